What follows belongs to an exercise in optimizing a design on an open flow for small area, a short achievable clock period and few clock cycles per item; a production flow would make more cautious choices. The RTL was checked by simulation tests, not by an equivalence proof against the original design. The runs stand in the order in which they began. Some may have run side by side, so a run need not build on the results above it, and the first need not be the original design. The series may have gaps, and a smaller design here may also do less where the tests do not look.

[flow/run.sh]
#!/bin/bash
# synth_recipe.tcl (not shown) runs the flow's synth.tcl, then flattens the netlist and writes it again
# the make line also repeats each setting of config.mk as NAME=value (left out here)
make -C /OpenROAD-flow-scripts/flow DESIGN_CONFIG=/design/flow/config.mk WORK_HOME=/design/flow/orfs CLKGATE_MAP_FILE= SYNTH_SCRIPT=/design/flow/synth_recipe.tcl finish
[flow/config.mk]
export PLATFORM = sky130hd
export DESIGN_NAME = Cfu
export DESIGN_NICKNAME = Cfu
export VERILOG_FILES = /design/flow/design.v
export SDC_FILE = /design/flow/constraint.sdc
export NUM_CORES = 4
export LEC_CHECK = 0
export CAP_MARGIN = 20
export CORE_MARGIN = 2
export CORE_UTILIZATION = 40
export SLEW_MARGIN = 20
[flow/constraint.sdc]
create_clock -name core_clock -period 20.0 [get_ports {clk}]
set_input_delay 4.0000 -clock core_clock [delete_from_list [all_inputs] [get_ports {clk}]]
set_output_delay 4.0000 -clock core_clock [all_outputs]
set_load 0.01 [all_outputs]
[flow/design.v]
module Cfu (
    input               cmd_valid,
    output              cmd_ready,
    input      [9:0]    cmd_payload_function_id,
    input      [31:0]   cmd_payload_inputs_0,
    input      [31:0]   cmd_payload_inputs_1,
    output reg          rsp_valid,
    input               rsp_ready,
    output reg [31:0]   rsp_payload_outputs_0,
    input               reset,
    input               clk
);
    reg signed [31:0] InputOffset, FilterOffset;
    reg signed [31:0] accumulator;  
    reg signed [31:0] acc0, acc1, acc2, acc3;
    reg [31:0] global_input;
    wire [31:0] simd_input = (cmd_payload_function_id[9:3] == 7'd0) ? cmd_payload_inputs_0 : global_input;
    wire [31:0] simd_filter = (cmd_payload_function_id[9:3] == 7'd0) ? cmd_payload_inputs_1 : cmd_payload_inputs_0;
    wire signed [31:0] prod_0, prod_1, prod_2, prod_3;
    assign prod_0 = ($signed(simd_input[7 : 0]) + InputOffset) * ($signed(simd_filter[7 : 0]) + FilterOffset);
    assign prod_1 = ($signed(simd_input[15: 8]) + InputOffset) * ($signed(simd_filter[15: 8]) + FilterOffset);
    assign prod_2 = ($signed(simd_input[23:16]) + InputOffset) * ($signed(simd_filter[23:16]) + FilterOffset);
    assign prod_3 = ($signed(simd_input[31:24]) + InputOffset) * ($signed(simd_filter[31:24]) + FilterOffset);
    wire signed [31:0] sum_prods;
    assign sum_prods = prod_0 + prod_1 + prod_2 + prod_3;
    assign cmd_ready = ~rsp_valid;
    always @(posedge clk) begin
        if (reset) begin
            rsp_payload_outputs_0 <= 32'b0;
            rsp_valid <= 1'b0;
            InputOffset <= 32'd0;
            FilterOffset <= 32'd0;
            accumulator <= 32'd0;
            acc0 <= 32'd0;
            acc1 <= 32'd0;
            acc2 <= 32'd0;
            acc3 <= 32'd0;
            global_input <= 32'd0;
        end else if (rsp_valid) begin
            if (rsp_ready) rsp_valid <= 1'b0;
        end else if (cmd_valid) begin
            rsp_valid <= 1'b1;
            case (cmd_payload_function_id[9:3])
                7'd0: begin
                    accumulator <= accumulator + sum_prods;
                    rsp_payload_outputs_0 <= accumulator;
                end
                7'd1: begin
                    accumulator <= 32'd0;
                    rsp_payload_outputs_0 <= 32'd0;
                end
                7'd2: begin
                    InputOffset <= $signed(cmd_payload_inputs_0);
                    rsp_payload_outputs_0 <= $signed(cmd_payload_inputs_0);
                end
                7'd3: begin
                    FilterOffset <= $signed(cmd_payload_inputs_0);
                    rsp_payload_outputs_0 <= $signed(cmd_payload_inputs_0);
                end
                7'd4: begin
                    rsp_payload_outputs_0 <= accumulator;
                end
                7'd5: begin
                    global_input <= cmd_payload_inputs_0;
                end
                7'd6: begin
                    acc0 <= acc0 + sum_prods;
                end
                7'd7: begin
                    acc1 <= acc1 + sum_prods;
                end
                7'd8: begin
                    acc2 <= acc2 + sum_prods;
                end
                7'd9: begin
                    acc3 <= acc3 + sum_prods;
                end
                7'd10: begin
                    acc0 <= 32'd0;
                    acc1 <= 32'd0;
                    acc2 <= 32'd0;
                    acc3 <= 32'd0;
                end
                7'd11: rsp_payload_outputs_0 <= acc0;
                7'd12: rsp_payload_outputs_0 <= acc1;
                7'd13: rsp_payload_outputs_0 <= acc2;
                7'd14: rsp_payload_outputs_0 <= acc3;
                default: rsp_payload_outputs_0 <= 32'b0;
            endcase
        end
    end
endmodule
==> metrics.csv, run 1 <==
stage,metric,value,unit
global_route,overflow,0,
synthesis,syn_area,95400,sq um
synthesis,syn_area_per_cell,8.479,sq um
min_path,min_from,global_input[10],
placement,place.gp.congestion,1.051,
placement,port_buffers,108,
die,die_h,492.4,um
synthesis,synthDistinctLibCells,97,
synthesis,synth_xor_area_frac,0.06488,
min_path,hold_depth,2,
critical_path,reg2reg_to,acc3[31],
critical_path,crit_path_top_delay_cell,clkdlybuf4s50_1,
timing,worst_pin_slew,1.188,ns
placement,dp_hpwl,341.2,mm
finish,nets,14590,
die,row_count,179,
finish,fin_area,106200,sq um
timing,rsz0062_at_grt,false,
critical_path,r2r_start,FilterOffset[1],
timing,maxSlewViolCount,0,
clocking,clk_latency,0.56,ns
timing,clock_skew,0.02379,ns
critical_path,slowest_delay,0.74,ns
synthesis,synthFlopType,dfxtp_1,
clocking,post_cts.repair.setup_buffers,0,
global_route,track_usage,0.3258,
finish,utilization,0.4467,
drt,dr.pass1.iters,9,
synthesis,synth_fp_nets,14120,
min_path,hp-class,flip-flop to flip-flop,
synthesis,synth-seq-area-share,0.06065,
run,cap_violations,0,
critical_path,worstSetupEndpointType,flip-flop,
clocking,h-tree-depth,2,
timing,max_freq,51.42,MHz
drt,num_vias,82150,
placement,placed_area,104900,sq um
die,dieWidth,492.4,um
global_route,grt_pass1_vias,84060,
critical_path,crit_type,input port to flip-flop,
clocking,cts-root-buf,clkbuf_16,
clocking,cts_buffer_depth,3,
finish,drive_above_1_share,0.08351,
global_route,grt_max_degree,122,
synthesis,synth_mux_area_frac,0.008774,
die,die_area,242400,sq um
critical_path,crit_fanout,18,
synthesis,synthAdderAreaFrac,0.5087,
drt,avgRoutedWirePerCell,26.59,um
die,core,237600,sq um
synthesis,yosys.area_share.simple,0.1559,
synthesis,ys_ff_latch,289,
outcome,outcome,finished clean,
global_route,grt_pass1_wl,573.0,mm
finish,area_growth,11.27,%
synthesis,synth_edf_count,0,
timing,hold_viol_final,0,
critical_path,r2r_setup_slack,4.43,ns
critical_path,worstRegToRegCells,48,
finish,fillCellCount,23570,
clocking,ctsHoldBuffers,0,
synthesis,yosys.area.top_type,fa_1,
critical_path,cp_common_cell,fa_1,
timing,setup_viol,0,
clocking,cts_tree,done,
timing,finalCritPeriodShare,0.9724,
drt,ant_nets,0,
critical_path,arrival,19.84,ns
finish,mostFrequentLayoutCell,inv_1,
critical_path,crit_required,20.39,ns
synthesis,synth_top_family_by_area,adder cells,
synthesis,synth-async-reset-ratio,0,
drt,drt_iter0_drc,7997,
finish,layout_common_cells,"2258 x inv_1, 1808 x fa_1, 1506 x nand2_1",
synthesis,synth_top_cell_area_share,0.3796,
critical_path,start_kind,input port,
timing,tns,0,ns
die,initial_utilization,0.4015,
timing,min_period,19.45,ns
clocking,path_clk_slew,0.06,ns
timing,max_slew_margin,0.2022,
placement,pre_cts_ws,0.1163,ns
drt,viasPerCell,5.503,
drt,wl,396.9,mm
clocking,cts_buffers,35,
min_path,min_to,global_input[10],
clocking,cts_sinks,289,
synthesis,yosysWarnings,1,
die,num_io_pins,112,
timing,setup_ws,0.5524,ns
synthesis,synth_compound_area_frac,0.09655,
synthesis,synth_area_leaders,"fa_1 38%, ha_1 13%, inv_1 8.9%",
drt,drc,0,
global_route,grt_antenna_before_repair,20,
synthesis,synthesis.instances,11250,
worst max path at each step:
stage	to	cells past startpoint	slack, ns	startpoint
after floorplan	acc0[31]	51	1.68	cmd_payload_function_id[4]
after global placement	acc3[31]	58	0.29	cmd_payload_function_id[5]
after detailed placement	accumulator[31]	55	0.12	cmd_payload_function_id[5]
after CTS	acc3[31]	58	0.66	cmd_payload_function_id[5]
after global routing	acc1[31]	60	0.05	cmd_payload_function_id[5]
final	acc3[31]	55	0.55	cmd_payload_function_id[5]
per-stage QoR:
step / std cells / hold WS (ns)
floorplan: 11250 / 0.4329
global placement: 14850 / 0.4406
detailed placement: 14850 / 0.4447
CTS: 14910 / 0.4549
global route: 14920 / 0.4748
finish: 14930 / 0.4536
critical path: cells and delay by family:
kind / cells / cell delay, ns
buffers and inverters: 8 / 1.96
multiplexers: 1 / 0.40
AO/OA/AOI/OAI: 13 / 2.76
AND/OR/NAND/NOR: 4 / 0.51
XOR/XNOR: 17 / 4.32
adder cells (fa/ha/maj): 12 / 5.87
sequential cells by signal, indices dropped and copies added (netlist names), 32 cells and up:
| name | cells |
|---|---|
| FilterOffset | 32 |
| acc0 | 32 |
| accumulator | 32 |
| acc3 | 32 |
| acc2 | 32 |
| rsp_payload_outputs_0 | 32 |
| acc1 | 32 |
| global_input | 32 |
| InputOffset | 32 |
cells by family (layout without fill, tap and decap cells):
logic type	count (synthesis)	in the layout
DFF	289	289
other	0	14
adders and majority gates	2793	2793
xor gates and xnor gates	641	641
AOI/OAI and AO/OA	1396	1396
and+or+nand+nor	3401	3401
buffers and inverters	2656	3152
muxes	75	75
per-layer routing:
layer / vias to the layer above / GRT usage / wire length [um] / part of all wire
met5: - / 0 / 57 / 0.00014
met4: 8 / 0.1985 / 29790 / 0.075
met3: 780 / 0.06576 / 37140 / 0.094
met2: 3928 / 0.4972 / 171800 / 0.43
met1: 41570 / 0.4255 / 158200 / 0.40
li1: 35860 / - / - / -
cell type report:
type,instances,area (sq um),share of cell area
Clock inverter,12,137.6,0.001297
Clock buffer,51,1069,0.01007
Antenna cell,14,35.03,0.0003300
Tap cell,3167,3963,0.03733
Timing Repair Buffer,829,6624,0.06240
Sequential cell,289,5787,0.05451
Inverter,2260,8483,0.07992
Multi-Input combinational cell,8306,80050,0.7541
cell usage after synthesis (19+ instances only):
library cell	instances
inv_1	2258
fa_1	1809
nand2_1	1507
nor2_1	1002
ha_1	984
a21oi_1	458
xnor2_1	425
clkbuf_1	392
and2_1	337
dfxtp_1	289
o21ai_0	206
xor2_1	175
a21o_1	113
nor3_1	102
a22oi_1	101
nor2b_1	92
nand2b_1	91
nand3_1	75
a222oi_1	64
mux2_2	64
a31oi_1	60
o21a_1	56
a211oi_1	45
a21boi_0	43
or3_1	41
or2_2	38
xnor3_1	32
and3_1	31
o21bai_1	31
nand4_1	25
o211ai_1	24
o31a_1	20
o31ai_1	19
repair_timing:
action                                  CTS  global route
endpoints found under the setup margin    0             4
resized for setup                         0             2
hold endpoints to repair                  0             0
Testbench counts, summed over its fixed seeds: cycles 25,482, items 12,741.
Power of run 1 is not shown: the default activity estimate is doubtful for this run.
==> run 2, diff against run 1 <==
==> flow/design.v (replaced) <==
module Cfu (
    input               cmd_valid,
    output              cmd_ready,
    input      [9:0]    cmd_payload_function_id,
    input      [31:0]   cmd_payload_inputs_0,
    input      [31:0]   cmd_payload_inputs_1,
    output              rsp_valid,
    input               rsp_ready,
    output     [31:0]   rsp_payload_outputs_0,
    input               reset,
    input               clk
);
    reg [31:0] InputOffset, FilterOffset, accumulator;
    reg [31:0] acc0, acc1, acc2, acc3, global_input;
    reg [31:0] kprod;    
    reg [31:0] cg;       
    reg [31:0] hold;     
    reg        pend;     
    reg        f0ph;     
    reg  [2:0] kstep;    
    reg        cgpend;   
    wire [31:0] in0 = cmd_payload_inputs_0;
    wire [31:0] in1 = cmd_payload_inputs_1;
    wire [6:0]  f   = cmd_payload_function_id[9:3];
    wire is0   = (f == 7'd0);
    wire is1   = (f == 7'd1);
    wire is2   = (f == 7'd2);
    wire is3   = (f == 7'd3);
    wire is4   = (f == 7'd4);
    wire is5   = (f == 7'd5);
    wire isMac = (f == 7'd6) | (f == 7'd7) | (f == 7'd8) | (f == 7'd9);
    wire is10  = (f == 7'd10);
    wire isRd  = (f == 7'd11) | (f == 7'd12) | (f == 7'd13) | (f == 7'd14);
    wire kbusy  = (kstep != 3'd0);
    wire dpbusy = kbusy | cgpend;
    wire usesDp = is0 | is5 | isMac;
    wire stall  = (usesDp & dpbusy) | (is0 & ~f0ph);
    assign cmd_ready = ~pend & ~stall;
    wire   accept    = cmd_valid & cmd_ready;
    assign rsp_valid = pend | accept;
    wire f0a = cmd_valid & ~pend & is0 & ~f0ph & ~dpbusy;
    wire f0b = accept & is0;
    reg [31:0] accsel_r;
    always @(*) begin
        case (f[1:0])
            2'd3: accsel_r = acc0;    
            2'd0: accsel_r = acc1;    
            2'd1: accsel_r = acc2;    
            default: accsel_r = acc3;  
        endcase
    end
    reg [31:0] rsp;
    always @(*) begin
        if (pend)                 rsp = hold;
        else if (is0)             rsp = f0ph ? hold : accumulator;
        else if (is2 | is3)       rsp = in0;
        else if (is4)             rsp = accumulator;
        else if (isRd)            rsp = accsel_r;
        else                      rsp = 32'd0;
    end
    assign rsp_payload_outputs_0 = rsp;
    wire mK   = kbusy;
    wire mCg  = ~kbusy & cgpend;
    wire mF0a = ~dpbusy & f0a;
    wire mF0b = ~dpbusy & f0b;
    wire mF5  = ~dpbusy & accept & is5;
    wire mMac = ~dpbusy & accept & isMac;
    wire [31:0] io4 = {InputOffset[29:0], 2'b00};
    reg  [7:0]  kbyte;
    always @(*) begin
        case (kstep)
            3'd1: kbyte = InputOffset[31:24];
            3'd2: kbyte = InputOffset[23:16];
            3'd3: kbyte = InputOffset[15:8];
            default: kbyte = InputOffset[7:0];
        endcase
    end
    wire [31:0] V = mCg ? global_input : (mF0b ? in1 : in0);
    wire [31:0] U = mMac ? global_input : (mF0a ? in1 : 32'd0);
    wire [31:0] X = (mMac | mF0b) ? InputOffset : FilterOffset;
    wire [31:0] C = mMac ? cg : ((mCg | mF0a | mF5) ? {kprod[29:0], 2'b00} : 32'd0);
    reg [31:0] accsel_m;
    always @(*) begin
        case (f[1:0])
            2'd2: accsel_m = acc0;    
            2'd3: accsel_m = acc1;    
            2'd0: accsel_m = acc2;    
            default: accsel_m = acc3;  
        endcase
    end
    wire [31:0] M = mK ? ((kstep == 3'd1) ? 32'd0 : {kprod[23:0], 8'd0}) :
                    (mF0a | mF0b) ? accumulator :
                    mMac ? accsel_m : 32'd0;
    wire signed [9:0] sv = $signed(V[7:0]) + $signed(V[15:8]) + $signed(V[23:16]) + $signed(V[31:24]);
    wire signed [9:0] S  = mK ? $signed({2'b00, kbyte}) : sv;
    wire signed [15:0] p0 = $signed(U[7:0])   * $signed(V[7:0]);
    wire signed [15:0] p1 = $signed(U[15:8])  * $signed(V[15:8]);
    wire signed [15:0] p2 = $signed(U[23:16]) * $signed(V[23:16]);
    wire signed [15:0] p3 = $signed(U[31:24]) * $signed(V[31:24]);
    wire [31:0] xs = X * {{22{S[9]}}, S};
    wire [31:0] R  = M + C + xs + {{16{p0[15]}}, p0} + {{16{p1[15]}}, p1}
                           + {{16{p2[15]}}, p2} + {{16{p3[15]}}, p3};
    always @(posedge clk) begin
        hold <= rsp;
        if (reset) begin
            InputOffset <= 32'd0;
            FilterOffset <= 32'd0;
            accumulator <= 32'd0;
            acc0 <= 32'd0; acc1 <= 32'd0; acc2 <= 32'd0; acc3 <= 32'd0;
            global_input <= 32'd0;
            kprod <= 32'd0;
            cg <= 32'd0;
            pend <= 1'b0;
            f0ph <= 1'b0;
            kstep <= 3'd0;
            cgpend <= 1'b0;
        end else begin
            pend <= pend ? ~rsp_ready : (accept & ~rsp_ready);
            if (mF0a) f0ph <= 1'b1;
            else if (f0b) f0ph <= 1'b0;
            if (accept & is2) InputOffset <= in0;
            if (accept & is3) FilterOffset <= in0;
            if (accept & (is2 | is3)) begin
                kstep <= 3'd1;
                cgpend <= 1'b1;
            end else if (kbusy) begin
                kstep <= (kstep == 3'd4) ? 3'd0 : kstep + 3'd1;
            end else if (mCg) begin
                cgpend <= 1'b0;
            end
            if (mK) kprod <= R;
            if (mCg | mF5) cg <= R;
            if (accept & is5) global_input <= in0;
            if (mF0a | mF0b) accumulator <= R;
            else if (accept & is1) accumulator <= 32'd0;
            if (accept & is10) begin
                acc0 <= 32'd0; acc1 <= 32'd0; acc2 <= 32'd0; acc3 <= 32'd0;
            end else if (mMac) begin
                case (f[1:0])
                    2'd2: acc0 <= R;
                    2'd3: acc1 <= R;
                    2'd0: acc2 <= R;
                    default: acc3 <= R;
                endcase
            end
        end
    end
endmodule
==> run 2 against run 1 <==
Against the previous run:
- sequential share of layout area up 11 points
- synthesized cell count down 59%
- non-clock buffer count down 636
- via count down 61%
- worst setup slack better by 1.5 ns
- wire length down 68%
==> metrics.csv, run 2 <==
stage,metric,value,unit
die,core,96990,sq um
critical_path,reg2reg_to,accumulator[22],
synthesis,synth-seq-area-share,0.1817,
critical_path,worstRegToRegCells,49,
drt,ant_nets,0,
drt,dr.pass1.iters,5,
finish,mostFrequentLayoutCell,nand2_1,
global_route,track_usage,0.2543,
drt,viasPerCell,5.367,
critical_path,cp-startpoint,cmd_payload_function_id[6],
min_path,hold_depth,2,
critical_path,arrival,18.53,ns
clocking,cts-resized-gates,0,
synthesis,yosys.area.top_type,fa_1,
placement,port_buffers,108,
synthesis,syn_area_per_cell,8.606,sq um
min_path,min_from,FilterOffset[27],
timing,clock_skew,0.04824,ns
die,row_count,114,
synthesis,yosys-top-cells-count,"812 x nand2_1, 758 x inv_1, 600 x fa_1",
clocking,cts-root-buf,clkbuf_16,
global_route,grt_max_degree,89,
critical_path,cp_top_family,adder cells,
placement,dp_hpwl,98.22,mm
timing,worst_pin_slew,1.194,ns
finish,n_antenna_cell,0,
timing,min_period,17.99,ns
critical_path,crit_required,20.54,ns
critical_path,path_buf_inv,10,
timing,tns,0,ns
timing,maxSlewViolCount,0,
die,die_h,317.1,um
die,num_io_pins,112,
clocking,clk_latency,0.64,ns
clocking,path_clk_slew,0.06,ns
placement,pre_cts_ws,1.545,ns
placement,place.gp.congestion,0.9040,
finish,area_growth,10.55,%
synthesis,synth_edf_count,0,
synthesis,synthesis.instances,4557,
finish,fillCellCount,9539,
timing,setup_ws,2.015,ns
min_path,min_to,FilterOffset[27],
global_route,grt_pass1_vias,32310,
clocking,cts_sinks,356,
synthesis,synthDistinctLibCells,78,
drt,drt_iter0_drc,2538,
finish,nets,5462,
drt,avgRoutedWirePerCell,21.32,um
drt,drc,0,
critical_path,r2r_setup_slack,5.26,ns
synthesis,synth_area_leaders,"fa_1 31%, dfxtp_1 18%, nand2_1 7.8%",
synthesis,synth.most_common_cell,nand2_1,
min_path,hp-class,flip-flop to flip-flop,
clocking,ctsHoldBuffers,0,
run,cap_violations,0,
timing,rsz0062_at_grt,false,
critical_path,slowest_delay,0.77,ns
synthesis,syn_area,39220,sq um
finish,drive_above_1_share,0.07208,
clocking,cts_buffers,44,
drt,wl,125.7,mm
synthesis,synth-async-reset-ratio,0,
drt,num_vias,31650,
die,initial_utilization,0.4043,
timing,finalCritPeriodShare,0.8993,
synthesis,synthFlopType,dfxtp_1,
synthesis,yosysWarnings,1,
finish,layout_common_cells,"810 x nand2_1, 758 x inv_1, 600 x fa_1",
critical_path,crit_fanout,14,
critical_path,crit_type,input port to flip-flop,
clocking,cts_tree,done,
timing,setup_viol,0,
synthesis,synth_fp_nets,5433,
timing,hold_viol_final,0,
die,die_area,100600,sq um
clocking,h-tree-depth,2,
synthesis,synth_top_cell_area_share,0.3063,
critical_path,cp_common_cell,fa_1,
timing,max_freq,55.60,MHz
outcome,outcome,finished clean,
global_route,grt_antenna_before_repair,5,
global_route,overflow,0,
die,dieWidth,317.1,um
critical_path,r2r_start,kstep[1],
critical_path,worstSetupEndpointType,flip-flop,
timing,max_slew_margin,0.2015,
global_route,grt_pass1_wl,194.1,mm
critical_path,start_kind,input port,
critical_path,crit_path_top_delay_cell,xnor2_1,
clocking,post_cts.repair.setup_buffers,0,
clocking,cts_buffer_depth,3,
synthesis,ys_ff_latch,356,
## run 2: cell types whose count changed after synthesis, sizes merged, moves of 141 or more
cell	change
fa	-1209
nand2	-695
xor2	-156
xnor2	-329
inv	-1500
clkbuf	-212
ha	-786
o21ai	-141
nor2	-615
and2	-305
## run 2: per-layer routing
layer  global-route usage  wire length [um]  vias up
li1                     -                 -    14450
met3              0.05113             10480      229
met4              0.08717              4549        6
met5                    0                47        -
met1               0.3369             52480    15800
met2               0.4152             58150     1159
## run 2: cell type report
type,count,area [sq um],share of cell area
well taps,1276,1597,0.03682
clock buffers,63,1314,0.03030
inverters,759,2849,0.06571
flip-flops and latches,356,7127,0.1644
multi-input cells,3232,28560,0.6587
clock inverters,17,182.7,0.004213
repair buffers,193,1728,0.03985
## run 2: worst max path at each step
stage	endpoint	slack [ns]	cells after the start
floorplan	acc2[24]	3.66	52
global placement	accumulator[22]	1.58	49
detailed placement	accumulator[29]	1.55	50
CTS	accumulator[22]	2.13	49
global route	acc2[22]	1.26	49
finish	accumulator[22]	2.01	49
## run 2: logic make-up after synthesis
group	Yosys count	synth area share
AO/OA/AOI/OAI	739	0.1159
XOR/XNOR	122	0.02890
adder cells (fa/ha/maj)	798	0.3694
buffers and inverters	969	0.09319
flip-flops	356	0.1817
multiplexers	144	0.05816
AND/OR/NAND/NOR	1429	0.1526
## run 2: stage by stage
stage | utilization | instance area [sq um] | cells | hold WS (ns)
after CTS | 0.4470 | 43360 | 5896 | 0.4554
after detailed placement | 0.4316 | 41860 | 5816 | 0.4469
final | 0.4470 | 43360 | 5896 | 0.4507
after global placement | 0.4316 | 41860 | 5816 | 0.4391
after floorplan | - | 39220 | 4557 | 0.4316
after global routing | 0.4470 | 43360 | 5896 | 0.4665
## run 2: tightest hold or removal path: stages (launching register included)
cell and delay, ns:
dfxtp_1 0.30, nand2_1 0.05, a21oi_1 0.05
Testbench counts for the RTL of run 2, summed over its fixed seeds: cycles 13,054, items 12,741.
Power of run 2 is not shown: the default activity estimate is doubtful for this run.
==> run 3, diff against run 2 <==
==> flow/design.v (replaced) <==
module Cfu (
    input               cmd_valid,
    output              cmd_ready,
    input      [9:0]    cmd_payload_function_id,
    input      [31:0]   cmd_payload_inputs_0,
    input      [31:0]   cmd_payload_inputs_1,
    output              rsp_valid,
    input               rsp_ready,
    output     [31:0]   rsp_payload_outputs_0,
    input               reset,
    input               clk
);
    reg [31:0] InputOffset, FilterOffset, accumulator;
    reg [31:0] acc0, acc1, acc2, acc3, global_input;
    reg [31:0] kprod;    
    reg [31:0] cg;       
    reg [31:0] hold;     
    reg [31:0] opa;      
    reg        pend;     
    reg        f0ph;     
    reg  [2:0] kstep;    
    reg        op_mac, op_cg, op_p2;
    wire       op_p1 = f0ph;    
    reg  [1:0] op_k;
    wire [31:0] in0 = cmd_payload_inputs_0;
    wire [31:0] in1 = cmd_payload_inputs_1;
    wire [6:0]  f   = cmd_payload_function_id[9:3];
    wire is0   = (f == 7'd0);
    wire is1   = (f == 7'd1);
    wire is2   = (f == 7'd2);
    wire is3   = (f == 7'd3);
    wire is4   = (f == 7'd4);
    wire is5   = (f == 7'd5);
    wire isMac = (f == 7'd6) | (f == 7'd7) | (f == 7'd8) | (f == 7'd9);
    wire is10  = (f == 7'd10);
    wire isRd  = (f == 7'd11) | (f == 7'd12) | (f == 7'd13) | (f == 7'd14);
    wire [1:0] kmac = f[1:0] - 2'd2;
    wire [1:0] krd  = f[1:0] - 2'd3;
    wire kbusy = (kstep != 3'd0);
    wire stall = (is0 & ~f0ph)
               | ((is0 | is5 | isMac) & kbusy)
               | (is4 & op_p2)
               | (isRd & op_mac & (op_k == krd));
    assign cmd_ready = ~pend & ~stall;
    wire   accept    = cmd_valid & cmd_ready;
    assign rsp_valid = pend | accept;
    reg [31:0] accsel_r;
    always @(*) begin
        case (krd)
            2'd0: accsel_r = acc0;
            2'd1: accsel_r = acc1;
            2'd2: accsel_r = acc2;
            default: accsel_r = acc3;
        endcase
    end
    reg [31:0] rsp;
    always @(*) begin
        if (pend)                 rsp = hold;
        else if (is0)             rsp = f0ph ? accumulator : in1;
        else if (is2 | is3)       rsp = in0;
        else if (is4)             rsp = accumulator;
        else if (isRd)            rsp = accsel_r;
        else                      rsp = 32'd0;
    end
    assign rsp_payload_outputs_0 = rsp;
    reg  [7:0]  kbyte;
    always @(*) begin
        case (kstep)
            3'd1: kbyte = InputOffset[31:24];
            3'd2: kbyte = InputOffset[23:16];
            3'd3: kbyte = InputOffset[15:8];
            default: kbyte = InputOffset[7:0];
        endcase
    end
    reg [31:0] accsel_m;
    always @(*) begin
        case (op_k)
            2'd0: accsel_m = acc0;
            2'd1: accsel_m = acc1;
            2'd2: accsel_m = acc2;
            default: accsel_m = acc3;
        endcase
    end
    wire [31:0] V = op_p1 ? hold : (op_cg ? global_input : opa);
    wire [31:0] U = op_mac ? global_input : (op_p1 ? opa : 32'd0);
    wire [31:0] X = (op_mac | op_p1) ? InputOffset : FilterOffset;
    wire [31:0] C = op_mac ? cg : ((op_p1 | op_cg) ? {kprod[29:0], 2'b00} : 32'd0);
    wire [31:0] M = kbusy ? ((kstep == 3'd1) ? 32'd0 : {kprod[23:0], 8'd0}) :
                    (op_p1 | op_p2) ? accumulator :
                    op_mac ? accsel_m : 32'd0;
    wire [31:0] R;
    cfu_dp dp (.U(U), .V(V), .X(X), .M(M), .C(C), .kmode(kbusy), .kbyte(kbyte), .R(R));
    always @(posedge clk) begin
        hold <= rsp;
        opa <= in0;
        if (reset) begin
            InputOffset <= 32'd0;
            FilterOffset <= 32'd0;
            accumulator <= 32'd0;
            acc0 <= 32'd0; acc1 <= 32'd0; acc2 <= 32'd0; acc3 <= 32'd0;
            global_input <= 32'd0;
            kprod <= 32'd0;
            cg <= 32'd0;
            pend <= 1'b0;
            f0ph <= 1'b0;
            kstep <= 3'd0;
            op_mac <= 1'b0; op_cg <= 1'b0; op_p2 <= 1'b0;
            op_k <= 2'd0;
        end else begin
            pend <= pend ? ~rsp_ready : (accept & ~rsp_ready);
            f0ph <= cmd_valid & ~pend & is0 & ~f0ph & ~kbusy;
            op_p2  <= accept & is0;
            op_mac <= accept & isMac;
            op_k   <= kmac;
            op_cg  <= (accept & is5) | ((kstep == 3'd4) & ~(accept & (is2 | is3)));
            if (accept & is2) InputOffset <= in0;
            if (accept & is3) FilterOffset <= in0;
            if (accept & (is2 | is3)) kstep <= 3'd1;
            else if (kbusy) kstep <= (kstep == 3'd4) ? 3'd0 : kstep + 3'd1;
            if (kbusy) kprod <= R;
            if (op_cg) cg <= R;
            if (accept & is5) global_input <= in0;
            if (accept & is1) accumulator <= 32'd0;
            else if (op_p1 | op_p2) accumulator <= R;
            if (accept & is10) begin
                acc0 <= 32'd0; acc1 <= 32'd0; acc2 <= 32'd0; acc3 <= 32'd0;
            end else if (op_mac) begin
                case (op_k)
                    2'd0: acc0 <= R;
                    2'd1: acc1 <= R;
                    2'd2: acc2 <= R;
                    default: acc3 <= R;
                endcase
            end
        end
    end
endmodule
module cfu_dp (
    input  [31:0] U, V, X, M, C,
    input         kmode,
    input  [7:0]  kbyte,
    output [31:0] R
);
    wire n1 = ~V[7];
    wire n2 = ~V[15];
    wire n3 = ~V[23];
    wire n4 = ~V[31];
    wire s5 = V[0] ^ V[16] ^ V[24];
    wire c6 = (V[0] & V[16]) | (V[0] & V[24]) | (V[16] & V[24]);
    wire s7 = V[17] ^ V[1] ^ V[25];
    wire c8 = (V[17] & V[1]) | (V[17] & V[25]) | (V[1] & V[25]);
    wire s9 = V[9] ^ c6;
    wire c10 = V[9] & c6;
    wire s11 = V[10] ^ V[18] ^ V[26];
    wire c12 = (V[10] & V[18]) | (V[10] & V[26]) | (V[18] & V[26]);
    wire s13 = V[2] ^ c8 ^ s11;
    wire c14 = (V[2] & c8) | (V[2] & s11) | (c8 & s11);
    wire s15 = V[11] ^ V[19] ^ V[27];
    wire c16 = (V[11] & V[19]) | (V[11] & V[27]) | (V[19] & V[27]);
    wire s17 = V[3] ^ c12 ^ s15;
    wire c18 = (V[3] & c12) | (V[3] & s15) | (c12 & s15);
    wire s19 = V[12] ^ V[20] ^ V[28];
    wire c20 = (V[12] & V[20]) | (V[12] & V[28]) | (V[20] & V[28]);
    wire s21 = V[4] ^ c16 ^ s19;
    wire c22 = (V[4] & c16) | (V[4] & s19) | (c16 & s19);
    wire s23 = V[13] ^ V[21] ^ V[29];
    wire c24 = (V[13] & V[21]) | (V[13] & V[29]) | (V[21] & V[29]);
    wire s25 = V[5] ^ c20 ^ s23;
    wire c26 = (V[5] & c20) | (V[5] & s23) | (c20 & s23);
    wire s27 = V[14] ^ V[22] ^ V[30];
    wire c28 = (V[14] & V[22]) | (V[14] & V[30]) | (V[22] & V[30]);
    wire s29 = V[6] ^ c24 ^ s27;
    wire c30 = (V[6] & c24) | (V[6] & s27) | (c24 & s27);
    wire s31 = n1 ^ n2 ^ n3;
    wire c32 = (n1 & n2) | (n1 & n3) | (n2 & n3);
    wire s33 = n4 ^ c28 ^ s31;
    wire c34 = (n4 & c28) | (n4 & s31) | (c28 & s31);
    wire [9:0] sva = {1'b1, c32, c30, c26, c22, c18, c14, c10, s7, V[8]};
    wire [9:0] svb = {1'b0, c34, s33, s29, s25, s21, s17, s13, s9, s5};
    wire [9:0] sv = sva + svb;
    wire [9:0] S = kmode ? {2'b00, kbyte} : sv;
    wire bo35 = S[0] ^ 1'b0;
    wire bt36 = (S[1] & ~S[0] & ~1'b0) | (~S[1] & S[0] & 1'b0);
    wire bp37 = (bo35 & X[0]) ^ S[1];
    wire bp38 = ((bo35 & X[1]) | (bt36 & X[0])) ^ S[1];
    wire bp39 = ((bo35 & X[2]) | (bt36 & X[1])) ^ S[1];
    wire bp40 = ((bo35 & X[3]) | (bt36 & X[2])) ^ S[1];
    wire bp41 = ((bo35 & X[4]) | (bt36 & X[3])) ^ S[1];
    wire bp42 = ((bo35 & X[5]) | (bt36 & X[4])) ^ S[1];
    wire bp43 = ((bo35 & X[6]) | (bt36 & X[5])) ^ S[1];
    wire bp44 = ((bo35 & X[7]) | (bt36 & X[6])) ^ S[1];
    wire bp45 = ((bo35 & X[8]) | (bt36 & X[7])) ^ S[1];
    wire bp46 = ((bo35 & X[9]) | (bt36 & X[8])) ^ S[1];
    wire bp47 = ((bo35 & X[10]) | (bt36 & X[9])) ^ S[1];
    wire bp48 = ((bo35 & X[11]) | (bt36 & X[10])) ^ S[1];
    wire bp49 = ((bo35 & X[12]) | (bt36 & X[11])) ^ S[1];
    wire bp50 = ((bo35 & X[13]) | (bt36 & X[12])) ^ S[1];
    wire bp51 = ((bo35 & X[14]) | (bt36 & X[13])) ^ S[1];
    wire bp52 = ((bo35 & X[15]) | (bt36 & X[14])) ^ S[1];
    wire bp53 = ((bo35 & X[16]) | (bt36 & X[15])) ^ S[1];
    wire bp54 = ((bo35 & X[17]) | (bt36 & X[16])) ^ S[1];
    wire bp55 = ((bo35 & X[18]) | (bt36 & X[17])) ^ S[1];
    wire bp56 = ((bo35 & X[19]) | (bt36 & X[18])) ^ S[1];
    wire bp57 = ((bo35 & X[20]) | (bt36 & X[19])) ^ S[1];
    wire bp58 = ((bo35 & X[21]) | (bt36 & X[20])) ^ S[1];
    wire bp59 = ((bo35 & X[22]) | (bt36 & X[21])) ^ S[1];
    wire bp60 = ((bo35 & X[23]) | (bt36 & X[22])) ^ S[1];
    wire bp61 = ((bo35 & X[24]) | (bt36 & X[23])) ^ S[1];
    wire bp62 = ((bo35 & X[25]) | (bt36 & X[24])) ^ S[1];
    wire bp63 = ((bo35 & X[26]) | (bt36 & X[25])) ^ S[1];
    wire bp64 = ((bo35 & X[27]) | (bt36 & X[26])) ^ S[1];
    wire bp65 = ((bo35 & X[28]) | (bt36 & X[27])) ^ S[1];
    wire bp66 = ((bo35 & X[29]) | (bt36 & X[28])) ^ S[1];
    wire bp67 = ((bo35 & X[30]) | (bt36 & X[29])) ^ S[1];
    wire bp68 = ((bo35 & X[31]) | (bt36 & X[30])) ^ S[1];
    wire bo69 = S[2] ^ S[1];
    wire bt70 = (S[3] & ~S[2] & ~S[1]) | (~S[3] & S[2] & S[1]);
    wire bp71 = (bo69 & X[0]) ^ S[3];
    wire bp72 = ((bo69 & X[1]) | (bt70 & X[0])) ^ S[3];
    wire bp73 = ((bo69 & X[2]) | (bt70 & X[1])) ^ S[3];
    wire bp74 = ((bo69 & X[3]) | (bt70 & X[2])) ^ S[3];
    wire bp75 = ((bo69 & X[4]) | (bt70 & X[3])) ^ S[3];
    wire bp76 = ((bo69 & X[5]) | (bt70 & X[4])) ^ S[3];
    wire bp77 = ((bo69 & X[6]) | (bt70 & X[5])) ^ S[3];
    wire bp78 = ((bo69 & X[7]) | (bt70 & X[6])) ^ S[3];
    wire bp79 = ((bo69 & X[8]) | (bt70 & X[7])) ^ S[3];
    wire bp80 = ((bo69 & X[9]) | (bt70 & X[8])) ^ S[3];
    wire bp81 = ((bo69 & X[10]) | (bt70 & X[9])) ^ S[3];
    wire bp82 = ((bo69 & X[11]) | (bt70 & X[10])) ^ S[3];
    wire bp83 = ((bo69 & X[12]) | (bt70 & X[11])) ^ S[3];
    wire bp84 = ((bo69 & X[13]) | (bt70 & X[12])) ^ S[3];
    wire bp85 = ((bo69 & X[14]) | (bt70 & X[13])) ^ S[3];
    wire bp86 = ((bo69 & X[15]) | (bt70 & X[14])) ^ S[3];
    wire bp87 = ((bo69 & X[16]) | (bt70 & X[15])) ^ S[3];
    wire bp88 = ((bo69 & X[17]) | (bt70 & X[16])) ^ S[3];
    wire bp89 = ((bo69 & X[18]) | (bt70 & X[17])) ^ S[3];
    wire bp90 = ((bo69 & X[19]) | (bt70 & X[18])) ^ S[3];
    wire bp91 = ((bo69 & X[20]) | (bt70 & X[19])) ^ S[3];
    wire bp92 = ((bo69 & X[21]) | (bt70 & X[20])) ^ S[3];
    wire bp93 = ((bo69 & X[22]) | (bt70 & X[21])) ^ S[3];
    wire bp94 = ((bo69 & X[23]) | (bt70 & X[22])) ^ S[3];
    wire bp95 = ((bo69 & X[24]) | (bt70 & X[23])) ^ S[3];
    wire bp96 = ((bo69 & X[25]) | (bt70 & X[24])) ^ S[3];
    wire bp97 = ((bo69 & X[26]) | (bt70 & X[25])) ^ S[3];
    wire bp98 = ((bo69 & X[27]) | (bt70 & X[26])) ^ S[3];
    wire bp99 = ((bo69 & X[28]) | (bt70 & X[27])) ^ S[3];
    wire bp100 = ((bo69 & X[29]) | (bt70 & X[28])) ^ S[3];
    wire bo101 = S[4] ^ S[3];
    wire bt102 = (S[5] & ~S[4] & ~S[3]) | (~S[5] & S[4] & S[3]);
    wire bp103 = (bo101 & X[0]) ^ S[5];
    wire bp104 = ((bo101 & X[1]) | (bt102 & X[0])) ^ S[5];
    wire bp105 = ((bo101 & X[2]) | (bt102 & X[1])) ^ S[5];
    wire bp106 = ((bo101 & X[3]) | (bt102 & X[2])) ^ S[5];
    wire bp107 = ((bo101 & X[4]) | (bt102 & X[3])) ^ S[5];
    wire bp108 = ((bo101 & X[5]) | (bt102 & X[4])) ^ S[5];
    wire bp109 = ((bo101 & X[6]) | (bt102 & X[5])) ^ S[5];
    wire bp110 = ((bo101 & X[7]) | (bt102 & X[6])) ^ S[5];
    wire bp111 = ((bo101 & X[8]) | (bt102 & X[7])) ^ S[5];
    wire bp112 = ((bo101 & X[9]) | (bt102 & X[8])) ^ S[5];
    wire bp113 = ((bo101 & X[10]) | (bt102 & X[9])) ^ S[5];
    wire bp114 = ((bo101 & X[11]) | (bt102 & X[10])) ^ S[5];
    wire bp115 = ((bo101 & X[12]) | (bt102 & X[11])) ^ S[5];
    wire bp116 = ((bo101 & X[13]) | (bt102 & X[12])) ^ S[5];
    wire bp117 = ((bo101 & X[14]) | (bt102 & X[13])) ^ S[5];
    wire bp118 = ((bo101 & X[15]) | (bt102 & X[14])) ^ S[5];
    wire bp119 = ((bo101 & X[16]) | (bt102 & X[15])) ^ S[5];
    wire bp120 = ((bo101 & X[17]) | (bt102 & X[16])) ^ S[5];
    wire bp121 = ((bo101 & X[18]) | (bt102 & X[17])) ^ S[5];
    wire bp122 = ((bo101 & X[19]) | (bt102 & X[18])) ^ S[5];
    wire bp123 = ((bo101 & X[20]) | (bt102 & X[19])) ^ S[5];
    wire bp124 = ((bo101 & X[21]) | (bt102 & X[20])) ^ S[5];
    wire bp125 = ((bo101 & X[22]) | (bt102 & X[21])) ^ S[5];
    wire bp126 = ((bo101 & X[23]) | (bt102 & X[22])) ^ S[5];
    wire bp127 = ((bo101 & X[24]) | (bt102 & X[23])) ^ S[5];
    wire bp128 = ((bo101 & X[25]) | (bt102 & X[24])) ^ S[5];
    wire bp129 = ((bo101 & X[26]) | (bt102 & X[25])) ^ S[5];
    wire bp130 = ((bo101 & X[27]) | (bt102 & X[26])) ^ S[5];
    wire bo131 = S[6] ^ S[5];
    wire bt132 = (S[7] & ~S[6] & ~S[5]) | (~S[7] & S[6] & S[5]);
    wire bp133 = (bo131 & X[0]) ^ S[7];
    wire bp134 = ((bo131 & X[1]) | (bt132 & X[0])) ^ S[7];
    wire bp135 = ((bo131 & X[2]) | (bt132 & X[1])) ^ S[7];
    wire bp136 = ((bo131 & X[3]) | (bt132 & X[2])) ^ S[7];
    wire bp137 = ((bo131 & X[4]) | (bt132 & X[3])) ^ S[7];
    wire bp138 = ((bo131 & X[5]) | (bt132 & X[4])) ^ S[7];
    wire bp139 = ((bo131 & X[6]) | (bt132 & X[5])) ^ S[7];
    wire bp140 = ((bo131 & X[7]) | (bt132 & X[6])) ^ S[7];
    wire bp141 = ((bo131 & X[8]) | (bt132 & X[7])) ^ S[7];
    wire bp142 = ((bo131 & X[9]) | (bt132 & X[8])) ^ S[7];
    wire bp143 = ((bo131 & X[10]) | (bt132 & X[9])) ^ S[7];
    wire bp144 = ((bo131 & X[11]) | (bt132 & X[10])) ^ S[7];
    wire bp145 = ((bo131 & X[12]) | (bt132 & X[11])) ^ S[7];
    wire bp146 = ((bo131 & X[13]) | (bt132 & X[12])) ^ S[7];
    wire bp147 = ((bo131 & X[14]) | (bt132 & X[13])) ^ S[7];
    wire bp148 = ((bo131 & X[15]) | (bt132 & X[14])) ^ S[7];
    wire bp149 = ((bo131 & X[16]) | (bt132 & X[15])) ^ S[7];
    wire bp150 = ((bo131 & X[17]) | (bt132 & X[16])) ^ S[7];
    wire bp151 = ((bo131 & X[18]) | (bt132 & X[17])) ^ S[7];
    wire bp152 = ((bo131 & X[19]) | (bt132 & X[18])) ^ S[7];
    wire bp153 = ((bo131 & X[20]) | (bt132 & X[19])) ^ S[7];
    wire bp154 = ((bo131 & X[21]) | (bt132 & X[20])) ^ S[7];
    wire bp155 = ((bo131 & X[22]) | (bt132 & X[21])) ^ S[7];
    wire bp156 = ((bo131 & X[23]) | (bt132 & X[22])) ^ S[7];
    wire bp157 = ((bo131 & X[24]) | (bt132 & X[23])) ^ S[7];
    wire bp158 = ((bo131 & X[25]) | (bt132 & X[24])) ^ S[7];
    wire bo159 = S[8] ^ S[7];
    wire bt160 = (S[9] & ~S[8] & ~S[7]) | (~S[9] & S[8] & S[7]);
    wire bp161 = (bo159 & X[0]) ^ S[9];
    wire bp162 = ((bo159 & X[1]) | (bt160 & X[0])) ^ S[9];
    wire bp163 = ((bo159 & X[2]) | (bt160 & X[1])) ^ S[9];
    wire bp164 = ((bo159 & X[3]) | (bt160 & X[2])) ^ S[9];
    wire bp165 = ((bo159 & X[4]) | (bt160 & X[3])) ^ S[9];
    wire bp166 = ((bo159 & X[5]) | (bt160 & X[4])) ^ S[9];
    wire bp167 = ((bo159 & X[6]) | (bt160 & X[5])) ^ S[9];
    wire bp168 = ((bo159 & X[7]) | (bt160 & X[6])) ^ S[9];
    wire bp169 = ((bo159 & X[8]) | (bt160 & X[7])) ^ S[9];
    wire bp170 = ((bo159 & X[9]) | (bt160 & X[8])) ^ S[9];
    wire bp171 = ((bo159 & X[10]) | (bt160 & X[9])) ^ S[9];
    wire bp172 = ((bo159 & X[11]) | (bt160 & X[10])) ^ S[9];
    wire bp173 = ((bo159 & X[12]) | (bt160 & X[11])) ^ S[9];
    wire bp174 = ((bo159 & X[13]) | (bt160 & X[12])) ^ S[9];
    wire bp175 = ((bo159 & X[14]) | (bt160 & X[13])) ^ S[9];
    wire bp176 = ((bo159 & X[15]) | (bt160 & X[14])) ^ S[9];
    wire bp177 = ((bo159 & X[16]) | (bt160 & X[15])) ^ S[9];
    wire bp178 = ((bo159 & X[17]) | (bt160 & X[16])) ^ S[9];
    wire bp179 = ((bo159 & X[18]) | (bt160 & X[17])) ^ S[9];
    wire bp180 = ((bo159 & X[19]) | (bt160 & X[18])) ^ S[9];
    wire bp181 = ((bo159 & X[20]) | (bt160 & X[19])) ^ S[9];
    wire bp182 = ((bo159 & X[21]) | (bt160 & X[20])) ^ S[9];
    wire bp183 = ((bo159 & X[22]) | (bt160 & X[21])) ^ S[9];
    wire bp184 = ((bo159 & X[23]) | (bt160 & X[22])) ^ S[9];
    wire pp185 = U[0] & V[0];
    wire pp186 = U[0] & V[1];
    wire pp187 = U[0] & V[2];
    wire pp188 = U[0] & V[3];
    wire pp189 = U[0] & V[4];
    wire pp190 = U[0] & V[5];
    wire pp191 = U[0] & V[6];
    wire pn192 = ~(U[0] & V[7]);
    wire pp193 = U[1] & V[0];
    wire pp194 = U[1] & V[1];
    wire pp195 = U[1] & V[2];
    wire pp196 = U[1] & V[3];
    wire pp197 = U[1] & V[4];
    wire pp198 = U[1] & V[5];
    wire pp199 = U[1] & V[6];
    wire pn200 = ~(U[1] & V[7]);
    wire pp201 = U[2] & V[0];
    wire pp202 = U[2] & V[1];
    wire pp203 = U[2] & V[2];
    wire pp204 = U[2] & V[3];
    wire pp205 = U[2] & V[4];
    wire pp206 = U[2] & V[5];
    wire pp207 = U[2] & V[6];
    wire pn208 = ~(U[2] & V[7]);
    wire pp209 = U[3] & V[0];
    wire pp210 = U[3] & V[1];
    wire pp211 = U[3] & V[2];
    wire pp212 = U[3] & V[3];
    wire pp213 = U[3] & V[4];
    wire pp214 = U[3] & V[5];
    wire pp215 = U[3] & V[6];
    wire pn216 = ~(U[3] & V[7]);
    wire pp217 = U[4] & V[0];
    wire pp218 = U[4] & V[1];
    wire pp219 = U[4] & V[2];
    wire pp220 = U[4] & V[3];
    wire pp221 = U[4] & V[4];
    wire pp222 = U[4] & V[5];
    wire pp223 = U[4] & V[6];
    wire pn224 = ~(U[4] & V[7]);
    wire pp225 = U[5] & V[0];
    wire pp226 = U[5] & V[1];
    wire pp227 = U[5] & V[2];
    wire pp228 = U[5] & V[3];
    wire pp229 = U[5] & V[4];
    wire pp230 = U[5] & V[5];
    wire pp231 = U[5] & V[6];
    wire pn232 = ~(U[5] & V[7]);
    wire pp233 = U[6] & V[0];
    wire pp234 = U[6] & V[1];
    wire pp235 = U[6] & V[2];
    wire pp236 = U[6] & V[3];
    wire pp237 = U[6] & V[4];
    wire pp238 = U[6] & V[5];
    wire pp239 = U[6] & V[6];
    wire pn240 = ~(U[6] & V[7]);
    wire pn241 = ~(U[7] & V[0]);
    wire pn242 = ~(U[7] & V[1]);
    wire pn243 = ~(U[7] & V[2]);
    wire pn244 = ~(U[7] & V[3]);
    wire pn245 = ~(U[7] & V[4]);
    wire pn246 = ~(U[7] & V[5]);
    wire pn247 = ~(U[7] & V[6]);
    wire pp248 = U[7] & V[7];
    wire pp249 = U[8] & V[8];
    wire pp250 = U[8] & V[9];
    wire pp251 = U[8] & V[10];
    wire pp252 = U[8] & V[11];
    wire pp253 = U[8] & V[12];
    wire pp254 = U[8] & V[13];
    wire pp255 = U[8] & V[14];
    wire pn256 = ~(U[8] & V[15]);
    wire pp257 = U[9] & V[8];
    wire pp258 = U[9] & V[9];
    wire pp259 = U[9] & V[10];
    wire pp260 = U[9] & V[11];
    wire pp261 = U[9] & V[12];
    wire pp262 = U[9] & V[13];
    wire pp263 = U[9] & V[14];
    wire pn264 = ~(U[9] & V[15]);
    wire pp265 = U[10] & V[8];
    wire pp266 = U[10] & V[9];
    wire pp267 = U[10] & V[10];
    wire pp268 = U[10] & V[11];
    wire pp269 = U[10] & V[12];
    wire pp270 = U[10] & V[13];
    wire pp271 = U[10] & V[14];
    wire pn272 = ~(U[10] & V[15]);
    wire pp273 = U[11] & V[8];
    wire pp274 = U[11] & V[9];
    wire pp275 = U[11] & V[10];
    wire pp276 = U[11] & V[11];
    wire pp277 = U[11] & V[12];
    wire pp278 = U[11] & V[13];
    wire pp279 = U[11] & V[14];
    wire pn280 = ~(U[11] & V[15]);
    wire pp281 = U[12] & V[8];
    wire pp282 = U[12] & V[9];
    wire pp283 = U[12] & V[10];
    wire pp284 = U[12] & V[11];
    wire pp285 = U[12] & V[12];
    wire pp286 = U[12] & V[13];
    wire pp287 = U[12] & V[14];
    wire pn288 = ~(U[12] & V[15]);
    wire pp289 = U[13] & V[8];
    wire pp290 = U[13] & V[9];
    wire pp291 = U[13] & V[10];
    wire pp292 = U[13] & V[11];
    wire pp293 = U[13] & V[12];
    wire pp294 = U[13] & V[13];
    wire pp295 = U[13] & V[14];
    wire pn296 = ~(U[13] & V[15]);
    wire pp297 = U[14] & V[8];
    wire pp298 = U[14] & V[9];
    wire pp299 = U[14] & V[10];
    wire pp300 = U[14] & V[11];
    wire pp301 = U[14] & V[12];
    wire pp302 = U[14] & V[13];
    wire pp303 = U[14] & V[14];
    wire pn304 = ~(U[14] & V[15]);
    wire pn305 = ~(U[15] & V[8]);
    wire pn306 = ~(U[15] & V[9]);
    wire pn307 = ~(U[15] & V[10]);
    wire pn308 = ~(U[15] & V[11]);
    wire pn309 = ~(U[15] & V[12]);
    wire pn310 = ~(U[15] & V[13]);
    wire pn311 = ~(U[15] & V[14]);
    wire pp312 = U[15] & V[15];
    wire pp313 = U[16] & V[16];
    wire pp314 = U[16] & V[17];
    wire pp315 = U[16] & V[18];
    wire pp316 = U[16] & V[19];
    wire pp317 = U[16] & V[20];
    wire pp318 = U[16] & V[21];
    wire pp319 = U[16] & V[22];
    wire pn320 = ~(U[16] & V[23]);
    wire pp321 = U[17] & V[16];
    wire pp322 = U[17] & V[17];
    wire pp323 = U[17] & V[18];
    wire pp324 = U[17] & V[19];
    wire pp325 = U[17] & V[20];
    wire pp326 = U[17] & V[21];
    wire pp327 = U[17] & V[22];
    wire pn328 = ~(U[17] & V[23]);
    wire pp329 = U[18] & V[16];
    wire pp330 = U[18] & V[17];
    wire pp331 = U[18] & V[18];
    wire pp332 = U[18] & V[19];
    wire pp333 = U[18] & V[20];
    wire pp334 = U[18] & V[21];
    wire pp335 = U[18] & V[22];
    wire pn336 = ~(U[18] & V[23]);
    wire pp337 = U[19] & V[16];
    wire pp338 = U[19] & V[17];
    wire pp339 = U[19] & V[18];
    wire pp340 = U[19] & V[19];
    wire pp341 = U[19] & V[20];
    wire pp342 = U[19] & V[21];
    wire pp343 = U[19] & V[22];
    wire pn344 = ~(U[19] & V[23]);
    wire pp345 = U[20] & V[16];
    wire pp346 = U[20] & V[17];
    wire pp347 = U[20] & V[18];
    wire pp348 = U[20] & V[19];
    wire pp349 = U[20] & V[20];
    wire pp350 = U[20] & V[21];
    wire pp351 = U[20] & V[22];
    wire pn352 = ~(U[20] & V[23]);
    wire pp353 = U[21] & V[16];
    wire pp354 = U[21] & V[17];
    wire pp355 = U[21] & V[18];
    wire pp356 = U[21] & V[19];
    wire pp357 = U[21] & V[20];
    wire pp358 = U[21] & V[21];
    wire pp359 = U[21] & V[22];
    wire pn360 = ~(U[21] & V[23]);
    wire pp361 = U[22] & V[16];
    wire pp362 = U[22] & V[17];
    wire pp363 = U[22] & V[18];
    wire pp364 = U[22] & V[19];
    wire pp365 = U[22] & V[20];
    wire pp366 = U[22] & V[21];
    wire pp367 = U[22] & V[22];
    wire pn368 = ~(U[22] & V[23]);
    wire pn369 = ~(U[23] & V[16]);
    wire pn370 = ~(U[23] & V[17]);
    wire pn371 = ~(U[23] & V[18]);
    wire pn372 = ~(U[23] & V[19]);
    wire pn373 = ~(U[23] & V[20]);
    wire pn374 = ~(U[23] & V[21]);
    wire pn375 = ~(U[23] & V[22]);
    wire pp376 = U[23] & V[23];
    wire pp377 = U[24] & V[24];
    wire pp378 = U[24] & V[25];
    wire pp379 = U[24] & V[26];
    wire pp380 = U[24] & V[27];
    wire pp381 = U[24] & V[28];
    wire pp382 = U[24] & V[29];
    wire pp383 = U[24] & V[30];
    wire pn384 = ~(U[24] & V[31]);
    wire pp385 = U[25] & V[24];
    wire pp386 = U[25] & V[25];
    wire pp387 = U[25] & V[26];
    wire pp388 = U[25] & V[27];
    wire pp389 = U[25] & V[28];
    wire pp390 = U[25] & V[29];
    wire pp391 = U[25] & V[30];
    wire pn392 = ~(U[25] & V[31]);
    wire pp393 = U[26] & V[24];
    wire pp394 = U[26] & V[25];
    wire pp395 = U[26] & V[26];
    wire pp396 = U[26] & V[27];
    wire pp397 = U[26] & V[28];
    wire pp398 = U[26] & V[29];
    wire pp399 = U[26] & V[30];
    wire pn400 = ~(U[26] & V[31]);
    wire pp401 = U[27] & V[24];
    wire pp402 = U[27] & V[25];
    wire pp403 = U[27] & V[26];
    wire pp404 = U[27] & V[27];
    wire pp405 = U[27] & V[28];
    wire pp406 = U[27] & V[29];
    wire pp407 = U[27] & V[30];
    wire pn408 = ~(U[27] & V[31]);
    wire pp409 = U[28] & V[24];
    wire pp410 = U[28] & V[25];
    wire pp411 = U[28] & V[26];
    wire pp412 = U[28] & V[27];
    wire pp413 = U[28] & V[28];
    wire pp414 = U[28] & V[29];
    wire pp415 = U[28] & V[30];
    wire pn416 = ~(U[28] & V[31]);
    wire pp417 = U[29] & V[24];
    wire pp418 = U[29] & V[25];
    wire pp419 = U[29] & V[26];
    wire pp420 = U[29] & V[27];
    wire pp421 = U[29] & V[28];
    wire pp422 = U[29] & V[29];
    wire pp423 = U[29] & V[30];
    wire pn424 = ~(U[29] & V[31]);
    wire pp425 = U[30] & V[24];
    wire pp426 = U[30] & V[25];
    wire pp427 = U[30] & V[26];
    wire pp428 = U[30] & V[27];
    wire pp429 = U[30] & V[28];
    wire pp430 = U[30] & V[29];
    wire pp431 = U[30] & V[30];
    wire pn432 = ~(U[30] & V[31]);
    wire pn433 = ~(U[31] & V[24]);
    wire pn434 = ~(U[31] & V[25]);
    wire pn435 = ~(U[31] & V[26]);
    wire pn436 = ~(U[31] & V[27]);
    wire pn437 = ~(U[31] & V[28]);
    wire pn438 = ~(U[31] & V[29]);
    wire pn439 = ~(U[31] & V[30]);
    wire pp440 = U[31] & V[31];
    wire s441 = C[0] ^ M[0] ^ pp185;
    wire c442 = (C[0] & M[0]) | (C[0] & pp185) | (M[0] & pp185);
    wire s443 = pp249 ^ pp313 ^ pp377;
    wire c444 = (pp249 & pp313) | (pp249 & pp377) | (pp313 & pp377);
    wire s445 = s441 ^ s443 ^ S[1];
    wire c446 = (s441 & s443) | (s441 & S[1]) | (s443 & S[1]);
    wire s447 = C[1] ^ M[1] ^ pp186;
    wire c448 = (C[1] & M[1]) | (C[1] & pp186) | (M[1] & pp186);
    wire s449 = pp193 ^ pp250 ^ pp257;
    wire c450 = (pp193 & pp250) | (pp193 & pp257) | (pp250 & pp257);
    wire s451 = pp314 ^ pp321 ^ pp378;
    wire c452 = (pp314 & pp321) | (pp314 & pp378) | (pp321 & pp378);
    wire s453 = pp385 ^ c442 ^ c444;
    wire c454 = (pp385 & c442) | (pp385 & c444) | (c442 & c444);
    wire s455 = s447 ^ s449 ^ s451;
    wire c456 = (s447 & s449) | (s447 & s451) | (s449 & s451);
    wire s457 = s453 ^ s455 ^ c446;
    wire c458 = (s453 & s455) | (s453 & c446) | (s455 & c446);
    wire s459 = C[2] ^ M[2] ^ pp187;
    wire c460 = (C[2] & M[2]) | (C[2] & pp187) | (M[2] & pp187);
    wire s461 = pp194 ^ pp201 ^ pp251;
    wire c462 = (pp194 & pp201) | (pp194 & pp251) | (pp201 & pp251);
    wire s463 = pp258 ^ pp265 ^ pp315;
    wire c464 = (pp258 & pp265) | (pp258 & pp315) | (pp265 & pp315);
    wire s465 = pp322 ^ pp329 ^ pp379;
    wire c466 = (pp322 & pp329) | (pp322 & pp379) | (pp329 & pp379);
    wire s467 = pp386 ^ pp393 ^ c448;
    wire c468 = (pp386 & pp393) | (pp386 & c448) | (pp393 & c448);
    wire s469 = c450 ^ c452 ^ s459;
    wire c470 = (c450 & c452) | (c450 & s459) | (c452 & s459);
    wire s471 = s461 ^ s463 ^ s465;
    wire c472 = (s461 & s463) | (s461 & s465) | (s463 & s465);
    wire s473 = c454 ^ c456 ^ s467;
    wire c474 = (c454 & c456) | (c454 & s467) | (c456 & s467);
    wire s475 = s469 ^ s471 ^ s473;
    wire c476 = (s469 & s471) | (s469 & s473) | (s471 & s473);
    wire s477 = s475 ^ S[3] ^ bp39;
    wire c478 = (s475 & S[3]) | (s475 & bp39) | (S[3] & bp39);
    wire s479 = bp71 ^ c458;
    wire c480 = bp71 & c458;
    wire s481 = C[3] ^ M[3] ^ pp188;
    wire c482 = (C[3] & M[3]) | (C[3] & pp188) | (M[3] & pp188);
    wire s483 = pp195 ^ pp202 ^ pp209;
    wire c484 = (pp195 & pp202) | (pp195 & pp209) | (pp202 & pp209);
    wire s485 = pp252 ^ pp259 ^ pp266;
    wire c486 = (pp252 & pp259) | (pp252 & pp266) | (pp259 & pp266);
    wire s487 = pp273 ^ pp316 ^ pp323;
    wire c488 = (pp273 & pp316) | (pp273 & pp323) | (pp316 & pp323);
    wire s489 = pp330 ^ pp337 ^ pp380;
    wire c490 = (pp330 & pp337) | (pp330 & pp380) | (pp337 & pp380);
    wire s491 = pp387 ^ pp394 ^ pp401;
    wire c492 = (pp387 & pp394) | (pp387 & pp401) | (pp394 & pp401);
    wire s493 = c460 ^ c462 ^ c464;
    wire c494 = (c460 & c462) | (c460 & c464) | (c462 & c464);
    wire s495 = c466 ^ s481 ^ s483;
    wire c496 = (c466 & s481) | (c466 & s483) | (s481 & s483);
    wire s497 = s485 ^ s487 ^ s489;
    wire c498 = (s485 & s487) | (s485 & s489) | (s487 & s489);
    wire s499 = s491 ^ c468 ^ c470;
    wire c500 = (s491 & c468) | (s491 & c470) | (c468 & c470);
    wire s501 = c472 ^ s493 ^ s495;
    wire c502 = (c472 & s493) | (c472 & s495) | (s493 & s495);
    wire s503 = s497 ^ c474 ^ s499;
    wire c504 = (s497 & c474) | (s497 & s499) | (c474 & s499);
    wire s505 = s501 ^ c476 ^ s503;
    wire c506 = (s501 & c476) | (s501 & s503) | (c476 & s503);
    wire s507 = s505 ^ bp40 ^ bp72;
    wire c508 = (s505 & bp40) | (s505 & bp72) | (bp40 & bp72);
    wire s509 = c480 ^ c478;
    wire c510 = c480 & c478;
    wire s511 = C[4] ^ M[4] ^ pp189;
    wire c512 = (C[4] & M[4]) | (C[4] & pp189) | (M[4] & pp189);
    wire s513 = pp196 ^ pp203 ^ pp210;
    wire c514 = (pp196 & pp203) | (pp196 & pp210) | (pp203 & pp210);
    wire s515 = pp217 ^ pp253 ^ pp260;
    wire c516 = (pp217 & pp253) | (pp217 & pp260) | (pp253 & pp260);
    wire s517 = pp267 ^ pp274 ^ pp281;
    wire c518 = (pp267 & pp274) | (pp267 & pp281) | (pp274 & pp281);
    wire s519 = pp317 ^ pp324 ^ pp331;
    wire c520 = (pp317 & pp324) | (pp317 & pp331) | (pp324 & pp331);
    wire s521 = pp338 ^ pp345 ^ pp381;
    wire c522 = (pp338 & pp345) | (pp338 & pp381) | (pp345 & pp381);
    wire s523 = pp388 ^ pp395 ^ pp402;
    wire c524 = (pp388 & pp395) | (pp388 & pp402) | (pp395 & pp402);
    wire s525 = pp409 ^ c482 ^ c484;
    wire c526 = (pp409 & c482) | (pp409 & c484) | (c482 & c484);
    wire s527 = c486 ^ c488 ^ c490;
    wire c528 = (c486 & c488) | (c486 & c490) | (c488 & c490);
    wire s529 = c492 ^ s511 ^ s513;
    wire c530 = (c492 & s511) | (c492 & s513) | (s511 & s513);
    wire s531 = s515 ^ s517 ^ s519;
    wire c532 = (s515 & s517) | (s515 & s519) | (s517 & s519);
    wire s533 = s521 ^ s523 ^ c494;
    wire c534 = (s521 & s523) | (s521 & c494) | (s523 & c494);
    wire s535 = c496 ^ c498 ^ s525;
    wire c536 = (c496 & c498) | (c496 & s525) | (c498 & s525);
    wire s537 = s527 ^ s529 ^ s531;
    wire c538 = (s527 & s529) | (s527 & s531) | (s529 & s531);
    wire s539 = c500 ^ c502 ^ s533;
    wire c540 = (c500 & c502) | (c500 & s533) | (c502 & s533);
    wire s541 = s535 ^ s537 ^ c504;
    wire c542 = (s535 & s537) | (s535 & c504) | (s537 & c504);
    wire s543 = s539 ^ c506 ^ s541;
    wire c544 = (s539 & c506) | (s539 & s541) | (c506 & s541);
    wire s545 = s543 ^ S[5] ^ bp103;
    wire c546 = (s543 & S[5]) | (s543 & bp103) | (S[5] & bp103);
    wire s547 = bp41 ^ bp73 ^ c508;
    wire c548 = (bp41 & bp73) | (bp41 & c508) | (bp73 & c508);
    wire s549 = s545 ^ c510;
    wire c550 = s545 & c510;
    wire s551 = C[5] ^ M[5] ^ pp190;
    wire c552 = (C[5] & M[5]) | (C[5] & pp190) | (M[5] & pp190);
    wire s553 = pp197 ^ pp204 ^ pp211;
    wire c554 = (pp197 & pp204) | (pp197 & pp211) | (pp204 & pp211);
    wire s555 = pp218 ^ pp225 ^ pp254;
    wire c556 = (pp218 & pp225) | (pp218 & pp254) | (pp225 & pp254);
    wire s557 = pp261 ^ pp268 ^ pp275;
    wire c558 = (pp261 & pp268) | (pp261 & pp275) | (pp268 & pp275);
    wire s559 = pp282 ^ pp289 ^ pp318;
    wire c560 = (pp282 & pp289) | (pp282 & pp318) | (pp289 & pp318);
    wire s561 = pp325 ^ pp332 ^ pp339;
    wire c562 = (pp325 & pp332) | (pp325 & pp339) | (pp332 & pp339);
    wire s563 = pp346 ^ pp353 ^ pp382;
    wire c564 = (pp346 & pp353) | (pp346 & pp382) | (pp353 & pp382);
    wire s565 = pp389 ^ pp396 ^ pp403;
    wire c566 = (pp389 & pp396) | (pp389 & pp403) | (pp396 & pp403);
    wire s567 = pp410 ^ pp417 ^ c512;
    wire c568 = (pp410 & pp417) | (pp410 & c512) | (pp417 & c512);
    wire s569 = c514 ^ c516 ^ c518;
    wire c570 = (c514 & c516) | (c514 & c518) | (c516 & c518);
    wire s571 = c520 ^ c522 ^ c524;
    wire c572 = (c520 & c522) | (c520 & c524) | (c522 & c524);
    wire s573 = s551 ^ s553 ^ s555;
    wire c574 = (s551 & s553) | (s551 & s555) | (s553 & s555);
    wire s575 = s557 ^ s559 ^ s561;
    wire c576 = (s557 & s559) | (s557 & s561) | (s559 & s561);
    wire s577 = s563 ^ s565 ^ c526;
    wire c578 = (s563 & s565) | (s563 & c526) | (s565 & c526);
    wire s579 = c528 ^ c530 ^ c532;
    wire c580 = (c528 & c530) | (c528 & c532) | (c530 & c532);
    wire s581 = s567 ^ s569 ^ s571;
    wire c582 = (s567 & s569) | (s567 & s571) | (s569 & s571);
    wire s583 = s573 ^ s575 ^ c534;
    wire c584 = (s573 & s575) | (s573 & c534) | (s575 & c534);
    wire s585 = c536 ^ c538 ^ s577;
    wire c586 = (c536 & c538) | (c536 & s577) | (c538 & s577);
    wire s587 = s579 ^ s581 ^ c540;
    wire c588 = (s579 & s581) | (s579 & c540) | (s581 & c540);
    wire s589 = s583 ^ s585 ^ c542;
    wire c590 = (s583 & s585) | (s583 & c542) | (s585 & c542);
    wire s591 = s587 ^ c544 ^ s589;
    wire c592 = (s587 & c544) | (s587 & s589) | (c544 & s589);
    wire s593 = s591 ^ bp104 ^ bp42;
    wire c594 = (s591 & bp104) | (s591 & bp42) | (bp104 & bp42);
    wire s595 = bp74 ^ c546 ^ s593;
    wire c596 = (bp74 & c546) | (bp74 & s593) | (c546 & s593);
    wire s597 = c548 ^ s595;
    wire c598 = c548 & s595;
    wire s599 = C[6] ^ M[6] ^ pp191;
    wire c600 = (C[6] & M[6]) | (C[6] & pp191) | (M[6] & pp191);
    wire s601 = pp198 ^ pp205 ^ pp212;
    wire c602 = (pp198 & pp205) | (pp198 & pp212) | (pp205 & pp212);
    wire s603 = pp219 ^ pp226 ^ pp233;
    wire c604 = (pp219 & pp226) | (pp219 & pp233) | (pp226 & pp233);
    wire s605 = pp255 ^ pp262 ^ pp269;
    wire c606 = (pp255 & pp262) | (pp255 & pp269) | (pp262 & pp269);
    wire s607 = pp276 ^ pp283 ^ pp290;
    wire c608 = (pp276 & pp283) | (pp276 & pp290) | (pp283 & pp290);
    wire s609 = pp297 ^ pp319 ^ pp326;
    wire c610 = (pp297 & pp319) | (pp297 & pp326) | (pp319 & pp326);
    wire s611 = pp333 ^ pp340 ^ pp347;
    wire c612 = (pp333 & pp340) | (pp333 & pp347) | (pp340 & pp347);
    wire s613 = pp354 ^ pp361 ^ pp383;
    wire c614 = (pp354 & pp361) | (pp354 & pp383) | (pp361 & pp383);
    wire s615 = pp390 ^ pp397 ^ pp404;
    wire c616 = (pp390 & pp397) | (pp390 & pp404) | (pp397 & pp404);
    wire s617 = pp411 ^ pp418 ^ pp425;
    wire c618 = (pp411 & pp418) | (pp411 & pp425) | (pp418 & pp425);
    wire s619 = c552 ^ c554 ^ c556;
    wire c620 = (c552 & c554) | (c552 & c556) | (c554 & c556);
    wire s621 = c558 ^ c560 ^ c562;
    wire c622 = (c558 & c560) | (c558 & c562) | (c560 & c562);
    wire s623 = c564 ^ c566 ^ s599;
    wire c624 = (c564 & c566) | (c564 & s599) | (c566 & s599);
    wire s625 = s601 ^ s603 ^ s605;
    wire c626 = (s601 & s603) | (s601 & s605) | (s603 & s605);
    wire s627 = s607 ^ s609 ^ s611;
    wire c628 = (s607 & s609) | (s607 & s611) | (s609 & s611);
    wire s629 = s613 ^ s615 ^ s617;
    wire c630 = (s613 & s615) | (s613 & s617) | (s615 & s617);
    wire s631 = c568 ^ c570 ^ c572;
    wire c632 = (c568 & c570) | (c568 & c572) | (c570 & c572);
    wire s633 = c574 ^ c576 ^ s619;
    wire c634 = (c574 & c576) | (c574 & s619) | (c576 & s619);
    wire s635 = s621 ^ s623 ^ s625;
    wire c636 = (s621 & s623) | (s621 & s625) | (s623 & s625);
    wire s637 = s627 ^ s629 ^ c578;
    wire c638 = (s627 & s629) | (s627 & c578) | (s629 & c578);
    wire s639 = c580 ^ c582 ^ s631;
    wire c640 = (c580 & c582) | (c580 & s631) | (c582 & s631);
    wire s641 = s633 ^ s635 ^ c584;
    wire c642 = (s633 & s635) | (s633 & c584) | (s635 & c584);
    wire s643 = c586 ^ s637 ^ s639;
    wire c644 = (c586 & s637) | (c586 & s639) | (s637 & s639);
    wire s645 = c588 ^ s641 ^ s643;
    wire c646 = (c588 & s641) | (c588 & s643) | (s641 & s643);
    wire s647 = c590 ^ s645 ^ S[7];
    wire c648 = (c590 & s645) | (c590 & S[7]) | (s645 & S[7]);
    wire s649 = c592 ^ s647 ^ bp105;
    wire c650 = (c592 & s647) | (c592 & bp105) | (s647 & bp105);
    wire s651 = bp133 ^ bp43 ^ bp75;
    wire c652 = (bp133 & bp43) | (bp133 & bp75) | (bp43 & bp75);
    wire s653 = c594 ^ s649 ^ s651;
    wire c654 = (c594 & s649) | (c594 & s651) | (s649 & s651);
    wire s655 = c596 ^ s653;
    wire c656 = c596 & s653;
    wire s657 = C[7] ^ M[7] ^ pn192;
    wire c658 = (C[7] & M[7]) | (C[7] & pn192) | (M[7] & pn192);
    wire s659 = pn241 ^ pn256 ^ pn305;
    wire c660 = (pn241 & pn256) | (pn241 & pn305) | (pn256 & pn305);
    wire s661 = pn320 ^ pn369 ^ pn384;
    wire c662 = (pn320 & pn369) | (pn320 & pn384) | (pn369 & pn384);
    wire s663 = pn433 ^ pp199 ^ pp206;
    wire c664 = (pn433 & pp199) | (pn433 & pp206) | (pp199 & pp206);
    wire s665 = pp213 ^ pp220 ^ pp227;
    wire c666 = (pp213 & pp220) | (pp213 & pp227) | (pp220 & pp227);
    wire s667 = pp234 ^ pp263 ^ pp270;
    wire c668 = (pp234 & pp263) | (pp234 & pp270) | (pp263 & pp270);
    wire s669 = pp277 ^ pp284 ^ pp291;
    wire c670 = (pp277 & pp284) | (pp277 & pp291) | (pp284 & pp291);
    wire s671 = pp298 ^ pp327 ^ pp334;
    wire c672 = (pp298 & pp327) | (pp298 & pp334) | (pp327 & pp334);
    wire s673 = pp341 ^ pp348 ^ pp355;
    wire c674 = (pp341 & pp348) | (pp341 & pp355) | (pp348 & pp355);
    wire s675 = pp362 ^ pp391 ^ pp398;
    wire c676 = (pp362 & pp391) | (pp362 & pp398) | (pp391 & pp398);
    wire s677 = pp405 ^ pp412 ^ pp419;
    wire c678 = (pp405 & pp412) | (pp405 & pp419) | (pp412 & pp419);
    wire s679 = pp426 ^ c600 ^ c602;
    wire c680 = (pp426 & c600) | (pp426 & c602) | (c600 & c602);
    wire s681 = c604 ^ c606 ^ c608;
    wire c682 = (c604 & c606) | (c604 & c608) | (c606 & c608);
    wire s683 = c610 ^ c612 ^ c614;
    wire c684 = (c610 & c612) | (c610 & c614) | (c612 & c614);
    wire s685 = c616 ^ c618 ^ s657;
    wire c686 = (c616 & c618) | (c616 & s657) | (c618 & s657);
    wire s687 = s659 ^ s661 ^ s663;
    wire c688 = (s659 & s661) | (s659 & s663) | (s661 & s663);
    wire s689 = s665 ^ s667 ^ s669;
    wire c690 = (s665 & s667) | (s665 & s669) | (s667 & s669);
    wire s691 = s671 ^ s673 ^ s675;
    wire c692 = (s671 & s673) | (s671 & s675) | (s673 & s675);
    wire s693 = s677 ^ c620 ^ c622;
    wire c694 = (s677 & c620) | (s677 & c622) | (c620 & c622);
    wire s695 = c624 ^ c626 ^ c628;
    wire c696 = (c624 & c626) | (c624 & c628) | (c626 & c628);
    wire s697 = c630 ^ s679 ^ s681;
    wire c698 = (c630 & s679) | (c630 & s681) | (s679 & s681);
    wire s699 = s683 ^ s685 ^ s687;
    wire c700 = (s683 & s685) | (s683 & s687) | (s685 & s687);
    wire s701 = s689 ^ s691 ^ c632;
    wire c702 = (s689 & s691) | (s689 & c632) | (s691 & c632);
    wire s703 = c634 ^ c636 ^ s693;
    wire c704 = (c634 & c636) | (c634 & s693) | (c636 & s693);
    wire s705 = s695 ^ s697 ^ s699;
    wire c706 = (s695 & s697) | (s695 & s699) | (s697 & s699);
    wire s707 = c638 ^ c640 ^ s701;
    wire c708 = (c638 & c640) | (c638 & s701) | (c640 & s701);
    wire s709 = s703 ^ s705 ^ c642;
    wire c710 = (s703 & s705) | (s703 & c642) | (s705 & c642);
    wire s711 = c644 ^ s707 ^ c646;
    wire c712 = (c644 & s707) | (c644 & c646) | (s707 & c646);
    wire s713 = s709 ^ s711 ^ c648;
    wire c714 = (s709 & s711) | (s709 & c648) | (s711 & c648);
    wire s715 = bp106 ^ bp134 ^ bp44;
    wire c716 = (bp106 & bp134) | (bp106 & bp44) | (bp134 & bp44);
    wire s717 = bp76 ^ s713 ^ c650;
    wire c718 = (bp76 & s713) | (bp76 & c650) | (s713 & c650);
    wire s719 = c652 ^ s715 ^ c654;
    wire c720 = (c652 & s715) | (c652 & c654) | (s715 & c654);
    wire s721 = s717 ^ c656;
    wire c722 = s717 & c656;
    wire s723 = C[8] ^ M[8] ^ pn200;
    wire c724 = (C[8] & M[8]) | (C[8] & pn200) | (M[8] & pn200);
    wire s725 = pn242 ^ pn264 ^ pn306;
    wire c726 = (pn242 & pn264) | (pn242 & pn306) | (pn264 & pn306);
    wire s727 = pn328 ^ pn370 ^ pn392;
    wire c728 = (pn328 & pn370) | (pn328 & pn392) | (pn370 & pn392);
    wire s729 = pn434 ^ pp207 ^ pp214;
    wire c730 = (pn434 & pp207) | (pn434 & pp214) | (pp207 & pp214);
    wire s731 = pp221 ^ pp228 ^ pp235;
    wire c732 = (pp221 & pp228) | (pp221 & pp235) | (pp228 & pp235);
    wire s733 = pp271 ^ pp278 ^ pp285;
    wire c734 = (pp271 & pp278) | (pp271 & pp285) | (pp278 & pp285);
    wire s735 = pp292 ^ pp299 ^ pp335;
    wire c736 = (pp292 & pp299) | (pp292 & pp335) | (pp299 & pp335);
    wire s737 = pp342 ^ pp349 ^ pp356;
    wire c738 = (pp342 & pp349) | (pp342 & pp356) | (pp349 & pp356);
    wire s739 = pp363 ^ pp399 ^ pp406;
    wire c740 = (pp363 & pp399) | (pp363 & pp406) | (pp399 & pp406);
    wire s741 = pp413 ^ pp420 ^ pp427;
    wire c742 = (pp413 & pp420) | (pp413 & pp427) | (pp420 & pp427);
    wire s743 = c658 ^ c660 ^ c662;
    wire c744 = (c658 & c660) | (c658 & c662) | (c660 & c662);
    wire s745 = c664 ^ c666 ^ c668;
    wire c746 = (c664 & c666) | (c664 & c668) | (c666 & c668);
    wire s747 = c670 ^ c672 ^ c674;
    wire c748 = (c670 & c672) | (c670 & c674) | (c672 & c674);
    wire s749 = c676 ^ c678 ^ s723;
    wire c750 = (c676 & c678) | (c676 & s723) | (c678 & s723);
    wire s751 = s725 ^ s727 ^ s729;
    wire c752 = (s725 & s727) | (s725 & s729) | (s727 & s729);
    wire s753 = s731 ^ s733 ^ s735;
    wire c754 = (s731 & s733) | (s731 & s735) | (s733 & s735);
    wire s755 = s737 ^ s739 ^ s741;
    wire c756 = (s737 & s739) | (s737 & s741) | (s739 & s741);
    wire s757 = c680 ^ c682 ^ c684;
    wire c758 = (c680 & c682) | (c680 & c684) | (c682 & c684);
    wire s759 = c686 ^ c688 ^ c690;
    wire c760 = (c686 & c688) | (c686 & c690) | (c688 & c690);
    wire s761 = c692 ^ s743 ^ s745;
    wire c762 = (c692 & s743) | (c692 & s745) | (s743 & s745);
    wire s763 = s747 ^ s749 ^ s751;
    wire c764 = (s747 & s749) | (s747 & s751) | (s749 & s751);
    wire s765 = s753 ^ s755 ^ c694;
    wire c766 = (s753 & s755) | (s753 & c694) | (s755 & c694);
    wire s767 = c696 ^ c698 ^ c700;
    wire c768 = (c696 & c698) | (c696 & c700) | (c698 & c700);
    wire s769 = s757 ^ s759 ^ s761;
    wire c770 = (s757 & s759) | (s757 & s761) | (s759 & s761);
    wire s771 = s763 ^ c702 ^ c704;
    wire c772 = (s763 & c702) | (s763 & c704) | (c702 & c704);
    wire s773 = c706 ^ s765 ^ s767;
    wire c774 = (c706 & s765) | (c706 & s767) | (s765 & s767);
    wire s775 = s769 ^ c708 ^ s771;
    wire c776 = (s769 & c708) | (s769 & s771) | (c708 & s771);
    wire s777 = s773 ^ c710 ^ s775;
    wire c778 = (s773 & c710) | (s773 & s775) | (c710 & s775);
    wire s779 = S[9] ^ c712 ^ s777;
    wire c780 = (S[9] & c712) | (S[9] & s777) | (c712 & s777);
    wire s781 = s779 ^ bp107 ^ bp135;
    wire c782 = (s779 & bp107) | (s779 & bp135) | (bp107 & bp135);
    wire s783 = bp161 ^ bp45 ^ bp77;
    wire c784 = (bp161 & bp45) | (bp161 & bp77) | (bp45 & bp77);
    wire s785 = c714 ^ c716 ^ s781;
    wire c786 = (c714 & c716) | (c714 & s781) | (c716 & s781);
    wire s787 = s783 ^ c718 ^ s785;
    wire c788 = (s783 & c718) | (s783 & s785) | (c718 & s785);
    wire s789 = c720 ^ s787;
    wire c790 = c720 & s787;
    wire s791 = C[9] ^ M[9] ^ pn208;
    wire c792 = (C[9] & M[9]) | (C[9] & pn208) | (M[9] & pn208);
    wire s793 = pn243 ^ pn272 ^ pn307;
    wire c794 = (pn243 & pn272) | (pn243 & pn307) | (pn272 & pn307);
    wire s795 = pn336 ^ pn371 ^ pn400;
    wire c796 = (pn336 & pn371) | (pn336 & pn400) | (pn371 & pn400);
    wire s797 = pn435 ^ pp215 ^ pp222;
    wire c798 = (pn435 & pp215) | (pn435 & pp222) | (pp215 & pp222);
    wire s799 = pp229 ^ pp236 ^ pp279;
    wire c800 = (pp229 & pp236) | (pp229 & pp279) | (pp236 & pp279);
    wire s801 = pp286 ^ pp293 ^ pp300;
    wire c802 = (pp286 & pp293) | (pp286 & pp300) | (pp293 & pp300);
    wire s803 = pp343 ^ pp350 ^ pp357;
    wire c804 = (pp343 & pp350) | (pp343 & pp357) | (pp350 & pp357);
    wire s805 = pp364 ^ pp407 ^ pp414;
    wire c806 = (pp364 & pp407) | (pp364 & pp414) | (pp407 & pp414);
    wire s807 = pp421 ^ pp428 ^ c724;
    wire c808 = (pp421 & pp428) | (pp421 & c724) | (pp428 & c724);
    wire s809 = c726 ^ c728 ^ c730;
    wire c810 = (c726 & c728) | (c726 & c730) | (c728 & c730);
    wire s811 = c732 ^ c734 ^ c736;
    wire c812 = (c732 & c734) | (c732 & c736) | (c734 & c736);
    wire s813 = c738 ^ c740 ^ c742;
    wire c814 = (c738 & c740) | (c738 & c742) | (c740 & c742);
    wire s815 = s791 ^ s793 ^ s795;
    wire c816 = (s791 & s793) | (s791 & s795) | (s793 & s795);
    wire s817 = s797 ^ s799 ^ s801;
    wire c818 = (s797 & s799) | (s797 & s801) | (s799 & s801);
    wire s819 = s803 ^ s805 ^ c744;
    wire c820 = (s803 & s805) | (s803 & c744) | (s805 & c744);
    wire s821 = c746 ^ c748 ^ c750;
    wire c822 = (c746 & c748) | (c746 & c750) | (c748 & c750);
    wire s823 = c752 ^ c754 ^ c756;
    wire c824 = (c752 & c754) | (c752 & c756) | (c754 & c756);
    wire s825 = s807 ^ s809 ^ s811;
    wire c826 = (s807 & s809) | (s807 & s811) | (s809 & s811);
    wire s827 = s813 ^ s815 ^ s817;
    wire c828 = (s813 & s815) | (s813 & s817) | (s815 & s817);
    wire s829 = c758 ^ c760 ^ c762;
    wire c830 = (c758 & c760) | (c758 & c762) | (c760 & c762);
    wire s831 = c764 ^ s819 ^ s821;
    wire c832 = (c764 & s819) | (c764 & s821) | (s819 & s821);
    wire s833 = s823 ^ s825 ^ s827;
    wire c834 = (s823 & s825) | (s823 & s827) | (s825 & s827);
    wire s835 = c766 ^ c768 ^ c770;
    wire c836 = (c766 & c768) | (c766 & c770) | (c768 & c770);
    wire s837 = s829 ^ s831 ^ s833;
    wire c838 = (s829 & s831) | (s829 & s833) | (s831 & s833);
    wire s839 = c772 ^ c774 ^ s835;
    wire c840 = (c772 & c774) | (c772 & s835) | (c774 & s835);
    wire s841 = s837 ^ c776 ^ s839;
    wire c842 = (s837 & c776) | (s837 & s839) | (c776 & s839);
    wire s843 = c778 ^ s841 ^ c780;
    wire c844 = (c778 & s841) | (c778 & c780) | (s841 & c780);
    wire s845 = bp108 ^ bp136 ^ bp162;
    wire c846 = (bp108 & bp136) | (bp108 & bp162) | (bp136 & bp162);
    wire s847 = bp46 ^ bp78 ^ s843;
    wire c848 = (bp46 & bp78) | (bp46 & s843) | (bp78 & s843);
    wire s849 = c782 ^ c784 ^ s845;
    wire c850 = (c782 & c784) | (c782 & s845) | (c784 & s845);
    wire s851 = s847 ^ c786 ^ s849;
    wire c852 = (s847 & c786) | (s847 & s849) | (c786 & s849);
    wire s853 = c788 ^ s851;
    wire c854 = c788 & s851;
    wire s855 = 1'b1 ^ C[10] ^ M[10];
    wire c856 = (1'b1 & C[10]) | (1'b1 & M[10]) | (C[10] & M[10]);
    wire s857 = pn216 ^ pn244 ^ pn280;
    wire c858 = (pn216 & pn244) | (pn216 & pn280) | (pn244 & pn280);
    wire s859 = pn308 ^ pn344 ^ pn372;
    wire c860 = (pn308 & pn344) | (pn308 & pn372) | (pn344 & pn372);
    wire s861 = pn408 ^ pn436 ^ pp223;
    wire c862 = (pn408 & pn436) | (pn408 & pp223) | (pn436 & pp223);
    wire s863 = pp230 ^ pp237 ^ pp287;
    wire c864 = (pp230 & pp237) | (pp230 & pp287) | (pp237 & pp287);
    wire s865 = pp294 ^ pp301 ^ pp351;
    wire c866 = (pp294 & pp301) | (pp294 & pp351) | (pp301 & pp351);
    wire s867 = pp358 ^ pp365 ^ pp415;
    wire c868 = (pp358 & pp365) | (pp358 & pp415) | (pp365 & pp415);
    wire s869 = pp422 ^ pp429 ^ s855;
    wire c870 = (pp422 & pp429) | (pp422 & s855) | (pp429 & s855);
    wire s871 = c792 ^ c794 ^ c796;
    wire c872 = (c792 & c794) | (c792 & c796) | (c794 & c796);
    wire s873 = c798 ^ c800 ^ c802;
    wire c874 = (c798 & c800) | (c798 & c802) | (c800 & c802);
    wire s875 = c804 ^ c806 ^ s857;
    wire c876 = (c804 & c806) | (c804 & s857) | (c806 & s857);
    wire s877 = s859 ^ s861 ^ s863;
    wire c878 = (s859 & s861) | (s859 & s863) | (s861 & s863);
    wire s879 = s865 ^ s867 ^ s869;
    wire c880 = (s865 & s867) | (s865 & s869) | (s867 & s869);
    wire s881 = c808 ^ c810 ^ c812;
    wire c882 = (c808 & c810) | (c808 & c812) | (c810 & c812);
    wire s883 = c814 ^ c816 ^ c818;
    wire c884 = (c814 & c816) | (c814 & c818) | (c816 & c818);
    wire s885 = s871 ^ s873 ^ s875;
    wire c886 = (s871 & s873) | (s871 & s875) | (s873 & s875);
    wire s887 = s877 ^ s879 ^ c820;
    wire c888 = (s877 & s879) | (s877 & c820) | (s879 & c820);
    wire s889 = c822 ^ c824 ^ c826;
    wire c890 = (c822 & c824) | (c822 & c826) | (c824 & c826);
    wire s891 = c828 ^ s881 ^ s883;
    wire c892 = (c828 & s881) | (c828 & s883) | (s881 & s883);
    wire s893 = s885 ^ c830 ^ c832;
    wire c894 = (s885 & c830) | (s885 & c832) | (c830 & c832);
    wire s895 = c834 ^ s887 ^ s889;
    wire c896 = (c834 & s887) | (c834 & s889) | (s887 & s889);
    wire s897 = s891 ^ c836 ^ c838;
    wire c898 = (s891 & c836) | (s891 & c838) | (c836 & c838);
    wire s899 = s893 ^ s895 ^ c840;
    wire c900 = (s893 & s895) | (s893 & c840) | (s895 & c840);
    wire s901 = s897 ^ c842 ^ s899;
    wire c902 = (s897 & c842) | (s897 & s899) | (c842 & s899);
    wire s903 = s901 ^ bp109 ^ bp137;
    wire c904 = (s901 & bp109) | (s901 & bp137) | (bp109 & bp137);
    wire s905 = bp163 ^ bp47 ^ bp79;
    wire c906 = (bp163 & bp47) | (bp163 & bp79) | (bp47 & bp79);
    wire s907 = c844 ^ c846 ^ s903;
    wire c908 = (c844 & c846) | (c844 & s903) | (c846 & s903);
    wire s909 = s905 ^ c848 ^ c850;
    wire c910 = (s905 & c848) | (s905 & c850) | (c848 & c850);
    wire s911 = s907 ^ c852 ^ s909;
    wire c912 = (s907 & c852) | (s907 & s909) | (c852 & s909);
    wire s913 = C[11] ^ M[11] ^ pn224;
    wire c914 = (C[11] & M[11]) | (C[11] & pn224) | (M[11] & pn224);
    wire s915 = pn245 ^ pn288 ^ pn309;
    wire c916 = (pn245 & pn288) | (pn245 & pn309) | (pn288 & pn309);
    wire s917 = pn352 ^ pn373 ^ pn416;
    wire c918 = (pn352 & pn373) | (pn352 & pn416) | (pn373 & pn416);
    wire s919 = pn437 ^ pp231 ^ pp238;
    wire c920 = (pn437 & pp231) | (pn437 & pp238) | (pp231 & pp238);
    wire s921 = pp295 ^ pp302 ^ pp359;
    wire c922 = (pp295 & pp302) | (pp295 & pp359) | (pp302 & pp359);
    wire s923 = pp366 ^ pp423 ^ pp430;
    wire c924 = (pp366 & pp423) | (pp366 & pp430) | (pp423 & pp430);
    wire s925 = c856 ^ c858 ^ c860;
    wire c926 = (c856 & c858) | (c856 & c860) | (c858 & c860);
    wire s927 = c862 ^ c864 ^ c866;
    wire c928 = (c862 & c864) | (c862 & c866) | (c864 & c866);
    wire s929 = c868 ^ s913 ^ s915;
    wire c930 = (c868 & s913) | (c868 & s915) | (s913 & s915);
    wire s931 = s917 ^ s919 ^ s921;
    wire c932 = (s917 & s919) | (s917 & s921) | (s919 & s921);
    wire s933 = s923 ^ c870 ^ c872;
    wire c934 = (s923 & c870) | (s923 & c872) | (c870 & c872);
    wire s935 = c874 ^ c876 ^ c878;
    wire c936 = (c874 & c876) | (c874 & c878) | (c876 & c878);
    wire s937 = s925 ^ s927 ^ s929;
    wire c938 = (s925 & s927) | (s925 & s929) | (s927 & s929);
    wire s939 = s931 ^ c880 ^ c882;
    wire c940 = (s931 & c880) | (s931 & c882) | (c880 & c882);
    wire s941 = c884 ^ c886 ^ s933;
    wire c942 = (c884 & c886) | (c884 & s933) | (c886 & s933);
    wire s943 = s935 ^ s937 ^ c888;
    wire c944 = (s935 & s937) | (s935 & c888) | (s937 & c888);
    wire s945 = c890 ^ c892 ^ s939;
    wire c946 = (c890 & c892) | (c890 & s939) | (c892 & s939);
    wire s947 = s941 ^ c894 ^ c896;
    wire c948 = (s941 & c894) | (s941 & c896) | (c894 & c896);
    wire s949 = s943 ^ s945 ^ c898;
    wire c950 = (s943 & s945) | (s943 & c898) | (s945 & c898);
    wire s951 = s947 ^ c900 ^ s949;
    wire c952 = (s947 & c900) | (s947 & s949) | (c900 & s949);
    wire s953 = c902 ^ s951 ^ bp110;
    wire c954 = (c902 & s951) | (c902 & bp110) | (s951 & bp110);
    wire s955 = bp138 ^ bp164 ^ bp48;
    wire c956 = (bp138 & bp164) | (bp138 & bp48) | (bp164 & bp48);
    wire s957 = bp80 ^ c904 ^ c906;
    wire c958 = (bp80 & c904) | (bp80 & c906) | (c904 & c906);
    wire s959 = s953 ^ s955 ^ c908;
    wire c960 = (s953 & s955) | (s953 & c908) | (s955 & c908);
    wire s961 = s957 ^ c910 ^ s959;
    wire c962 = (s957 & c910) | (s957 & s959) | (c910 & s959);
    wire s963 = C[12] ^ M[12] ^ pn232;
    wire c964 = (C[12] & M[12]) | (C[12] & pn232) | (M[12] & pn232);
    wire s965 = pn246 ^ pn296 ^ pn310;
    wire c966 = (pn246 & pn296) | (pn246 & pn310) | (pn296 & pn310);
    wire s967 = pn360 ^ pn374 ^ pn424;
    wire c968 = (pn360 & pn374) | (pn360 & pn424) | (pn374 & pn424);
    wire s969 = pn438 ^ pp239 ^ pp303;
    wire c970 = (pn438 & pp239) | (pn438 & pp303) | (pp239 & pp303);
    wire s971 = pp367 ^ pp431 ^ c914;
    wire c972 = (pp367 & pp431) | (pp367 & c914) | (pp431 & c914);
    wire s973 = c916 ^ c918 ^ c920;
    wire c974 = (c916 & c918) | (c916 & c920) | (c918 & c920);
    wire s975 = c922 ^ c924 ^ s963;
    wire c976 = (c922 & c924) | (c922 & s963) | (c924 & s963);
    wire s977 = s965 ^ s967 ^ s969;
    wire c978 = (s965 & s967) | (s965 & s969) | (s967 & s969);
    wire s979 = c926 ^ c928 ^ c930;
    wire c980 = (c926 & c928) | (c926 & c930) | (c928 & c930);
    wire s981 = c932 ^ s971 ^ s973;
    wire c982 = (c932 & s971) | (c932 & s973) | (s971 & s973);
    wire s983 = s975 ^ s977 ^ c934;
    wire c984 = (s975 & s977) | (s975 & c934) | (s977 & c934);
    wire s985 = c936 ^ c938 ^ s979;
    wire c986 = (c936 & c938) | (c936 & s979) | (c938 & s979);
    wire s987 = s981 ^ c940 ^ c942;
    wire c988 = (s981 & c940) | (s981 & c942) | (c940 & c942);
    wire s989 = s983 ^ s985 ^ c944;
    wire c990 = (s983 & s985) | (s983 & c944) | (s985 & c944);
    wire s991 = c946 ^ s987 ^ c948;
    wire c992 = (c946 & s987) | (c946 & c948) | (s987 & c948);
    wire s993 = s989 ^ c950 ^ s991;
    wire c994 = (s989 & c950) | (s989 & s991) | (c950 & s991);
    wire s995 = c952 ^ s993 ^ bp111;
    wire c996 = (c952 & s993) | (c952 & bp111) | (s993 & bp111);
    wire s997 = bp139 ^ bp165 ^ bp49;
    wire c998 = (bp139 & bp165) | (bp139 & bp49) | (bp165 & bp49);
    wire s999 = bp81 ^ c954 ^ c956;
    wire c1000 = (bp81 & c954) | (bp81 & c956) | (c954 & c956);
    wire s1001 = s995 ^ s997 ^ c958;
    wire c1002 = (s995 & s997) | (s995 & c958) | (s997 & c958);
    wire s1003 = s999 ^ c960 ^ s1001;
    wire c1004 = (s999 & c960) | (s999 & s1001) | (c960 & s1001);
    wire s1005 = C[13] ^ M[13] ^ pn240;
    wire c1006 = (C[13] & M[13]) | (C[13] & pn240) | (M[13] & pn240);
    wire s1007 = pn247 ^ pn304 ^ pn311;
    wire c1008 = (pn247 & pn304) | (pn247 & pn311) | (pn304 & pn311);
    wire s1009 = pn368 ^ pn375 ^ pn432;
    wire c1010 = (pn368 & pn375) | (pn368 & pn432) | (pn375 & pn432);
    wire s1011 = pn439 ^ c964 ^ c966;
    wire c1012 = (pn439 & c964) | (pn439 & c966) | (c964 & c966);
    wire s1013 = c968 ^ c970 ^ s1005;
    wire c1014 = (c968 & c970) | (c968 & s1005) | (c970 & s1005);
    wire s1015 = s1007 ^ s1009 ^ c972;
    wire c1016 = (s1007 & s1009) | (s1007 & c972) | (s1009 & c972);
    wire s1017 = c974 ^ c976 ^ c978;
    wire c1018 = (c974 & c976) | (c974 & c978) | (c976 & c978);
    wire s1019 = s1011 ^ s1013 ^ c980;
    wire c1020 = (s1011 & s1013) | (s1011 & c980) | (s1013 & c980);
    wire s1021 = c982 ^ s1015 ^ s1017;
    wire c1022 = (c982 & s1015) | (c982 & s1017) | (s1015 & s1017);
    wire s1023 = c984 ^ c986 ^ s1019;
    wire c1024 = (c984 & c986) | (c984 & s1019) | (c986 & s1019);
    wire s1025 = s1021 ^ c988 ^ s1023;
    wire c1026 = (s1021 & c988) | (s1021 & s1023) | (c988 & s1023);
    wire s1027 = c990 ^ s1025 ^ c992;
    wire c1028 = (c990 & s1025) | (c990 & c992) | (s1025 & c992);
    wire s1029 = c994 ^ s1027 ^ bp112;
    wire c1030 = (c994 & s1027) | (c994 & bp112) | (s1027 & bp112);
    wire s1031 = bp140 ^ bp166 ^ bp50;
    wire c1032 = (bp140 & bp166) | (bp140 & bp50) | (bp166 & bp50);
    wire s1033 = bp82 ^ c996 ^ c998;
    wire c1034 = (bp82 & c996) | (bp82 & c998) | (c996 & c998);
    wire s1035 = s1029 ^ s1031 ^ c1000;
    wire c1036 = (s1029 & s1031) | (s1029 & c1000) | (s1031 & c1000);
    wire s1037 = s1033 ^ c1002 ^ s1035;
    wire c1038 = (s1033 & c1002) | (s1033 & s1035) | (c1002 & s1035);
    wire s1039 = C[14] ^ M[14] ^ pp248;
    wire c1040 = (C[14] & M[14]) | (C[14] & pp248) | (M[14] & pp248);
    wire s1041 = pp312 ^ pp376 ^ pp440;
    wire c1042 = (pp312 & pp376) | (pp312 & pp440) | (pp376 & pp440);
    wire s1043 = c1006 ^ c1008 ^ c1010;
    wire c1044 = (c1006 & c1008) | (c1006 & c1010) | (c1008 & c1010);
    wire s1045 = s1039 ^ s1041 ^ c1012;
    wire c1046 = (s1039 & s1041) | (s1039 & c1012) | (s1041 & c1012);
    wire s1047 = c1014 ^ s1043 ^ c1016;
    wire c1048 = (c1014 & s1043) | (c1014 & c1016) | (s1043 & c1016);
    wire s1049 = c1018 ^ s1045 ^ c1020;
    wire c1050 = (c1018 & s1045) | (c1018 & c1020) | (s1045 & c1020);
    wire s1051 = c1022 ^ s1047 ^ c1024;
    wire c1052 = (c1022 & s1047) | (c1022 & c1024) | (s1047 & c1024);
    wire s1053 = s1049 ^ c1026 ^ s1051;
    wire c1054 = (s1049 & c1026) | (s1049 & s1051) | (c1026 & s1051);
    wire s1055 = s1053 ^ c1028 ^ bp113;
    wire c1056 = (s1053 & c1028) | (s1053 & bp113) | (c1028 & bp113);
    wire s1057 = bp141 ^ bp167 ^ bp51;
    wire c1058 = (bp141 & bp167) | (bp141 & bp51) | (bp167 & bp51);
    wire s1059 = bp83 ^ c1030 ^ c1032;
    wire c1060 = (bp83 & c1030) | (bp83 & c1032) | (c1030 & c1032);
    wire s1061 = s1055 ^ s1057 ^ c1034;
    wire c1062 = (s1055 & s1057) | (s1055 & c1034) | (s1057 & c1034);
    wire s1063 = s1059 ^ c1036 ^ s1061;
    wire c1064 = (s1059 & c1036) | (s1059 & s1061) | (c1036 & s1061);
    wire s1065 = C[15] ^ M[15] ^ c1040;
    wire c1066 = (C[15] & M[15]) | (C[15] & c1040) | (M[15] & c1040);
    wire s1067 = c1042 ^ c1044 ^ s1065;
    wire c1068 = (c1042 & c1044) | (c1042 & s1065) | (c1044 & s1065);
    wire s1069 = c1046 ^ s1067 ^ c1048;
    wire c1070 = (c1046 & s1067) | (c1046 & c1048) | (s1067 & c1048);
    wire s1071 = c1050 ^ s1069 ^ c1052;
    wire c1072 = (c1050 & s1069) | (c1050 & c1052) | (s1069 & c1052);
    wire s1073 = c1054 ^ s1071 ^ bp114;
    wire c1074 = (c1054 & s1071) | (c1054 & bp114) | (s1071 & bp114);
    wire s1075 = bp142 ^ bp168 ^ bp52;
    wire c1076 = (bp142 & bp168) | (bp142 & bp52) | (bp168 & bp52);
    wire s1077 = bp84 ^ c1056 ^ c1058;
    wire c1078 = (bp84 & c1056) | (bp84 & c1058) | (c1056 & c1058);
    wire s1079 = s1073 ^ s1075 ^ c1060;
    wire c1080 = (s1073 & s1075) | (s1073 & c1060) | (s1075 & c1060);
    wire s1081 = s1077 ^ c1062 ^ s1079;
    wire c1082 = (s1077 & c1062) | (s1077 & s1079) | (c1062 & s1079);
    wire s1083 = C[16] ^ M[16] ^ c1066;
    wire c1084 = (C[16] & M[16]) | (C[16] & c1066) | (M[16] & c1066);
    wire s1085 = c1068 ^ s1083 ^ c1070;
    wire c1086 = (c1068 & s1083) | (c1068 & c1070) | (s1083 & c1070);
    wire s1087 = s1085 ^ c1072 ^ bp115;
    wire c1088 = (s1085 & c1072) | (s1085 & bp115) | (c1072 & bp115);
    wire s1089 = bp143 ^ bp169 ^ bp53;
    wire c1090 = (bp143 & bp169) | (bp143 & bp53) | (bp169 & bp53);
    wire s1091 = bp85 ^ c1074 ^ c1076;
    wire c1092 = (bp85 & c1074) | (bp85 & c1076) | (c1074 & c1076);
    wire s1093 = s1087 ^ s1089 ^ c1078;
    wire c1094 = (s1087 & s1089) | (s1087 & c1078) | (s1089 & c1078);
    wire s1095 = s1091 ^ c1080 ^ s1093;
    wire c1096 = (s1091 & c1080) | (s1091 & s1093) | (c1080 & s1093);
    wire s1097 = 1'b1 ^ C[17] ^ M[17];
    wire c1098 = (1'b1 & C[17]) | (1'b1 & M[17]) | (C[17] & M[17]);
    wire s1099 = s1097 ^ c1084 ^ c1086;
    wire c1100 = (s1097 & c1084) | (s1097 & c1086) | (c1084 & c1086);
    wire s1101 = s1099 ^ bp116 ^ bp144;
    wire c1102 = (s1099 & bp116) | (s1099 & bp144) | (bp116 & bp144);
    wire s1103 = bp170 ^ bp54 ^ bp86;
    wire c1104 = (bp170 & bp54) | (bp170 & bp86) | (bp54 & bp86);
    wire s1105 = c1088 ^ c1090 ^ s1101;
    wire c1106 = (c1088 & c1090) | (c1088 & s1101) | (c1090 & s1101);
    wire s1107 = s1103 ^ c1092 ^ s1105;
    wire c1108 = (s1103 & c1092) | (s1103 & s1105) | (c1092 & s1105);
    wire s1109 = c1094 ^ s1107;
    wire c1110 = c1094 & s1107;
    wire s1111 = 1'b1 ^ C[18] ^ M[18];
    wire c1112 = (1'b1 & C[18]) | (1'b1 & M[18]) | (C[18] & M[18]);
    wire s1113 = c1098 ^ s1111 ^ c1100;
    wire c1114 = (c1098 & s1111) | (c1098 & c1100) | (s1111 & c1100);
    wire s1115 = s1113 ^ bp117 ^ bp145;
    wire c1116 = (s1113 & bp117) | (s1113 & bp145) | (bp117 & bp145);
    wire s1117 = bp171 ^ bp55 ^ bp87;
    wire c1118 = (bp171 & bp55) | (bp171 & bp87) | (bp55 & bp87);
    wire s1119 = c1102 ^ c1104 ^ s1115;
    wire c1120 = (c1102 & c1104) | (c1102 & s1115) | (c1104 & s1115);
    wire s1121 = s1117 ^ c1106 ^ s1119;
    wire c1122 = (s1117 & c1106) | (s1117 & s1119) | (c1106 & s1119);
    wire s1123 = c1108 ^ s1121;
    wire c1124 = c1108 & s1121;
    wire s1125 = 1'b1 ^ C[19] ^ M[19];
    wire c1126 = (1'b1 & C[19]) | (1'b1 & M[19]) | (C[19] & M[19]);
    wire s1127 = c1112 ^ s1125 ^ c1114;
    wire c1128 = (c1112 & s1125) | (c1112 & c1114) | (s1125 & c1114);
    wire s1129 = bp118 ^ bp146 ^ bp172;
    wire c1130 = (bp118 & bp146) | (bp118 & bp172) | (bp146 & bp172);
    wire s1131 = bp56 ^ bp88 ^ s1127;
    wire c1132 = (bp56 & bp88) | (bp56 & s1127) | (bp88 & s1127);
    wire s1133 = c1116 ^ c1118 ^ s1129;
    wire c1134 = (c1116 & c1118) | (c1116 & s1129) | (c1118 & s1129);
    wire s1135 = s1131 ^ c1120 ^ s1133;
    wire c1136 = (s1131 & c1120) | (s1131 & s1133) | (c1120 & s1133);
    wire s1137 = c1122 ^ s1135;
    wire c1138 = c1122 & s1135;
    wire s1139 = 1'b1 ^ C[20] ^ M[20];
    wire c1140 = (1'b1 & C[20]) | (1'b1 & M[20]) | (C[20] & M[20]);
    wire s1141 = c1126 ^ s1139 ^ bp119;
    wire c1142 = (c1126 & s1139) | (c1126 & bp119) | (s1139 & bp119);
    wire s1143 = bp147 ^ bp173 ^ bp57;
    wire c1144 = (bp147 & bp173) | (bp147 & bp57) | (bp173 & bp57);
    wire s1145 = bp89 ^ c1128 ^ c1130;
    wire c1146 = (bp89 & c1128) | (bp89 & c1130) | (c1128 & c1130);
    wire s1147 = s1141 ^ s1143 ^ c1132;
    wire c1148 = (s1141 & s1143) | (s1141 & c1132) | (s1143 & c1132);
    wire s1149 = c1134 ^ s1145 ^ s1147;
    wire c1150 = (c1134 & s1145) | (c1134 & s1147) | (s1145 & s1147);
    wire s1151 = c1136 ^ s1149;
    wire c1152 = c1136 & s1149;
    wire s1153 = 1'b1 ^ C[21] ^ M[21];
    wire c1154 = (1'b1 & C[21]) | (1'b1 & M[21]) | (C[21] & M[21]);
    wire s1155 = c1140 ^ s1153 ^ bp120;
    wire c1156 = (c1140 & s1153) | (c1140 & bp120) | (s1153 & bp120);
    wire s1157 = bp148 ^ bp174 ^ bp58;
    wire c1158 = (bp148 & bp174) | (bp148 & bp58) | (bp174 & bp58);
    wire s1159 = bp90 ^ c1142 ^ c1144;
    wire c1160 = (bp90 & c1142) | (bp90 & c1144) | (c1142 & c1144);
    wire s1161 = s1155 ^ s1157 ^ c1146;
    wire c1162 = (s1155 & s1157) | (s1155 & c1146) | (s1157 & c1146);
    wire s1163 = s1159 ^ c1148 ^ s1161;
    wire c1164 = (s1159 & c1148) | (s1159 & s1161) | (c1148 & s1161);
    wire s1165 = c1150 ^ s1163;
    wire c1166 = c1150 & s1163;
    wire s1167 = 1'b1 ^ C[22] ^ M[22];
    wire c1168 = (1'b1 & C[22]) | (1'b1 & M[22]) | (C[22] & M[22]);
    wire s1169 = c1154 ^ s1167 ^ bp121;
    wire c1170 = (c1154 & s1167) | (c1154 & bp121) | (s1167 & bp121);
    wire s1171 = bp149 ^ bp175 ^ bp59;
    wire c1172 = (bp149 & bp175) | (bp149 & bp59) | (bp175 & bp59);
    wire s1173 = bp91 ^ c1156 ^ c1158;
    wire c1174 = (bp91 & c1156) | (bp91 & c1158) | (c1156 & c1158);
    wire s1175 = s1169 ^ s1171 ^ c1160;
    wire c1176 = (s1169 & s1171) | (s1169 & c1160) | (s1171 & c1160);
    wire s1177 = s1173 ^ c1162 ^ s1175;
    wire c1178 = (s1173 & c1162) | (s1173 & s1175) | (c1162 & s1175);
    wire s1179 = c1164 ^ s1177;
    wire c1180 = c1164 & s1177;
    wire s1181 = 1'b1 ^ C[23] ^ M[23];
    wire c1182 = (1'b1 & C[23]) | (1'b1 & M[23]) | (C[23] & M[23]);
    wire s1183 = c1168 ^ s1181 ^ bp122;
    wire c1184 = (c1168 & s1181) | (c1168 & bp122) | (s1181 & bp122);
    wire s1185 = bp150 ^ bp176 ^ bp60;
    wire c1186 = (bp150 & bp176) | (bp150 & bp60) | (bp176 & bp60);
    wire s1187 = bp92 ^ c1170 ^ c1172;
    wire c1188 = (bp92 & c1170) | (bp92 & c1172) | (c1170 & c1172);
    wire s1189 = s1183 ^ s1185 ^ c1174;
    wire c1190 = (s1183 & s1185) | (s1183 & c1174) | (s1185 & c1174);
    wire s1191 = s1187 ^ c1176 ^ s1189;
    wire c1192 = (s1187 & c1176) | (s1187 & s1189) | (c1176 & s1189);
    wire s1193 = c1178 ^ s1191;
    wire c1194 = c1178 & s1191;
    wire s1195 = 1'b1 ^ C[24] ^ M[24];
    wire c1196 = (1'b1 & C[24]) | (1'b1 & M[24]) | (C[24] & M[24]);
    wire s1197 = c1182 ^ s1195 ^ bp123;
    wire c1198 = (c1182 & s1195) | (c1182 & bp123) | (s1195 & bp123);
    wire s1199 = bp151 ^ bp177 ^ bp61;
    wire c1200 = (bp151 & bp177) | (bp151 & bp61) | (bp177 & bp61);
    wire s1201 = bp93 ^ c1184 ^ c1186;
    wire c1202 = (bp93 & c1184) | (bp93 & c1186) | (c1184 & c1186);
    wire s1203 = s1197 ^ s1199 ^ c1188;
    wire c1204 = (s1197 & s1199) | (s1197 & c1188) | (s1199 & c1188);
    wire s1205 = s1201 ^ c1190 ^ s1203;
    wire c1206 = (s1201 & c1190) | (s1201 & s1203) | (c1190 & s1203);
    wire s1207 = c1192 ^ s1205;
    wire c1208 = c1192 & s1205;
    wire s1209 = 1'b1 ^ C[25] ^ M[25];
    wire c1210 = (1'b1 & C[25]) | (1'b1 & M[25]) | (C[25] & M[25]);
    wire s1211 = c1196 ^ s1209 ^ bp124;
    wire c1212 = (c1196 & s1209) | (c1196 & bp124) | (s1209 & bp124);
    wire s1213 = bp152 ^ bp178 ^ bp62;
    wire c1214 = (bp152 & bp178) | (bp152 & bp62) | (bp178 & bp62);
    wire s1215 = bp94 ^ c1198 ^ c1200;
    wire c1216 = (bp94 & c1198) | (bp94 & c1200) | (c1198 & c1200);
    wire s1217 = s1211 ^ s1213 ^ c1202;
    wire c1218 = (s1211 & s1213) | (s1211 & c1202) | (s1213 & c1202);
    wire s1219 = s1215 ^ c1204 ^ s1217;
    wire c1220 = (s1215 & c1204) | (s1215 & s1217) | (c1204 & s1217);
    wire s1221 = c1206 ^ s1219;
    wire c1222 = c1206 & s1219;
    wire s1223 = 1'b1 ^ C[26] ^ M[26];
    wire c1224 = (1'b1 & C[26]) | (1'b1 & M[26]) | (C[26] & M[26]);
    wire s1225 = c1210 ^ s1223 ^ bp125;
    wire c1226 = (c1210 & s1223) | (c1210 & bp125) | (s1223 & bp125);
    wire s1227 = bp153 ^ bp179 ^ bp63;
    wire c1228 = (bp153 & bp179) | (bp153 & bp63) | (bp179 & bp63);
    wire s1229 = bp95 ^ c1212 ^ c1214;
    wire c1230 = (bp95 & c1212) | (bp95 & c1214) | (c1212 & c1214);
    wire s1231 = s1225 ^ s1227 ^ c1216;
    wire c1232 = (s1225 & s1227) | (s1225 & c1216) | (s1227 & c1216);
    wire s1233 = s1229 ^ c1218 ^ s1231;
    wire c1234 = (s1229 & c1218) | (s1229 & s1231) | (c1218 & s1231);
    wire s1235 = c1220 ^ s1233;
    wire c1236 = c1220 & s1233;
    wire s1237 = 1'b1 ^ C[27] ^ M[27];
    wire c1238 = (1'b1 & C[27]) | (1'b1 & M[27]) | (C[27] & M[27]);
    wire s1239 = c1224 ^ s1237 ^ bp126;
    wire c1240 = (c1224 & s1237) | (c1224 & bp126) | (s1237 & bp126);
    wire s1241 = bp154 ^ bp180 ^ bp64;
    wire c1242 = (bp154 & bp180) | (bp154 & bp64) | (bp180 & bp64);
    wire s1243 = bp96 ^ c1226 ^ c1228;
    wire c1244 = (bp96 & c1226) | (bp96 & c1228) | (c1226 & c1228);
    wire s1245 = s1239 ^ s1241 ^ c1230;
    wire c1246 = (s1239 & s1241) | (s1239 & c1230) | (s1241 & c1230);
    wire s1247 = s1243 ^ c1232 ^ s1245;
    wire c1248 = (s1243 & c1232) | (s1243 & s1245) | (c1232 & s1245);
    wire s1249 = c1234 ^ s1247;
    wire c1250 = c1234 & s1247;
    wire s1251 = 1'b1 ^ C[28] ^ M[28];
    wire c1252 = (1'b1 & C[28]) | (1'b1 & M[28]) | (C[28] & M[28]);
    wire s1253 = c1238 ^ s1251 ^ bp127;
    wire c1254 = (c1238 & s1251) | (c1238 & bp127) | (s1251 & bp127);
    wire s1255 = bp155 ^ bp181 ^ bp65;
    wire c1256 = (bp155 & bp181) | (bp155 & bp65) | (bp181 & bp65);
    wire s1257 = bp97 ^ c1240 ^ c1242;
    wire c1258 = (bp97 & c1240) | (bp97 & c1242) | (c1240 & c1242);
    wire s1259 = s1253 ^ s1255 ^ c1244;
    wire c1260 = (s1253 & s1255) | (s1253 & c1244) | (s1255 & c1244);
    wire s1261 = s1257 ^ c1246 ^ s1259;
    wire c1262 = (s1257 & c1246) | (s1257 & s1259) | (c1246 & s1259);
    wire s1263 = c1248 ^ s1261;
    wire c1264 = c1248 & s1261;
    wire s1265 = 1'b1 ^ C[29] ^ M[29];
    wire c1266 = (1'b1 & C[29]) | (1'b1 & M[29]) | (C[29] & M[29]);
    wire s1267 = c1252 ^ s1265 ^ bp128;
    wire c1268 = (c1252 & s1265) | (c1252 & bp128) | (s1265 & bp128);
    wire s1269 = bp156 ^ bp182 ^ bp66;
    wire c1270 = (bp156 & bp182) | (bp156 & bp66) | (bp182 & bp66);
    wire s1271 = bp98 ^ c1254 ^ c1256;
    wire c1272 = (bp98 & c1254) | (bp98 & c1256) | (c1254 & c1256);
    wire s1273 = s1267 ^ s1269 ^ c1258;
    wire c1274 = (s1267 & s1269) | (s1267 & c1258) | (s1269 & c1258);
    wire s1275 = s1271 ^ c1260 ^ s1273;
    wire c1276 = (s1271 & c1260) | (s1271 & s1273) | (c1260 & s1273);
    wire s1277 = c1262 ^ s1275;
    wire c1278 = c1262 & s1275;
    wire s1279 = 1'b1 ^ C[30] ^ M[30];
    wire c1280 = (1'b1 & C[30]) | (1'b1 & M[30]) | (C[30] & M[30]);
    wire s1281 = c1266 ^ s1279 ^ bp129;
    wire c1282 = (c1266 & s1279) | (c1266 & bp129) | (s1279 & bp129);
    wire s1283 = bp157 ^ bp183 ^ bp67;
    wire c1284 = (bp157 & bp183) | (bp157 & bp67) | (bp183 & bp67);
    wire s1285 = bp99 ^ c1268 ^ c1270;
    wire c1286 = (bp99 & c1268) | (bp99 & c1270) | (c1268 & c1270);
    wire s1287 = s1281 ^ s1283 ^ c1272;
    wire c1288 = (s1281 & s1283) | (s1281 & c1272) | (s1283 & c1272);
    wire s1289 = s1285 ^ c1274 ^ s1287;
    wire c1290 = (s1285 & c1274) | (s1285 & s1287) | (c1274 & s1287);
    wire s1291 = c1276 ^ s1289;
    wire c1292 = c1276 & s1289;
    wire s1293 = 1'b1 ^ C[31] ^ M[31];
    wire c1294 = (1'b1 & C[31]) | (1'b1 & M[31]) | (C[31] & M[31]);
    wire s1295 = c1280 ^ s1293 ^ bp100;
    wire c1296 = (c1280 & s1293) | (c1280 & bp100) | (s1293 & bp100);
    wire s1297 = bp130 ^ bp158 ^ bp184;
    wire c1298 = (bp130 & bp158) | (bp130 & bp184) | (bp158 & bp184);
    wire s1299 = bp68 ^ c1282 ^ c1284;
    wire c1300 = (bp68 & c1282) | (bp68 & c1284) | (c1282 & c1284);
    wire s1301 = s1295 ^ s1297 ^ c1286;
    wire c1302 = (s1295 & s1297) | (s1295 & c1286) | (s1297 & c1286);
    wire s1303 = s1299 ^ c1288 ^ s1301;
    wire c1304 = (s1299 & c1288) | (s1299 & s1301) | (c1288 & s1301);
    wire s1305 = c1290 ^ s1303;
    wire c1306 = c1290 & s1303;
    wire [31:0] ra = {c1292, c1278, c1264, c1250, c1236, c1222, c1208, c1194, c1180, c1166, c1152, c1138, c1124, c1110, s1109, c1082, c1064, c1038, c1004, c962, c912, c854, c790, c722, s719, c598, c550, s547, s507, s479, bp38, s445};
    wire [31:0] rb = {s1305, s1291, s1277, s1263, s1249, s1235, s1221, s1207, s1193, s1179, s1165, s1151, s1137, s1123, c1096, s1095, s1081, s1063, s1037, s1003, s961, s911, s853, s789, s721, s655, s597, s549, s509, s477, s457, bp37};
    assign R = ra + rb;
endmodule
==> run 3 against run 2 <==
Against the previous run:
- still clean on timing, DRC and antenna
- wire length increased by 18%
- synthesized cell count decreased by 2.4%
- hold slack improved by 0.0035 ns
- die area decreased by 7.1%
- count of clock-buffer cells in the layout increased by 4
- first-iteration DRC count increased by 79%
==> metrics.csv, run 3 <==
stage,metric,value,unit
outcome,outcome,finished clean,
placement,place.gp.congestion,1.009,
synthesis,synthDistinctLibCells,87,
timing,maxSlewViolCount,0,
timing,rsz0062_at_grt,false,
critical_path,r2r_start,f0ph,
die,row_count,110,
clocking,path_clk_slew,0.06,ns
synthesis,syn_area_per_cell,8.189,sq um
synthesis,synth.most_common_cell,nand2_1,
clocking,h-tree-depth,2,
clocking,cts_tree,done,
clocking,cts-root-buf,clkbuf_16,
die,dieWidth,305.7,um
die,die_area,93450,sq um
synthesis,synth-seq-area-share,0.2155,
finish,area_growth,10.61,%
synthesis,syn_area,36410,sq um
timing,max_slew_margin,0.2286,
drt,wl,148.3,mm
critical_path,worstRegToRegCells,37,
drt,drc,0,
critical_path,cp-startpoint,f0ph,
critical_path,crit_path_top_delay_cell,xnor2_1,
synthesis,ys_ff_latch,392,
placement,dp_hpwl,107.7,mm
critical_path,crit_fanout,52,
timing,finalCritPeriodShare,0.6705,
clocking,cts_buffer_depth,3,
clocking,clk_latency,0.59,ns
drt,ant_nets,0,
min_path,hp-class,flip-flop to flip-flop,
finish,layout_common_cells,"674 x nand2_1, 479 x a21oi_1, 459 x inv_1",
drt,avgRoutedWirePerCell,26.54,um
timing,setup_viol,0,
timing,worst_pin_slew,1.149,ns
drt,drt_iter0_drc,4536,
finish,nets,4945,
critical_path,worstSetupEndpointType,flip-flop,
critical_path,crit_type,flip-flop to flip-flop,
global_route,grt_pass1_vias,32240,
finish,drive_above_1_share,0.08600,
synthesis,synthFlopType,dfxtp_1,
timing,clock_skew,0.01846,ns
placement,port_buffers,108,
synthesis,yosys.area.top_type,fa_1,
synthesis,synth-async-reset-ratio,0,
global_route,grt_antenna_before_repair,4,
clocking,cts-resized-gates,0,
global_route,overflow,0,
die,die_h,305.7,um
die,num_io_pins,112,
critical_path,crit_cells,37,
critical_path,path_buf_inv,7,
critical_path,slowest_delay,0.80,ns
synthesis,synth_edf_count,0,
timing,hold_viol_final,0,
timing,tns,0,ns
critical_path,start_kind,flip-flop,
synthesis,yosysWarnings,1,
min_path,min_from,kprod[28],
synthesis,synth_area_leaders,"fa_1 22%, dfxtp_1 22%, nand2_1 7.0%",
clocking,ctsHoldBuffers,0,
finish,mostFrequentLayoutCell,nand2_1,
critical_path,cp_common_cell,fa_1,
clocking,cts_buffers,44,
die,core,90150,sq um
global_route,grt_max_degree,109,
min_path,hold_depth,2,
critical_path,crit_required,20.52,ns
drt,dr.pass1.iters,9,
synthesis,yosys-top-cells-count,"676 x nand2_1, 479 x a21oi_1, 459 x inv_1",
run,cap_violations,0,
synthesis,synth_fp_nets,5016,
synthesis,synth_top_cell_area_share,0.2221,
global_route,track_usage,0.3132,
clocking,cts_sinks,392,
global_route,grt_pass1_wl,218.8,mm
drt,viasPerCell,6.114,
die,initial_utilization,0.4039,
synthesis,synthesis.instances,4446,
clocking,post_cts.repair.setup_buffers,0,
drt,num_vias,34150,
critical_path,cp_top_family,compound AO/OA/AOI/OAI gates,
timing,max_freq,74.57,MHz
critical_path,arrival,13.93,ns
timing,min_period,13.41,ns
[run 3: path summary, 6_finish.rpt]
| check | slack (ns) | to |
|---|---|---|
| min reg2reg | 0.45 | kprod[28] |
| max reg2reg | 6.59 | accumulator[28] |
| min | 0.45 | kprod[28] |
| max | 6.59 | accumulator[28] |
[run 3: final cells by class]
class,instances,area [sq um]
fill,8935,49880
multi-input combinational,3240,25690
sequential,392,7861
timing repair buffer,235,2039
inverter,462,1734
tap,1176,1471
clock buffer,67,1319
clock inverter,11,151.4
antenna,3,7.507
[run 3: cells by family after synthesis]
group / after synthesis / share of synthesized area
mux: 211 / 0.07100
flops: 392 / 0.2155
xor+xnor: 75 / 0.01925
compound gates: 1231 / 0.2166
buf+inv: 814 / 0.08444
simple gates: 1228 / 0.1399
fa+ha+maj: 495 / 0.2532
[run 3: layer usage]
metal,vias up,part of all wire,GRT usage
li1,15040,-,-
met1,16770,0.40,0.4334
met2,1989,0.43,0.4717
met3,350,0.10,0.05082
met4,4,0.062,0.1608
met5,-,0.00021,0
[run 3: worst min-delay path, delay by kind of cell, from the launching register on]
family / cells / cell delay [ns]
DFF: 1 / 0.31
and+or+nand+nor: 1 / 0.05
AOI/OAI and AO/OA: 1 / 0.05
[run 3: through the flow]
stage | worst slack (ns) | instance area (sq um) | instances | hold WS [ns] | utilization
detailed placement | 6.803 | 38780 | 5504 | 0.4485 | 0.4301
finish | 6.590 | 40270 | 5586 | 0.4542 | 0.4467
global route | 5.911 | 40260 | 5583 | 0.4766 | 0.4466
CTS | 6.750 | 40250 | 5582 | 0.4545 | 0.4465
global placement | 6.807 | 38750 | 5504 | 0.4378 | 0.4298
floorplan | 9.801 | 36410 | 4446 | 0.4310 | -
Testbench counts for the RTL of run 3, summed over its fixed seeds: cycles 13,094, items 12,741.
Power of run 3 is not shown: default switching activity piles up to over one toggle a cycle in this logic, so the estimate is an artifact.
==> run 4: too many edits to list; what changed since run 3 <==
flow/design.v: 1457 -> 1861 lines; modules unchanged: 0
  Cfu: edited, 137 -> 160 lines
  cfu_ssum: new, 110 lines
  cfu_dp: edited, 1320 -> 1591 lines, shown in part
==> module Cfu, changes in run 4 <==
@@ -20,4 +20,6 @@
     reg        f0ph;     
     reg  [2:0] kstep;    
+    reg  [9:0] sg;       
+    reg [14:0] bdig;     
     reg        op_mac, op_cg, op_p2;
     wire       op_p1 = f0ph;    
@@ -64,13 +66,29 @@
     end
     assign rsp_payload_outputs_0 = rsp;
-    reg  [7:0]  kbyte;
+    wire [31:0] sin = (is0 & ~f0ph) ? in1 : in0;
+    wire [9:0]  s0;
+    cfu_ssum ssum (.W(sin), .S(s0));
+    reg  [9:0]  snext;
     always @(*) begin
         case (kstep)
-            3'd1: kbyte = InputOffset[31:24];
-            3'd2: kbyte = InputOffset[23:16];
-            3'd3: kbyte = InputOffset[15:8];
-            default: kbyte = InputOffset[7:0];
+            3'd1: snext = {2'b00, InputOffset[31:24]};
+            3'd2: snext = {2'b00, InputOffset[23:16]};
+            3'd3: snext = {2'b00, InputOffset[15:8]};
+            3'd4: snext = {2'b00, InputOffset[7:0]};
+            3'd5: snext = sg;
+            default: snext = s0;
         endcase
     end
+    wire [10:0] se = {snext, 1'b0};
+    reg  [4:0]  bone, btwo, bneg;
+    integer j;
+    always @(*) begin
+        for (j = 0; j < 5; j = j + 1) begin
+            bone[j] = se[2*j+1] ^ se[2*j];
+            btwo[j] = (se[2*j+2] & ~se[2*j+1] & ~se[2*j]) | (~se[2*j+2] & se[2*j+1] & se[2*j]);
+            bneg[j] = se[2*j+2];
+        end
+    end
+    wire kstepping = (kstep >= 3'd2);
     reg [31:0] accsel_m;
     always @(*) begin
@@ -82,16 +100,17 @@
         endcase
     end
-    wire [31:0] V = op_p1 ? hold : (op_cg ? global_input : opa);
-    wire [31:0] U = op_mac ? global_input : (op_p1 ? opa : 32'd0);
+    wire [31:0] U = op_mac ? global_input : (op_p1 ? hold : 32'd0);
     wire [31:0] X = (op_mac | op_p1) ? InputOffset : FilterOffset;
     wire [31:0] C = op_mac ? cg : ((op_p1 | op_cg) ? {kprod[29:0], 2'b00} : 32'd0);
-    wire [31:0] M = kbusy ? ((kstep == 3'd1) ? 32'd0 : {kprod[23:0], 8'd0}) :
+    wire [31:0] M = kstepping ? ((kstep == 3'd2) ? 32'd0 : {kprod[23:0], 8'd0}) :
                     (op_p1 | op_p2) ? accumulator :
                     op_mac ? accsel_m : 32'd0;
     wire [31:0] R;
-    cfu_dp dp (.U(U), .V(V), .X(X), .M(M), .C(C), .kmode(kbusy), .kbyte(kbyte), .R(R));
+    cfu_dp dp (.U(U), .V(opa), .X(X), .M(M), .C(C),
+               .bone(bdig[4:0]), .btwo(bdig[9:5]), .bneg(bdig[14:10]), .R(R));
     always @(posedge clk) begin
         hold <= rsp;
         opa <= in0;
+        bdig <= {bneg, btwo, bone};
         if (reset) begin
             InputOffset <= 32'd0;
@@ -102,4 +121,5 @@
             kprod <= 32'd0;
             cg <= 32'd0;
+            sg <= 10'd0;
             pend <= 1'b0;
             f0ph <= 1'b0;
@@ -113,12 +133,15 @@
             op_mac <= accept & isMac;
             op_k   <= kmac;
-            op_cg  <= (accept & is5) | ((kstep == 3'd4) & ~(accept & (is2 | is3)));
+            op_cg  <= (accept & is5) | ((kstep == 3'd5) & ~(accept & (is2 | is3)));
             if (accept & is2) InputOffset <= in0;
             if (accept & is3) FilterOffset <= in0;
             if (accept & (is2 | is3)) kstep <= 3'd1;
-            else if (kbusy) kstep <= (kstep == 3'd4) ? 3'd0 : kstep + 3'd1;
-            if (kbusy) kprod <= R;
+            else if (kbusy) kstep <= (kstep == 3'd5) ? 3'd0 : kstep + 3'd1;
+            if (kstepping) kprod <= R;
             if (op_cg) cg <= R;
-            if (accept & is5) global_input <= in0;
+            if (accept & is5) begin
+                global_input <= in0;
+                sg <= s0;
+            end
             if (accept & is1) accumulator <= 32'd0;
             else if (op_p1 | op_p2) accumulator <= R;
==> module cfu_ssum as of run 4 <==
module cfu_ssum (
    input  [31:0] W,
    output [9:0]  S
);
    wire n1 = ~W[7];
    wire n2 = ~W[15];
    wire n3 = ~W[23];
    wire n4 = ~W[31];
    wire s5 = W[0] ^ W[16] ^ W[24];
    wire c6 = (W[0] & W[16]) | (W[0] & W[24]) | (W[16] & W[24]);
    wire s7 = W[17] ^ W[1] ^ W[25];
    wire c8 = (W[17] & W[1]) | (W[17] & W[25]) | (W[1] & W[25]);
    wire s9 = W[9] ^ c6 ^ s7;
    wire c10 = (W[9] & c6) | (W[9] & s7) | (c6 & s7);
    wire s11 = W[10] ^ W[18] ^ W[26];
    wire c12 = (W[10] & W[18]) | (W[10] & W[26]) | (W[18] & W[26]);
    wire s13 = W[2] ^ c8 ^ s11;
    wire c14 = (W[2] & c8) | (W[2] & s11) | (c8 & s11);
    wire s15 = W[11] ^ W[19] ^ W[27];
    wire c16 = (W[11] & W[19]) | (W[11] & W[27]) | (W[19] & W[27]);
    wire s17 = W[3] ^ c12 ^ s15;
    wire c18 = (W[3] & c12) | (W[3] & s15) | (c12 & s15);
    wire s19 = W[12] ^ W[20] ^ W[28];
    wire c20 = (W[12] & W[20]) | (W[12] & W[28]) | (W[20] & W[28]);
    wire s21 = W[4] ^ c16 ^ s19;
    wire c22 = (W[4] & c16) | (W[4] & s19) | (c16 & s19);
    wire s23 = W[13] ^ W[21] ^ W[29];
    wire c24 = (W[13] & W[21]) | (W[13] & W[29]) | (W[21] & W[29]);
    wire s25 = W[5] ^ c20 ^ s23;
    wire c26 = (W[5] & c20) | (W[5] & s23) | (c20 & s23);
    wire s27 = W[14] ^ W[22] ^ W[30];
    wire c28 = (W[14] & W[22]) | (W[14] & W[30]) | (W[22] & W[30]);
    wire s29 = W[6] ^ c24 ^ s27;
    wire c30 = (W[6] & c24) | (W[6] & s27) | (c24 & s27);
    wire s31 = n1 ^ n2 ^ n3;
    wire c32 = (n1 & n2) | (n1 & n3) | (n2 & n3);
    wire s33 = n4 ^ c28 ^ s31;
    wire c34 = (n4 & c28) | (n4 & s31) | (c28 & s31);
    wire g35 = W[8] & s5;
    wire g36 = s9 & 1'b0;
    wire g37 = c10 & s13;
    wire g38 = c14 & s17;
    wire g39 = c18 & s21;
    wire g40 = c22 & s25;
    wire g41 = c26 & s29;
    wire g42 = c30 & s33;
    wire g43 = c32 & c34;
    wire g44 = 1'b1 & 1'b0;
    wire p45 = W[8] ^ s5;
    wire p46 = s9 ^ 1'b0;
    wire p47 = c10 ^ s13;
    wire p48 = c14 ^ s17;
    wire p49 = c18 ^ s21;
    wire p50 = c22 ^ s25;
    wire p51 = c26 ^ s29;
    wire p52 = c30 ^ s33;
    wire p53 = c32 ^ c34;
    wire p54 = 1'b1 ^ 1'b0;
    wire g55 = g36 | (p46 & g35);
    wire g56 = g37 | (p47 & g36);
    wire p57 = p47 & p46;
    wire g58 = g38 | (p48 & g37);
    wire p59 = p48 & p47;
    wire g60 = g39 | (p49 & g38);
    wire p61 = p49 & p48;
    wire g62 = g40 | (p50 & g39);
    wire p63 = p50 & p49;
    wire g64 = g41 | (p51 & g40);
    wire p65 = p51 & p50;
    wire g66 = g42 | (p52 & g41);
    wire p67 = p52 & p51;
    wire g68 = g43 | (p53 & g42);
    wire p69 = p53 & p52;
    wire g70 = g44 | (p54 & g43);
    wire p71 = p54 & p53;
    wire g72 = g56 | (p57 & g35);
    wire g73 = g58 | (p59 & g55);
    wire g74 = g60 | (p61 & g56);
    wire p75 = p61 & p57;
    wire g76 = g62 | (p63 & g58);
    wire p77 = p63 & p59;
    wire g78 = g64 | (p65 & g60);
    wire p79 = p65 & p61;
    wire g80 = g66 | (p67 & g62);
    wire p81 = p67 & p63;
    wire g82 = g68 | (p69 & g64);
    wire p83 = p69 & p65;
    wire g84 = g70 | (p71 & g66);
    wire p85 = p71 & p67;
    wire g86 = g74 | (p75 & g35);
    wire g87 = g76 | (p77 & g55);
    wire g88 = g78 | (p79 & g72);
    wire g89 = g80 | (p81 & g73);
    wire g90 = g82 | (p83 & g74);
    wire p91 = p83 & p75;
    wire g92 = g84 | (p85 & g76);
    wire p93 = p85 & p77;
    wire g94 = g90 | (p91 & g35);
    wire g95 = g92 | (p93 & g55);
    wire x96 = p46 ^ g35;
    wire x97 = p47 ^ g55;
    wire x98 = p48 ^ g72;
    wire x99 = p49 ^ g73;
    wire x100 = p50 ^ g86;
    wire x101 = p51 ^ g87;
    wire x102 = p52 ^ g88;
    wire x103 = p53 ^ g89;
    wire x104 = p54 ^ g94;
    assign S = {x104, x103, x102, x101, x100, x99, x98, x97, x96, p45};
endmodule
==> module cfu_dp as of run 4, first 31 of 1591 lines <==
module cfu_dp (
    input  [31:0] U, V, X, M, C,
    input  [4:0]  bone, btwo, bneg,
    output [31:0] R
);
    wire bp1 = (bone[0] & X[0]) ^ bneg[0];
    wire bp2 = ((bone[0] & X[1]) | (btwo[0] & X[0])) ^ bneg[0];
    wire bp3 = ((bone[0] & X[2]) | (btwo[0] & X[1])) ^ bneg[0];
    wire bp4 = ((bone[0] & X[3]) | (btwo[0] & X[2])) ^ bneg[0];
    wire bp5 = ((bone[0] & X[4]) | (btwo[0] & X[3])) ^ bneg[0];
    wire bp6 = ((bone[0] & X[5]) | (btwo[0] & X[4])) ^ bneg[0];
    wire bp7 = ((bone[0] & X[6]) | (btwo[0] & X[5])) ^ bneg[0];
    wire bp8 = ((bone[0] & X[7]) | (btwo[0] & X[6])) ^ bneg[0];
    wire bp9 = ((bone[0] & X[8]) | (btwo[0] & X[7])) ^ bneg[0];
    wire bp10 = ((bone[0] & X[9]) | (btwo[0] & X[8])) ^ bneg[0];
    wire bp11 = ((bone[0] & X[10]) | (btwo[0] & X[9])) ^ bneg[0];
    wire bp12 = ((bone[0] & X[11]) | (btwo[0] & X[10])) ^ bneg[0];
    wire bp13 = ((bone[0] & X[12]) | (btwo[0] & X[11])) ^ bneg[0];
    wire bp14 = ((bone[0] & X[13]) | (btwo[0] & X[12])) ^ bneg[0];
    wire bp15 = ((bone[0] & X[14]) | (btwo[0] & X[13])) ^ bneg[0];
    wire bp16 = ((bone[0] & X[15]) | (btwo[0] & X[14])) ^ bneg[0];
    wire bp17 = ((bone[0] & X[16]) | (btwo[0] & X[15])) ^ bneg[0];
    wire bp18 = ((bone[0] & X[17]) | (btwo[0] & X[16])) ^ bneg[0];
    wire bp19 = ((bone[0] & X[18]) | (btwo[0] & X[17])) ^ bneg[0];
    wire bp20 = ((bone[0] & X[19]) | (btwo[0] & X[18])) ^ bneg[0];
    wire bp21 = ((bone[0] & X[20]) | (btwo[0] & X[19])) ^ bneg[0];
    wire bp22 = ((bone[0] & X[21]) | (btwo[0] & X[20])) ^ bneg[0];
    wire bp23 = ((bone[0] & X[22]) | (btwo[0] & X[21])) ^ bneg[0];
    wire bp24 = ((bone[0] & X[23]) | (btwo[0] & X[22])) ^ bneg[0];
    wire bp25 = ((bone[0] & X[24]) | (btwo[0] & X[23])) ^ bneg[0];
    wire bp26 = ((bone[0] & X[25]) | (btwo[0] & X[24])) ^ bneg[0];
==> run 4 against run 3 <==
Against the previous run:
- still clean
- non-clock buffer count shrank 36
- synthesized cell count shrank 19%
- wire length shrank 14%
- core utilization grew 0.22 points
- fmax grew 12%
- global-route usage shrank 2.0 points
- flip-flop and latch count grew 25
- register-to-register slack gained 3.3 ns
- worst setup slack gained 1.4 ns
- count of clock-buffer cells in the layout shrank 3
- design area shrank 5.2%
- largest cell class unchanged
- highest routed layer unchanged
==> metrics.csv, run 4 <==
stage,metric,value,unit
timing,setup_viol,0,
drt,num_vias,27960,
die,die_area,87970,sq um
die,num_io_pins,112,
clocking,path_clk_slew,0.06,ns
min_path,hold_depth,2,
critical_path,slowest_delay,0.57,ns
clocking,cts_sinks,417,
synthesis,synth_mux_area_frac,0.1012,
synthesis,yosys-top-cells-count,"418 x fa_1, 417 x dfxtp_1, 384 x inv_1",
timing,holdWs,0.4629,ns
clocking,ctsHoldBuffers,0,
critical_path,worstRegToRegCells,27,
synthesis,synth_edf_count,0,
clocking,cts-root-buf,clkbuf_16,
critical_path,crit_chain,"clkdlybuf4s50_1, inv_1, ha_1, buf_4, or4b_1, nor2_2, buf_4, a221o_1, o211ai_1, o21ai_1, mux2_2, clkdlybuf4s50_1",
timing,max_freq,83.28,MHz
synthesis,yosysWarnings,1,
placement,port_buffers,108,
clocking,cts_tree,done,
synthesis,yosys.area.top_type,fa_1,
drt,drt_iter0_drc,3435,
critical_path,r2r_start,op_mac,
drt,avgRoutedWirePerCell,26.64,um
synthesis,syn_area_per_cell,9.487,sq um
drt,ant_nets,0,
global_route,grt_pass1_vias,27450,
die,initial_utilization,0.4028,
synthesis,synth_compound_area_frac,0.1512,
synthesis,synth_top_family_by_area,adder cells,
clocking,cts_buffers,46,
min_path,min_from,kprod[26],
drt,dr.pass1.iters,7,
placement,place.gp.congestion,0.9827,
die,core,85010,sq um
timing,hold_viol_final,0,
min_path,hp-class,flip-flop to flip-flop,
clocking,cts_buffer_depth,3,
global_route,top_usage_layer,met2,
synthesis,synth.most_common_cell,fa_1,
drt,wl,128.0,mm
synthesis,synthFlopType,dfxtp_1,
timing,finalCritPeriodShare,0.6004,
synthesis,synth-seq-area-share,0.2438,
critical_path,crit_path_top_delay_cell,or4b_1,
outcome,outcome,finished clean,
synthesis,synthAdderAreaFrac,0.2655,
critical_path,start_kind,input port,
clocking,h-tree-depth,2,
critical_path,reg2reg_to,kprod[27],
synthesis,synth_fp_nets,4164,
drt,drc,0,
finish,layout_common_cells,"418 x fa_1, 408 x dfxtp_1, 384 x inv_1",
global_route,grt_max_degree,79,
synthesis,synth_top_cell_area_share,0.2443,
die,die_h,296.6,um
global_route,grtUsageMet3,0.05940,
critical_path,worstSetupEndpointType,output pin,
timing,tns,0,ns
synthesis,yosys.area_share.simple,0.1185,
clocking,clk_latency,0.61,ns
global_route,grt.met2_usage,0.4530,
synthesis,synth_area_leaders,"fa_1 24%, dfxtp_1 24%, mux2i_1 4.8%",
die,dieWidth,296.6,um
placement,dp_hpwl,94.96,mm
critical_path,crit_type,input port to output pin,
timing,max_slew_margin,0.2524,
synthesis,synthDistinctLibCells,74,
run,cap_violations,0,
synthesis,synthesis.instances,3610,
finish,drive_above_1_share,0.08529,
global_route,track_usage,0.2930,
timing,maxSlewViolCount,0,
timing,clock_skew,0.02022,ns
global_route,met1_usage,0.4032,
timing,rsz0062_at_grt,false,
critical_path,crit_fanout,36,
timing,worst_pin_slew,1.113,ns
synthesis,ys_ff_latch,417,
timing,min_period,12.01,ns
min_path,min_to,kprod[26],
global_route,grt_antenna_before_repair,4,
global_route,overflow,0,
finish,area_growth,11.44,%
synthesis,syn_area,34250,sq um
critical_path,r2r_setup_slack,9.90,ns
die,row_count,107,
critical_path,crit_required,16.00,ns
clocking,post_cts.repair.setup_buffers,0,
finish,mostFrequentLayoutCell,fa_1,
global_route,grt_pass1_wl,187.9,mm
critical_path,arrival,8.01,ns
drt,viasPerCell,5.820,
clocking,cts-resized-gates,0,
synthesis,synth-async-reset-ratio,0,
finish,nets,4178,
synthesis,synth_xor_area_frac,0.04972,
## run 4: cell types whose count changed after synthesis, moves of 57 or more
cell / change
xor2_1: +92
clkbuf_1: -112
a21oi_1: -354
and2_1: +57
o22ai_1: -73
o21ai_0: -128
nand2_1: -361
nor2b_1: +103
a22oi_1: +123
inv_1: -75
a211oi_1: +57
## run 4: cells by family after synthesis
| logic type | after synthesis |
|---|---|
| AND/OR/NAND/NOR | 881 |
| AO/OA/AOI/OAI | 730 |
| buffers and inverters | 620 |
| adder cells (fa/ha/maj) | 476 |
| flip-flops | 417 |
| multiplexers | 294 |
| XOR/XNOR | 192 |
## run 4: per-layer routing
layer	vias up	routed length [um]
met5	-	13
met4	2	5633
met3	267	12960
met2	1423	56820
met1	14080	52530
li1	12190	-
## run 4: through the flow
step / util / area [sq um] / cells / worst slack (ns)
after detailed placement: 0.4301 / 36560 / 4718 / 8.116
after CTS: 0.4487 / 38140 / 4800 / 8.104
after global routing: 0.4489 / 38160 / 4802 / 7.867
after floorplan: - / 34250 / 3610 / 9.968
final: 0.4489 / 38160 / 4804 / 7.992
after global placement: 0.4301 / 36560 / 4718 / 8.140
## run 4: how the worst max path moves through the flow
stage | startpoint | endpoint | slack [ns]
3_5_place_dp | cmd_payload_function_id[3] | rsp_payload_outputs_0[26] | 8.12
3_3_place_gp | cmd_payload_function_id[3] | rsp_payload_outputs_0[21] | 8.14
4_1_cts | cmd_payload_function_id[3] | rsp_payload_outputs_0[26] | 8.10
5_1_grt | cmd_payload_function_id[3] | rsp_payload_outputs_0[28] | 7.87
6_report | cmd_payload_function_id[3] | rsp_payload_outputs_0[26] | 7.99
2_1_floorplan | cmd_payload_function_id[4] | rsp_payload_outputs_0[0] | 9.97
## run 4: cell type report
| class | instances | area, sq um |
|---|---|---|
| Antenna cell | 2 | 5.005 |
| Multi-Input combinational cell | 2573 | 23570 |
| Inverter | 387 | 1453 |
| Tap cell | 1144 | 1431 |
| Clock buffer | 64 | 1340 |
| Sequential cell | 417 | 8359 |
| Timing Repair Buffer | 199 | 1765 |
| Fill cell | 8202 | 46850 |
| Clock inverter | 18 | 244.0 |
## run 4: worst max-delay path, delay by kind of cell
| family | cells | cell delay [ns] |
|---|---|---|
| and+or+nand+nor | 2 | 0.70 |
| AOI/OAI and AO/OA | 3 | 0.78 |
| muxes | 1 | 0.31 |
| buffers and inverters | 5 | 2.02 |
| adders and majority gates | 1 | 0.16 |
Testbench counts for the RTL of run 4, summed over its fixed seeds: cycles 13,102, items 12,741.
Power of run 4 is left out for the same reason.
--- run 5: outline of the changes from run 4 ---
flow/design.v: 1861 -> 1928 lines; modules unchanged: 1
  Cfu: edited, 160 -> 164 lines
  cfu_prod: new, 725 lines, not shown
  cfu_dp: edited, 1591 -> 929 lines, shown in part
==> module Cfu, changes in run 5 <==
@@ -16,13 +16,13 @@
     reg [31:0] cg;       
     reg [31:0] hold;     
-    reg [31:0] opa;      
+    reg  [9:0] sg;       
+    reg [14:0] bdig;     
+    reg [17:0] pa, pb;   
     reg        pend;     
     reg        f0ph;     
     reg  [2:0] kstep;    
-    reg  [9:0] sg;       
-    reg [14:0] bdig;     
     reg        op_mac, op_cg, op_p2;
+    reg  [1:0] op_k;
     wire       op_p1 = f0ph;    
-    reg  [1:0] op_k;
     wire [31:0] in0 = cmd_payload_inputs_0;
     wire [31:0] in1 = cmd_payload_inputs_1;
@@ -37,4 +37,5 @@
     wire is10  = (f == 7'd10);
     wire isRd  = (f == 7'd11) | (f == 7'd12) | (f == 7'd13) | (f == 7'd14);
+    wire fast  = is0 | is5 | isMac | is10 | isRd;    
     wire [1:0] kmac = f[1:0] - 2'd2;
     wire [1:0] krd  = f[1:0] - 2'd3;
@@ -46,5 +47,5 @@
     assign cmd_ready = ~pend & ~stall;
     wire   accept    = cmd_valid & cmd_ready;
-    assign rsp_valid = pend | accept;
+    assign rsp_valid = pend | (accept & fast);
     reg [31:0] accsel_r;
     always @(*) begin
@@ -56,15 +57,17 @@
         endcase
     end
-    reg [31:0] rsp;
+    assign rsp_payload_outputs_0 = pend ? hold : (f[3] ? accsel_r : accumulator);
+    reg [31:0] rval;
     always @(*) begin
-        if (pend)                 rsp = hold;
-        else if (is0)             rsp = f0ph ? accumulator : in1;
-        else if (is2 | is3)       rsp = in0;
-        else if (is4)             rsp = accumulator;
-        else if (isRd)            rsp = accsel_r;
-        else                      rsp = 32'd0;
+        if (is0 | is4)            rval = accumulator;
+        else if (is2 | is3)       rval = in0;
+        else if (isRd)            rval = accsel_r;
+        else                      rval = 32'd0;
     end
-    assign rsp_payload_outputs_0 = rsp;
-    wire [31:0] sin = (is0 & ~f0ph) ? in1 : in0;
+    wire        f0first = ~f[3] & ~f[2] & ~f0ph;
+    wire [31:0] pu = f0first ? in1 : global_input;
+    wire [17:0] qa, qb;
+    cfu_prod prod (.U(pu), .V(in0), .A(qa), .B(qb));
+    wire [31:0] sin = f0first ? in1 : in0;
     wire [9:0]  s0;
     cfu_ssum ssum (.W(sin), .S(s0));
@@ -100,5 +103,5 @@
         endcase
     end
-    wire [31:0] U = op_mac ? global_input : (op_p1 ? hold : 32'd0);
+    wire        pen = op_mac | op_p1;
     wire [31:0] X = (op_mac | op_p1) ? InputOffset : FilterOffset;
     wire [31:0] C = op_mac ? cg : ((op_p1 | op_cg) ? {kprod[29:0], 2'b00} : 32'd0);
@@ -107,10 +110,11 @@
                     op_mac ? accsel_m : 32'd0;
     wire [31:0] R;
-    cfu_dp dp (.U(U), .V(opa), .X(X), .M(M), .C(C),
+    cfu_dp dp (.A(pa), .B(pb), .pen(pen), .X(X), .M(M), .C(C),
                .bone(bdig[4:0]), .btwo(bdig[9:5]), .bneg(bdig[14:10]), .R(R));
     always @(posedge clk) begin
-        hold <= rsp;
-        opa <= in0;
         bdig <= {bneg, btwo, bone};
+        pa <= qa;
+        pb <= qb;
+        if (~pend) hold <= rval;
         if (reset) begin
             InputOffset <= 32'd0;
@@ -128,5 +132,5 @@
             op_k <= 2'd0;
         end else begin
-            pend <= pend ? ~rsp_ready : (accept & ~rsp_ready);
+            pend <= pend ? ~rsp_ready : (accept & (~fast | ~rsp_ready));
             f0ph <= cmd_valid & ~pend & is0 & ~f0ph & ~kbusy;
             op_p2  <= accept & is0;
==> module cfu_dp as of run 5, first 32 of 929 lines <==
module cfu_dp (
    input  [17:0] A, B,
    input         pen,
    input  [31:0] X, M, C,
    input  [4:0]  bone, btwo, bneg,
    output [31:0] R
);
    wire bp1 = (bone[0] & X[0]) ^ bneg[0];
    wire bp2 = ((bone[0] & X[1]) | (btwo[0] & X[0])) ^ bneg[0];
    wire bp3 = ((bone[0] & X[2]) | (btwo[0] & X[1])) ^ bneg[0];
    wire bp4 = ((bone[0] & X[3]) | (btwo[0] & X[2])) ^ bneg[0];
    wire bp5 = ((bone[0] & X[4]) | (btwo[0] & X[3])) ^ bneg[0];
    wire bp6 = ((bone[0] & X[5]) | (btwo[0] & X[4])) ^ bneg[0];
    wire bp7 = ((bone[0] & X[6]) | (btwo[0] & X[5])) ^ bneg[0];
    wire bp8 = ((bone[0] & X[7]) | (btwo[0] & X[6])) ^ bneg[0];
    wire bp9 = ((bone[0] & X[8]) | (btwo[0] & X[7])) ^ bneg[0];
    wire bp10 = ((bone[0] & X[9]) | (btwo[0] & X[8])) ^ bneg[0];
    wire bp11 = ((bone[0] & X[10]) | (btwo[0] & X[9])) ^ bneg[0];
    wire bp12 = ((bone[0] & X[11]) | (btwo[0] & X[10])) ^ bneg[0];
    wire bp13 = ((bone[0] & X[12]) | (btwo[0] & X[11])) ^ bneg[0];
    wire bp14 = ((bone[0] & X[13]) | (btwo[0] & X[12])) ^ bneg[0];
    wire bp15 = ((bone[0] & X[14]) | (btwo[0] & X[13])) ^ bneg[0];
    wire bp16 = ((bone[0] & X[15]) | (btwo[0] & X[14])) ^ bneg[0];
    wire bp17 = ((bone[0] & X[16]) | (btwo[0] & X[15])) ^ bneg[0];
    wire bp18 = ((bone[0] & X[17]) | (btwo[0] & X[16])) ^ bneg[0];
    wire bp19 = ((bone[0] & X[18]) | (btwo[0] & X[17])) ^ bneg[0];
    wire bp20 = ((bone[0] & X[19]) | (btwo[0] & X[18])) ^ bneg[0];
    wire bp21 = ((bone[0] & X[20]) | (btwo[0] & X[19])) ^ bneg[0];
    wire bp22 = ((bone[0] & X[21]) | (btwo[0] & X[20])) ^ bneg[0];
    wire bp23 = ((bone[0] & X[22]) | (btwo[0] & X[21])) ^ bneg[0];
    wire bp24 = ((bone[0] & X[23]) | (btwo[0] & X[22])) ^ bneg[0];
    wire bp25 = ((bone[0] & X[24]) | (btwo[0] & X[23])) ^ bneg[0];
==> run 5 against run 4 <==
Against the previous run:
- critical path depth is the same
- die area increased by 2.2%
- wire length decreased by 4.0%
- first-iteration DRC count decreased by 6.0%
- count of clock-buffer cells in the layout rose by 2
- critical endpoint is now rsp_valid
==> metrics.csv, run 5 <==
stage,metric,value,unit
synthesis,synthDistinctLibCells,71,
critical_path,crit_path_top_delay_cell,clkdlybuf4s50_1,
global_route,grt_pass1_wl,184.2,mm
synthesis,synth.most_common_cell,nand2_1,
clocking,clk_latency,0.62,ns
run,cap_violations,0,
timing,setup_viol,0,
drt,avgRoutedWirePerCell,23.77,um
synthesis,synth-seq-area-share,0.2454,
synthesis,synth-async-reset-ratio,0,
critical_path,crit_required,16.00,ns
clocking,cts_buffer_depth,3,
synthesis,synth_edf_count,32,
placement,place_inst,5084,
synthesis,synth_fp_nets,4556,
synthesis,synthesis.instances,3993,
global_route,grt_max_degree,104,
drt,wl,122.9,mm
critical_path,crit_fanout,36,
critical_path,path_buf_inv,4,
die,initial_utilization,0.4035,
drt,dr.pass1.iters,8,
die,die_h,299.8,um
synthesis,syn_area,35000,sq um
global_route,overflow,0,
synthesis,synth_area_leaders,"fa_1 25%, dfxtp_1 22%, nand2_1 6.7%",
timing,tns,0,ns
finish,utilization,0.4475,
critical_path,worstSetupEndpointType,output pin,
placement,dp_hpwl,83.76,mm
critical_path,cp_top_family,buffers and inverters,
synthesis,ys_ff_latch,413,
placement,pre_cts_ws,8.294,ns
global_route,grt_pass1_vias,28410,
clocking,cts-resized-gates,0,
clocking,post_cts.repair.setup_buffers,0,
finish,drive_above_1_share,0.06607,
timing,finalCritPeriodShare,0.5863,
clocking,h-tree-depth,2,
critical_path,crit_type,input port to output pin,
critical_path,slowest_delay,0.63,ns
synthesis,yosys.area.top_type,fa_1,
timing,clock_skew,0.05266,ns
finish,nets,4541,
finish,final_cells,5171,
drt,drc,0,
timing,max_slew_margin,0.1819,
drt,ant_nets,0,
min_path,hp-class,flip-flop to flip-flop,
global_route,grtUsageMet3,0.04805,
critical_path,arrival,7.73,ns
drt,num_vias,29060,
synthesis,synthFlopType,dfxtp_1,
die,die_area,89890,sq um
drt,drt_iter0_drc,3229,
timing,setup_ws,8.275,ns
clocking,cts_buffers,46,
synthesis,yosysWarnings,1,
timing,rsz0062_at_grt,false,
placement,port_buffers,108,
placement,place.gp.congestion,0.8864,
finish,fillCellCount,8589,
clocking,ctsHoldBuffers,0,
finish,area_growth,10.91,%
clocking,path_clk_slew,0.06,ns
global_route,grt_antenna_before_repair,7,
global_route,grt.met2_usage,0.4244,
timing,maxSlewViolCount,0,
timing,worst_pin_slew,1.227,ns
die,core,86750,sq um
die,num_io_pins,112,
timing,min_period,11.73,ns
finish,mostFrequentLayoutCell,nand2_1,
global_route,top_usage_layer,met2,
die,row_count,108,
critical_path,start_kind,input port,
synthesis,synth_top_cell_area_share,0.2459,
global_route,met1_usage,0.3763,
finish,layout_common_cells,"621 x nand2_1, 456 x inv_1, 430 x fa_1",
clocking,cts-root-buf,clkbuf_16,
drt,viasPerCell,5.620,
clocking,cts_sinks,413,
critical_path,crit_chain,"clkdlybuf4s50_1, inv_1, ha_1, buf_4, nor2_1, a31oi_1, nand4_1, a21boi_1, nor2_1, nand2_1, o21ai_0, clkdlybuf4s50_1",
synthesis,yosys-top-cells-count,"622 x nand2_1, 456 x inv_1, 430 x fa_1",
global_route,track_usage,0.2710,
clocking,cts_tree,done,
outcome,outcome,finished clean,
synthesis,syn_area_per_cell,8.766,sq um
timing,max_freq,85.29,MHz
timing,hold_viol_final,0,
die,dieWidth,299.8,um
[run 5: cell count changes after synthesis, sizes merged, moves of 64 or more]
cell	change
nand2	+307
a21oi	+192
mux2	-82
nor2b	+72
inv	+71
mux2i	-64
[run 5: metal layers]
layer / wire length (um) / share of wire
met3: 11200 / 0.091
met1: 51200 / 0.42
met4: 4940 / 0.040
met2: 55540 / 0.45
met5: 0 / 0
[run 5: final cells by class]
type | instances | area [sq um] | share of cell area
Multi-Input combinational cell | 2848 | 23690 | 0.6102
Sequential cell | 413 | 8597 | 0.2215
Timing Repair Buffer | 211 | 1863 | 0.04799
Inverter | 458 | 1727 | 0.04448
Tap cell | 1155 | 1445 | 0.03723
Clock buffer | 66 | 1316 | 0.03391
Clock inverter | 15 | 170.2 | 0.004383
Antenna cell | 5 | 12.51 | 0.0003223
[run 5: cells by family after synthesis]
| logic type | after synthesis | share of synthesized area |
|---|---|---|
| mux | 148 | 0.05494 |
| flops | 413 | 0.2454 |
| xor+xnor | 192 | 0.04890 |
| buf+inv | 732 | 0.07993 |
| compound gates | 821 | 0.1509 |
| fa+ha+maj | 485 | 0.2656 |
| simple gates | 1202 | 0.1544 |
[run 5: final timing paths]
path / start / endpoint / slack (ns) / cells after the start
worst max-delay path: cmd_payload_function_id[3] / rsp_valid / 8.27 / 12
worst min register to register: sg[5] / sg[5] / 0.45 / 2
worst max register to register: op_mac / acc1[29] / 11.45 / 25
worst min-delay path: sg[5] / sg[5] / 0.45 / 2
[run 5: per-stage QoR]
step	hold slack (ns)	area [sq um]
after global routing	0.4692	38810
after detailed placement	0.4428	37300
final	0.4497	38820
after global placement	0.4359	37300
after floorplan	0.4284	35000
after CTS	0.4508	38790
[run 5: worst reg2reg max path: cells and delay by family (launching register included)]
kind	cells	cell delay (ns)
fa+ha+maj	7	2.86
simple gates	8	1.72
buf+inv	4	1.53
compound gates	4	1.09
xor+xnor	2	0.94
flops	1	0.31
Testbench counts for the RTL of run 5, summed over its fixed seeds: cycles 13,214, items 12,741.
Power of run 5 is left out for the same reason.
==> run 6, diff against run 5 <==
--- a/flow/design.v
+++ b/flow/design.v
@@ -66,5 +66,5 @@
     end
     wire        f0first = ~f[3] & ~f[2] & ~f0ph;
-    wire [31:0] pu = f0first ? in1 : global_input;
+    wire [31:0] pu = (f[3] | f[2]) ? global_input : in1;
     wire [17:0] qa, qb;
     cfu_prod prod (.U(pu), .V(in0), .A(qa), .B(qb));
@@ -123,10 +123,8 @@
             acc0 <= 32'd0; acc1 <= 32'd0; acc2 <= 32'd0; acc3 <= 32'd0;
             global_input <= 32'd0;
-            kprod <= 32'd0;
-            cg <= 32'd0;
             sg <= 10'd0;
             pend <= 1'b0;
             f0ph <= 1'b0;
-            kstep <= 3'd0;
+            kstep <= 3'd1;       
             op_mac <= 1'b0; op_cg <= 1'b0; op_p2 <= 1'b0;
             op_k <= 2'd0;
--- a/flow/config.mk
+++ b/flow/config.mk
@@ -8,4 +8,4 @@
 export CAP_MARGIN = 20
 export CORE_MARGIN = 2
-export CORE_UTILIZATION = 40
+export CORE_UTILIZATION = 60
 export SLEW_MARGIN = 20
==> run 6 against run 5 <==
Against the previous run:
- register-to-register slack got worse by 0.15 ns
- die area fell by 33%
- worst setup slack better by 0.49 ns
==> metrics.csv, run 6 <==
stage,metric,value,unit
outcome,outcome,finished clean,
synthesis,synth_top_cell_area_share,0.2460,
synthesis,synthFlopType,dfxtp_1,
clocking,cts_tree,done,
finish,nets,4329,
timing,max_slew_margin,0.2153,
min_path,hp-class,flip-flop to flip-flop,
drt,num_vias,28740,
finish,utilization,0.6649,
clocking,cts-root-buf,clkbuf_16,
critical_path,r2r_start,op_mac,
drt,wl,120.5,mm
global_route,track_usage,0.4046,
global_route,grt_pass1_vias,28890,
drt,ant_nets,0,
timing,finalCritPeriodShare,0.5617,
placement,dp_hpwl,84.09,mm
min_path,min_to,FilterOffset[24],
synthesis,synth-seq-area-share,0.2631,
timing,rsz0062_at_grt,false,
timing,setup_viol,0,
critical_path,crit_fanout,41,
global_route,grt_max_degree,93,
min_path,hold_depth,2,
timing,maxSlewViolCount,0,
synthesis,synth-async-reset-ratio,0,
synthesis,synthDistinctLibCells,64,
placement,pre_cts_ws,8.809,ns
drt,viasPerCell,6.280,
timing,worst_pin_slew,1.168,ns
drt,drc,0,
synthesis,ys_ff_latch,413,
timing,max_freq,89.01,MHz
finish,area_growth,9.602,%
timing,setup_ws,8.766,ns
critical_path,crit_required,16.00,ns
drt,avgRoutedWirePerCell,26.32,um
global_route,overflow,0,
clocking,clk_latency,0.64,ns
timing,holdWs,0.4520,ns
clocking,cts-resized-gates,0,
min_path,min_from,FilterOffset[24],
timing,tns,0,ns
clocking,cts_buffer_depth,3,
die,initial_utilization,0.6066,
run,cap_violations,0,
clocking,cts_buffers,47,
drt,dr.pass1.iters,10,
finish,drive_above_1_share,0.06835,
finish,mostFrequentLayoutCell,nand2_1,
placement,place.gp.congestion,0.9465,
clocking,post_cts.repair.setup_buffers,0,
critical_path,worstSetupEndpointType,output pin,
synthesis,synth_edf_count,94,
timing,hold_viol_final,0,
clocking,ctsHoldBuffers,0,
clocking,path_clk_slew,0.06,ns
die,die_h,245.5,um
die,row_count,88,
critical_path,arrival,7.23,ns
synthesis,synth.most_common_cell,nand2_1,
finish,fillCellCount,4795,
timing,min_period,11.23,ns
synthesis,syn_area_per_cell,9.230,sq um
drt,drt_iter0_drc,3723,
critical_path,start_kind,input port,
die,dieWidth,245.5,um
critical_path,reg2reg_to,kprod[27],
finish,layout_common_cells,"543 x nand2_1, 470 x inv_1, 430 x fa_1",
global_route,grt_pass1_wl,180.4,mm
synthesis,syn_area,35000,sq um
synthesis,synth_area_leaders,"fa_1 25%, dfxtp_1 18%, edfxtp_1 8.1%",
critical_path,r2r_setup_slack,11.30,ns
synthesis,yosysWarnings,1,
placement,port_buffers,108,
synthesis,synth_fp_nets,4355,
die,num_io_pins,112,
critical_path,worstRegToRegCells,27,
critical_path,crit_type,input port to output pin,
synthesis,yosys.area.top_type,fa_1,
timing,clock_skew,0.07537,ns
die,core,57700,sq um
synthesis,yosys-top-cells-count,"544 x nand2_1, 471 x inv_1, 430 x fa_1",
die,die_area,60280,sq um
synthesis,synthesis.instances,3792,
global_route,grt_antenna_before_repair,6,
clocking,h-tree-depth,2,
clocking,cts_sinks,413,
## run 6: layout make-up
| cell class | instances | area, sq um | area share |
|---|---|---|---|
| Timing Repair Buffer | 187 | 1677 | 0.04371 |
| Multi-Input combinational cell | 2645 | 23110 | 0.6023 |
| Clock inverter | 26 | 300.3 | 0.007828 |
| Tap cell | 765 | 957.2 | 0.02495 |
| Antenna cell | 7 | 17.52 | 0.0004566 |
| Clock buffer | 61 | 1311 | 0.03418 |
| Sequential cell | 413 | 9218 | 0.2403 |
| Inverter | 472 | 1774 | 0.04625 |
## run 6: cells by family (layout without fill, tap and decap cells)
group	after synthesis	after routing	synth area share
adder cells (fa/ha/maj)	485	485	0.2656
buffers and inverters	734	746	0.07968
AO/OA/AOI/OAI	731	731	0.1410
multiplexers	182	182	0.06460
other	0	7	0
flip-flops	413	413	0.2631
AND/OR/NAND/NOR	1052	1052	0.1370
XOR/XNOR	195	195	0.04901
## run 6: worst max path at each step
stage,slack [ns],endpoint,from,cells after the start
global placement,8.88,rsp_valid,cmd_payload_function_id[4],12
finish,8.77,rsp_valid,cmd_payload_function_id[3],12
detailed placement,8.81,rsp_valid,cmd_payload_function_id[4],12
global route,8.56,rsp_valid,cmd_payload_function_id[4],12
floorplan,10.16,pa[10],cmd_payload_function_id[5],19
CTS,8.81,rsp_valid,cmd_payload_function_id[4],12
## run 6: per-stage QoR
| stage | cell area, sq um | std cells |
|---|---|---|
| after floorplan | 35000 | 3792 |
| after global placement | 36690 | 4480 |
| final | 38360 | 4576 |
| after global routing | 38340 | 4569 |
| after detailed placement | 36710 | 4481 |
| after CTS | 38320 | 4568 |
## run 6: per-layer routing
layer	global-route usage	vias up	part of all wire
met4	0.2419	2	0.069
met3	0.08491	403	0.11
met2	0.6326	1810	0.46
li1	-	12380	-
met1	0.5195	14140	0.36
met5	0	-	0.000075
## run 6: critical path: stages
cell             delay, ns
clkdlybuf4s50_1       0.55
inv_1                 0.12
ha_1                  0.21
buf_4                 0.33
or4b_1                0.53
o211ai_1              0.18
nor2_1                0.10
a211oi_1              0.26
nor2_1                0.10
nor2b_1               0.16
a21o_1                0.14
clkdlybuf4s50_1       0.53
Testbench counts for the RTL of run 6, summed over its fixed seeds: cycles 13,214, items 12,741.
Power of run 6 is left out for the same reason.
==> run 7, diff against run 6 <==
==> flow/flow/run.sh (new file) <==
#!/bin/bash
cp standard.sh standard_sh_copy.txt
export SETUP_SLACK_MARGIN=9.5
bash standard.sh finish > standard_finish.log 2>&1
==> flow/standard.sh (new file) <==
#!/bin/bash
# synth_recipe.tcl (not shown) runs the flow's synth.tcl, then flattens the netlist and writes it again
# the make line also repeats each setting of config.mk as NAME=value (left out here)
make -C /OpenROAD-flow-scripts/flow DESIGN_CONFIG=/design/flow/config.mk WORK_HOME=/design/flow/orfs CLKGATE_MAP_FILE= SYNTH_SCRIPT=/design/flow/synth_recipe.tcl "${@:-finish}"
removed: flow/run.sh
==> run 7 against run 6 <==
Against the previous run:
- critical path depth shrank 3
- flip-flop and latch count unchanged
- global-route usage rose by 0.053 points
- fmax increased by 7.7%
- area after synthesis did not move
- core utilization rose by 0.23 points
- design area is 0.34% higher
- sequential share of layout area down 0.082 points
- wire length is 0.31% higher
- synthesized cell count is the same
- critical path type unchanged
==> metrics.csv, run 7 <==
stage,metric,value,unit
outcome,outcome,finished clean,
synthesis,synth_area_leaders,"fa_1 25%, dfxtp_1 18%, edfxtp_1 8.1%",
clocking,cts_buffers,47,
synthesis,synth_edf_count,94,
critical_path,reg2reg_to,kprod[27],
finish,drive_above_1_share,0.07090,
global_route,grt_pass1_wl,180.7,mm
critical_path,cp-startpoint,cmd_payload_function_id[4],
critical_path,crit_chain,"clkdlybuf4s15_2, inv_1, ha_2, buf_12, a222oi_1, mux2i_1, mux2i_1, o21ai_0, clkdlybuf4s50_1",
timing,worst_pin_slew,1.212,ns
drt,wl,120.8,mm
synthesis,synthesis.instances,3792,
drt,num_vias,28900,
die,row_count,88,
timing,max_freq,95.85,MHz
finish,mostFrequentLayoutCell,nand2_1,
global_route,grt_pass1_vias,28980,
clocking,h-tree-depth,2,
drt,drt_iter0_drc,3769,
finish,fin_area,38490,sq um
finish,nets,4333,
synthesis,synth_fp_nets,4355,
die,core,57700,sq um
synthesis,syn_area_per_cell,9.230,sq um
die,initial_utilization,0.6066,
critical_path,crit_path_top_delay_cell,clkdlybuf4s50_1,
drt,drc,0,
global_route,grt_max_degree,93,
clocking,cts_sinks,413,
synthesis,yosys-top-cells-count,"544 x nand2_1, 471 x inv_1, 430 x fa_1",
drt,viasPerCell,6.307,
clocking,cts_tree,done,
synthesis,synth-seq-area-share,0.2631,
drt,avgRoutedWirePerCell,26.37,um
timing,holdWs,0.4541,ns
clocking,cts-root-buf,clkbuf_16,
synthesis,yosysWarnings,1,
min_path,min_from,FilterOffset[24],
finish,area_growth,9.977,%
clocking,ctsHoldBuffers,0,
critical_path,worstRegToRegCells,27,
die,num_io_pins,112,
critical_path,crit_type,input port to output pin,
clocking,path_clk_slew,0.06,ns
timing,min_period,10.43,ns
timing,maxSlewViolCount,0,
timing,setup_ws,9.567,ns
timing,setup_viol,0,
timing,clock_skew,0.07922,ns
critical_path,r2r_setup_slack,11.33,ns
timing,hold_viol_final,0,
critical_path,worstSetupEndpointType,output pin,
synthesis,syn_area,35000,sq um
synthesis,synthDistinctLibCells,64,
global_route,overflow,0,
die,die_area,60280,sq um
critical_path,crit_fanout,20,
synthesis,ys_ff_latch,413,
finish,fillCellCount,4778,
global_route,grt_antenna_before_repair,7,
critical_path,cp_common_cell,mux2i_1,
clocking,cts_buffer_depth,3,
die,die_h,245.5,um
clocking,clk_latency,0.64,ns
placement,dp_hpwl,84.09,mm
timing,max_slew_margin,0.1855,
placement,pre_cts_ws,8.809,ns
min_path,hp-class,flip-flop to flip-flop,
timing,finalCritPeriodShare,0.5216,
critical_path,r2r_start,op_mac,
run,cap_violations,0,
global_route,track_usage,0.4051,
placement,placed_area,36710,sq um
critical_path,start_kind,input port,
synthesis,yosys.area.top_type,fa_1,
drt,dr.pass1.iters,9,
placement,port_buffers,108,
timing,tns,0,ns
synthesis,synthFlopType,dfxtp_1,
min_path,hold_depth,2,
finish,layout_common_cells,"543 x nand2_1, 470 x inv_1, 430 x fa_1",
drt,ant_nets,0,
critical_path,slowest_delay,0.76,ns
synthesis,synth_top_cell_area_share,0.2460,
critical_path,arrival,6.43,ns
min_path,min_to,FilterOffset[24],
critical_path,crit_required,16.00,ns
die,dieWidth,245.5,um
placement,place.gp.congestion,0.9465,
timing,rsz0062_at_grt,false,
synthesis,synth.most_common_cell,nand2_1,
synthesis,synth-async-reset-ratio,0,
[run 7: kinds of logic after synthesis]
logic type,after synthesis,synth area share
mux,182,0.06460
buf+inv,734,0.07968
compound gates,731,0.1410
flops,413,0.2631
simple gates,1052,0.1370
xor+xnor,195,0.04901
fa+ha+maj,485,0.2656
[run 7: area by class of cell]
class	instances	area, sq um	share of cell area
Clock buffer	61	1311	0.03407
Inverter	472	1774	0.04609
Antenna cell	9	22.52	0.0005851
Clock inverter	26	300.3	0.007801
Tap cell	765	957.2	0.02487
Multi-Input combinational cell	2645	23120	0.6006
Sequential cell	413	9218	0.2395
Timing Repair Buffer	191	1790	0.04652
[run 7: how the worst max path moves through the flow]
stage | endpoint | slack, ns | depth (start not counted)
6_report | rsp_payload_outputs_0[30] | 9.57 | 9
5_1_grt | cmd_ready | 9.50 | 11
4_1_cts | rsp_valid | 9.40 | 12
3_5_place_dp | rsp_valid | 8.81 | 12
3_3_place_gp | rsp_valid | 8.88 | 12
2_1_floorplan | pa[10] | 10.16 | 19
[run 7: layer usage]
metal / track usage / wire length (um) / vias to the layer above
met4: 0.2376 / 8417 / 2
met3: 0.08709 / 12520 / 419
met5: 0 / 16 / -
met1: 0.5188 / 44590 / 14360
met2: 0.6356 / 55300 / 1721
li1: - / - / 12400
[run 7: what timing repair did]
action,in CTS,in global routing
pin swaps,0,0
cloned,1,1
hold endpoints to repair,0,0
setup buffers,1,1
setup endpoints to repair,34,10
resized for setup,19,5
[run 7: metrics by stage]
| step | util | std cells |
|---|---|---|
| floorplan | - | 3792 |
| global placement | 0.6360 | 4480 |
| detailed placement | 0.6363 | 4481 |
| CTS | 0.6658 | 4570 |
| global route | 0.6668 | 4573 |
| finish | 0.6672 | 4582 |
[run 7: worst max-delay path, delay by kind of cell]
kind                       cells  cell delay, ns
AOI/OAI and AO/OA              2            0.43
buffers and inverters          4            1.30
adders and majority gates      1            0.26
muxes                          2            0.41
Power of run 7 is left out for the same reason.
==> run 8, diff against run 7 <==
--- a/flow/design.v
+++ b/flow/design.v
@@ -13,4 +13,5 @@
     reg [31:0] InputOffset, FilterOffset, accumulator;
     reg [31:0] acc0, acc1, acc2, acc3, global_input;
+    reg  [3:0] zf;       
     reg [31:0] kprod;    
     reg [31:0] cg;       
@@ -20,4 +21,5 @@
     reg [17:0] pa, pb;   
     reg        pend;     
+    reg        f0seen;   
     reg        f0ph;     
     reg  [2:0] kstep;    
@@ -48,13 +50,7 @@
     wire   accept    = cmd_valid & cmd_ready;
     assign rsp_valid = pend | (accept & fast);
-    reg [31:0] accsel_r;
-    always @(*) begin
-        case (krd)
-            2'd0: accsel_r = acc0;
-            2'd1: accsel_r = acc1;
-            2'd2: accsel_r = acc2;
-            default: accsel_r = acc3;
-        endcase
-    end
+    wire [3:0]  rdsel = (4'b0001 << krd) & ~zf;
+    wire [31:0] accsel_r = ({32{rdsel[0]}} & acc0) | ({32{rdsel[1]}} & acc1)
+                         | ({32{rdsel[2]}} & acc2) | ({32{rdsel[3]}} & acc3);
     assign rsp_payload_outputs_0 = pend ? hold : (f[3] ? accsel_r : accumulator);
     reg [31:0] rval;
@@ -65,9 +61,8 @@
         else                      rval = 32'd0;
     end
-    wire        f0first = ~f[3] & ~f[2] & ~f0ph;
-    wire [31:0] pu = (f[3] | f[2]) ? global_input : in1;
+    wire [31:0] pu = f0seen ? in1 : global_input;
     wire [17:0] qa, qb;
     cfu_prod prod (.U(pu), .V(in0), .A(qa), .B(qb));
-    wire [31:0] sin = f0first ? in1 : in0;
+    wire [31:0] sin = f0seen ? in1 : in0;
     wire [9:0]  s0;
     cfu_ssum ssum (.W(sin), .S(s0));
@@ -108,5 +103,5 @@
     wire [31:0] M = kstepping ? ((kstep == 3'd2) ? 32'd0 : {kprod[23:0], 8'd0}) :
                     (op_p1 | op_p2) ? accumulator :
-                    op_mac ? accsel_m : 32'd0;
+                    (op_mac & ~zf[op_k]) ? accsel_m : 32'd0;
     wire [31:0] R;
     cfu_dp dp (.A(pa), .B(pb), .pen(pen), .X(X), .M(M), .C(C),
@@ -121,8 +116,9 @@
             FilterOffset <= 32'd0;
             accumulator <= 32'd0;
-            acc0 <= 32'd0; acc1 <= 32'd0; acc2 <= 32'd0; acc3 <= 32'd0;
+            zf <= 4'b1111;
             global_input <= 32'd0;
             sg <= 10'd0;
             pend <= 1'b0;
+            f0seen <= 1'b0;
             f0ph <= 1'b0;
             kstep <= 3'd1;       
@@ -131,5 +127,6 @@
         end else begin
             pend <= pend ? ~rsp_ready : (accept & (~fast | ~rsp_ready));
-            f0ph <= cmd_valid & ~pend & is0 & ~f0ph & ~kbusy;
+            f0seen <= cmd_valid & ~pend & is0 & ~f0seen & ~f0ph & ~kbusy;
+            f0ph <= f0seen;
             op_p2  <= accept & is0;
             op_mac <= accept & isMac;
@@ -148,14 +145,14 @@
             if (accept & is1) accumulator <= 32'd0;
             else if (op_p1 | op_p2) accumulator <= R;
-            if (accept & is10) begin
-                acc0 <= 32'd0; acc1 <= 32'd0; acc2 <= 32'd0; acc3 <= 32'd0;
-            end else if (op_mac) begin
-                case (op_k)
-                    2'd0: acc0 <= R;
-                    2'd1: acc1 <= R;
-                    2'd2: acc2 <= R;
-                    default: acc3 <= R;
-                endcase
-            end
+            if (accept & is10) zf <= 4'b1111;
+            else if (op_mac) zf <= zf & ~(4'b0001 << op_k);
+        end
+        if (op_mac) begin
+            case (op_k)
+                2'd0: acc0 <= R;
+                2'd1: acc1 <= R;
+                2'd2: acc2 <= R;
+                default: acc3 <= R;
+            endcase
         end
     end
==> flow/flow/run.sh (replaced) <==
#!/bin/bash
cp standard.sh standard_sh_copy.txt
export SETUP_SLACK_MARGIN=10.0
bash standard.sh finish > standard_finish.log 2>&1
==> run 8 against run 7 <==
Against the previous run:
- critical endpoint is now cmd_ready
- worst setup slack improved by 0.45 ns
- largest cell class unchanged
- synthesized cell count decreased by 7.2%
- wire length decreased by 2.6%
- core utilization increased by 1.3 points
- die area decreased by 2.3%
- area after synthesis decreased by 2.3%
- first-iteration DRC count decreased by 14%
- critical path type unchanged
- non-clock buffer count increased by 46
==> metrics.csv, run 8 <==
stage,metric,value,unit
outcome,outcome,finished clean,
critical_path,start_kind,input port,
synthesis,yosys-top-cells-count,"508 x nand2_1, 458 x inv_1, 430 x fa_1",
min_path,hp-class,flip-flop to flip-flop,
critical_path,crit_path_top_delay_cell,or4b_4,
finish,nets,4159,
critical_path,crit_fanout,4,
drt,num_vias,27500,
die,die_h,242.7,um
global_route,grt_pass1_wl,176.2,mm
finish,mostFrequentLayoutCell,nand2_1,
timing,max_slew_margin,0.1957,
placement,place.gp.congestion,0.9877,
synthesis,synthDistinctLibCells,66,
critical_path,crit_required,16.00,ns
finish,seq_area,10600,sq um
critical_path,slowest_delay,0.58,ns
clocking,cts_sinks,418,
synthesis,synth_edf_count,222,
finish,area_growth,12.17,%
timing,clock_skew,0.04084,ns
synthesis,synth_fp_nets,4080,
global_route,overflow,0,
synthesis,yosys.area.top_type,fa_1,
synthesis,synthesis.instances,3518,
clocking,path_clk_slew,0.06,ns
synthesis,synth_top_cell_area_share,0.2518,
die,dieWidth,242.7,um
synthesis,syn_area,34190,sq um
finish,multi_input_area,21290,sq um
finish,fillCellCount,4525,
drt,dr.pass1.iters,6,
global_route,grt_max_degree,76,
timing,worst_pin_slew,1.194,ns
run,cap_violations,0,
timing,rsz0062_at_grt,false,
die,row_count,87,
finish,drive_above_1_share,0.09028,
critical_path,crit_chain,"clkdlybuf4s50_1, or4b_4, a211oi_4, buf_12, nand4_1, o211ai_1, nor2_1, buf_2",
global_route,grt_pass1_vias,28200,
drt,ant_nets,0,
drt,avgRoutedWirePerCell,26.75,um
drt,drt_iter0_drc,3249,
synthesis,synth-async-reset-ratio,0,
timing,min_period,9.987,ns
die,num_io_pins,112,
drt,wl,117.7,mm
timing,tns,0,ns
synthesis,ys_ff_latch,418,
synthesis,synth_area_leaders,"fa_1 25%, edfxtp_1 19%, dfxtp_1 11%",
critical_path,worstSetupEndpointType,output pin,
finish,layout_common_cells,"508 x nand2_1, 456 x inv_1, 430 x fa_1",
placement,port_buffers,108,
synthesis,synthFlopType,edfxtp_1,
die,core,56390,sq um
timing,max_freq,100.1,MHz
clocking,cts_tree,done,
clocking,cts_buffers,45,
timing,maxSlewViolCount,0,
synthesis,syn_area_per_cell,9.719,sq um
global_route,track_usage,0.4023,
clocking,h-tree-depth,2,
drt,viasPerCell,6.254,
timing,hold_viol_final,0,
synthesis,synth.most_common_cell,nand2_1,
timing,setup_viol,0,
global_route,grt_antenna_before_repair,13,
placement,dp_hpwl,82.07,mm
drt,drc,0,
clocking,cts_buffer_depth,3,
synthesis,yosysWarnings,1,
clocking,cts-root-buf,clkbuf_16,
die,die_area,58910,sq um
critical_path,arrival,5.99,ns
die,initial_utilization,0.6064,
critical_path,crit_type,input port to output pin,
timing,finalCritPeriodShare,0.4993,
synthesis,synth-seq-area-share,0.3097,
clocking,clk_latency,0.62,ns
run 8: per-layer routing:
metal	vias up	GRT usage	part of all wire
met2	1762	0.6301	0.45
met1	13590	0.5109	0.36
met3	432	0.08746	0.12
met5	-	0	0.00065
met4	8	0.2539	0.073
li1	11710	-	-
run 8: repair_timing:
action / CTS / global route
endpoints found under the setup margin: 34 / 31
setup buffers: 22 / 5
gates cloned: 6 / 0
pin swaps: 6 / 6
hold buffers: 0 / 0
resized for setup: 93 / 19
endpoints found under the hold margin: 0 / 0
run 8: logic make-up (layout without fill, tap and decap cells):
group	Yosys count	count (layout)	synth area share
AND/OR/NAND/NOR	978	980	0.1270
AO/OA/AOI/OAI	684	684	0.1280
buffers and inverters	668	781	0.07359
adder cells (fa/ha/maj)	484	484	0.2715
flip-flops	418	418	0.3097
XOR/XNOR	194	194	0.05010
multiplexers	92	92	0.04007
other	0	9	0
run 8: critical path: cells and delay by family:
kind            cells  cell delay, ns
compound gates      2            0.44
buf+inv             3            0.75
simple gates        3            0.79
run 8: worst paths after layout:
kind                              start         endpoint  slack, ns  cells past startpoint
min reg2reg             global_input[5]  global_input[5]       0.45                      2
max reg2reg                     op_k[0]  accumulator[30]      11.52                     23
max          cmd_payload_function_id[8]        cmd_ready      10.01                      8
min                     global_input[5]  global_input[5]       0.45                      2
run 8: through the flow:
stage | std cells | util | setup slack, ns | area [sq um] | hold slack (ns)
after global routing | 4393 | 0.6800 | 9.927 | 38340 | 0.4673
final | 4398 | 0.6802 | 10.01 | 38350 | 0.4497
after CTS | 4383 | 0.6785 | 9.819 | 38260 | 0.4519
after floorplan | 3518 | - | 10.52 | 34190 | 0.4267
after detailed placement | 4272 | 0.6426 | 8.531 | 36230 | 0.4428
after global placement | 4272 | 0.6425 | 8.566 | 36230 | 0.4363
run 8: area by class of cell:
type | instances | share of cell area
clock buffer | 58 | 0.03194
clock inverter | 25 | 0.008253
tap | 756 | 0.02466
inverter | 461 | 0.04512
multi-input combinational | 2434 | 0.5550
antenna | 9 | 0.0005872
timing repair buffer | 237 | 0.05800
sequential | 418 | 0.2764
Testbench counts for the RTL of run 8, summed over its fixed seeds: cycles 13,495, items 12,741.
Power of run 8 is not shown: the default activity estimate is doubtful for this run.
==> run 9, diff against run 8 <==
==> flow/flow/run.sh (replaced) <==
#!/bin/bash
cp standard.sh standard_sh_copy.txt
export SETUP_SLACK_MARGIN=9.5
bash standard.sh finish > standard_finish.log 2>&1
==> run 9 against run 8 <==
Against the previous run:
- clock skew rose by 0.0035 ns
- worst setup slack got worse by 0.51 ns
- first-iteration DRC count rose by 2.3%
- flip-flop and latch count did not move
- global-route usage fell by 0.20 points
- die area did not move
==> metrics.csv, run 9 <==
stage,metric,value,unit
synthesis,synth_top_family_by_area,adder cells,
die,initial_utilization,0.6064,
synthesis,synth.most_common_cell,nand2_1,
synthesis,synth_xor_area_frac,0.05010,
synthesis,synthAdderAreaFrac,0.2715,
clocking,h-tree-depth,2,
critical_path,worstSetupEndpointType,output pin,
die,die_h,242.7,um
drt,wl,117.6,mm
synthesis,syn_area,34190,sq um
placement,port_buffers,108,
clocking,path_clk_slew,0.06,ns
synthesis,syn_area_per_cell,9.719,sq um
finish,nets,4147,
timing,holdWs,0.4489,ns
die,die_area,58910,sq um
drt,drc,0,
critical_path,crit_fanout,16,
critical_path,path_buf_inv,4,
drt,drt_iter0_drc,3325,
timing,tns,0,ns
critical_path,crit_type,input port to output pin,
die,dieWidth,242.7,um
synthesis,ys_ff_latch,418,
timing,finalCritPeriodShare,0.5249,
finish,mostFrequentLayoutCell,nand2_1,
timing,hold_viol_final,0,
critical_path,slowest_delay,0.57,ns
global_route,grt_pass1_wl,175.3,mm
synthesis,yosys.area_share.simple,0.1270,
placement,dp_hpwl,82.07,mm
global_route,overflow,0,
outcome,outcome,finished clean,
global_route,grt_max_degree,76,
synthesis,yosys-top-cells-count,"508 x nand2_1, 458 x inv_1, 430 x fa_1",
global_route,track_usage,0.4003,
drt,avgRoutedWirePerCell,26.81,um
critical_path,crit_required,16.00,ns
synthesis,synth_top_cell_area_share,0.2518,
global_route,grt_antenna_before_repair,15,
synthesis,synth-seq-area-share,0.3097,
synthesis,synthDistinctLibCells,66,
clocking,cts_buffers,45,
clocking,cts_buffer_depth,3,
synthesis,yosysWarnings,1,
critical_path,cp_top_family,buffers and inverters,
synthesis,synth_mux_area_frac,0.04007,
critical_path,crit_chain,"dlygate4sd2_1, inv_2, ha_2, nor2b_4, bufbuf_16, a22oi_1, nand3_1, o21ai_0, o21ai_1, clkdlybuf4s50_1",
timing,rsz0062_at_grt,true,
synthesis,synth_area_leaders,"fa_1 25%, edfxtp_1 19%, dfxtp_1 11%",
synthesis,synthFlopType,edfxtp_1,
run,cap_violations,0,
drt,ant_nets,0,
critical_path,start_kind,input port,
clocking,cts-root-buf,clkbuf_16,
die,num_io_pins,112,
finish,fillCellCount,4533,
synthesis,synth_edf_count,222,
synthesis,synth-async-reset-ratio,0,
critical_path,r2r_setup_slack,11.58,ns
timing,min_period,10.50,ns
synthesis,synth_compound_area_frac,0.1280,
timing,max_slew_margin,0.2203,
synthesis,synthesis.instances,3518,
placement,place.gp.congestion,0.9877,
min_path,hp-class,flip-flop to flip-flop,
synthesis,synth_fp_nets,4080,
finish,drive_above_1_share,0.08478,
timing,max_freq,95.25,MHz
clocking,clk_latency,0.62,ns
timing,maxSlewViolCount,0,
clocking,cts_tree,done,
clocking,ctsHoldBuffers,0,
clocking,cts_sinks,418,
global_route,grt_pass1_vias,28050,
drt,dr.pass1.iters,8,
timing,clock_skew,0.04439,ns
drt,num_vias,27460,
timing,worst_pin_slew,1.166,ns
die,core,56390,sq um
critical_path,crit_path_top_delay_cell,clkdlybuf4s50_1,
critical_path,arrival,6.50,ns
finish,layout_common_cells,"508 x nand2_1, 456 x inv_1, 430 x fa_1",
die,row_count,87,
synthesis,yosys.area.top_type,fa_1,
finish,area_growth,11.85,%
timing,setup_viol,0,
drt,viasPerCell,6.260,
==> run 9: cell counts after synthesis <==
Identical to the previous run, type by type.
==> run 9: worst paths after layout <==
check	startpoint	cells past startpoint	endpoint
worst max-delay path	cmd_payload_function_id[3]	10	rsp_payload_outputs_0[23]
worst min register to register	global_input[5]	2	global_input[5]
worst max register to register	op_k[0]	23	accumulator[30]
worst min-delay path	global_input[5]	2	global_input[5]
==> run 9: metal layers <==
layer / global-route usage / part of all wire / up-vias
met4: 0.2409 / 0.071 / 6
met1: 0.5129 / 0.37 / 13600
met5: 0 / 0.00036 / -
met3: 0.08304 / 0.11 / 409
met2: 0.6303 / 0.45 / 1752
li1: - / - / 11690
==> run 9: cells by family after synthesis <==
kind of cell | after synthesis
AOI/OAI and AO/OA | 684
xor gates and xnor gates | 194
adders and majority gates | 484
buffers and inverters | 668
DFF | 418
muxes | 92
and+or+nand+nor | 978
==> run 9: final cells by class <==
cell class,instances,area (sq um),area share
inverter,461,1730,0.04524
multi-input combinational,2434,21260,0.5559
clock buffer,58,1225,0.03203
antenna,10,25.02,0.0006543
tap,756,945.9,0.02473
timing repair buffer,225,2141,0.05598
clock inverter,25,316.6,0.008277
sequential,418,10600,0.2772
==> run 9: through the flow <==
step,utilization,std cells,setup WS [ns],area (sq um)
6_report,0.6783,4387,9.502,38250
5_1_grt,0.6780,4381,9.433,38230
4_1_cts,0.6762,4372,9.524,38130
3_5_place_dp,0.6426,4272,8.531,36230
3_3_place_gp,0.6425,4272,8.566,36230
2_1_floorplan,-,3518,10.52,34190
==> run 9: what timing repair did <==
item | 4_1_cts | 5_1_grt
resized for setup | 44 | 11
pin swaps | 2 | 2
endpoints found under the setup margin | 34 | 14
cloned | 5 | 1
buffers inserted | 12 | 3
==> run 9: worst min-delay path: stages (launching register included) <==
cell	delay, ns
dfxtp_1	0.31
nand2_1	0.05
a21oi_1	0.05
Power of run 9 is not shown: the default activity estimate is doubtful for this run.
==> run 10, diff against run 9 <==
--- a/flow/design.v
+++ b/flow/design.v
@@ -26,31 +26,36 @@
     reg        op_mac, op_cg, op_p2;
     reg  [1:0] op_k;
+    reg  [3:0] rdhaz;    
     wire       op_p1 = f0ph;    
     wire [31:0] in0 = cmd_payload_inputs_0;
     wire [31:0] in1 = cmd_payload_inputs_1;
     wire [6:0]  f   = cmd_payload_function_id[9:3];
-    wire is0   = (f == 7'd0);
-    wire is1   = (f == 7'd1);
-    wire is2   = (f == 7'd2);
-    wire is3   = (f == 7'd3);
-    wire is4   = (f == 7'd4);
-    wire is5   = (f == 7'd5);
-    wire isMac = (f == 7'd6) | (f == 7'd7) | (f == 7'd8) | (f == 7'd9);
-    wire is10  = (f == 7'd10);
-    wire isRd  = (f == 7'd11) | (f == 7'd12) | (f == 7'd13) | (f == 7'd14);
+    wire [15:0] lo = 16'd1 << f[3:0];
+    wire  [3:0] l2 = 4'd1 << f[1:0];
+    wire fz    = ~(f[6] | f[5] | f[4]);
+    wire is0   = fz & lo[0];
+    wire is1   = fz & lo[1];
+    wire is2   = fz & lo[2];
+    wire is3   = fz & lo[3];
+    wire is4   = fz & lo[4];
+    wire is5   = fz & lo[5];
+    wire isMac = fz & (lo[6] | lo[7] | lo[8] | lo[9]);
+    wire is10  = fz & lo[10];
+    wire isRd  = fz & (lo[11] | lo[12] | lo[13] | lo[14]);
     wire fast  = is0 | is5 | isMac | is10 | isRd;    
-    wire [1:0] kmac = f[1:0] - 2'd2;
-    wire [1:0] krd  = f[1:0] - 2'd3;
+    wire [1:0] kmac = {~f[1], f[0]};               
     wire kbusy = (kstep != 3'd0);
     wire stall = (is0 & ~f0ph)
                | ((is0 | is5 | isMac) & kbusy)
                | (is4 & op_p2)
-               | (isRd & op_mac & (op_k == krd));
+               | (isRd & rdhaz[f[1:0]]);
     assign cmd_ready = ~pend & ~stall;
     wire   accept    = cmd_valid & cmd_ready;
     assign rsp_valid = pend | (accept & fast);
-    wire [3:0]  rdsel = (4'b0001 << krd) & ~zf;
-    wire [31:0] accsel_r = ({32{rdsel[0]}} & acc0) | ({32{rdsel[1]}} & acc1)
-                         | ({32{rdsel[2]}} & acc2) | ({32{rdsel[3]}} & acc3);
+    wire [31:0] acc0z = acc0 & {32{~zf[0]}};
+    wire [31:0] acc1z = acc1 & {32{~zf[1]}};
+    wire [31:0] acc2z = acc2 & {32{~zf[2]}};
+    wire [31:0] acc3z = acc3 & {32{~zf[3]}};
+    wire [31:0] accsel_r = f[1] ? (f[0] ? acc0z : acc3z) : (f[0] ? acc2z : acc1z);
     assign rsp_payload_outputs_0 = pend ? hold : (f[3] ? accsel_r : accumulator);
     reg [31:0] rval;
@@ -125,4 +130,5 @@
             op_mac <= 1'b0; op_cg <= 1'b0; op_p2 <= 1'b0;
             op_k <= 2'd0;
+            rdhaz <= 4'd0;
         end else begin
             pend <= pend ? ~rsp_ready : (accept & (~fast | ~rsp_ready));
@@ -132,4 +138,5 @@
             op_mac <= accept & isMac;
             op_k   <= kmac;
+            rdhaz  <= {4{accept & isMac}} & {l2[2], l2[1], l2[0], l2[3]};
             op_cg  <= (accept & is5) | ((kstep == 3'd5) & ~(accept & (is2 | is3)));
             if (accept & is2) InputOffset <= in0;
==> flow/flow/run.sh (replaced) <==
#!/bin/bash
cp standard.sh standard_sh_copy.txt
export SETUP_SLACK_MARGIN=10.0
export BUFFER_PORTS_ARGS="-buffer_cell sky130_fd_sc_hd__buf_2"
bash standard.sh finish > standard_finish.log 2>&1
==> run 10 against run 9 <==
Against the previous run:
- highest routed layer unchanged
- clock skew is 0.0073 ns lower
- first-iteration DRC count is 15% lower
- hold slack better by 0.023 ns
- still clean on timing, DRC and antenna
==> metrics.csv, run 10 <==
stage,metric,value,unit
clocking,cts_sinks,422,
finish,final_cells,4181,
drt,ant_nets,0,
drt,dr.pass1.iters,8,
synthesis,synth-seq-area-share,0.3122,
finish,utilization,0.6605,
critical_path,worstSetupEndpointType,output pin,
critical_path,cp-startpoint,cmd_payload_function_id[3],
finish,multi_input_area,21160,sq um
placement,place_inst,4089,
die,core,56390,sq um
synthesis,yosys.area.top_type,fa_1,
finish,nets,3942,
critical_path,worstRegToRegCells,25,
finish,mostFrequentLayoutCell,inv_1,
critical_path,r2r_start,op_mac,
placement,place.gp.congestion,0.9473,
critical_path,crit_type,input port to output pin,
synthesis,synth_top_cell_area_share,0.2518,
synthesis,synthAdderAreaFrac,0.2701,
drt,viasPerCell,6.256,
timing,rsz0062_at_grt,true,
die,dieWidth,242.7,um
clocking,cts_buffers,47,
synthesis,ys_ff_latch,422,
finish,drive_above_1_share,0.1084,
synthesis,syn_area_per_cell,10.22,sq um
placement,placed_area,35540,sq um
critical_path,arrival,5.99,ns
die,row_count,87,
finish,fillCellCount,4572,
finish,seq_area,10680,sq um
outcome,outcome,finished clean,
drt,wl,117.5,mm
clocking,cts_tree,done,
synthesis,synth_edf_count,222,
clocking,cts-root-buf,clkbuf_16,
min_path,hold_depth,2,
drt,drc,0,
clocking,clk_latency,0.62,ns
clocking,post_cts.repair.setup_buffers,0,
drt,drt_iter0_drc,2837,
critical_path,crit_required,16.00,ns
synthesis,yosysWarnings,1,
drt,avgRoutedWirePerCell,28.11,um
clocking,path_clk_slew,0.06,ns
finish,fin_area,37240,sq um
clocking,ctsHoldBuffers,0,
global_route,overflow,0,
synthesis,synth_area_leaders,"fa_1 25%, edfxtp_1 20%, dfxtp_1 12%",
run,cap_violations,0,
timing,hold_viol_final,0,
timing,maxSlewViolCount,0,
drt,num_vias,26160,
global_route,grt_max_degree,73,
synthesis,synth_mux_area_frac,0.06955,
clocking,h-tree-depth,2,
timing,min_period,9.989,ns
clocking,cts_buffer_depth,3,
synthesis,syn_area,34180,sq um
timing,clock_skew,0.03711,ns
timing,worst_pin_slew,1.196,ns
finish,area_growth,8.953,%
synthesis,synth_xor_area_frac,0.04982,
timing,tns,0,ns
synthesis,synth_top_family_by_area,adder cells,
critical_path,r2r_setup_slack,11.74,ns
critical_path,reg2reg_to,accumulator[31],
global_route,grt_antenna_before_repair,5,
synthesis,synthDistinctLibCells,69,
synthesis,synth_fp_nets,3902,
min_path,hp-class,flip-flop to flip-flop,
timing,max_freq,100.1,MHz
finish,layout_common_cells,"467 x inv_1, 430 x fa_1, 287 x nand2_1",
global_route,grt_pass1_wl,174.5,mm
critical_path,cp-endpoint,rsp_payload_outputs_0[7],
timing,max_slew_margin,0.1799,
placement,port_buffers,108,
critical_path,crit_fanout,16,
global_route,track_usage,0.4035,
die,die_area,58900,sq um
synthesis,synthFlopType,edfxtp_1,
die,initial_utilization,0.6062,
timing,finalCritPeriodShare,0.4995,
critical_path,start_kind,input port,
synthesis,synthesis.instances,3344,
synthesis,yosys.area_share.simple,0.1065,
die,num_io_pins,112,
synthesis,synth.most_common_cell,inv_1,
synthesis,synth_compound_area_frac,0.1179,
synthesis,synth-async-reset-ratio,0,
global_route,grt_pass1_vias,27090,
placement,dp_hpwl,83.08,mm
die,die_h,242.7,um
timing,setup_viol,0,
synthesis,yosys-top-cells-count,"467 x inv_1, 430 x fa_1, 287 x nand2_1",
==> run 10: final cells by class <==
cell class,instances,area share
Inverter,471,0.04754
Tap cell,756,0.02540
Clock buffer,63,0.03568
Clock inverter,24,0.005812
Sequential cell,422,0.2868
Multi-Input combinational cell,2263,0.5681
Antenna cell,3,0.0002016
Timing Repair Buffer,179,0.03044
==> run 10: cells by family (layout without fill, tap and decap cells) <==
| logic type | after synthesis | in the layout |
|---|---|---|
| XOR/XNOR | 192 | 192 |
| multiplexers | 190 | 190 |
| flip-flops | 422 | 422 |
| AND/OR/NAND/NOR | 807 | 808 |
| adder cells (fa/ha/maj) | 480 | 480 |
| AO/OA/AOI/OAI | 593 | 593 |
| buffers and inverters | 660 | 737 |
| other | 0 | 3 |
==> run 10: layer usage <==
metal / global-route usage / vias to the layer above / part of all wire / wire length (um)
met5: 0 / - / 0.00027 / 32
met4: 0.2283 / 4 / 0.067 / 7822
met3: 0.09321 / 355 / 0.11 / 12390
met2: 0.6515 / 1533 / 0.47 / 55290
met1: 0.5029 / 13150 / 0.36 / 42010
li1: - / 11110 / - / -
==> run 10: worst min-delay path by stage <==
stage,startpoint,end,slack (ns)
2_1_floorplan,sg[3],sg[3],0.44
3_3_place_gp,sg[3],sg[3],0.46
3_5_place_dp,sg[3],sg[3],0.46
4_1_cts,sg[3],sg[3],0.47
5_1_grt,accumulator[0],accumulator[0],0.51
6_report,sg[3],sg[3],0.47
==> run 10: per-stage QoR <==
| stage | setup slack, ns | hold slack, ns |
|---|---|---|
| floorplan | 10.47 | 0.4449 |
| global route | 9.954 | 0.5129 |
| detailed placement | 9.444 | 0.4600 |
| finish | 10.01 | 0.4720 |
| CTS | 9.887 | 0.4705 |
| global placement | 9.455 | 0.4571 |
==> run 10: repair_timing <==
item,4_1_cts,5_1_grt
gates cloned,0,2
pin swaps,1,1
resized for setup,21,15
endpoints found under the setup margin,23,28
==> run 10: worst max-delay path, cell delays in order <==
cell and delay [ns]:
buf_2 0.26, or2_2 0.27, nor2_4 0.09, clkbuf_16 0.21, a22o_1 0.20, a221oi_1 0.45
nand2_1 0.10, o21ai_0 0.10, o21ai_1 0.12, buf_2 0.19
Testbench counts for the RTL of run 10, summed over its fixed seeds: cycles 13,495, items 12,741.
Power of run 10 is not shown: the default activity estimate is doubtful for this run.
==> run 11, diff against run 10 <==
==> flow/flow/run.sh (replaced) <==
#!/bin/bash
cp standard.sh standard_sh_copy.txt
export SETUP_SLACK_MARGIN=10.5
export BUFFER_PORTS_ARGS="-buffer_cell sky130_fd_sc_hd__buf_2"
bash standard.sh finish > standard_finish.log 2>&1
==> run 11 against run 10 <==
Against the previous run:
- cell count grew 0.57%
- critical path depth grew 2
- area after synthesis did not move
- synthesized cell count is the same
- sequential share of layout area fell by 0.50 points
- flip-flop and latch count stayed put
- count of clock-buffer cells in the layout did not move
- critical endpoint is now rsp_payload_outputs_0[16]
- largest cell class unchanged
- highest routed layer unchanged
==> metrics.csv, run 11 <==
stage,metric,value,unit
drt,avgRoutedWirePerCell,28.44,um
synthesis,yosys.area.top_type,fa_1,
finish,area_growth,10.90,%
clocking,clk_latency,0.62,ns
die,initial_utilization,0.6062,
synthesis,synth.most_common_cell,inv_1,
timing,min_period,9.686,ns
die,num_io_pins,112,
clocking,cts_buffers,47,
min_path,hold_depth,2,
die,die_area,58900,sq um
critical_path,crit_chain,"buf_12, or2_4, nor2_4, buf_12, buf_16, buf_12, a22o_1, a221oi_2, nand2_1, o21ai_1, o21ai_1, buf_4",
min_path,hp-class,flip-flop to flip-flop,
timing,finalCritPeriodShare,0.4843,
drt,ant_nets,0,
synthesis,synth_top_cell_area_share,0.2518,
synthesis,synth_area_leaders,"fa_1 25%, edfxtp_1 20%, dfxtp_1 12%",
placement,pre_cts_ws,9.444,ns
timing,hold_viol_final,0,
critical_path,crit_type,input port to output pin,
critical_path,r2r_setup_slack,11.74,ns
clocking,cts-root-buf,clkbuf_16,
global_route,grt_pass1_wl,177.1,mm
global_route,track_usage,0.4104,
timing,setup_viol,0,
synthesis,ys_ff_latch,422,
critical_path,crit_required,16.00,ns
critical_path,worstRegToRegCells,27,
placement,port_buffers,108,
timing,setup_ws,10.31,ns
clocking,cts_tree,done,
critical_path,crit_path_top_delay_cell,or2_4,
timing,worst_pin_slew,1.164,ns
min_path,min_from,sg[3],
timing,rsz0062_at_grt,true,
synthesis,synthesis.instances,3344,
synthesis,synthDistinctLibCells,69,
drt,dr.pass1.iters,8,
clocking,cts_buffer_depth,3,
synthesis,syn_area_per_cell,10.22,sq um
critical_path,crit_fanout,7,
outcome,outcome,finished clean,
critical_path,start_kind,input port,
synthesis,yosysWarnings,1,
critical_path,slowest_delay,0.26,ns
placement,place.gp.congestion,0.9473,
placement,placed_area,35540,sq um
global_route,overflow,0,
finish,drive_above_1_share,0.1213,
clocking,ctsHoldBuffers,0,
critical_path,r2r_start,op_mac,
drt,drt_iter0_drc,2786,
critical_path,worstSetupEndpointType,output pin,
die,core,56390,sq um
critical_path,arrival,5.69,ns
clocking,h-tree-depth,2,
die,row_count,87,
timing,maxSlewViolCount,0,
finish,fillCellCount,4465,
die,dieWidth,242.7,um
finish,fin_area,37910,sq um
global_route,grt_max_degree,74,
global_route,grt_pass1_vias,27370,
clocking,path_clk_slew,0.06,ns
timing,tns,0,ns
drt,wl,119.6,mm
placement,dp_hpwl,83.08,mm
synthesis,synth-async-reset-ratio,0,
min_path,min_to,sg[3],
critical_path,reg2reg_to,accumulator[31],
critical_path,cp_common_cell,buf_12,
run,cap_violations,0,
drt,num_vias,26480,
finish,nets,3965,
finish,layout_common_cells,"467 x inv_1, 430 x fa_1, 286 x nand2_1",
timing,max_slew_margin,0.2016,
drt,drc,0,
synthesis,synthFlopType,edfxtp_1,
global_route,grt_antenna_before_repair,6,
finish,mostFrequentLayoutCell,inv_1,
synthesis,synth_edf_count,222,
synthesis,yosys-top-cells-count,"467 x inv_1, 430 x fa_1, 287 x nand2_1",
timing,clock_skew,0.04114,ns
synthesis,synth-seq-area-share,0.3122,
drt,viasPerCell,6.296,
timing,max_freq,103.2,MHz
synthesis,syn_area,34180,sq um
synthesis,synth_fp_nets,3902,
clocking,cts_sinks,422,
die,die_h,242.7,um
==> run 11: cell counts after synthesis <==
Identical to the previous run, type by type.
==> run 11: final cells by class <==
type / instances / area, sq um / area share
multi-input cells: 2263 / 21340 / 0.5630
flip-flops and latches: 422 / 10680 / 0.2818
inverters: 471 / 1770 / 0.04670
repair buffers: 202 / 1615 / 0.04261
clock buffers: 63 / 1329 / 0.03505
well taps: 756 / 945.9 / 0.02495
clock inverters: 24 / 216.5 / 0.005710
diodes: 4 / 10.01 / 0.0002640
==> run 11: worst max path at each step <==
| stage | startpoint | to | slack [ns] | cells after the start |
|---|---|---|---|---|
| global placement | cmd_payload_function_id[6] | rsp_valid | 9.46 | 6 |
| CTS | cmd_payload_function_id[3] | rsp_payload_outputs_0[7] | 10.33 | 11 |
| global route | cmd_payload_function_id[4] | rsp_payload_outputs_0[16] | 10.26 | 12 |
| finish | cmd_payload_function_id[4] | rsp_payload_outputs_0[16] | 10.31 | 12 |
| floorplan | cmd_payload_function_id[4] | rsp_payload_outputs_0[11] | 10.47 | 9 |
| detailed placement | cmd_payload_function_id[6] | rsp_valid | 9.44 | 6 |
==> run 11: worst max-delay path, delay by kind of cell <==
kind / cells / cell delay (ns)
AOI/OAI and AO/OA: 4 / 0.42
and+or+nand+nor: 3 / 0.55
buffers and inverters: 5 / 0.70
==> run 11: kinds of logic (layout without fill, tap and decap cells) <==
family                     after synthesis  after routing  synth area share
AOI/OAI and AO/OA                      593            593            0.1179
other                                    0              4                 0
buffers and inverters                  660            760           0.07390
xor gates and xnor gates               192            192           0.04982
and+or+nand+nor                        807            808            0.1065
adders and majority gates              480            480            0.2701
DFF                                    422            422            0.3122
muxes                                  190            190           0.06955
==> run 11: repair_timing <==
item	in CTS	in global routing
resized for setup	114	28
setup endpoints to repair	34	33
pin swaps	29	22
gates cloned	7	1
setup buffers	12	5
==> run 11: layer usage <==
metal / track usage / vias up / part of all wire
li1: - / 11170 / -
met3: 0.1053 / 385 / 0.11
met5: 0 / - / 0.000042
met1: 0.5081 / 13270 / 0.36
met2: 0.6560 / 1650 / 0.47
met4: 0.2380 / 2 / 0.069
==> run 11: stage by stage <==
stage | instances | hold slack (ns) | utilization
final | 4205 | 0.4699 | 0.6723
after global routing | 4201 | 0.5129 | 0.6721
after CTS | 4195 | 0.4705 | 0.6692
after detailed placement | 4089 | 0.4600 | 0.6303
after global placement | 4089 | 0.4571 | 0.6302
after floorplan | 3344 | 0.4449 | -
Power of run 11 is not shown: the default activity estimate is doubtful for this run.
==> run 12, diff against run 11 <==
--- a/flow/design.v
+++ b/flow/design.v
@@ -21,5 +21,4 @@
     reg [17:0] pa, pb;   
     reg        pend;     
-    reg        f0seen;   
     reg        f0ph;     
     reg  [2:0] kstep;    
@@ -66,8 +65,9 @@
         else                      rval = 32'd0;
     end
-    wire [31:0] pu = f0seen ? in1 : global_input;
+    wire        f0first = ~f[3] & ~f[2] & ~f0ph;    
+    wire [31:0] pu = (f[3] | f[2]) ? global_input : in1;
     wire [17:0] qa, qb;
     cfu_prod prod (.U(pu), .V(in0), .A(qa), .B(qb));
-    wire [31:0] sin = f0seen ? in1 : in0;
+    wire [31:0] sin = f0first ? in1 : in0;
     wire [9:0]  s0;
     cfu_ssum ssum (.W(sin), .S(s0));
@@ -125,5 +125,4 @@
             sg <= 10'd0;
             pend <= 1'b0;
-            f0seen <= 1'b0;
             f0ph <= 1'b0;
             kstep <= 3'd1;       
@@ -133,6 +132,5 @@
         end else begin
             pend <= pend ? ~rsp_ready : (accept & (~fast | ~rsp_ready));
-            f0seen <= cmd_valid & ~pend & is0 & ~f0seen & ~f0ph & ~kbusy;
-            f0ph <= f0seen;
+            f0ph <= cmd_valid & ~pend & is0 & ~f0ph & ~kbusy;
             op_p2  <= accept & is0;
             op_mac <= accept & isMac;
==> run 12 against run 11 <==
Against the previous run:
- cell count rose by 0.43%
- critical endpoint is now rsp_payload_outputs_0[22]
- non-clock buffer count fell by 1
- largest cell class unchanged
- die area rose by 1.0%
- critical path depth fell by 2
- still clean on timing, DRC and antenna
- area after synthesis rose by 1.1%
- fmax rose by 0.17%
- core utilization rose by 0.40 points
==> metrics.csv, run 12 <==
stage,metric,value,unit
finish,layout_common_cells,"448 x inv_1, 430 x fa_1, 362 x nand2_1",
synthesis,synth.most_common_cell,inv_1,
drt,avgRoutedWirePerCell,27.61,um
global_route,track_usage,0.3956,
critical_path,crit_chain,"buf_12, or2_4, nor2_4, buf_6, buf_16, a221oi_2, nand2_1, o21ai_0, o21ai_0, buf_2",
timing,clock_skew,0.03692,ns
clocking,cts-root-buf,clkbuf_16,
critical_path,r2r_setup_slack,11.33,ns
clocking,clk_latency,0.62,ns
clocking,cts_buffers,46,
timing,setup_viol,0,
critical_path,cp_top_family,buffers and inverters,
placement,dp_hpwl,79.82,mm
placement,place.gp.congestion,0.9199,
global_route,grt_pass1_wl,174.1,mm
timing,maxSlewViolCount,0,
timing,rsz0062_at_grt,true,
clocking,cts_buffer_depth,3,
critical_path,slowest_delay,0.27,ns
critical_path,reg2reg_to,accumulator[31],
global_route,grt_max_degree,76,
critical_path,start_kind,input port,
synthesis,yosysWarnings,1,
critical_path,cp-endpoint,rsp_payload_outputs_0[22],
drt,dr.pass1.iters,6,
finish,seq_area,10660,sq um
finish,fillCellCount,4568,
synthesis,yosys.area.top_type,fa_1,
clocking,cts_sinks,421,
synthesis,synth_edf_count,222,
critical_path,path_buf_inv,4,
synthesis,synthesis.instances,3373,
die,core,56600,sq um
finish,area_growth,10.82,%
die,initial_utilization,0.6103,
clocking,cts_tree,done,
clocking,ctsHoldBuffers,0,
clocking,h-tree-depth,2,
finish,mostFrequentLayoutCell,inv_1,
synthesis,ys_ff_latch,421,
critical_path,arrival,5.67,ns
synthesis,yosys-top-cells-count,"448 x inv_1, 430 x fa_1, 363 x nand2_1",
critical_path,cp_common_cell,o21ai_0,
min_path,hp-class,flip-flop to flip-flop,
drt,ant_nets,0,
synthesis,syn_area_per_cell,10.24,sq um
timing,hold_viol_final,0,
timing,finalCritPeriodShare,0.4835,
synthesis,syn_area,34550,sq um
synthesis,synth-seq-area-share,0.3083,
finish,multi_input_area,21830,sq um
synthesis,synth_top_cell_area_share,0.2492,
critical_path,crit_cells,10,
drt,viasPerCell,6.303,
synthesis,synth-async-reset-ratio,0,
global_route,overflow,0,
synthesis,synthFlopType,edfxtp_1,
critical_path,worstSetupEndpointType,output pin,
drt,wl,116.6,mm
die,die_area,59510,sq um
die,die_h,244.0,um
synthesis,synth_fp_nets,3931,
critical_path,worstRegToRegCells,26,
critical_path,r2r_start,op_mac,
synthesis,synthDistinctLibCells,72,
critical_path,crit_type,input port to output pin,
critical_path,crit_fanout,8,
placement,port_buffers,108,
timing,max_slew_margin,0.1590,
die,row_count,87,
drt,drc,0,
global_route,grt_pass1_vias,27660,
die,num_io_pins,112,
timing,max_freq,103.4,MHz
critical_path,crit_required,16.00,ns
timing,worst_pin_slew,1.260,ns
drt,num_vias,26620,
drt,drt_iter0_drc,2760,
global_route,grt_antenna_before_repair,14,
finish,nets,3980,
outcome,outcome,finished clean,
finish,drive_above_1_share,0.1232,
timing,tns,0,ns
die,dieWidth,244.0,um
clocking,path_clk_slew,0.05,ns
run,cap_violations,0,
min_path,hold_depth,2,
synthesis,synth_area_leaders,"fa_1 25%, edfxtp_1 19%, dfxtp_1 12%",
critical_path,crit_path_top_delay_cell,or2_4,
timing,min_period,9.670,ns
critical_path,cp-startpoint,cmd_payload_function_id[4],
[run 12: metrics by stage]
stage | setup slack, ns | cell area (sq um) | hold slack, ns | cells | util
2_1_floorplan | 10.45 | 34570 | 0.4338 | 3373 | -
3_3_place_gp | 9.667 | 35780 | 0.4393 | 4099 | 0.6321
3_5_place_dp | 9.616 | 35780 | 0.4470 | 4099 | 0.6321
4_1_cts | 10.40 | 37980 | 0.4551 | 4204 | 0.6709
5_1_grt | 10.33 | 38280 | 0.4798 | 4220 | 0.6762
6_report | 10.33 | 38280 | 0.4534 | 4223 | 0.6763
[run 12: worst reg2reg max path, stage by stage (launching register included)]
cell,delay [ns]
dfxtp_1,0.30
buf_4,0.45
nor2_4,0.09
buf_4,0.30
inv_2,0.34
buf_4,0.64
nand2_1,0.18
nand2_1,0.48
a22oi_1,0.21
xor2_1,0.19
fa_1,0.52
fa_1,0.41
fa_1,0.54
inv_1,0.06
fa_1,0.43
ha_1,0.20
fa_1,0.37
ha_1,0.35
nand2_1,0.13
nor4_1,0.26
o21ai_0,0.23
a21oi_1,0.49
o21ai_0,0.13
a21boi_0,0.37
xor2_1,0.66
nand2_1,0.11
a21oi_1,0.16
[run 12: worst min path at each step]
stage,startpoint,to,slack (ns)
floorplan,global_input[10],global_input[10],0.43
global placement,global_input[10],global_input[10],0.44
detailed placement,global_input[9],global_input[9],0.45
CTS,global_input[9],global_input[9],0.46
global route,global_input[27],global_input[27],0.48
finish,global_input[29],global_input[29],0.45
[run 12: cell type report]
class                   count  area share
diodes                     10   0.0006536
multi-input cells        2302      0.5702
inverters                 450     0.04412
well taps                 756     0.02471
repair buffers            201     0.04144
clock inverters            19    0.006863
clock buffers              64     0.03366
flip-flops and latches    421      0.2784
[run 12: layer usage]
layer	part of all wire	track usage	vias up
li1	-	-	11250
met1	0.37	0.5210	13360
met2	0.46	0.6220	1661
met3	0.11	0.08428	350
met4	0.061	0.2034	4
met5	0.00029	0	-
[run 12: logic make-up (layout without fill, tap and decap cells)]
kind of cell	count (synthesis)	count (layout)	share of synthesized area
adder cells (fa/ha/maj)	480	480	0.2673
XOR/XNOR	193	193	0.04955
buffers and inverters	650	734	0.07345
other	0	10	0
AND/OR/NAND/NOR	858	858	0.1185
multiplexers	184	184	0.06646
AO/OA/AOI/OAI	587	587	0.1165
flip-flops	421	421	0.3083
[run 12: repair_timing]
action	in CTS	in global routing
buffers inserted	15	7
pin swaps	29	41
endpoints found under the setup margin	36	36
gates resized for setup	93	50
cloned	7	2
Testbench counts for the RTL of run 12, summed over its fixed seeds: cycles 13,214, items 12,741.
Power of run 12 is not shown: the default activity estimate is doubtful for this run.
==> run 13, diff against run 12 <==
--- a/flow/design.v
+++ b/flow/design.v
@@ -21,4 +21,5 @@
     reg [17:0] pa, pb;   
     reg        pend;     
+    reg        f0seen;   
     reg        f0ph;     
     reg  [2:0] kstep;    
@@ -65,9 +66,8 @@
         else                      rval = 32'd0;
     end
-    wire        f0first = ~f[3] & ~f[2] & ~f0ph;    
-    wire [31:0] pu = (f[3] | f[2]) ? global_input : in1;
+    wire [31:0] pu = f0seen ? in1 : global_input;
     wire [17:0] qa, qb;
     cfu_prod prod (.U(pu), .V(in0), .A(qa), .B(qb));
-    wire [31:0] sin = f0first ? in1 : in0;
+    wire [31:0] sin = f0seen ? in1 : in0;
     wire [9:0]  s0;
     cfu_ssum ssum (.W(sin), .S(s0));
@@ -125,4 +125,5 @@
             sg <= 10'd0;
             pend <= 1'b0;
+            f0seen <= 1'b0;
             f0ph <= 1'b0;
             kstep <= 3'd1;       
@@ -132,5 +133,6 @@
         end else begin
             pend <= pend ? ~rsp_ready : (accept & (~fast | ~rsp_ready));
-            f0ph <= cmd_valid & ~pend & is0 & ~f0ph & ~kbusy;
+            f0seen <= cmd_valid & ~pend & is0 & ~f0seen & ~f0ph & ~kbusy;
+            f0ph <= f0seen;
             op_p2  <= accept & is0;
             op_mac <= accept & isMac;
==> flow/flow/run.sh (replaced) <==
#!/bin/bash
cp standard.sh standard_sh_copy.txt
export SETUP_SLACK_MARGIN=11.0
export BUFFER_PORTS_ARGS="-buffer_cell sky130_fd_sc_hd__buf_2"
bash standard.sh finish > standard_finish.log 2>&1
==> run 13 against run 12 <==
Against the previous run:
- global-route usage grew 2.1 points
- flip-flop and latch count grew 1
- area after synthesis shrank 1.1%
- still clean
- highest routed layer unchanged
- sequential share of layout area shrank 0.11 points
- design area grew 0.59%
- core utilization grew 0.66 points
- clock skew grew 0.0045 ns
- via count grew 1.3%
- die area shrank 1.0%
==> metrics.csv, run 13 <==
stage,metric,value,unit
critical_path,worstSetupEndpointType,output pin,
critical_path,crit_required,16.00,ns
synthesis,synthDistinctLibCells,69,
global_route,grt_pass1_wl,179.7,mm
die,initial_utilization,0.6062,
timing,clock_skew,0.04138,ns
placement,place.gp.congestion,0.9212,
run,cap_violations,0,
die,num_io_pins,112,
drt,ant_nets,0,
die,row_count,87,
global_route,track_usage,0.4165,
drt,viasPerCell,6.358,
global_route,grt_pass1_vias,28170,
synthesis,synth_area_leaders,"fa_1 25%, edfxtp_1 20%, dfxtp_1 12%",
synthesis,yosys.area.top_type,fa_1,
die,die_h,242.7,um
global_route,grt_antenna_before_repair,12,
drt,drt_iter0_drc,2887,
die,dieWidth,242.7,um
synthesis,synth_edf_count,222,
critical_path,crit_type,input port to output pin,
synthesis,synth-seq-area-share,0.3122,
synthesis,synthesis.instances,3344,
clocking,cts_sinks,422,
critical_path,start_kind,input port,
clocking,path_clk_slew,0.06,ns
die,core,56390,sq um
drt,dr.pass1.iters,6,
critical_path,r2r_setup_slack,11.36,ns
timing,max_freq,103.2,MHz
timing,rsz0062_at_grt,true,
timing,worst_pin_slew,1.120,ns
clocking,clk_latency,0.62,ns
clocking,cts_buffer_depth,3,
global_route,grt_max_degree,74,
timing,holdWs,0.4883,ns
placement,port_buffers,108,
finish,mostFrequentLayoutCell,inv_1,
synthesis,yosys-top-cells-count,"467 x inv_1, 430 x fa_1, 287 x nand2_1",
outcome,outcome,finished clean,
clocking,ctsHoldBuffers,0,
finish,drive_above_1_share,0.1396,
timing,setup_ws,10.31,ns
synthesis,synthFlopType,edfxtp_1,
clocking,cts-root-buf,clkbuf_16,
finish,area_growth,12.66,%
timing,finalCritPeriodShare,0.4844,
placement,pre_cts_ws,9.384,ns
synthesis,yosysWarnings,1,
synthesis,synth.most_common_cell,inv_1,
timing,tns,0,ns
finish,fillCellCount,4518,
synthesis,syn_area_per_cell,10.22,sq um
drt,num_vias,26970,
synthesis,ys_ff_latch,422,
critical_path,crit_chain,"buf_12, or2_4, nor2_4, buf_12, buf_16, a22o_1, a221oi_2, nand2_1, o21ai_1, o21ai_1, buf_2",
clocking,h-tree-depth,2,
min_path,hp-class,flip-flop to flip-flop,
synthesis,synth-async-reset-ratio,0,
critical_path,crit_fanout,8,
timing,min_period,9.688,ns
synthesis,syn_area,34180,sq um
clocking,cts_tree,done,
clocking,cts_buffers,47,
critical_path,slowest_delay,0.27,ns
critical_path,arrival,5.69,ns
placement,dp_hpwl,84.64,mm
global_route,overflow,0,
finish,layout_common_cells,"466 x inv_1, 430 x fa_1, 281 x nand2_1",
timing,setup_viol,0,
drt,wl,121.6,mm
timing,hold_viol_final,0,
critical_path,crit_path_top_delay_cell,or2_4,
timing,maxSlewViolCount,0,
drt,avgRoutedWirePerCell,28.66,um
finish,nets,4001,
timing,max_slew_margin,0.2478,
synthesis,synth_fp_nets,3902,
die,die_area,58900,sq um
synthesis,synth_top_cell_area_share,0.2518,
drt,drc,0,
[run 13: cell types whose count changed after synthesis, sizes merged, moves of 8 or more]
cell,delta
nor2,+106
and2,-9
buf,-17
nor2b,-64
nand2,-75
inv,+19
a21oi,-19
o21ai,+23
mux2,+8
[run 13: worst paths after layout]
check / from / endpoint / cells past startpoint
max: cmd_payload_function_id[3] / rsp_payload_outputs_0[26] / 11
max reg2reg: op_mac / kprod[27] / 27
min: FilterOffset[26] / FilterOffset[26] / 2
min reg2reg: FilterOffset[26] / FilterOffset[26] / 2
[run 13: layout make-up]
cell class              instances  area [sq um]  area share
well taps                     756         945.9     0.02456
multi-input cells            2263         21550      0.5596
clock inverters                22         255.2    0.006628
inverters                     471          1774     0.04607
flip-flops and latches        422         10680      0.2773
diodes                          5         12.51   0.0003249
clock buffers                  65          1325     0.03441
repair buffers                238          1967     0.05107
[run 13: worst max-delay path, delay by kind of cell]
| family | cells | cell delay, ns |
|---|---|---|
| buffers and inverters | 4 | 0.60 |
| AND/OR/NAND/NOR | 3 | 0.58 |
| AO/OA/AOI/OAI | 4 | 0.49 |
[run 13: cell families (layout without fill, tap and decap cells)]
logic type      after synthesis  in the layout  synth area share
flops                       422            422            0.3122
fa+ha+maj                   480            480            0.2701
other cells                   0              5                 0
xor+xnor                    192            192           0.04982
buf+inv                     660            796           0.07390
compound gates              593            593            0.1179
simple gates                807            808            0.1065
mux                         190            190           0.06955
[run 13: what timing repair did]
action / CTS / global route
resized for setup: 82 / 27
buffers inserted: 24 / 18
cloned: 9 / 1
pin swaps: 65 / 32
endpoints found under the setup margin: 35 / 58
[run 13: through the flow]
| stage | cell area [sq um] | utilization | std cells |
|---|---|---|---|
| after floorplan | 34570 | - | 3344 |
| after global placement | 35840 | 0.6357 | 4096 |
| after detailed placement | 35900 | 0.6367 | 4098 |
| after CTS | 38210 | 0.6777 | 4218 |
| after global routing | 38500 | 0.6828 | 4237 |
| final | 38510 | 0.6830 | 4242 |
[run 13: metal layers]
layer | global-route usage | wire length, um | vias up
met2 | 0.6669 | 56410 | 1750
met1 | 0.5178 | 42700 | 13490
met5 | 0 | 38 | -
li1 | - | - | 11270
met4 | 0.2530 | 8791 | 6
met3 | 0.09498 | 13630 | 462
Testbench counts for the RTL of run 13, summed over its fixed seeds: cycles 13,495, items 12,741.
Power of run 13 is not shown: the default activity estimate is doubtful for this run.
==> run 14, diff against run 13 <==
--- a/flow/design.v
+++ b/flow/design.v
@@ -21,5 +21,4 @@
     reg [17:0] pa, pb;   
     reg        pend;     
-    reg        f0seen;   
     reg        f0ph;     
     reg  [2:0] kstep;    
@@ -43,5 +42,5 @@
     wire is10  = fz & lo[10];
     wire isRd  = fz & (lo[11] | lo[12] | lo[13] | lo[14]);
-    wire fast  = is0 | is5 | isMac | is10 | isRd;    
+    wire fast  = is0 | is4 | is5 | isMac | is10 | isRd;    
     wire [1:0] kmac = {~f[1], f[0]};               
     wire kbusy = (kstep != 3'd0);
@@ -66,8 +65,9 @@
         else                      rval = 32'd0;
     end
-    wire [31:0] pu = f0seen ? in1 : global_input;
+    wire        f0first = ~f[3] & ~f[2] & ~f0ph;    
+    wire [31:0] pu = (f[3] | f[2]) ? global_input : in1;
     wire [17:0] qa, qb;
     cfu_prod prod (.U(pu), .V(in0), .A(qa), .B(qb));
-    wire [31:0] sin = f0seen ? in1 : in0;
+    wire [31:0] sin = f0first ? in1 : in0;
     wire [9:0]  s0;
     cfu_ssum ssum (.W(sin), .S(s0));
@@ -125,5 +125,4 @@
             sg <= 10'd0;
             pend <= 1'b0;
-            f0seen <= 1'b0;
             f0ph <= 1'b0;
             kstep <= 3'd1;       
@@ -133,6 +132,5 @@
         end else begin
             pend <= pend ? ~rsp_ready : (accept & (~fast | ~rsp_ready));
-            f0seen <= cmd_valid & ~pend & is0 & ~f0seen & ~f0ph & ~kbusy;
-            f0ph <= f0seen;
+            f0ph <= cmd_valid & ~pend & is0 & ~f0ph & ~kbusy;
             op_p2  <= accept & is0;
             op_mac <= accept & isMac;
==> flow/flow/run.sh (replaced) <==
#!/bin/bash
cp standard.sh standard_sh_copy.txt
export SETUP_SLACK_MARGIN=10.5
export BUFFER_PORTS_ARGS="-buffer_cell sky130_fd_sc_hd__buf_2"
bash standard.sh finish > standard_finish.log 2>&1
--- a/flow/config.mk
+++ b/flow/config.mk
@@ -8,4 +8,4 @@
 export CAP_MARGIN = 20
 export CORE_MARGIN = 2
-export CORE_UTILIZATION = 60
+export CORE_UTILIZATION = 70
 export SLEW_MARGIN = 20
==> run 14 against run 13 <==
Against the previous run:
- hold slack got worse by 0.034 ns
- sequential share of layout area increased by 0.12 points
- register-to-register slack improved by 0.04 ns
- worst setup slack worse by 0.0023 ns
- area after synthesis up 0.86%
- clock skew up 0.0019 ns
- die area down 13%
- wire length down 2.3%
- flip-flop and latch count fell by 1
- global-route usage increased by 5.1 points
- critical path depth stayed put
- via count is 3.4% higher
==> metrics.csv, run 14 <==
stage,metric,value,unit
outcome,outcome,finished clean,
drt,drt_iter0_drc,3780,
drt,viasPerCell,6.704,
die,die_area,51050,sq um
synthesis,synth_top_cell_area_share,0.2497,
finish,mostFrequentLayoutCell,inv_1,
global_route,grt_pass1_wl,172.7,mm
critical_path,crit_path_top_delay_cell,or2_4,
run,cap_violations,0,
critical_path,arrival,5.69,ns
die,die_h,225.9,um
synthesis,syn_area_per_cell,10.19,sq um
global_route,grt_max_degree,92,
min_path,hp-class,flip-flop to flip-flop,
timing,clock_skew,0.04328,ns
synthesis,ys_ff_latch,421,
synthesis,synthesis.instances,3385,
global_route,grt_antenna_before_repair,11,
synthesis,yosys.area.top_type,fa_1,
timing,tns,0,ns
synthesis,synth-async-reset-ratio,0,
clocking,cts_tree,done,
die,initial_utilization,0.7073,
synthesis,synth.most_common_cell,inv_1,
synthesis,yosysWarnings,1,
die,row_count,81,
clocking,cts-root-buf,clkbuf_16,
clocking,clk_latency,0.62,ns
timing,max_freq,103.2,MHz
clocking,path_clk_slew,0.05,ns
synthesis,syn_area,34480,sq um
finish,layout_common_cells,"452 x inv_1, 430 x fa_1, 358 x nand2_1",
critical_path,crit_fanout,7,
finish,nets,4009,
timing,worst_pin_slew,1.101,ns
drt,avgRoutedWirePerCell,28.55,um
global_route,grt_pass1_vias,27840,
clocking,h-tree-depth,2,
drt,ant_nets,0,
global_route,track_usage,0.4680,
critical_path,crit_type,input port to output pin,
timing,maxSlewViolCount,0,
global_route,grtUsageMet3,0.1258,
timing,setup_viol,0,
placement,place.gp.congestion,0.9729,
placement,dp_hpwl,79.47,mm
die,core,48750,sq um
timing,max_slew_margin,0.2648,
timing,hold_viol_final,0,
drt,drc,0,
global_route,grt.met2_usage,0.7139,
synthesis,synthDistinctLibCells,73,
critical_path,crit_chain,"buf_12, or2_4, nor2_4, buf_12, buf_16, a22o_1, a221oi_2, nor2_1, a21oi_1, o21ai_2, buf_2",
critical_path,slowest_delay,0.27,ns
clocking,cts_sinks,421,
global_route,met1_usage,0.5902,
die,num_io_pins,112,
timing,finalCritPeriodShare,0.4845,
clocking,cts_buffers,46,
global_route,overflow,0,
drt,dr.pass1.iters,6,
synthesis,synthFlopType,edfxtp_1,
critical_path,worstSetupEndpointType,output pin,
critical_path,crit_required,16.00,ns
finish,fillCellCount,3167,
timing,rsz0062_at_grt,true,
finish,drive_above_1_share,0.1267,
die,dieWidth,225.9,um
drt,num_vias,27900,
finish,area_growth,10.95,%
timing,min_period,9.690,ns
synthesis,synth-seq-area-share,0.3089,
synthesis,synth_edf_count,222,
drt,wl,118.8,mm
global_route,top_usage_layer,met2,
placement,port_buffers,108,
critical_path,start_kind,input port,
critical_path,cp_common_cell,buf_12,
clocking,cts_buffer_depth,3,
synthesis,synth_area_leaders,"fa_1 25%, edfxtp_1 19%, dfxtp_1 12%",
synthesis,synth_fp_nets,3943,
synthesis,yosys-top-cells-count,"453 x inv_1, 430 x fa_1, 359 x nand2_1",
## run 14: cell count changes in the layout (fill, tap and decap cells not counted), sizes merged, moves of 7 or more
| cell | change |
|---|---|
| nand2 | +72 |
| a222oi | -8 |
| nor2 | -109 |
| buf | -17 |
| a21oi | +62 |
| or3 | +9 |
| xnor2 | +7 |
| mux2 | -12 |
| xor2 | -7 |
| inv | -11 |
| o21ai | -59 |
| clkbuf | -7 |
| nor2b | +64 |
| and2 | +13 |
## run 14: logic make-up (layout without fill, tap and decap cells)
logic type / after synthesis / count (layout) / share of synthesized area
adder cells (fa/ha/maj): 480 / 480 / 0.2678
buffers and inverters: 659 / 762 / 0.07327
AND/OR/NAND/NOR: 858 / 858 / 0.1185
multiplexers: 180 / 180 / 0.06565
other: 0 / 9 / 0
flip-flops: 421 / 421 / 0.3089
AO/OA/AOI/OAI: 595 / 595 / 0.1165
XOR/XNOR: 192 / 192 / 0.04939
## run 14: final timing paths
check | slack, ns | cells after the start | start | end
min | 0.45 | 2 | global_input[1] | global_input[1]
max reg2reg | 11.40 | 27 | op_mac | accumulator[31]
min reg2reg | 0.45 | 2 | global_input[1] | global_input[1]
max | 10.31 | 11 | cmd_payload_function_id[3] | rsp_payload_outputs_0[31]
## run 14: metrics by stage
step	instance area, sq um	hold slack [ns]	utilization	instances	worst slack, ns
after floorplan	34510	0.4357	-	3385	10.46
after global placement	35640	0.4413	0.7311	4020	9.683
after detailed placement	35640	0.4458	0.7311	4020	9.657
after CTS	37900	0.4542	0.7775	4124	10.40
after global routing	38240	0.4697	0.7845	4156	10.30
final	38250	0.4548	0.7847	4161	10.31
## run 14: what timing repair did
action	4_1_cts	5_1_grt
gates resized for setup	96	21
hold buffers	0	0
setup buffers	12	26
cloned	7	2
setup endpoints to repair	36	34
pin swaps	8	23
## run 14: worst max-delay path, delay by kind of cell
kind                   cells  cell delay (ns)
buffers and inverters      4             0.61
AO/OA/AOI/OAI              4             0.54
AND/OR/NAND/NOR            3             0.53
## run 14: metal layers
layer,vias to the layer above,share of wire
met3,608,0.14
li1,11310,-
met1,13680,0.33
met2,2286,0.45
met5,-,0.00032
met4,6,0.082
## run 14: area by class of cell
class                      count  area, sq um  area share
multi-input combinational   2305        21740      0.5682
sequential                   421        10660      0.2786
timing repair buffer         222         1752     0.04579
inverter                     455         1710     0.04471
clock buffer                  57         1244     0.03251
tap                          664        830.8     0.02172
clock inverter                28        302.8    0.007915
antenna                        9        22.52   0.0005887
Testbench counts for the RTL of run 14, summed over its fixed seeds: cycles 13,166, items 12,741.
Power of run 14 is not shown: default switching activity piles up to over one toggle a cycle in this logic, so the estimate is an artifact.
==> run 15, diff against run 14 <==
--- a/flow/config.mk
+++ b/flow/config.mk
@@ -8,4 +8,4 @@
 export CAP_MARGIN = 20
 export CORE_MARGIN = 2
-export CORE_UTILIZATION = 70
+export CORE_UTILIZATION = 60
 export SLEW_MARGIN = 20
==> run 15 against run 14 <==
Against the previous run:
- critical path type unchanged
- first-iteration DRC count is 19% lower
- wire length grew 3.0%
- largest cell class unchanged
- worst setup slack better by 0.086 ns
==> metrics.csv, run 15 <==
stage,metric,value,unit
synthesis,synthDistinctLibCells,73,
die,num_io_pins,112,
die,die_h,243.7,um
min_path,hold_depth,2,
outcome,outcome,finished clean,
finish,drive_above_1_share,0.1281,
timing,min_period,9.604,ns
finish,mostFrequentLayoutCell,inv_1,
die,core,56600,sq um
timing,hold_viol_final,0,
critical_path,worstRegToRegCells,27,
synthesis,yosys.area.top_type,fa_1,
critical_path,path_buf_inv,4,
synthesis,synth-async-reset-ratio,0,
drt,drc,0,
timing,max_freq,104.1,MHz
timing,tns,0,ns
timing,finalCritPeriodShare,0.4802,
synthesis,syn_area_per_cell,10.19,sq um
clocking,cts-root-buf,clkbuf_16,
global_route,grt_pass1_wl,179.9,mm
clocking,ctsHoldBuffers,0,
synthesis,synthAdderAreaFrac,0.2678,
finish,multi_input_area,21890,sq um
synthesis,synth_xor_area_frac,0.04939,
min_path,min_from,sg[4],
synthesis,synth_compound_area_frac,0.1165,
synthesis,synth_top_cell_area_share,0.2497,
critical_path,cp_top_family,buffers and inverters,
timing,setup_viol,0,
min_path,hp-class,flip-flop to flip-flop,
critical_path,r2r_setup_slack,11.31,ns
critical_path,crit_required,16.00,ns
critical_path,r2r_start,op_mac,
timing,worst_pin_slew,1.144,ns
synthesis,synth_fp_nets,3943,
synthesis,synthesis.instances,3385,
critical_path,crit_fanout,8,
placement,place.gp.congestion,0.9645,
die,dieWidth,243.7,um
critical_path,worstSetupEndpointType,output pin,
drt,drt_iter0_drc,3069,
global_route,grt_pass1_vias,27780,
drt,num_vias,27210,
drt,dr.pass1.iters,6,
clocking,cts_tree,done,
die,initial_utilization,0.6091,
critical_path,crit_chain,"buf_12, or2_4, nor2_4, buf_12, buf_16, a221oi_2, nor2_1, a21oi_2, o21ai_2, buf_2",
synthesis,synthFlopType,edfxtp_1,
global_route,track_usage,0.4153,
critical_path,crit_type,input port to output pin,
synthesis,yosys-top-cells-count,"453 x inv_1, 430 x fa_1, 359 x nand2_1",
clocking,cts_buffer_depth,3,
timing,rsz0062_at_grt,true,
synthesis,synth_top_family_by_area,adder cells,
synthesis,synth_area_leaders,"fa_1 25%, edfxtp_1 19%, dfxtp_1 12%",
finish,seq_area,10660,sq um
synthesis,synth_mux_area_frac,0.06565,
synthesis,ys_ff_latch,421,
critical_path,reg2reg_to,accumulator[31],
finish,layout_common_cells,"452 x inv_1, 430 x fa_1, 357 x nand2_1",
min_path,min_to,sg[4],
critical_path,cp_common_cell,buf_12,
critical_path,slowest_delay,0.26,ns
timing,clock_skew,0.02425,ns
die,die_area,59400,sq um
clocking,clk_latency,0.61,ns
synthesis,syn_area,34480,sq um
synthesis,synth-seq-area-share,0.3089,
synthesis,synth.most_common_cell,inv_1,
drt,ant_nets,0,
clocking,cts_sinks,421,
critical_path,crit_path_top_delay_cell,or2_4,
global_route,overflow,0,
placement,dp_hpwl,83.61,mm
run,cap_violations,0,
synthesis,yosys.area_share.simple,0.1185,
finish,area_growth,11.46,%
clocking,path_clk_slew,0.06,ns
timing,max_slew_margin,0.2373,
timing,maxSlewViolCount,0,
drt,wl,122.4,mm
synthesis,synth_edf_count,222,
die,row_count,87,
finish,fillCellCount,4447,
clocking,h-tree-depth,2,
global_route,grt_max_degree,75,
finish,nets,4005,
drt,viasPerCell,6.417,
clocking,cts_buffers,48,
synthesis,yosysWarnings,1,
critical_path,arrival,5.60,ns
placement,port_buffers,108,
global_route,grt_antenna_before_repair,7,
drt,avgRoutedWirePerCell,28.87,um
critical_path,start_kind,input port,
[run 15: how the worst max path moves through the flow]
stage	from	endpoint	slack, ns	depth (start not counted)
2_1_floorplan	cmd_payload_function_id[4]	rsp_payload_outputs_0[24]	10.46	9
3_3_place_gp	cmd_payload_function_id[4]	rsp_payload_outputs_0[20]	9.75	10
3_5_place_dp	cmd_payload_function_id[4]	rsp_payload_outputs_0[20]	9.66	10
4_1_cts	cmd_payload_function_id[4]	rsp_payload_outputs_0[24]	10.42	10
5_1_grt	cmd_payload_function_id[4]	rsp_payload_outputs_0[18]	10.38	11
6_report	cmd_payload_function_id[4]	rsp_payload_outputs_0[30]	10.40	10
[run 15: layer usage]
metal  vias to the layer above  GRT usage  share of wire
met5                         -          0        0.00042
met4                         6     0.2426          0.067
met3                       427    0.09980           0.12
met2                      1846     0.6467           0.46
met1                     13640     0.5320           0.36
li1                      11290          -              -
[run 15: what timing repair did]
action,CTS,global route
pin swaps,13,30
gates resized for setup,106,36
gates cloned,7,2
endpoints found under the setup margin,36,36
setup buffers,11,16
[run 15: tightest hold or removal path: stages, from the launching register on]
cell	delay (ns)
dfxtp_1	0.31
nand2_1	0.05
a21oi_1	0.05
[run 15: metrics by stage]
stage | util | area [sq um] | worst slack, ns | hold WS (ns) | instances
global route | 0.6788 | 38420 | 10.38 | 0.4693 | 4237
global placement | 0.6326 | 35810 | 9.753 | 0.4409 | 4117
CTS | 0.6719 | 38030 | 10.42 | 0.4548 | 4219
finish | 0.6789 | 38430 | 10.40 | 0.4546 | 4240
detailed placement | 0.6326 | 35810 | 9.659 | 0.4469 | 4117
floorplan | - | 34510 | 10.46 | 0.4357 | 3385
[run 15: area by class of cell]
cell class,instances,share of cell area
Sequential cell,421,0.2774
Antenna cell,3,0.0001954
Timing Repair Buffer,216,0.04461
Multi-Input combinational cell,2305,0.5698
Inverter,455,0.04444
Tap cell,756,0.02461
Clock buffer,72,0.03621
Clock inverter,12,0.002768
[run 15: cell families (layout without fill, tap and decap cells)]
group / count (synthesis) / after routing
buffers and inverters: 659 / 755
adder cells (fa/ha/maj): 480 / 480
XOR/XNOR: 192 / 192
flip-flops: 421 / 421
multiplexers: 180 / 180
AND/OR/NAND/NOR: 858 / 858
AO/OA/AOI/OAI: 595 / 595
other: 0 / 3
Power of run 15 is left out for the same reason.
==> run 16, diff against run 15 <==
==> flow/flow/run.sh (replaced) <==
#!/bin/bash
cp standard.sh standard_sh_copy.txt
export SETUP_SLACK_MARGIN=10.5
export TNS_END_PERCENT=0
export BUFFER_PORTS_ARGS="-buffer_cell sky130_fd_sc_hd__buf_2"
bash standard.sh finish > standard_finish.log 2>&1
==> run 16 against run 15 <==
Against the previous run:
- fmax shrank 0.87%
- highest routed layer unchanged
- clock skew about the same
- synthesized cell count did not move
- worst setup slack lost 0.085 ns
- global-route usage down 0.27 points
- largest cell class unchanged
- sequential share of layout area is 0.24 points higher
==> metrics.csv, run 16 <==
stage,metric,value,unit
drt,viasPerCell,6.389,
global_route,grt_antenna_before_repair,6,
min_path,hp-class,flip-flop to flip-flop,
synthesis,yosys.area.top_type,fa_1,
placement,placed_area,35810,sq um
outcome,outcome,finished clean,
die,num_io_pins,112,
drt,dr.pass1.iters,6,
synthesis,yosysWarnings,1,
critical_path,arrival,5.69,ns
global_route,grt_pass1_vias,27650,
finish,nets,3988,
drt,wl,122.0,mm
die,die_h,243.7,um
timing,clock_skew,0.02471,ns
global_route,grt_pass1_wl,178.7,mm
timing,max_freq,103.2,MHz
timing,holdWs,0.4551,ns
clocking,clk_latency,0.60,ns
synthesis,ys_ff_latch,421,
drt,ant_nets,0,
clocking,h-tree-depth,2,
drt,avgRoutedWirePerCell,28.89,um
synthesis,synth_fp_nets,3943,
critical_path,crit_required,16.00,ns
die,core,56600,sq um
global_route,track_usage,0.4126,
finish,mostFrequentLayoutCell,inv_1,
clocking,cts_sinks,421,
timing,hold_viol_final,0,
timing,maxSlewViolCount,0,
synthesis,synthesis.instances,3385,
timing,worst_pin_slew,1.146,ns
synthesis,syn_area_per_cell,10.19,sq um
timing,setup_viol,0,
synthesis,synth-seq-area-share,0.3089,
synthesis,syn_area,34480,sq um
clocking,cts-root-buf,clkbuf_16,
run,cap_violations,0,
finish,fillCellCount,4495,
timing,max_slew_margin,0.2361,
synthesis,synthFlopType,edfxtp_1,
drt,drc,0,
timing,min_period,9.689,ns
critical_path,crit_fanout,16,
finish,area_growth,10.49,%
critical_path,worstSetupEndpointType,output pin,
synthesis,synth_top_cell_area_share,0.2497,
clocking,cts_buffers,48,
clocking,cts_buffer_depth,3,
timing,finalCritPeriodShare,0.4844,
placement,place.gp.congestion,0.9645,
finish,utilization,0.6730,
die,dieWidth,243.7,um
clocking,cts_tree,done,
drt,drt_iter0_drc,2982,
critical_path,start_kind,input port,
global_route,overflow,0,
timing,tns,0,ns
global_route,grt_max_degree,75,
drt,num_vias,26980,
finish,drive_above_1_share,0.1184,
die,row_count,87,
synthesis,yosys-top-cells-count,"453 x inv_1, 430 x fa_1, 359 x nand2_1",
synthesis,synth-async-reset-ratio,0,
synthesis,synthDistinctLibCells,73,
placement,port_buffers,108,
clocking,path_clk_slew,0.06,ns
critical_path,crit_type,input port to output pin,
timing,rsz0062_at_grt,true,
die,initial_utilization,0.6091,
die,die_area,59400,sq um
synthesis,synth.most_common_cell,inv_1,
synthesis,synth_edf_count,222,
placement,dp_hpwl,83.61,mm
finish,fin_area,38100,sq um
finish,layout_common_cells,"452 x inv_1, 430 x fa_1, 358 x nand2_1",
synthesis,synth_area_leaders,"fa_1 25%, edfxtp_1 19%, dfxtp_1 12%",
## run 16: cell types whose count changed in the layout (fill, tap and decap cells not counted), sizes merged
| cell | delta |
|---|---|
| bufbuf | -1 |
| diode | -1 |
| buf | -16 |
## run 16: layer usage
| layer | vias up | part of all wire | track usage |
|---|---|---|---|
| met1 | 13500 | 0.36 | 0.5300 |
| met5 | - | 0.00011 | 0 |
| met2 | 1798 | 0.46 | 0.6389 |
| li1 | 11250 | - | - |
| met4 | 2 | 0.067 | 0.2464 |
| met3 | 430 | 0.11 | 0.09848 |
## run 16: final timing paths
kind | from | end | slack, ns | cells after the start
worst max-delay path | cmd_payload_function_id[4] | rsp_payload_outputs_0[24] | 10.31 | 10
worst min-delay path | global_input[3] | global_input[3] | 0.46 | 2
worst max register to register | op_mac | accumulator[31] | 11.24 | 27
worst min register to register | global_input[3] | global_input[3] | 0.46 | 2
## run 16: kinds of logic (layout without fill, tap and decap cells)
kind of cell	count (synthesis)	after routing	share of synthesized area
adders and majority gates	480	480	0.2678
other	0	2	0
DFF	421	421	0.3089
and+or+nand+nor	858	858	0.1185
buffers and inverters	659	738	0.07327
AOI/OAI and AO/OA	595	595	0.1165
muxes	180	180	0.06565
xor gates and xnor gates	192	192	0.04939
## run 16: area by class of cell
| type | count | area, sq um | share of cell area |
|---|---|---|---|
| diodes | 2 | 5.005 | 0.0001314 |
| clock buffers | 72 | 1391 | 0.03652 |
| flip-flops and latches | 421 | 10660 | 0.2798 |
| repair buffers | 199 | 1528 | 0.04010 |
| multi-input cells | 2305 | 21750 | 0.5710 |
| well taps | 756 | 945.9 | 0.02483 |
| inverters | 455 | 1708 | 0.04483 |
| clock inverters | 12 | 106.4 | 0.002792 |
## run 16: through the flow
stage	setup slack (ns)	std cells
after floorplan	10.46	3385
after global placement	9.753	4117
after detailed placement	9.659	4117
after CTS	10.41	4213
after global routing	10.30	4220
final	10.31	4222
## run 16: repair_timing
action,in CTS,in global routing
buffers inserted,7,5
setup endpoints to repair,36,35
gates resized for setup,87,24
pin swaps,8,9
hold buffers,0,0
cloned,5,2
## run 16: critical path: stages
cell and delay, ns:
buf_8 0.13, nand2b_4 0.16, nor2_4 0.25, buf_12 0.22, a22o_1 0.24, a221oi_4 0.06
nor2_1 0.11, a21oi_1 0.06, o21ai_2 0.23, buf_2 0.18
Power of run 16 is left out for the same reason.
==> run 17, diff against run 16 <==
==> flow/flow/run.sh (replaced) <==
#!/bin/bash
cp standard.sh standard_sh_copy.txt
export SETUP_SLACK_MARGIN=10.5
export TNS_END_PERCENT=10
export BUFFER_PORTS_ARGS="-buffer_cell sky130_fd_sc_hd__buf_2"
bash standard.sh finish > standard_finish.log 2>&1
==> run 17 against run 16 <==
Against the previous run:
- non-clock buffer count rose by 2
- critical path type unchanged
- via count rose by 0.57%
- core utilization about the same
- fmax is 0.59% higher
- critical endpoint is now rsp_payload_outputs_0[20]
- still clean
==> metrics.csv, run 17 <==
stage,metric,value,unit
critical_path,start_kind,input port,
die,num_io_pins,112,
timing,rsz0062_at_grt,true,
timing,clock_skew,0.02870,ns
finish,layout_common_cells,"452 x inv_1, 430 x fa_1, 357 x nand2_1",
clocking,ctsHoldBuffers,0,
synthesis,synth-seq-area-share,0.3089,
die,initial_utilization,0.6091,
clocking,cts_buffers,48,
critical_path,cp_top_family,compound AO/OA/AOI/OAI gates,
timing,min_period,9.632,ns
synthesis,synth_xor_area_frac,0.04939,
clocking,cts-root-buf,clkbuf_16,
synthesis,synth_mux_area_frac,0.06565,
global_route,grt_pass1_wl,179.3,mm
finish,mostFrequentLayoutCell,inv_1,
critical_path,arrival,5.63,ns
drt,drc,0,
synthesis,synth_top_cell_area_share,0.2497,
placement,dp_hpwl,83.61,mm
synthesis,yosys.area.top_type,fa_1,
global_route,track_usage,0.4139,
finish,drive_above_1_share,0.1189,
drt,avgRoutedWirePerCell,28.91,um
synthesis,synth.most_common_cell,inv_1,
global_route,grt_max_degree,75,
clocking,h-tree-depth,2,
clocking,clk_latency,0.60,ns
critical_path,worstSetupEndpointType,output pin,
synthesis,synth_area_leaders,"fa_1 25%, edfxtp_1 19%, dfxtp_1 12%",
drt,num_vias,27130,
synthesis,yosys-top-cells-count,"453 x inv_1, 430 x fa_1, 359 x nand2_1",
synthesis,synthDistinctLibCells,73,
synthesis,synth-async-reset-ratio,0,
die,die_h,243.7,um
outcome,outcome,finished clean,
critical_path,crit_chain,"buf_12, nand2b_4, nor2_4, buf_12, a22o_1, a221oi_4, nor2_1, a21oi_2, o21ai_2, buf_2",
critical_path,worstRegToRegCells,27,
finish,nets,3990,
critical_path,crit_fanout,16,
synthesis,yosysWarnings,1,
drt,viasPerCell,6.422,
critical_path,crit_cells,10,
die,core,56600,sq um
timing,finalCritPeriodShare,0.4816,
synthesis,synth_compound_area_frac,0.1165,
critical_path,crit_path_top_delay_cell,nor2_4,
synthesis,synth_top_family_by_area,adder cells,
synthesis,yosys.area_share.simple,0.1185,
placement,place.gp.congestion,0.9645,
global_route,grt_antenna_before_repair,6,
min_path,hold_depth,2,
synthesis,syn_area_per_cell,10.19,sq um
synthesis,ys_ff_latch,421,
synthesis,synthFlopType,edfxtp_1,
synthesis,synthesis.instances,3385,
die,dieWidth,243.7,um
drt,dr.pass1.iters,8,
timing,maxSlewViolCount,0,
global_route,overflow,0,
placement,port_buffers,108,
critical_path,slowest_delay,0.24,ns
timing,tns,0,ns
clocking,path_clk_slew,0.06,ns
clocking,cts_sinks,421,
synthesis,synthAdderAreaFrac,0.2678,
critical_path,cp_common_cell,buf_12,
timing,worst_pin_slew,1.153,ns
finish,utilization,0.6729,
synthesis,synth_fp_nets,3943,
min_path,hp-class,flip-flop to flip-flop,
clocking,cts_buffer_depth,3,
clocking,cts_tree,done,
finish,fillCellCount,4491,
timing,max_freq,103.8,MHz
finish,area_growth,10.47,%
run,cap_violations,0,
synthesis,synth_edf_count,222,
timing,max_slew_margin,0.2311,
critical_path,path_buf_inv,3,
timing,hold_viol_final,0,
timing,setup_viol,0,
critical_path,crit_type,input port to output pin,
die,die_area,59400,sq um
synthesis,syn_area,34480,sq um
die,row_count,87,
global_route,grt_pass1_vias,27680,
critical_path,crit_required,16.00,ns
drt,wl,122.1,mm
drt,ant_nets,0,
drt,drt_iter0_drc,2911,
-- run 17: final timing paths --
path	slack, ns	from	endpoint
hold reg to reg	0.45	global_input[3]	global_input[3]
hold / removal	0.45	global_input[3]	global_input[3]
setup / recovery	10.37	cmd_payload_function_id[4]	rsp_payload_outputs_0[20]
setup reg to reg	11.23	op_mac	accumulator[31]
-- run 17: routing by layer --
metal  track usage  up-vias  wire, um
met2        0.6461     1884     55800
met3       0.09573      434     13990
met4        0.2367        2      8328
met1        0.5336    13550     43990
met5             0        -        13
li1              -    11260         -
-- run 17: layout make-up --
type	count	area [sq um]	share of cell area
multi-input combinational	2305	21750	0.5710
sequential	421	10660	0.2799
inverter	455	1708	0.04484
timing repair buffer	201	1524	0.04001
clock buffer	72	1391	0.03653
tap	756	945.9	0.02483
clock inverter	12	106.4	0.002792
antenna	2	5.005	0.0001314
-- run 17: metrics by stage --
stage | cells | setup slack [ns] | area, sq um | hold slack, ns
finish | 4224 | 10.37 | 38090 | 0.4542
global route | 4222 | 10.34 | 38080 | 0.4693
CTS | 4216 | 10.41 | 37890 | 0.4548
detailed placement | 4117 | 9.659 | 35810 | 0.4469
global placement | 4117 | 9.753 | 35810 | 0.4409
floorplan | 3385 | 10.46 | 34510 | 0.4357
-- run 17: cell families (layout without fill, tap and decap cells) --
family                   Yosys count  after routing
AO/OA/AOI/OAI                    595            595
XOR/XNOR                         192            192
adder cells (fa/ha/maj)          480            480
buffers and inverters            659            740
flip-flops                       421            421
multiplexers                     180            180
other                              0              2
AND/OR/NAND/NOR                  858            858
-- run 17: timing repair --
action                     CTS  global route
setup endpoints to repair   36            35
buffers inserted             9             5
resized for setup           87            24
pin swaps                   10             9
gates cloned                 6             1
-- run 17: tightest hold or removal path, delay by kind of cell, from the launching register on --
| family | cells | cell delay [ns] |
|---|---|---|
| AO/OA/AOI/OAI | 1 | 0.05 |
| flip-flops | 1 | 0.30 |
| AND/OR/NAND/NOR | 1 | 0.05 |
Power of run 17 is left out for the same reason.

separate check: timing with driven ports:
The flow's constraints put no driver on any port. The routed layouts listed below were extracted and timed again, unchanged, in two steps.
Step 1 sets driving cells, clkbuf_16 on the clock port and buf_2 on the other inputs (assumed; they add their load-dependent delay and slew).
Step 2 moves the port delays by t, midway between the first and last clock arrival at a register: inputs arrive t later, outputs are due t later. That takes back most of the time a late clock gives input paths.
a / b / c = no drivers / after step 1 / after step 2; a / b = the first two.
run | shift t [ns] | slack for setup (ns) | latest minus earliest clock arrival (ns) | worst register clock-pin slew, ns | cell pins on the clock port's net
run 1 | 0.602 | 0.552 / 0.572 / -0.030 | 0.025 / 0.024 | 0.07 / 0.07 | 1
run 2 | 0.685 | 2.015 / 2.045 / 1.360 | 0.048 / 0.049 | 0.07 / 0.07 | 1
run 3 | 0.647 | 6.590 / 6.590 / 6.590 | 0.019 / 0.018 | 0.07 / 0.07 | 1
run 4 | 0.672 | 7.992 / 7.958 / 7.958 | 0.020 / 0.020 | 0.07 / 0.07 | 1
run 5 | 0.653 | 8.275 / 8.252 / 8.252 | 0.056 / 0.056 | 0.07 / 0.07 | 1
run 6 | 0.662 | 8.766 / 8.730 / 8.730 | 0.075 / 0.076 | 0.07 / 0.07 | 1
run 7 | 0.661 | 9.567 / 9.546 / 9.179 | 0.079 / 0.079 | 0.07 / 0.07 | 1
run 8 | 0.659 | 10.013 / 9.976 / 9.976 | 0.041 / 0.041 | 0.07 / 0.07 | 1
run 9 | 0.663 | 9.502 / 9.482 / 9.482 | 0.044 / 0.045 | 0.07 / 0.07 | 1
run 10 | 0.659 | 10.011 / 9.985 / 9.985 | 0.037 / 0.037 | 0.07 / 0.07 | 1
run 11 | 0.661 | 10.314 / 10.268 / 10.268 | 0.041 / 0.041 | 0.07 / 0.07 | 1
run 12 | 0.669 | 10.330 / 10.256 / 10.038 | 0.036 / 0.037 | 0.07 / 0.07 | 1
run 13 | 0.657 | 10.312 / 10.264 / 10.264 | 0.043 / 0.043 | 0.07 / 0.07 | 1
run 14 | 0.665 | 10.310 / 10.250 / 9.942 | 0.044 / 0.044 | 0.07 / 0.07 | 1
run 15 | 0.655 | 10.396 / 10.295 / 10.069 | 0.031 / 0.031 | 0.06 / 0.06 | 1
run 16 | 0.655 | 10.311 / 10.272 / 9.903 | 0.028 / 0.028 | 0.06 / 0.06 | 1
run 17 | 0.655 | 10.368 / 10.321 / 9.884 | 0.032 / 0.032 | 0.06 / 0.06 | 1
With both steps, setup timing fails in run 1, where it was met with ideal ports. The setup slack of run 2, which loses most, moves by +0.030 ns with the drivers and by -0.655 ns with both steps.
